Source: an optimization exercise on an open RTL-to-GDS flow (aim: small area and a short achievable clock period). Production flows keep margins and buffers that such runs may drop.
RTL that was checked went through simulation tests only; none was proved equivalent to the original.
The runs stand in the order in which they began. Some may have run side by side, so a run need not build on the results above it, and the first need not be the original design.
Not every run is shown, and edits may drop behaviour that the tests do not exercise.
Function not checked in runs 2 to 4 and 8: the RTL went through the layout flow alone.
No activity file was given, so power comes from the tool's default toggle rates.

--- flow/config.mk ---
export PLATFORM = sky130hd
export DESIGN_NAME = multi_push_multi_pop_fifo
export DESIGN_NICKNAME = multi_push_multi_pop_fifo
export VERILOG_FILES = /design/flow/design.v
export SDC_FILE = /design/flow/constraint.sdc
export NUM_CORES = 4
export LEC_CHECK = 0
export CAP_MARGIN = 20
export CORE_MARGIN = 2
export CORE_UTILIZATION = 40
export PLACE_DENSITY = 0.6
export SETUP_SLACK_MARGIN = 0.3
export SLEW_MARGIN = 20
--- flow/constraint.sdc ---
create_clock -name core_clock -period 6.0 [get_ports {clk_i}]
set_input_delay 1.2000 -clock core_clock [delete_from_list [all_inputs] [get_ports {clk_i}]]
set_output_delay 1.2000 -clock core_clock [all_outputs]
set_load 0.01 [all_outputs]
--- flow/design.v ---
module multi_push_multi_pop_fifo
    #(
        parameter DATA_WIDTH = 13,                 
        parameter FIFO_DEPTH = 19,                 
        parameter N          = 3,                  
        parameter NW         = $clog2 (N + 1),
        parameter DW         = DATA_WIDTH
    )
    (
        input  wire                  clk_i,        
        input  wire                  rst_i,        
        input  wire [NW-1:0]         push_i,       
        input  wire [N*DW-1:0]       push_data_i,  
        input  wire [NW-1:0]         pop_i,        
        output wire [N*DW-1:0]       pop_data_o,   
        output wire [NW-1:0]         can_push_o,   
        output wire [NW-1:0]         can_pop_o     
    );
    localparam PW    = $clog2(FIFO_DEPTH);  
    localparam PTHRS = FIFO_DEPTH - 1'b1;   
    wire           dont_push_w;
    wire           dont_pop_w;
    wire           do_push_w;
    wire           do_pop_w;
    logic [PW-1:0] counter_l;
    wire  [PW-1:0] counter_next_w;
    wire  [PW-1:0] counter_remainder_w;
    wire  [NW-1:0] wr_update_w;
    wire  [NW-1:0] rd_update_w;
    logic [PW-1:0] wr_ptr_l;
    wire  [PW-1:0] wr_ptr_remainder_w;
    wire  [PW-1:0] wr_ptr_next_w;
    wire           wr_ptr_edge_cross_w;
    logic [PW-1:0] rd_ptr_l;
    wire  [PW-1:0] rd_ptr_remainder_w;
    wire  [PW-1:0] rd_ptr_next_w;
    wire           rd_ptr_edge_cross_w;
    logic [NW-1:0] can_push_l;
    wire  [NW-1:0] can_push_next_w;
    wire           can_push_use_rem_w;
    logic [NW-1:0] can_pop_l;
    wire  [NW-1:0] can_pop_next_w;
    wire           can_pop_use_def_w;
    wire           push_en_w        [N];
    wire  [PW-1:0] push_base_w      [N];
    wire           push_cross_edge_w[N];
    wire  [PW-1:0] push_index_w     [N];
    wire  [PW-1:0] pop_base_w       [N];
    wire           pop_cross_edge_w [N];
    wire  [PW-1:0] pop_index_w      [N];
    logic [DW-1:0] fifo_l               [FIFO_DEPTH];
    wire  [DW-1:0] fifo_next_w          [FIFO_DEPTH];
    wire           fifo_en_w            [FIFO_DEPTH][N];
    wire  [DW-1:0] fifo_data_mask_w     [FIFO_DEPTH][N];
    wire  [DW-1:0] fifo_push_data_w     [FIFO_DEPTH][N];
    logic [DW-1:0] fifo_assembled_data_w[FIFO_DEPTH];
    logic          fifo_assembled_en_w  [FIFO_DEPTH];
    assign dont_push_w         = (can_push_l < push_i);
    assign dont_pop_w          = (can_pop_l  < pop_i );
    assign do_push_w           = ~dont_push_w;
    assign do_pop_w            = ~dont_pop_w;
    assign wr_update_w         = push_i & {NW{do_push_w}};
    assign rd_update_w         = pop_i  & {NW{do_pop_w}};
    assign counter_next_w      = counter_l + wr_update_w - rd_update_w;
    assign counter_remainder_w = FIFO_DEPTH - counter_next_w;
    assign wr_ptr_remainder_w  = PTHRS - wr_ptr_l;
    assign wr_ptr_edge_cross_w = wr_update_w > wr_ptr_remainder_w;
    assign wr_ptr_next_w       = (wr_ptr_edge_cross_w) ? (wr_update_w - wr_ptr_remainder_w - 1'b1) :
                                                         (wr_update_w + wr_ptr_l);
    assign rd_ptr_remainder_w  = PTHRS - rd_ptr_l;
    assign rd_ptr_edge_cross_w = rd_update_w > rd_ptr_remainder_w;
    assign rd_ptr_next_w       = (rd_ptr_edge_cross_w) ? (rd_update_w - rd_ptr_remainder_w - 1'b1) :
                                                         (rd_update_w + rd_ptr_l);
    assign can_push_use_rem_w  = (counter_remainder_w < N);
    assign can_push_next_w     = (can_push_use_rem_w) ? counter_remainder_w[NW-1:0] : N;
    assign can_pop_use_def_w   = (counter_next_w > N);
    assign can_pop_next_w      = (can_pop_use_def_w) ? N : counter_next_w[NW-1:0];
    always_ff @(posedge clk_i)
        if (rst_i) begin
            counter_l  <= {PW{1'b0}};
            wr_ptr_l   <= {PW{1'b0}};
            rd_ptr_l   <= {PW{1'b0}};
            can_push_l <= N;
            can_pop_l  <= {NW{1'b0}};
        end else begin
            counter_l  <= counter_next_w;
            wr_ptr_l   <= wr_ptr_next_w;
            rd_ptr_l   <= rd_ptr_next_w;
            can_push_l <= can_push_next_w;
            can_pop_l  <= can_pop_next_w;
        end
    generate
        for (genvar p = 0; p < N; p = p + 1) begin: port
            assign push_en_w        [p] = wr_update_w > p;
            assign push_base_w      [p] = wr_ptr_l + p;
            assign push_cross_edge_w[p] = (push_base_w[p] > PTHRS);
            assign push_index_w     [p] = (push_cross_edge_w[p]) ? (push_base_w[p] - FIFO_DEPTH) : push_base_w[p];
            assign pop_base_w       [p] = rd_ptr_l + p;
            assign pop_cross_edge_w [p] = (pop_base_w[p] > PTHRS);
            assign pop_index_w      [p] = (pop_cross_edge_w[p] ) ? (pop_base_w[p] - FIFO_DEPTH ) : pop_base_w[p];
            assign pop_data_o[p*DW +: DW] = fifo_l[pop_index_w[p]];
        end
        for (genvar f = 0; f < FIFO_DEPTH; f = f + 1) begin: fifo
            for (genvar p = 0; p < N; p = p + 1) begin
                assign fifo_en_w       [f][p] = (f == push_index_w[p]) && push_en_w[p];
                assign fifo_data_mask_w[f][p] = {DW{fifo_en_w[f][p]}};
                assign fifo_push_data_w[f][p] = push_data_i[p*DW +: DW] & fifo_data_mask_w[f][p];
            end
            always_comb begin
                fifo_assembled_data_w[f] = {DW{1'b0}};
                fifo_assembled_en_w  [f] = 1'b0;
                for (int n = 0; n < N; n = n + 1) begin
                    fifo_assembled_data_w[f] = fifo_assembled_data_w[f] | fifo_push_data_w[f][n];
                    fifo_assembled_en_w  [f] = fifo_assembled_en_w  [f] | fifo_en_w       [f][n];
                end
            end
            assign fifo_next_w[f] = (fifo_assembled_en_w[f]) ? fifo_assembled_data_w[f] : fifo_l[f];
            always_ff @(posedge clk_i)
                fifo_l[f] <= fifo_next_w[f];
        end
    endgenerate
    assign can_push_o = can_push_l;
    assign can_pop_o  = can_pop_l;
endmodule
--- flow/run.sh ---
#!/bin/bash
# synth_recipe.tcl (not shown) runs the flow's synth.tcl, then flattens the netlist and writes it again
# the make line also repeats each setting of config.mk as NAME=value (left out here)
make -C /OpenROAD-flow-scripts/flow DESIGN_CONFIG=/design/flow/config.mk WORK_HOME=/design/flow/orfs CLKGATE_MAP_FILE= SYNTH_SCRIPT=/design/flow/synth_recipe.tcl finish
==> results of run 1 <==
## worst max-delay path by stage
| stage | from | endpoint | slack (ns) |
|---|---|---|---|
| 2_1_floorplan | rd_ptr_l[2]$_SDFF_PP0_ | pop_data_o[27] | 1.45 |
| 4_1_cts | rd_ptr_l[1]$_SDFF_PP0_ | pop_data_o[14] | 0.30 |
| 5_1_grt | rd_ptr_l[2]$_SDFF_PP0_ | pop_data_o[31] | 0.23 |
| 6_report | rd_ptr_l[2]$_SDFF_PP0_ | pop_data_o[31] | 0.26 |
| 3_5_place_dp | pop_i[1] | can_push_l[1]$_SDFF_PP1_ | 0.45 |
| 3_3_place_gp | rd_ptr_l[1]$_SDFF_PP0_ | pop_data_o[30] | 0.47 |
## critical path, delay by kind of cell, from the launching register on
family	cells	cell delay (ns)
simple gates	2	0.62
compound gates	6	1.83
flops	1	0.36
buf+inv	4	1.16
## cell families after synthesis
| logic type | synth area share |
|---|---|
| fa+ha+maj | 0.0252 |
| flops | 0.360 |
| mux | 0.0373 |
| simple gates | 0.182 |
| xor+xnor | 0.0144 |
| buf+inv | 0.0660 |
| compound gates | 0.316 |
## flip-flops by register name, summed over array words and instances, names as in the netlist
register / count
rd_ptr_l: 5
can_pop_l: 2
fifo_l: 247
wr_ptr_l: 5
counter_l: 5
can_push_l: 2
## power by group through the flow
stage	registers (mW)	clock network (mW)	logic [mW]
floorplan	2.59	0	3.87
global placement	2.86	0	7.12
detailed placement	2.84	0	7.14
CTS	2.81	2.15	7.27
global route	2.84	2.22	7.93
finish	2.84	2.14	7.73
## metal layers
layer | vias to the layer above | GRT usage
met5 | - | 0
met4 | 4 | 0.334
met3 | 559 | 0.113
met2 | 2053 | 0.706
met1 | 11600 | 0.544
li1 | 9525 | -
## cells in the final DEF (no fill, tap or decap), types with 18 or more instances in the layout
cell             instances
nand2_1                242
o22ai_1                 25
a32oi_1                 19
ha_1                    29
nand4_1                 18
o21ai_0                 49
clkbuf_16               36
and2_1                 164
inv_1                   93
or3_1                   22
a221o_1                170
a21oi_1                 82
nand3_1                 55
nor3_1                  31
a22o_1                  44
clkdlybuf4s50_1         81
a22oi_1                 75
a222oi_1                94
edfxtp_1               247
mux2i_1                 50
o211ai_1                50
mux2_2                  26
buf_4                  184
a221oi_1                20
nor2_1                 114
## per-stage QoR
| step | util | setup WS, ns | std cells |
|---|---|---|---|
| after global placement | 0.444 | 0.468 | 3073 |
| after global routing | 0.477 | 0.225 | 3156 |
| after CTS | 0.470 | 0.302 | 3142 |
| after floorplan | - | 1.45 | 2357 |
| final | 0.477 | 0.261 | 3161 |
| after detailed placement | 0.444 | 0.449 | 3073 |
## area by class of cell
type	count	area, sq um	area share
inverter	98	372	0.0145
tap	696	871	0.0340
sequential	266	7810	0.305
antenna	5	12.5	0.000489
clock inverter	22	263	0.0103
timing repair buffer	290	2550	0.0995
multi-input combinational	1746	12800	0.502
clock buffer	38	887	0.0346
## timing repair
action	4_1_cts	5_1_grt
endpoints found under the setup margin	39	35
gates resized for setup	40	59
pin swaps	8	10
cloned	0	1
buffers inserted	9	12
==> metrics.md, run 1 <==
| Metric | Value |
|---|---|
| Worst setup SP type | register |
| Fin. max-slew vios | 0 |
| CTS max path bufs | 3 |
| Ys flop type | edfxtp_1 |
| PD cells | 496 mW/mm^2 |
| CTS root buf | clkbuf_16 |
| Register share of total power | 0.224 |
| CTS Buf Count | 34 |
| Flop2flop setup slack | 1.15 ns |
| Synth unique cells | 103 |
| Netlist Area Pre-Place | 0.0217 sq mm |
| Highest routed layer | met5 |
| Slew margin rel. | 0.151 |
| DP Area | around 0.024 sq mm |
| Pin count of the biggest net entering global routing | 36 |
| Via density | 7.51 |
| Met3 wire length | 15000 um |
| Design area | roughly 0.026 sq mm |
| Mapped Nets | between 2000 and 2500 |
| Antenna-violating nets left | 0 |
| Setup violators final | 0 |
| Vias in the first global route | 22200 |
| CTS tree | done |
| Clk slew on worst S/H paths | 0.06 ns |
| Drt total wl | 130000 um |
| Most common cell in the netlist | edfxtp_1 |
| Internal power | 6.58 mW |
| Clk latency of the worst-skew pair | 0.56 ns |
| Die Wd | 237 um |
| Max IR drop VDD | about 0.34 mV |
| CP endpoint kind | output pin |
| Asr flop ratio synth | 0 |
| Area contributors post-synth | edfxtp_1, a221o_1, and2_1 |
| Critical Path Fanout Max | 15 |
| Synth area leader | edfxtp_1 |
| Critical path type | reg -> out |
| Outcome | finished clean |
| Worst path max stage delay | around 0.58 ns |
| Worst-margin pin slew | 1.27 ns |
| Via count | around 24000 |
| Leakage Power | 9.43 nW |
| Total GRT Usage | 0.453 |
| Reg-to-reg startpoint | wr_ptr_l[2]$_SDFF_PP0_ |
| Routed met1 length | 45500 um |
| Area grow syn2layout | 18.2% |
| Combinational share of power | 0.608 |
| Hold/Removal Path Class | reg -> reg |
| Initial drt markers | 4352 |
| Top cell type's share of synthesized area | 0.342 |
| Dpl hpwl | 97200 um |
| # IOs | 88 |
| Sw Ratio | 0.482 |
| Max_cap viols | 0 |
| Synth warn | 4 |
| Share of cells above drive strength 1 | 0.163 |
| Unrepaired setup endpoints after global routing | yes |
| Hold Path End | counter_l[0]$_SDFF_PP0_ |
| Syn Area/Cell | 9.19 sq um |
| Top cells by count, synth | edfxtp_1, nand2_1, a221o_1, and2_1, clkbuf_1 |
| Hold Path Cell Cnt | 3 |
| Most used cell, CP | buf_4 |
| First-pass GRT wire length | approximately 180000 um |
| Starting Density | 0.403 |
| H-tree Lvls | 2 |
| GPL Wtd Cong | between 1 and 1.5 |
| Fillcell total | 5063 |
| Clock Power Share | 0.168 |
| Critical Path RT | ~4.8 ns |
| Residual DRC | 0 |
| # rows | 85 |
| R2R depth | 11 |
| Crit path cell chain | buf_4, nand3_1, or3_1, a2111oi_4, o21ai_2, a21boi_4, buf_12, buf_4, a22oi_1, o21ai_1, o32a_1, clkdlybuf4s50_1 |
| Metal2 WL | 57000 um |
| FF-to-FF End | fifo_l[4][3]$_DFFE_PP_ |
| Arrival time worst endpoint | 4.54 ns |
| GRT overflow | 0 |
| Part of the cycle the worst path needs | 0.957 |
| Post-synth EDFFs | 247 |
| Critical hold path startpoint | counter_l[0]$_SDFF_PP0_ |
| Hold Violations, Final | 0 |
| Die height | 237 um |
| Final Skew | 0.0207 ns |
| Final #Nets | about 2500 |
| Register bit count reported by yosys | 266 |
| TritonRoute pass-1 iters | 10 |
| Final total power | 12.7 mW |
| Antenna violations before repair | 9 |
| Mapped Cells | 2357 |
| Drt wl/cell | between 40 and 50 um |
| Fin crit period | 5.74 ns |
| Core area | 0.0537 sq mm |
| Die area | roughly 0.056 sq mm |
| Hold-fix buffers at CTS | 0 |
| Clock Sinks | 266 |
| Hold slack | 0.687 ns |
| Sw Pwr | between 6 and 7 mW |
| Number of port buffers | 87 |
| Fmax | 174 MHz |
| Final setup TNS | 0 ns |
| Seq/Total Area, Yosys | 0.360 |
| CP max stage cell | clkdlybuf4s50_1 |
==> run 2: changes to the inputs <==
==> flow/design.v (replaced) <==
module multi_push_multi_pop_fifo
    #(
        parameter DATA_WIDTH = 13,
        parameter FIFO_DEPTH = 19,
        parameter N          = 3,
        parameter NW         = $clog2 (N + 1),
        parameter DW         = DATA_WIDTH
    )
    (
        input  wire                  clk_i,
        input  wire                  rst_i,
        input  wire [NW-1:0]         push_i,
        input  wire [N*DW-1:0]       push_data_i,
        input  wire [NW-1:0]         pop_i,
        output wire [N*DW-1:0]       pop_data_o,
        output wire [NW-1:0]         can_push_o,
        output wire [NW-1:0]         can_pop_o
    );
    localparam R  = (FIFO_DEPTH + N - 1) / N;  
    localparam RW = $clog2(R);
    localparam CW = $clog2(FIFO_DEPTH + 1);
    logic [CW-1:0] count_l;
    logic [NW-1:0] can_push_l;
    logic [NW-1:0] can_pop_l;
    logic [N-1:0]  wr_ph_l;               
    logic [N-1:0]  rd_ph_l;               
    logic [RW-1:0] wr_row_l [N];
    logic [RW-1:0] rd_row_l [N];
    logic [DW-1:0] mem_l    [N][R];
    wire  [NW-1:0] np_w = (push_i <= can_push_l) ? push_i : {NW{1'b0}};
    wire  [NW-1:0] nq_w = (pop_i  <= can_pop_l ) ? pop_i  : {NW{1'b0}};
    wire  [CW-1:0] count_next_w = count_l + np_w - nq_w;
    logic [N-1:0]  bank_we_w;
    logic [N-1:0]  bank_re_w;
    logic [DW-1:0] bank_wd_w [N];
    logic [DW-1:0] bank_rd_w [N];
    logic [N-1:0]  wr_ph_next_w;
    logic [N-1:0]  rd_ph_next_w;
    always_comb begin
        for (int b = 0; b < N; b++) begin
            bank_we_w[b] = 1'b0;
            bank_re_w[b] = 1'b0;
            bank_wd_w[b] = {DW{1'b0}};
            for (int k = 0; k < N; k++) begin
                if (wr_ph_l[(b - k + N) % N]) begin
                    bank_we_w[b] = bank_we_w[b] | (np_w > k);
                    bank_wd_w[b] = bank_wd_w[b] | push_data_i[k*DW +: DW];
                end
                if (rd_ph_l[(b - k + N) % N])
                    bank_re_w[b] = bank_re_w[b] | (nq_w > k);
            end
        end
        for (int b = 0; b < N; b++) begin
            wr_ph_next_w[b] = 1'b0;
            rd_ph_next_w[b] = 1'b0;
            for (int k = 0; k < N; k++) begin
                if (np_w == k) wr_ph_next_w[b] = wr_ph_next_w[b] | wr_ph_l[(b - k + N) % N];
                if (nq_w == k) rd_ph_next_w[b] = rd_ph_next_w[b] | rd_ph_l[(b - k + N) % N];
            end
            if (np_w == N) wr_ph_next_w[b] = wr_ph_l[b];
            if (nq_w == N) rd_ph_next_w[b] = rd_ph_l[b];
        end
    end
    always_ff @(posedge clk_i)
        if (rst_i) begin
            count_l    <= {CW{1'b0}};
            can_push_l <= N;
            can_pop_l  <= {NW{1'b0}};
            wr_ph_l    <= 1;
            rd_ph_l    <= 1;
        end else begin
            count_l    <= count_next_w;
            can_push_l <= (FIFO_DEPTH - count_next_w < N) ? FIFO_DEPTH - count_next_w : N;
            can_pop_l  <= (count_next_w > N) ? N : count_next_w;
            wr_ph_l    <= wr_ph_next_w;
            rd_ph_l    <= rd_ph_next_w;
        end
    generate
        for (genvar b = 0; b < N; b++) begin: bank
            always_ff @(posedge clk_i)
                if (rst_i) begin
                    wr_row_l[b] <= {RW{1'b0}};
                    rd_row_l[b] <= {RW{1'b0}};
                end else begin
                    if (bank_we_w[b]) wr_row_l[b] <= (wr_row_l[b] == R - 1) ? {RW{1'b0}} : wr_row_l[b] + 1'b1;
                    if (bank_re_w[b]) rd_row_l[b] <= (rd_row_l[b] == R - 1) ? {RW{1'b0}} : rd_row_l[b] + 1'b1;
                end
            for (genvar r = 0; r < R; r++) begin: row
                always_ff @(posedge clk_i)
                    if (bank_we_w[b] && wr_row_l[b] == r)
                        mem_l[b][r] <= bank_wd_w[b];
            end
            assign bank_rd_w[b] = mem_l[b][rd_row_l[b]];
        end
        for (genvar p = 0; p < N; p++) begin: port
            logic [DW-1:0] word;
            always_comb begin
                word = {DW{1'b0}};
                for (int b = 0; b < N; b++)
                    if (rd_ph_l[(b - p + N) % N]) word = word | bank_rd_w[b];
            end
            assign pop_data_o[p*DW +: DW] = word;
        end
    endgenerate
    assign can_push_o = can_push_l;
    assign can_pop_o  = can_pop_l;
endmodule
==> run 2 against run 1 <==
Compared with the run above:
- still clean on timing, DRC and antenna
- via count decreased by 48%
- global-route usage is 16 points lower
- register-to-register slack better by 1.4 ns
- non-clock buffer count is 147 lower
- sequential cell count rose by 40
- design area down 29%
- hold slack lost 0.12 ns
- clock skew is 0.0057 ns lower
- combinational power fell by 48%
==> metrics.md, run 2 <==
| Metric | Value |
|---|---|
| Outcome | finished clean (unchanged) |
| Clock Sinks | 306 (was 266) |
| Worst setup SP type | register (unchanged) |
| Leading cell types in the layout, fill and taps excluded | edfxtp_1, clkdlybuf4s50_1, nor2_1, nand2_1, inv_1 (was edfxtp_1, nand2_1, buf_4, a221o_1, and2_1) |
| Initial drt markers | 2201 (was 4352) |
| Synth area leader | edfxtp_1 (unchanged) |
| Post-synth EDFFs | 273 (was 247) |
| Leakage Power | 6.28 nW (was 9.43 nW) |
| Max IR drop VDD | 0.343 mV (was 0.340 mV) |
| Mapped Nets | 1335 (was 2442) |
| Top cell type's share of synthesized area | 0.533 (was 0.342) |
| Fmax | 182 MHz (was 174 MHz) |
| Most common cell in the netlist | edfxtp_1 (unchanged) |
| First-pass GRT wire length | 82900 um (was 179000 um) |
| GRT overflow | 0 (unchanged) |
| Hold-fix buffers at CTS | 0 (unchanged) |
| Die Wd | 200 um (was 237 um) |
| PD cells | 516 mW/mm^2 (was 496 mW/mm^2) |
| Worst-margin pin slew | 1.20 ns (was 1.27 ns) |
| Critical Path RT | 4.80 ns (about the same) |
| Unrepaired setup endpoints after global routing | no (was yes) |
| Arrival time worst endpoint | 4.29 ns (was 4.54 ns) |
| Diode count | 0 (was 5) |
| Residual DRC | 0 (unchanged) |
| H-tree Lvls | 2 (unchanged) |
| CTS root buf | clkbuf_16 (unchanged) |
| Core area | 0.0378 sq mm (was 0.0537 sq mm) |
| Asr flop ratio synth | 0 (unchanged) |
| TritonRoute pass-1 iters | 10 (unchanged) |
| Register share of total power | 0.333 (was 0.224) |
| Netlist Area Pre-Place | 0.0154 sq mm (was 0.0217 sq mm) |
| Internal power | 5.76 mW (was 6.58 mW) |
| Critical path type | reg -> out (unchanged) |
| Sw Pwr | 3.58 mW (was 6.13 mW) |
| Combinational share of power | 0.429 (was 0.608) |
| Hold/Removal Path Class | reg -> reg (unchanged) |
| Number of port buffers | 87 (unchanged) |
| Via count | 12500 (was 23700) |
| Die area | 0.0400 sq mm (was 0.0560 sq mm) |
| Vias in the first global route | 11900 (was 22200) |
| CTS Buf Count | 36 (was 34) |
| Clk slew on worst S/H paths | 0.06 ns (about the same) |
| Top cells by count, synth | edfxtp_1, nor2_1, nand2_1, inv_1 (was edfxtp_1, nand2_1, a221o_1, and2_1, clkbuf_1) |
| Share of cells above drive strength 1 | 0.139 (was 0.163) |
| Synth unique cells | 74 (was 103) |
| Ys flop type | edfxtp_1 (unchanged) |
| Seq/Total Area, Yosys | 0.576 (was 0.360) |
| Most common cell after layout, fill and taps aside | edfxtp_1 (unchanged) |
| Largest Register | mem_l (was fifo_l) |
| Final core utilization | 0.479 (was 0.477) |
| Starting Density | 0.407 (was 0.403) |
| Max_cap viols | 0 (unchanged) |
| Synth warn | 6 (was 4) |
| Post_cts resized | 0 (was 40) |
| Biggest regs | mem_l (273), rd_row_l (9), wr_row_l (9) |
| Drt wl/cell | 31.2 um (was 41.1 um) |
| Setup bufs post-CTS | 0 (was 9) |
| Area contributors post-synth | edfxtp_1, dfxtp_1, a222oi_1 (was edfxtp_1, a221o_1, and2_1) |
| Drt total wl | 58800 um (was 130000 um) |
| Area grow syn2layout | 17.7% (was 18.2%) |
| Dpl hpwl | 41300 um (was 97200 um) |
| Mapped Cells | 1272 (was 2357) |
| Clock Power Share | 0.238 (was 0.168) |
| # IOs | 88 (unchanged) |
| CP endpoint kind | output pin (unchanged) |
| CTS max path bufs | 3 (unchanged) |
| Fin. max-slew vios | 0 (unchanged) |
| Final Skew | 0.0150 ns (was 0.0207 ns) |
| Via density | 6.60 (was 7.51) |
| Setup violators final | 0 (unchanged) |
| Sw Ratio | 0.383 (was 0.482) |
| Critical Path Fanout Max | 29 (was 15) |
| Number of flip-flops in the largest register | 273 (was 247) |
| Clk latency of the worst-skew pair | 0.54 ns (was 0.56 ns) |
| Pin count of the biggest net entering global routing | 50 (was 36) |
| Final setup TNS | 0 ns (unchanged) |
| GPL Wtd Cong | 1.01 (was 1.18) |
| CTS tree | done (unchanged) |
| Hold Violations, Final | 0 (unchanged) |
| Fin crit period | 5.49 ns (was 5.74 ns) |
| Antenna-violating nets left | 0 (unchanged) |
| Total GRT Usage | 0.295 (was 0.453) |
| Part of the cycle the worst path needs | 0.915 (was 0.957) |
| Syn Area/Cell | 12.1 sq um (was 9.19 sq um) |
| Die height | 200 um (was 237 um) |
| # rows | 71 (was 85) |
| Slew margin rel. | 0.199 (was 0.151) |
| Final #Nets | 1412 (was 2521) |
| Antenna violations before repair | 0 (was 9) |
| Register bit count reported by yosys | 306 (was 266) |
-- run 2: cell types whose count changed in the layout (fill, tap and decap cells not counted), sizes merged, moves of 24 or more --
| cell | previous run | this run |
|---|---|---|
| a21oi | 87 | 60 |
| buf | 204 | 56 |
| nand2 | 245 | 63 |
| edfxtp | 247 | 273 |
| inv | 98 | 66 |
| o211ai | 50 | 9 |
| nor2 | 120 | 78 |
| a222oi | 94 | 51 |
| mux2i | 51 | 19 |
| nand3 | 59 | 16 |
| a221o | 170 | 15 |
| a22oi | 75 | 40 |
| nor3 | 39 | 15 |
| and2 | 170 | 12 |
-- run 2: power by group through the flow --
stage | combinational (mW) | sequential [mW] | clock (mW)
2_1_floorplan | 2.32 | 2.97 | 0
3_3_place_gp | 3.89 | 3.13 | 0
3_5_place_dp | 3.92 | 3.13 | 0
6_report | 4.00 | 3.10 | 2.22
4_1_cts | 3.94 | 3.09 | 2.23
5_1_grt | 4.25 | 3.12 | 2.33
-- run 2: path summary, 6_finish.rpt --
path                                    start                     endpoint  slack [ns]  cells past startpoint
setup reg to reg      can_pop_l[1]$_SDFF_PP0_      can_pop_l[1]$_SDFF_PP0_        2.56                     16
hold / removal    wr_row_l[0][1]$_SDFFE_PP0P_  wr_row_l[0][1]$_SDFFE_PP0P_        0.57                      2
setup / recovery  rd_row_l[2][1]$_SDFFE_PP0P_               pop_data_o[23]        0.51                      7
hold reg to reg   wr_row_l[0][1]$_SDFFE_PP0P_  wr_row_l[0][1]$_SDFFE_PP0P_        0.57                      2
-- run 2: worst max-delay path: stages (launching register included) --
cell and delay, ns:
dfxtp_2 0.37, inv_1 0.09, ha_2 0.65, inv_1 0.52
o41ai_1 1.03, o22a_1 0.34, a221o_1 0.17, clkdlybuf4s50_1 0.54
-- run 2: area by class of cell --
class                      instances  area [sq um]
inverter                          65           244
sequential                       306          8860
clock buffer                      41           951
clock inverter                    24           238
tap                              511           639
fill                            3354         19700
timing repair buffer             143          1290
multi-input combinational        797          5870
-- run 2: per-stage QoR --
stage	total power, mW	area [sq um]	std cells	worst slack [ns]	hold WS [ns]
floorplan	5.29	15400	1272	1.76	0.505
global placement	7.02	16900	1821	1.13	0.554
detailed placement	7.05	16900	1821	1.08	0.562
CTS	9.26	18100	1886	0.623	0.572
global route	9.70	18100	1887	0.413	0.607
finish	9.33	18100	1887	0.513	0.569
-- run 2: logic make-up (layout without fill, tap and decap cells) --
family	count (synthesis)	after routing	share of synthesized area
and+or+nand+nor	268	268	0.0865
buffers and inverters	169	273	0.0462
adders and majority gates	18	18	0.0156
muxes	75	75	0.0620
AOI/OAI and AO/OA	431	431	0.210
xor gates and xnor gates	5	5	0.00285
DFF	306	306	0.576
-- run 2: routing by layer --
layer | vias up | GRT usage | wire, um
li1 | 5240 | - | -
met1 | 6147 | 0.372 | 21600
met2 | 862 | 0.464 | 26800
met3 | 201 | 0.0724 | 6730
met4 | 0 | 0.168 | 3710
met5 | - | 0 | 0
==> run 3: changes to the inputs <==
--- a/flow/design.v
+++ b/flow/design.v
@@ -18,3 +18,4 @@
     );
-    localparam R  = (FIFO_DEPTH + N - 1) / N;  
+    localparam RD = FIFO_DEPTH - N;           
+    localparam R  = (RD + N - 1) / N;         
     localparam RW = $clog2(R);
@@ -24,4 +25,5 @@
     logic [NW-1:0] can_pop_l;
-    logic [N-1:0]  wr_ph_l;               
-    logic [N-1:0]  rd_ph_l;               
+    logic [DW-1:0] head_l   [N];
+    logic [N-1:0]  wr_ph_l;                   
+    logic [N-1:0]  rd_ph_l;                   
     logic [RW-1:0] wr_row_l [N];
@@ -32,2 +34,9 @@
     wire  [CW-1:0] count_next_w = count_l + np_w - nq_w;
+    wire  [CW-1:0] rest_w       = count_l - nq_w;            
+    wire  [CW-1:0] ring_cnt_w   = (count_l > N) ? count_l - N : {CW{1'b0}};
+    wire  [NW-1:0] ring_pop_w   = (nq_w > ring_cnt_w) ? ring_cnt_w[NW-1:0] : nq_w;
+    wire  [NW-1:0] first_w      = (rest_w >= N) ? {NW{1'b0}} : N - rest_w[NW-1:0];
+    wire  [NW-1:0] ring_push_w  = (np_w > first_w) ? np_w - first_w : {NW{1'b0}};
+    logic [DW-1:0] ring_rd_w [N];             
+    logic [DW-1:0] bank_rd_w [N];
     logic [N-1:0]  bank_we_w;
@@ -35,5 +44,5 @@
     logic [DW-1:0] bank_wd_w [N];
-    logic [DW-1:0] bank_rd_w [N];
     logic [N-1:0]  wr_ph_next_w;
     logic [N-1:0]  rd_ph_next_w;
+    logic [DW-1:0] head_next_w [N];
     always_comb begin
@@ -43,9 +52,10 @@
             bank_wd_w[b] = {DW{1'b0}};
-            for (int k = 0; k < N; k++) begin
-                if (wr_ph_l[(b - k + N) % N]) begin
-                    bank_we_w[b] = bank_we_w[b] | (np_w > k);
-                    bank_wd_w[b] = bank_wd_w[b] | push_data_i[k*DW +: DW];
+            for (int j = 0; j < N; j++) begin
+                if (wr_ph_l[(b - j + N) % N]) begin
+                    bank_we_w[b] = bank_we_w[b] | (ring_push_w > j);
+                    for (int k = 0; k < N; k++)
+                        if (first_w + j == k) bank_wd_w[b] = bank_wd_w[b] | push_data_i[k*DW +: DW];
                 end
-                if (rd_ph_l[(b - k + N) % N])
-                    bank_re_w[b] = bank_re_w[b] | (nq_w > k);
+                if (rd_ph_l[(b - j + N) % N])
+                    bank_re_w[b] = bank_re_w[b] | (ring_pop_w > j);
             end
@@ -56,7 +66,26 @@
             for (int k = 0; k < N; k++) begin
-                if (np_w == k) wr_ph_next_w[b] = wr_ph_next_w[b] | wr_ph_l[(b - k + N) % N];
-                if (nq_w == k) rd_ph_next_w[b] = rd_ph_next_w[b] | rd_ph_l[(b - k + N) % N];
+                if (ring_push_w == k) wr_ph_next_w[b] = wr_ph_next_w[b] | wr_ph_l[(b - k + N) % N];
+                if (ring_pop_w  == k) rd_ph_next_w[b] = rd_ph_next_w[b] | rd_ph_l[(b - k + N) % N];
             end
-            if (np_w == N) wr_ph_next_w[b] = wr_ph_l[b];
-            if (nq_w == N) rd_ph_next_w[b] = rd_ph_l[b];
+            if (ring_push_w == N) wr_ph_next_w[b] = wr_ph_l[b];
+            if (ring_pop_w  == N) rd_ph_next_w[b] = rd_ph_l[b];
+        end
+        for (int j = 0; j < N; j++) begin
+            ring_rd_w[j] = {DW{1'b0}};
+            for (int b = 0; b < N; b++)
+                if (rd_ph_l[(b - j + N) % N]) ring_rd_w[j] = ring_rd_w[j] | bank_rd_w[b];
+        end
+        for (int p = 0; p < N; p++) begin
+            head_next_w[p] = {DW{1'b0}};
+            for (int i = 0; i <= N; i++) begin
+                int e;
+                e = p + i;
+                if (nq_w == i) begin
+                    if (e < count_l)
+                        head_next_w[p] = (e < N) ? head_l[e % N] : ring_rd_w[(e - N) % N];
+                    else
+                        for (int k = 0; k < N; k++)
+                            if (e - count_l == k) head_next_w[p] = push_data_i[k*DW +: DW];
+                end
+            end
         end
@@ -77,2 +106,5 @@
         end
+    always_ff @(posedge clk_i)
+        for (int p = 0; p < N; p++)
+            head_l[p] <= head_next_w[p];
     generate
@@ -95,9 +127,3 @@
         for (genvar p = 0; p < N; p++) begin: port
-            logic [DW-1:0] word;
-            always_comb begin
-                word = {DW{1'b0}};
-                for (int b = 0; b < N; b++)
-                    if (rd_ph_l[(b - p + N) % N]) word = word | bank_rd_w[b];
-            end
-            assign pop_data_o[p*DW +: DW] = word;
+            assign pop_data_o[p*DW +: DW] = head_l[p];
         end
--- a/flow/config.mk
+++ b/flow/config.mk
@@ -11,3 +11,3 @@
 export PLACE_DENSITY = 0.6
-export SETUP_SLACK_MARGIN = 0.3
+export SETUP_SLACK_MARGIN = 3.6
 export SLEW_MARGIN = 20
==> run 3 against run 2 <==
Compared with the run above:
- still clean
- synthesized cell count increased by 57%
- critical path depth up 15
- combinational power rose to 3.1 times the previous value
- critical path type is now in -> reg
- highest routed layer is now met5
==> metrics.md, run 3 <==
| Metric | Value |
|---|---|
| Leakage Power | 9.90 nW (was 6.28 nW) |
| Die height | 221 um (was 200 um) |
| Dpl hpwl | 62200 um (was 41300 um) |
| R2R depth | 22 (was 16) |
| Total GRT Usage | 0.363 (was 0.295) |
| Top cells by count, synth | edfxtp_1, nand2_1, a21oi_1, o21ai_0, nor2_1 (was edfxtp_1, nor2_1, nand2_1, inv_1) |
| Seq/Total Area, Yosys | 0.448 (was 0.576) |
| Simple-gate portion of the synthesized area | 0.144 (was 0.0865) |
| Worst-margin pin slew | 0.804 ns (was 1.20 ns) |
| Max_cap viols | 0 (unchanged) |
| Critical Path RT | 6.30 ns (was 4.80 ns) |
| Hold/Removal Path Class | reg -> reg (unchanged) |
| Final #Nets | 2395 (was 1412) |
| Clock Sinks | 306 (unchanged) |
| Critical Path Fanout Max | 7 (was 29) |
| Final Skew | 0.0390 ns (was 0.0150 ns) |
| Delay-heaviest family, CP | simple AND/OR/NAND/NOR gates (was compound AO/OA/AOI/OAI gates) |
| Vias in the first global route | 18500 (was 11900) |
| Hold Path End | head_l[0][9]$_DFF_P_ (was wr_row_l[0][1]$_SDFFE_PP0P_) |
| Area contributors post-synth | edfxtp_1, dfxtp_1, a21oi_1 (was edfxtp_1, dfxtp_1, a222oi_1) |
| Die Wd | 221 um (was 200 um) |
| Worst Path Buf+Inv | 7 (was 3) |
| Critical hold path startpoint | head_l[0][9]$_DFF_P_ (was wr_row_l[0][1]$_SDFFE_PP0P_) |
| Hold Path Cell Cnt | 2 (unchanged) |
| Flop2flop setup slack | 1.35 ns (was 2.56 ns) |
| First-pass GRT wire length | 132000 um (was 82900 um) |
| CTS Buf Count | 36 (unchanged) |
| Starting Density | 0.406 (was 0.407) |
| CTS root buf | clkbuf_16 (unchanged) |
| Main combinational cell family by area after synthesis | compound AO/OA/AOI/OAI gates (unchanged) |
| Worst setup SP type | primary input (was register) |
| Post-synth EDFFs | 234 (was 273) |
| DP Area | 0.0207 sq mm (was 0.0169 sq mm) |
| Synth area leader | edfxtp_1 (unchanged) |
| TritonRoute pass-1 iters | 10 (unchanged) |
| Arrival time worst endpoint | 5.15 ns (was 4.29 ns) |
| Via density | 7.22 (was 6.60) |
| Number of port buffers | 87 (unchanged) |
| Biggest regs | mem_l (234), head_l (39) (was mem_l (273), rd_row_l (9), wr_row_l (9)) |
| H-tree Lvls | 2 (unchanged) |
| Clk slew on worst S/H paths | 0.06 ns (about the same) |
| Most common cell after layout, fill and taps aside | edfxtp_1 (unchanged) |
| Top cell type's share of synthesized area | 0.372 (was 0.533) |
| Outcome | finished clean (unchanged) |
| # IOs | 88 (unchanged) |
| Synth unique cells | 94 (was 74) |
| Setup violators final | 0 (unchanged) |
| Adder-Cell Fraction of Synth Area | 0.0301 (was 0.0156) |
| Die area | 0.0490 sq mm (was 0.0400 sq mm) |
| Synth warn | 9 (was 6) |
| Mapped Nets | 2082 (was 1335) |
| Drt total wl | 98200 um (was 58800 um) |
| Critical path type | in -> reg (was reg -> out) |
| Leading cell types in the layout, fill and taps excluded | edfxtp_1, buf_4, nand2_1, a21oi_1, nor2_1 (was edfxtp_1, clkdlybuf4s50_1, nor2_1, nand2_1, inv_1) |
| Hold Violations, Final | 0 (unchanged) |
| Worst path max stage delay | 0.55 ns (was 1.03 ns) |
| Syn Area/Cell | 9.47 sq um (was 12.1 sq um) |
| Antenna-violating nets left | 0 (unchanged) |
| Asr flop ratio synth | 0 (unchanged) |
| CTS max path bufs | 3 (unchanged) |
| # rows | 79 (was 71) |
| Pin count of the biggest net entering global routing | 62 (was 50) |
| Fillcell total | 3662 (was 3354) |
| Fin crit period | 4.85 ns (was 5.49 ns) |
| GPL Wtd Cong | 1.02 (was 1.01) |
| Unrepaired setup endpoints after global routing | yes (was no) |
| Crit path cell chain | buf_8, ha_4, nor2b_4, o21ai_4, nand2_4, inv_4, ha_4, inv_4, fa_2, o31ai_4, buf_4, nand3_4, or2_4, fa_2, nand3_4, buf_4, nor2_4, a21oi_4, or3_4, nor2_4, buf_12, buf_16 (was inv_1, ha_2, inv_1, o41ai_1, o22a_1, a221o_1, clkdlybuf4s50_1) |
| Netlist Area Pre-Place | 0.0189 sq mm (was 0.0154 sq mm) |
| Clk latency of the worst-skew pair | 0.59 ns (was 0.54 ns) |
| Slew margin rel. | 0.462 (was 0.199) |
| Mux cell area share after synthesis | 0.0286 (was 0.0620) |
| Core area | 0.0466 sq mm (was 0.0378 sq mm) |
| PD cells | 669 mW/mm^2 (was 516 mW/mm^2) |
| Largest Register | mem_l (unchanged) |
| Initial drt markers | 4512 (was 2201) |
| Multi-input logic area | 0.0121 sq mm (was 0.00587 sq mm) |
| Part of the cycle the worst path needs | 0.808 (was 0.915) |
| Max IR drop VDD | 0.304 mV (was 0.343 mV) |
| Final setup TNS | 0 ns (unchanged) |
| Register bit count reported by yosys | 306 (unchanged) |
| CP max stage cell | fa_2 (was o41ai_1) |
| CP endpoint kind | register (was output pin) |
| Fmax | 206 MHz (was 182 MHz) |
| Fin. max-slew vios | 0 (unchanged) |
| Via count | 21300 (was 12500) |
| Complex-gate fraction of the synthesized area | 0.289 (was 0.210) |
| Mapped Cells | 1994 (was 1272) |
| Post-synthesis xor/xnor area fraction | 0.00464 (was 0.00285) |
| Share of cells above drive strength 1 | 0.401 (was 0.139) |
| Design area | 0.0278 sq mm (was 0.0181 sq mm) |
| GRT overflow | 0 (unchanged) |
| Number of flip-flops in the largest register | 234 (was 273) |
| FF-to-FF End | mem_l[5][0]$_DFFE_PP_ (was can_pop_l[1]$_SDFF_PP0_) |
| Reg-to-reg startpoint | can_pop_l[1]$_SDFF_PP0_ (unchanged) |
| CTS tree | done (unchanged) |
| Most common cell in the netlist | edfxtp_1 (unchanged) |
| Area grow syn2layout | 47.2% (was 17.7%) |
| Drt wl/cell | 33.4 um (was 31.2 um) |
| Antenna violations before repair | 3 (was 0) |
| Residual DRC | 0 (unchanged) |
| Ys flop type | edfxtp_1 (unchanged) |
| Storage cell area | 0.00852 sq mm (was 0.00886 sq mm) |
==> run 3: kinds of logic after synthesis <==
| logic type | count (synthesis) |
|---|---|
| AOI/OAI and AO/OA | 782 |
| and+or+nand+nor | 551 |
| DFF | 306 |
| buffers and inverters | 253 |
| muxes | 49 |
| adders and majority gates | 43 |
| xor gates and xnor gates | 10 |
==> run 3: worst register-to-register path, delay by kind of cell (launching register included) <==
kind                       cells  cell delay (ns)
DFF                            1             0.38
buffers and inverters          7             0.79
adders and majority gates      4             1.29
AOI/OAI and AO/OA              3             0.53
and+or+nand+nor                8             1.39
==> run 3: metrics by stage <==
stage           util  power [mW]  hold WS (ns)  cells  worst slack (ns)
4_1_cts        0.538        15.6         0.527   2807              1.23
3_3_place_gp   0.445        11.4         0.489   2591             0.186
3_5_place_dp   0.445        11.5         0.491   2591            0.0665
6_report       0.597        18.6         0.505   2943              1.15
5_1_grt        0.597        19.0         0.531   2940              1.07
2_1_floorplan      -        8.22         0.465   1994             0.666
==> run 3: final cells by class <==
| class | count | share of cell area |
|---|---|---|
| diodes | 3 | 0.000270 |
| clock inverters | 17 | 0.00828 |
| multi-input cells | 1437 | 0.437 |
| well taps | 607 | 0.0273 |
| repair buffers | 460 | 0.172 |
| clock buffers | 47 | 0.0365 |
| repair inverters | 2 | 0.000585 |
| flip-flops and latches | 306 | 0.307 |
| inverters | 64 | 0.0116 |
==> run 3: worst max path at each step <==
stage                                   end  startpoint  cells after the start  slack [ns]
floorplan             mem_l[5][0]$_DFFE_PP_    pop_i[1]                     20        0.67
global placement      mem_l[5][7]$_DFFE_PP_    pop_i[1]                     17        0.19
detailed placement  mem_l[11][10]$_DFFE_PP_    pop_i[1]                     17        0.07
CTS                  mem_l[13][5]$_DFFE_PP_    pop_i[1]                     20        1.23
global route          mem_l[5][9]$_DFFE_PP_    pop_i[1]                     22        1.07
finish                mem_l[5][0]$_DFFE_PP_    pop_i[1]                     22        1.15
==> run 3: what timing repair did <==
item	CTS	global route
endpoints found under the setup margin	583	574
setup buffers	134	120
cloned	18	13
hold buffers	0	0
resized for setup	521	421
pin swaps	93	180
==> run 3: power by group <==
| part | leakage, nW | internal, mW | switching, mW |
|---|---|---|---|
| Combinational | 6.56 | 5.08 | 7.41 |
| Sequential | 2.74 | 3.23 | 0.557 |
| Clock | 0.607 | 1.37 | 0.947 |
==> run 3: routing by layer <==
layer | track usage | part of all wire | up-vias
met5 | 0 | 0.00013 | -
met4 | 0.210 | 0.084 | 2
li1 | - | - | 8429
met2 | 0.517 | 0.40 | 2215
met3 | 0.0983 | 0.16 | 562
met1 | 0.493 | 0.35 | 10100
==> run 4: changes to the inputs <==
--- a/flow/design.v
+++ b/flow/design.v
@@ -31,4 +31,18 @@
     logic [DW-1:0] mem_l    [N][R];
-    wire  [NW-1:0] np_w = (push_i <= can_push_l) ? push_i : {NW{1'b0}};
-    wire  [NW-1:0] nq_w = (pop_i  <= can_pop_l ) ? pop_i  : {NW{1'b0}};
+    wire  [DW-1:0] pd_w [N];
+    for (genvar k = 0; k < N; k++) begin: pd
+        assign pd_w[k] = push_data_i[k*DW +: DW];
+    end
+    wire           do_push_w = (push_i <= can_push_l);
+    wire           do_pop_w  = (pop_i  <= can_pop_l );
+    wire  [NW-1:0] np_w = do_push_w ? push_i : {NW{1'b0}};
+    wire  [NW-1:0] nq_w = do_pop_w  ? pop_i  : {NW{1'b0}};
+    logic [N:0]    nq_oh_w;
+    logic [2*N-1:0] cnt_oh_w;                 
+    logic [2*N:0]  cgt_w;                     
+    always_comb begin
+        for (int i = 0; i <= N; i++) nq_oh_w[i] = (nq_w == i);
+        for (int v = 0; v < 2*N; v++) cnt_oh_w[v] = (count_l == v);
+        for (int e = 0; e <= 2*N; e++) cgt_w[e] = (count_l > e);
+    end
     wire  [CW-1:0] count_next_w = count_l + np_w - nq_w;
@@ -56,3 +70,3 @@
                     for (int k = 0; k < N; k++)
-                        if (first_w + j == k) bank_wd_w[b] = bank_wd_w[b] | push_data_i[k*DW +: DW];
+                        if (first_w + j == k) bank_wd_w[b] = bank_wd_w[b] | pd_w[k];
                 end
@@ -77,15 +91,19 @@
         end
-        for (int p = 0; p < N; p++) begin
+    end
+    for (genvar p = 0; p < N; p++) begin: hd
+        logic [N:0]   sel_old;                
+        logic [N-1:0] sel_new;                
+        always_comb begin
+            sel_new = {N{1'b0}};
+            for (int i = 0; i <= N; i++) begin
+                sel_old[i] = nq_oh_w[i] & cgt_w[p + i];
+                for (int k = 0; k < N; k++)
+                    if (p + i - k >= 0)
+                        sel_new[k] = sel_new[k] | (nq_oh_w[i] & cnt_oh_w[p + i - k]);
+            end
             head_next_w[p] = {DW{1'b0}};
-            for (int i = 0; i <= N; i++) begin
-                int e;
-                e = p + i;
-                if (nq_w == i) begin
-                    if (e < count_l)
-                        head_next_w[p] = (e < N) ? head_l[e % N] : ring_rd_w[(e - N) % N];
-                    else
-                        for (int k = 0; k < N; k++)
-                            if (e - count_l == k) head_next_w[p] = push_data_i[k*DW +: DW];
-                end
-            end
+            for (int i = 0; i <= N; i++)
+                head_next_w[p] = head_next_w[p] | ({DW{sel_old[i]}} & ((p + i < N) ? head_l[(p + i) % N] : ring_rd_w[(p + i + N) % N]));
+            for (int k = 0; k < N; k++)
+                head_next_w[p] = head_next_w[p] | ({DW{sel_new[k]}} & pd_w[k]);
         end
==> run 4 against run 3 <==
Compared with the run above:
- still clean on timing, DRC and antenna
- hold slack gained 0.031 ns
- core utilization shrank 5.6 points
- synthesized area shrank 9.6%
- design area shrank 18%
- cell count shrank 21%
- combinational power shrank 25%
- critical endpoint is now mem_l[5][5]$_DFFE_PP_
- largest power group unchanged
==> metrics.md, run 4 <==
| Metric | Value |
|---|---|
| Final total power | 15.3 mW (was 18.6 mW) |
| Fmax | 200 MHz (was 206 MHz) |
| Max IR drop VDD | 0.414 mV (was 0.304 mV) |
| Number of flip-flops in the largest register | 234 (unchanged) |
| TritonRoute pass-1 iters | 12 (was 10) |
| Hold Path Cell Cnt | 2 (unchanged) |
| Reg-to-reg startpoint | can_pop_l[1]$_SDFF_PP0_ (unchanged) |
| Hold Path End | head_l[0][7]$_DFF_P_ (was head_l[0][9]$_DFF_P_) |
| Drt wl/cell | 27.7 um (was 33.4 um) |
| Combinational share of power | 0.611 (was 0.671) |
| Flop2flop setup slack | 1.30 ns (was 1.35 ns) |
| Via count | 15700 (was 21300) |
| Total GRT Usage | 0.283 (was 0.363) |
| CTS root buf | clkbuf_16 (unchanged) |
| Fillcell total | 3517 (was 3662) |
| Residual DRC | 0 (unchanged) |
| Post-synth EDFFs | 234 (unchanged) |
| Die height | 211 um (was 221 um) |
| Setup violators final | 0 (unchanged) |
| Critical hold path startpoint | head_l[2][7]$_DFF_P_ (was head_l[0][9]$_DFF_P_) |
| Antenna violations before repair | 1 (was 3) |
| Final #Nets | 1849 (was 2395) |
| Die Wd | 211 um (was 221 um) |
| Area grow syn2layout | 33.3% (was 47.2%) |
| GPL Wtd Cong | 0.931 (was 1.02) |
| Hold/Removal Path Class | reg -> reg (unchanged) |
| Fin crit period | 4.99 ns (was 4.85 ns) |
| Critical path type | in -> reg (unchanged) |
| Outcome | finished clean (unchanged) |
| Sw Ratio | 0.439 (was 0.479) |
| Asr flop ratio synth | 0 (unchanged) |
| Arrival time worst endpoint | 5.28 ns (was 5.15 ns) |
| R2R depth | 24 (was 22) |
| Mapped Nets | 1679 (was 2082) |
| Share of cells above drive strength 1 | 0.310 (was 0.401) |
| Core area | 0.0420 sq mm (was 0.0466 sq mm) |
| CTS Buf Count | 37 (was 36) |
| Register bit count reported by yosys | 306 (unchanged) |
| Register share of total power | 0.241 (was 0.204) |
| Top cell type's share of synthesized area | 0.412 (was 0.372) |
| Most common cell in the netlist | edfxtp_1 (unchanged) |
| Unrepaired setup endpoints after global routing | yes (unchanged) |
| Clk slew on worst S/H paths | 0.06 ns (about the same) |
| Number of port buffers | 87 (unchanged) |
| Most common cell after layout, fill and taps aside | edfxtp_1 (unchanged) |
| Seq/Total Area, Yosys | 0.496 (was 0.448) |
| Placed cell count | 2169 (was 2591) |
| Clk latency of the worst-skew pair | 0.57 ns (was 0.59 ns) |
| Ys flop type | edfxtp_1 (unchanged) |
| Leakage Power | 7.83 nW (was 9.90 nW) |
| Synth area leader | edfxtp_1 (unchanged) |
| # rows | 75 (was 79) |
| CP endpoint kind | register (unchanged) |
| CTS max path bufs | 3 (unchanged) |
| Antenna-violating nets left | 0 (unchanged) |
| Top cells by count, synth | edfxtp_1, nand2_1, clkbuf_1, a222oi_1 (was edfxtp_1, nand2_1, a21oi_1, o21ai_0, nor2_1) |
| Post-route insts no fill | 2339 (was 2943) |
| Critical Path RT | 6.29 ns (was 6.30 ns) |
| Final Skew | 0.0258 ns (was 0.0390 ns) |
| Largest Register | mem_l (unchanged) |
| Fin. max-slew vios | 0 (unchanged) |
| Biggest regs | mem_l (234), head_l (39) (unchanged) |
| Sw Pwr | 6.74 mW (was 8.91 mW) |
| Mapped Cells | 1600 (was 1994) |
| Syn Area/Cell | 10.7 sq um (was 9.47 sq um) |
| Slew margin rel. | 0.262 (was 0.462) |
| Clock Sinks | 306 (unchanged) |
| Worst-margin pin slew | 1.10 ns (was 0.804 ns) |
| Internal power | 8.61 mW (was 9.69 mW) |
| Critical Path Fanout Max | 7 (unchanged) |
| Pin count of the biggest net entering global routing | 54 (was 62) |
| CTS tree | done (unchanged) |
| Area contributors post-synth | edfxtp_1, dfxtp_1, a222oi_1 (was edfxtp_1, dfxtp_1, a21oi_1) |
| Initial drt markers | 2269 (was 4512) |
| Netlist Area Pre-Place | 0.0171 sq mm (was 0.0189 sq mm) |
| FF-to-FF End | mem_l[5][5]$_DFFE_PP_ (was mem_l[5][0]$_DFFE_PP_) |
| Via density | 6.72 (was 7.22) |
| Clock Power Share | 0.148 (was 0.125) |
| Worst setup SP type | primary input (unchanged) |
| Synth unique cells | 78 (was 94) |
| Part of the cycle the worst path needs | 0.832 (was 0.808) |
| Max_cap viols | 0 (unchanged) |
| Final core utilization | 0.542 (was 0.597) |
| PD cells | 674 mW/mm^2 (was 669 mW/mm^2) |
| First-pass GRT wire length | 95400 um (was 132000 um) |
| Hold Violations, Final | 0 (unchanged) |
| GRT overflow | 0 (unchanged) |
| Starting Density | 0.406 (about the same) |
| Dpl hpwl | 44700 um (was 62200 um) |
| H-tree Lvls | 2 (unchanged) |
| Leading cell types in the layout, fill and taps excluded | edfxtp_1, nand2_1, buf_4, a222oi_1, a22oi_1 (was edfxtp_1, buf_4, nand2_1, a21oi_1, nor2_1) |
| Die area | 0.0444 sq mm (was 0.0490 sq mm) |
| Synth warn | 9 (unchanged) |
| Final setup TNS | 0 ns (unchanged) |
| # IOs | 88 (unchanged) |
| Drt total wl | 64700 um (was 98200 um) |
| Vias in the first global route | 15100 (was 18500) |
run 4: changes by cell type after synthesis, moves of 21 or more:
cell,previous run,this run
nand3_1,41,62
a222oi_1,21,94
a22oi_1,60,92
a21oi_1,174,51
a221oi_1,68,14
inv_1,60,39
o21ai_0,156,92
a32oi_1,47,19
mux2i_1,39,18
nor2_1,128,44
a211oi_1,36,8
buf_2,48,26
run 4: final cells by class:
class	instances	area (sq um)	share of cell area
timing repair buffer	272	2910	0.128
sequential	306	8510	0.374
antenna	1	2.50	0.000110
clock inverter	24	250	0.0110
multi-input combinational	1112	9270	0.407
tap	539	674	0.0296
inverter	41	180	0.00791
clock buffer	44	972	0.0427
run 4: critical path, stage by stage:
cell and delay (ns):
buf_8 0.10, ha_4 0.20, nor2b_4 0.12, o21a_1 0.21, nor2_4 0.13, ha_2 0.19, inv_2 0.04, fa_2 0.33
nor2b_1 0.12, a32oi_1 0.11, a2111o_2 0.46, nor2_2 0.11, ha_2 0.17, inv_2 0.04, fa_2 0.55, nand3_4 0.10
buf_6 0.14, nor2_4 0.09, a21oi_4 0.05, buf_6 0.14, nor4b_4 0.28, buf_6 0.15, buf_12 0.10, buf_16 0.13
run 4: timing repair:
| item | in CTS | in global routing |
|---|---|---|
| hold buffers | 0 | 0 |
| setup buffers | 64 | 25 |
| setup endpoints to repair | 583 | 561 |
| gates cloned | 8 | 4 |
| gates resized for setup | 390 | 110 |
| pin swaps | 97 | 73 |
run 4: kinds of logic (layout without fill, tap and decap cells):
group	count (synthesis)	count (layout)	share of synthesized area
compound gates	564	564	0.253
xor+xnor	6	6	0.00308
fa+ha+maj	34	34	0.0267
buf+inv	183	381	0.0454
flops	306	306	0.496
mux	47	47	0.0383
other cells	0	1	0
simple gates	460	461	0.137
run 4: how the worst max path moves through the flow:
stage	from	to	slack [ns]	cells past startpoint
2_1_floorplan	pop_i[0]	mem_l[5][0]$_DFFE_PP_	0.16	22
3_3_place_gp	pop_i[0]	mem_l[9][9]$_DFFE_PP_	-0.12	18
3_5_place_dp	pop_i[0]	mem_l[7][12]$_DFFE_PP_	-0.24	19
4_1_cts	pop_i[1]	mem_l[11][3]$_DFFE_PP_	0.98	22
5_1_grt	pop_i[1]	mem_l[5][3]$_DFFE_PP_	0.87	24
6_report	pop_i[1]	mem_l[5][5]$_DFFE_PP_	1.01	24
run 4: layer usage:
layer | GRT usage | routed length, um | vias up
met4 | 0.117 | 2800 | 0
met2 | 0.482 | 31800 | 915
met1 | 0.361 | 24700 | 7828
li1 | - | - | 6843
met5 | 0 | 0 | -
met3 | 0.0401 | 5440 | 137
run 4: per-stage QoR:
step | instance area [sq um] | worst slack (ns) | hold slack [ns]
2_1_floorplan | 17500 | 0.157 | 0.468
3_3_place_gp | 19200 | -0.122 | 0.480
3_5_place_dp | 19200 | -0.243 | 0.506
4_1_cts | 22100 | 0.979 | 0.532
5_1_grt | 22800 | 0.872 | 0.545
6_report | 22800 | 1.01 | 0.536
run 4: power by group through the flow:
stage               registers [mW]  clock network, mW  logic [mW]
floorplan                     3.56                  0        4.40
global placement              3.70                  0        6.69
detailed placement            3.70                  0        6.84
CTS                           3.68               2.29        8.47
global route                  3.73               2.38        9.94
finish                        3.70               2.26        9.38
==> run 5: changes to the inputs <==
==> flow/design.v (replaced) <==
module multi_push_multi_pop_fifo
    #(
        parameter DATA_WIDTH = 13,
        parameter FIFO_DEPTH = 19,
        parameter N          = 3,
        parameter NW         = $clog2 (N + 1),
        parameter DW         = DATA_WIDTH
    )
    (
        input  wire                  clk_i,
        input  wire                  rst_i,
        input  wire [NW-1:0]         push_i,
        input  wire [N*DW-1:0]       push_data_i,
        input  wire [NW-1:0]         pop_i,
        output wire [N*DW-1:0]       pop_data_o,
        output wire [NW-1:0]         can_push_o,
        output wire [NW-1:0]         can_pop_o
    );
    localparam R  = (FIFO_DEPTH - 1 + N - 1) / N;   
    localparam RW = $clog2(R);
    localparam CW = $clog2(FIFO_DEPTH + 1);
    logic [CW-1:0] count_l;
    logic [NW-1:0] can_push_l;
    logic [NW-1:0] can_pop_l;
    logic [DW-1:0] head_l   [N];
    logic [N-1:0]  wr_ph_l;                   
    logic [N-1:0]  rd_ph_l;                   
    logic [RW-1:0] wr_row_l [N];
    logic [RW-1:0] rd_row_l [N];
    logic [DW-1:0] mem_l    [N][R];
    wire  [DW-1:0] pd_w [N];
    for (genvar k = 0; k < N; k++) begin: pd
        assign pd_w[k] = push_data_i[k*DW +: DW];
    end
    logic [2*N:0]  ceq_w;                     
    logic [2*N:0]  cgt_w;                     
    logic [N:0]    cpush_ge_w;                
    logic [N:0]    cpop_ge_w;                 
    logic [CW-1:0] cnt_d_w   [2*N+1];         
    logic [NW-1:0] cpush_d_w [2*N+1];
    logic [NW-1:0] cpop_d_w  [2*N+1];
    always_comb begin
        for (int v = 0; v <= 2*N; v++) begin
            ceq_w[v] = (count_l == v);
            cgt_w[v] = (count_l >  v);
        end
        for (int n = 0; n <= N; n++) begin
            cpush_ge_w[n] = (can_push_l >= n);
            cpop_ge_w[n]  = (can_pop_l  >= n);
        end
        for (int d = 0; d <= 2*N; d++) begin
            logic [CW:0] c;
            c = {1'b0, count_l} + d - N;
            cnt_d_w[d]   = c[CW-1:0];
            cpush_d_w[d] = (FIFO_DEPTH - c < N) ? FIFO_DEPTH - c : N;
            cpop_d_w[d]  = (c > N) ? N : c;
        end
    end
    logic [N:0]    np_oh_w, nq_oh_w;          
    logic [N+1:0]  np_ge_w, nq_ge_w;          
    always_comb begin
        for (int n = 1; n <= N; n++) begin
            np_oh_w[n] = (push_i == n) & cpush_ge_w[n];
            nq_oh_w[n] = (pop_i  == n) & cpop_ge_w[n];
        end
        np_oh_w[0] = ~|np_oh_w[N:1];
        nq_oh_w[0] = ~|nq_oh_w[N:1];
        np_ge_w[N+1] = 1'b0;
        nq_ge_w[N+1] = 1'b0;
        for (int n = N; n >= 0; n--) begin
            np_ge_w[n] = np_ge_w[n+1] | np_oh_w[n];
            nq_ge_w[n] = nq_ge_w[n+1] | nq_oh_w[n];
        end
    end
    logic [2*N:0]  d_oh_w;
    always_comb begin
        d_oh_w = {(2*N+1){1'b0}};
        for (int n = 0; n <= N; n++)
            for (int i = 0; i <= N; i++)
                d_oh_w[n - i + N] = d_oh_w[n - i + N] | (np_oh_w[n] & nq_oh_w[i]);
    end
    logic [CW-1:0] count_next_w;
    logic [NW-1:0] can_push_next_w, can_pop_next_w;
    always_comb begin
        count_next_w    = {CW{1'b0}};
        can_push_next_w = {NW{1'b0}};
        can_pop_next_w  = {NW{1'b0}};
        for (int d = 0; d <= 2*N; d++) begin
            count_next_w    = count_next_w    | ({CW{d_oh_w[d]}} & cnt_d_w[d]);
            can_push_next_w = can_push_next_w | ({NW{d_oh_w[d]}} & cpush_d_w[d]);
            can_pop_next_w  = can_pop_next_w  | ({NW{d_oh_w[d]}} & cpop_d_w[d]);
        end
    end
    logic [DW-1:0] bank_rd_w [N];
    logic [N-1:0]  bank_we_w;
    logic [N-1:0]  bank_re_w;
    logic [DW-1:0] bank_wd_w [N];
    logic [N-1:0]  wr_ph_next_w;
    logic [N-1:0]  rd_ph_next_w;
    always_comb begin
        for (int b = 0; b < N; b++) begin
            bank_we_w[b] = 1'b0;
            bank_re_w[b] = 1'b0;
            bank_wd_w[b] = {DW{1'b0}};
            wr_ph_next_w[b] = 1'b0;
            rd_ph_next_w[b] = 1'b0;
            for (int j = 0; j < N; j++) begin
                if (wr_ph_l[(b - j + N) % N]) begin
                    bank_we_w[b] = bank_we_w[b] | np_ge_w[j + 1];
                    bank_wd_w[b] = bank_wd_w[b] | pd_w[j];
                end
                if (rd_ph_l[(b - j + N) % N])
                    bank_re_w[b] = bank_re_w[b] | nq_ge_w[j + 1];
            end
            for (int m = 0; m <= N; m++) begin
                wr_ph_next_w[b] = wr_ph_next_w[b] | (np_oh_w[m] & wr_ph_l[(b - m % N + N) % N]);
                rd_ph_next_w[b] = rd_ph_next_w[b] | (nq_oh_w[m] & rd_ph_l[(b - m % N + N) % N]);
            end
        end
    end
    logic [DW-1:0] head_next_w [N];
    for (genvar p = 0; p < N; p++) begin: hd
        logic [N-1:0] sel_head;               
        logic [N-1:0] sel_bank;               
        logic [N-1:0] sel_new;                
        always_comb begin
            sel_head = {N{1'b0}};
            sel_bank = {N{1'b0}};
            sel_new  = {N{1'b0}};
            for (int i = 0; i <= N; i++) begin
                if (p + i < N)
                    sel_head[p + i] = nq_oh_w[i] & cgt_w[p + i];
                else
                    for (int b = 0; b < N; b++)
                        sel_bank[b] = sel_bank[b] | (nq_oh_w[i] & cgt_w[p + i] & rd_ph_l[(b - (p + i - N) + N) % N]);
                for (int k = 0; k < N; k++)
                    if (p + i - k >= 0)
                        sel_new[k] = sel_new[k] | (nq_oh_w[i] & ceq_w[p + i - k]);
            end
            head_next_w[p] = {DW{1'b0}};
            for (int e = 0; e < N; e++)
                head_next_w[p] = head_next_w[p] | ({DW{sel_head[e]}} & head_l[e]);
            for (int b = 0; b < N; b++)
                head_next_w[p] = head_next_w[p] | ({DW{sel_bank[b]}} & bank_rd_w[b]);
            for (int k = 0; k < N; k++)
                head_next_w[p] = head_next_w[p] | ({DW{sel_new[k]}} & pd_w[k]);
        end
    end
    always_ff @(posedge clk_i)
        if (rst_i) begin
            count_l    <= {CW{1'b0}};
            can_push_l <= N;
            can_pop_l  <= {NW{1'b0}};
            wr_ph_l    <= 1;
            rd_ph_l    <= 1;                  
        end else begin
            count_l    <= count_next_w;
            can_push_l <= can_push_next_w;
            can_pop_l  <= can_pop_next_w;
            wr_ph_l    <= wr_ph_next_w;
            rd_ph_l    <= rd_ph_next_w;
        end
    always_ff @(posedge clk_i)
        for (int p = 0; p < N; p++)
            head_l[p] <= head_next_w[p];
    generate
        for (genvar b = 0; b < N; b++) begin: bank
            always_ff @(posedge clk_i)
                if (rst_i) begin
                    wr_row_l[b] <= {RW{1'b0}};
                    rd_row_l[b] <= 1;         
                end else begin
                    if (bank_we_w[b]) wr_row_l[b] <= (wr_row_l[b] == R - 1) ? {RW{1'b0}} : wr_row_l[b] + 1'b1;
                    if (bank_re_w[b]) rd_row_l[b] <= (rd_row_l[b] == R - 1) ? {RW{1'b0}} : rd_row_l[b] + 1'b1;
                end
            for (genvar r = 0; r < R; r++) begin: row
                always_ff @(posedge clk_i)
                    if (bank_we_w[b] && wr_row_l[b] == r)
                        mem_l[b][r] <= bank_wd_w[b];
            end
            assign bank_rd_w[b] = mem_l[b][rd_row_l[b]];
        end
        for (genvar p = 0; p < N; p++) begin: port
            assign pop_data_o[p*DW +: DW] = head_l[p];
        end
    endgenerate
    assign can_push_o = can_push_l;
    assign can_pop_o  = can_pop_l;
endmodule
==> flow/flow/run.sh (new file) <==
#!/bin/bash
# Standard ORFS layout, except that ABC maps the logic with flow/abc_speed.script
# (area-leaner than ORFS's speed script; the registers are mapped as in the
# standard synthesis, before ABC runs). Each step's output goes to its own log.
set -euo pipefail
W=$PWD
rm -rf "$W/scripts_mod"
cp -r "$FLOW_HOME/scripts" "$W/scripts_mod"
cp "$W/flow/abc_speed.script" "$W/scripts_mod/abc_speed.script"
bash standard.sh SCRIPTS_DIR="$W/scripts_mod" synth > "$W/synth.log" 2>&1
bash standard.sh SCRIPTS_DIR="$W/scripts_mod" finish > "$W/layout.log" 2>&1
==> flow/flow/abc_speed.script (new file) <==
strash
&get -n
&st
&dch
&nf -R 1000
&put
buffer -c
upsize -c
dnsize -c
==> flow/standard.sh (new file) <==
#!/bin/bash
# synth_recipe.tcl (not shown) runs the flow's synth.tcl, then flattens the netlist and writes it again
# the make line also repeats each setting of config.mk as NAME=value (left out here)
make -C /OpenROAD-flow-scripts/flow DESIGN_CONFIG=/design/flow/config.mk WORK_HOME=/design/flow/orfs CLKGATE_MAP_FILE= SYNTH_SCRIPT=/design/flow/synth_recipe.tcl "${@:-finish}"
--- a/flow/config.mk
+++ b/flow/config.mk
@@ -11,3 +11,3 @@
 export PLACE_DENSITY = 0.6
-export SETUP_SLACK_MARGIN = 3.6
+export SETUP_SLACK_MARGIN = 3.5
 export SLEW_MARGIN = 20
removed: flow/run.sh
==> run 5 against run 4 <==
Compared with the run above:
- combinational power decreased by 54%
- core utilization about the same
- global-route usage decreased by 2.2 points
- largest power group unchanged
- critical path depth decreased by 12
- count of clock-buffer cells in the layout decreased by 1
- register-to-register slack improved by 2.1 ns
- maximum frequency increased by 94%
- still clean
- via count decreased by 13%
- die area decreased by 11%
- total power decreased by 38%
- sequential cell count unchanged
- synthesized area decreased by 11%
==> metrics.md, run 5 <==
| Metric | Value |
|---|---|
| Outcome | finished clean (unchanged) |
| Number of port buffers | 87 (unchanged) |
| CP endpoint kind | register (unchanged) |
| Top cell type's share of synthesized area | 0.465 (was 0.412) |
| # IOs | 88 (unchanged) |
| Unrepaired setup endpoints after global routing | yes (unchanged) |
| Max IR drop VDD | 0.340 mV (was 0.414 mV) |
| Asr flop ratio synth | 0 (unchanged) |
| Core area | 0.0374 sq mm (was 0.0420 sq mm) |
| Area grow syn2layout | 34.0% (was 33.3%) |
| CTS Buf Count | 34 (was 37) |
| Hold/Removal Path Class | reg -> reg (unchanged) |
| Area contributors post-synth | edfxtp_1, dfxtp_1, a222oi_1 (unchanged) |
| Netlist Area Pre-Place | 0.0151 sq mm (was 0.0171 sq mm) |
| Starting Density | 0.404 (was 0.406) |
| Final total power | 9.54 mW (was 15.3 mW) |
| Post-synth EDFFs | 234 (unchanged) |
| First-pass GRT wire length | 78100 um (was 95400 um) |
| Initial drt markers | 2218 (was 2269) |
| Total GRT Usage | 0.261 (was 0.283) |
| Worst-margin pin slew | 0.870 ns (was 1.10 ns) |
| Final Skew | 0.0292 ns (was 0.0258 ns) |
| Number of flip-flops in the largest register | 234 (unchanged) |
| Complex-gate fraction of the synthesized area | 0.242 (was 0.253) |
| Seq/Total Area, Yosys | 0.560 (was 0.496) |
| Dpl hpwl | 34900 um (was 44700 um) |
| Die Wd | 198 um (was 211 um) |
| Share of cells above drive strength 1 | 0.278 (was 0.310) |
| Top cells by count, synth | edfxtp_1, nand2_1, a22oi_1, a222oi_1, nor2_1 (was edfxtp_1, nand2_1, clkbuf_1, a222oi_1) |
| Critical Path RT | 6.40 ns (was 6.29 ns) |
| Synth unique cells | 65 (was 78) |
| Mapped Cells | 1384 (was 1600) |
| GRT overflow | 0 (unchanged) |
| Setup violators final | 0 (unchanged) |
| Antenna-violating nets left | 0 (unchanged) |
| Clock Sinks | 306 (unchanged) |
| Critical Path Fanout Max | 7 (unchanged) |
| Antenna violations before repair | 0 (was 1) |
| Simple-gate portion of the synthesized area | 0.135 (was 0.137) |
| Most common cell after layout, fill and taps aside | edfxtp_1 (unchanged) |
| Via count | 13700 (was 15700) |
| PD cells | 471 mW/mm^2 (was 674 mW/mm^2) |
| Ys flop type | edfxtp_1 (unchanged) |
| GPL Wtd Cong | 0.907 (was 0.931) |
| Largest Register | mem_l (unchanged) |
| Leakage Power | 7.16 nW (was 7.83 nW) |
| Main combinational cell family by area after synthesis | compound AO/OA/AOI/OAI gates (unchanged) |
| Part of the cycle the worst path needs | 0.429 (was 0.832) |
| Register bit count reported by yosys | 306 (unchanged) |
| Hold slack | 0.494 ns (was 0.536 ns) |
| Most common cell in the netlist | edfxtp_1 (unchanged) |
| Die height | 198 um (was 211 um) |
| Syn Area/Cell | 10.9 sq um (was 10.7 sq um) |
| Post-synthesis xor/xnor area fraction | 0.00927 (was 0.00308) |
| Die area | 0.0393 sq mm (was 0.0444 sq mm) |
| # rows | 71 (was 75) |
| Via density | 6.50 (was 6.72) |
| Fmax | 388 MHz (was 200 MHz) |
| CTS max path bufs | 3 (unchanged) |
| Vias in the first global route | 12700 (was 15100) |
| Fillcell total | 3182 (was 3517) |
| Adder-Cell Fraction of Synth Area | 0.0174 (was 0.0267) |
| Pin count of the biggest net entering global routing | 46 (was 54) |
| Leading cell types in the layout, fill and taps excluded | edfxtp_1, nand2_1, a22oi_1, buf_4, a222oi_1 (was edfxtp_1, nand2_1, buf_4, a222oi_1, a22oi_1) |
| Synth warn | 11 (was 9) |
| Mapped Nets | 1450 (was 1679) |
| Final #Nets | 1634 (was 1849) |
| Synth area leader | edfxtp_1 (unchanged) |
| Drt wl/cell | 25.3 um (was 27.7 um) |
| Slew margin rel. | 0.418 (was 0.262) |
| Fin. max-slew vios | 0 (unchanged) |
| Diode count | 0 (was 1) |
| Arrival time worst endpoint | 2.98 ns (was 5.28 ns) |
| Fin crit period | 2.58 ns (was 4.99 ns) |
| Storage cell area | 0.00852 sq mm (was 0.00851 sq mm) |
| Drt total wl | 53200 um (was 64700 um) |
| Max_cap viols | 0 (unchanged) |
| Critical path type | in -> reg (unchanged) |
| Clk slew on worst S/H paths | 0.06 ns (about the same) |
| Hold-fix buffers at CTS | 0 (unchanged) |
| Multi-input logic area | 0.00741 sq mm (was 0.00927 sq mm) |
| Clk latency of the worst-skew pair | 0.54 ns (was 0.57 ns) |
| Mux cell area share after synthesis | 0.00207 (was 0.0383) |
| H-tree Lvls | 2 (unchanged) |
| CTS tree | done (unchanged) |
| CTS root buf | clkbuf_16 (unchanged) |
| Biggest regs | mem_l (234), head_l (39) (unchanged) |
| Worst setup SP type | primary input (unchanged) |
| Residual DRC | 0 (unchanged) |
| Final setup TNS | 0 ns (unchanged) |
| TritonRoute pass-1 iters | 9 (was 12) |
| Hold Violations, Final | 0 (unchanged) |
==> run 5: changes by cell type in the layout (fill, tap and decap cells not counted), sizes merged, moves of 21 or more <==
cell,before,now
clkdlybuf4s15,30,0
nand3b,23,0
o21ai,94,51
dlygate4sd2,4,43
buf,182,160
nor2,44,99
a22oi,92,130
o22ai,10,31
==> run 5: repair_timing <==
item	in CTS	in global routing
setup endpoints to repair	345	99
pin swaps	46	74
cloned	5	2
resized for setup	209	131
setup buffers	67	57
==> run 5: logic make-up after synthesis <==
kind of cell,Yosys count
buffers and inverters,119
adder cells (fa/ha/maj),21
flip-flops,306
AO/OA/AOI/OAI,478
multiplexers,3
XOR/XNOR,16
AND/OR/NAND/NOR,441
==> run 5: where the power goes <==
part | switching (mW) | internal, mW
Combinational | 2.48 | 1.82
Sequential | 0.351 | 2.75
Clock | 0.866 | 1.26
Total | 3.70 | 5.84
==> run 5: metal layers <==
metal	vias up	GRT usage	part of all wire
met5	-	0	0
met4	0	0.0760	0.029
met3	116	0.0482	0.10
met2	876	0.398	0.45
met1	6697	0.378	0.42
li1	5983	-	-
==> run 5: critical path, stage by stage <==
cell	delay (ns)
buf_8	0.09
nand4_1	0.11
buf_6	0.15
buf_6	0.12
nand2_4	0.06
nor2_4	0.06
a21oi_2	0.20
o21ai_4	0.11
buf_12	0.14
a222oi_1	0.28
o21ai_1	0.12
or3_1	0.33
==> run 5: stage by stage <==
stage	utilization	setup slack, ns	cell area (sq um)	cells
final	0.541	3.42	20200	2105
after CTS	0.514	3.45	19200	2046
after detailed placement	0.451	1.76	16900	1912
after floorplan	-	3.11	15600	1384
after global routing	0.541	3.32	20200	2105
after global placement	0.451	1.79	16900	1912
==> run 5: final cells by class <==
type,count,area share
flip-flops and latches,306,0.421
multi-input cells,960,0.366
repair buffers,246,0.121
clock buffers,43,0.0452
well taps,511,0.0316
clock inverters,19,0.0105
inverters,20,0.00414
==> run 5: worst paths after layout <==
check                              start                           to  slack [ns]  cells past startpoint
max reg2reg        count_l[1]$_SDFF_PP0_        head_l[0][11]$_DFF_P_        3.43                     14
max                             pop_i[1]         head_l[2][0]$_DFF_P_        3.42                     12
min reg2reg  rd_row_l[1][2]$_SDFFE_PP0P_  rd_row_l[1][2]$_SDFFE_PP0P_        0.49                      1
min          rd_row_l[1][2]$_SDFFE_PP0P_  rd_row_l[1][2]$_SDFFE_PP0P_        0.49                      1
==> run 6: changes to the inputs <==
==> flow/run.sh (new file) <==
#!/bin/bash
# synth_recipe.tcl (not shown) runs the flow's synth.tcl, then flattens the netlist and writes it again
# the make line also repeats each setting of config.mk as NAME=value (left out here)
make -C /OpenROAD-flow-scripts/flow DESIGN_CONFIG=/design/flow/config.mk WORK_HOME=/design/flow/orfs CLKGATE_MAP_FILE= SYNTH_SCRIPT=/design/flow/synth_recipe.tcl finish
removed: flow/flow/run.sh
removed: flow/flow/abc_speed.script
removed: flow/standard.sh
==> run 6 against run 5 <==
Compared with the run above:
- largest cell class is now multi-input combinational cells
- synthesized cell count grew 14%
- clock power grew 13%
- global-route usage rose by 3.7 points
- critical path type unchanged
- total power increased by 4.8%
- sequential share of layout area is 3.8 points lower
- design area is 9.7% higher
- register-to-register slack better by 0.08 ns
==> metrics.md, run 6 <==
| Metric | Value |
|---|---|
| Combinational share of power | 0.452 (about the same) |
| Post-synth EDFFs | 234 (unchanged) |
| Area contributors post-synth | edfxtp_1, dfxtp_1, a222oi_1 (unchanged) |
| Synth area leader | edfxtp_1 (unchanged) |
| Ys flop type | edfxtp_1 (unchanged) |
| Die Wd | 209 um (was 198 um) |
| H-tree Lvls | 2 (unchanged) |
| Reg-to-reg startpoint | rd_row_l[1][1]$_SDFFE_PP0P_ (was count_l[1]$_SDFF_PP0_) |
| Drt total wl | 68100 um (was 53200 um) |
| Worst Path Buf+Inv | 2 (was 4) |
| Biggest regs | mem_l (234), head_l (39) (unchanged) |
| Drt wl/cell | 29.4 um (was 25.3 um) |
| First-pass GRT wire length | 97400 um (was 78100 um) |
| GRT overflow | 0 (unchanged) |
| Die height | 209 um (was 198 um) |
| DP Area | 0.0184 sq mm (was 0.0169 sq mm) |
| Clk latency of the worst-skew pair | 0.56 ns (was 0.54 ns) |
| Final Skew | 0.0296 ns (was 0.0292 ns) |
| Flop2flop setup slack | 3.51 ns (was 3.43 ns) |
| Syn Area/Cell | 10.7 sq um (was 10.9 sq um) |
| Synth warn | 11 (unchanged) |
| Antenna-violating nets left | 0 (unchanged) |
| Final worst slack | 3.44 ns (was 3.42 ns) |
| Register bit count reported by yosys | 306 (unchanged) |
| Part of the cycle the worst path needs | 0.427 (was 0.429) |
| CTS root buf | clkbuf_16 (unchanged) |
| Origin of the worst setup path | push_data_i[4] (was pop_i[1]) |
| Worst-margin pin slew | 1.02 ns (was 0.870 ns) |
| Worst path depth | 3 (was 12) |
| Share of cells above drive strength 1 | 0.259 (was 0.278) |
| CP max stage cell | a222oi_1 (was or3_1) |
| Asr flop ratio synth | 0 (unchanged) |
| Mapped Nets | 1642 (was 1450) |
| Leakage Power | 7.70 nW (was 7.16 nW) |
| Clk slew on worst S/H paths | 0.06 ns (about the same) |
| Hold/Removal Path Class | reg -> reg (unchanged) |
| R2R depth | 9 (was 14) |
| Delay-heaviest family, CP | buffers and inverters (was compound AO/OA/AOI/OAI gates) |
| Setup violators final | 0 (unchanged) |
| Placed cell count | 2097 (was 1912) |
| CP endpoint kind | register (unchanged) |
| Fmax | 391 MHz (was 388 MHz) |
| Design area | 0.0222 sq mm (was 0.0202 sq mm) |
| Slew margin rel. | 0.320 (was 0.418) |
| Via count | 15800 (was 13700) |
| Worst path max stage delay | 0.76 ns (was 0.33 ns) |
| Seq/Total Area, Yosys | 0.502 (was 0.560) |
| PD cells | 450 mW/mm^2 (was 471 mW/mm^2) |
| Antenna violations before repair | 1 (was 0) |
| Residual DRC | 0 (unchanged) |
| # IOs | 88 (unchanged) |
| # rows | 75 (was 71) |
| Largest Register | mem_l (unchanged) |
| Most common cell after layout, fill and taps aside | edfxtp_1 (unchanged) |
| Max_cap viols | 0 (unchanged) |
| Sw Pwr | 3.90 mW (was 3.70 mW) |
| Final core utilization | 0.532 (was 0.541) |
| Vias in the first global route | 14700 (was 12700) |
| Clock Power Share | 0.241 (was 0.223) |
| Total GRT Usage | 0.298 (was 0.261) |
| Most common cell in the netlist | edfxtp_1 (unchanged) |
| FF-to-FF End | head_l[0][7]$_DFF_P_ (was head_l[0][11]$_DFF_P_) |
| Register share of total power | 0.307 (was 0.325) |
| Internal power | 6.09 mW (was 5.84 mW) |
| Max IR drop VDD | 0.273 mV (was 0.340 mV) |
| Core area | 0.0418 sq mm (was 0.0374 sq mm) |
| Fin crit period | 2.56 ns (was 2.58 ns) |
| Netlist Area Pre-Place | 0.0169 sq mm (was 0.0151 sq mm) |
| Sw Ratio | 0.390 (was 0.388) |
| Post-route insts no fill | 2319 (was 2105) |
| GPL Wtd Cong | 0.957 (was 0.907) |
| Fin. max-slew vios | 0 (unchanged) |
| Dpl hpwl | 44200 um (was 34900 um) |
| Critical Path Fanout Max | 6 (was 7) |
| Hold Violations, Final | 0 (unchanged) |
| Crit path cell chain | clkdlybuf4s50_1, a222oi_1, inv_1 (was buf_8, nand4_1, buf_6, buf_6, nand2_4, nor2_4, a21oi_2, o21ai_4, buf_12, a222oi_1, o21ai_1, or3_1) |
| Number of flip-flops in the largest register | 234 (unchanged) |
| Via density | 6.80 (was 6.50) |
| Outcome | finished clean (unchanged) |
| Number of port buffers | 87 (unchanged) |
| Top cell type's share of synthesized area | 0.416 (was 0.465) |
| Top cells by count, synth | edfxtp_1, nand2_1, a222oi_1, nor2_1, a21oi_1 (was edfxtp_1, nand2_1, a22oi_1, a222oi_1, nor2_1) |
| TritonRoute pass-1 iters | 12 (was 9) |
| Die area | 0.0439 sq mm (was 0.0393 sq mm) |
| Critical path type | in -> reg (unchanged) |
| Area grow syn2layout | 31.6% (was 34.0%) |
| Hold-fix buffers at CTS | 0 (unchanged) |
| Worst setup SP type | primary input (unchanged) |
| CTS tree | done (unchanged) |
| Arrival time worst endpoint | 2.78 ns (was 2.98 ns) |
| Fillcell total | 3561 (was 3182) |
| Initial drt markers | 2510 (was 2218) |
| Synth unique cells | 96 (was 65) |
| Unrepaired setup endpoints after global routing | yes (unchanged) |
| Starting Density | 0.404 (about the same) |
| Leading cell types in the layout, fill and taps excluded | edfxtp_1, buf_4, nand2_1, a222oi_1, nor2_1 (was edfxtp_1, nand2_1, a22oi_1, buf_4, a222oi_1) |
| Final setup TNS | 0 ns (unchanged) |
| Critical Path RT | 6.22 ns (was 6.40 ns) |
| Pre-CTS setup slack | 2.03 ns (was 1.76 ns) |
| CP endpoint | mem_l[14][4]$_DFFE_PP_ (was head_l[2][0]$_DFF_P_) |
| Final #Nets | 1816 (was 1634) |
| CTS Buf Count | 36 (was 34) |
| Pin count of the biggest net entering global routing | 63 (was 46) |
| Clock Sinks | 306 (unchanged) |
| Mapped Cells | 1576 (was 1384) |
| CTS max path bufs | 3 (unchanged) |
==> run 6: cell types whose count changed after synthesis, moves of 18 or more <==
cell | previous run | this run
mux2i_1 | 2 | 29
a22oi_1 | 128 | 74
buf_2 | 22 | 48
nand3b_1 | 0 | 22
a21oi_1 | 58 | 76
mux2_2 | 1 | 23
inv_1 | 14 | 72
nand2_1 | 177 | 108
==> run 6: worst min-delay path by stage <==
stage                           startpoint                           to  slack (ns)  cells after the start
6_report              head_l[0][4]$_DFF_P_         head_l[0][4]$_DFF_P_        0.51                      2
5_1_grt               head_l[0][4]$_DFF_P_         head_l[0][4]$_DFF_P_        0.55                      2
4_1_cts               head_l[0][4]$_DFF_P_         head_l[0][4]$_DFF_P_        0.51                      2
3_5_place_dp   rd_row_l[1][1]$_SDFFE_PP0P_  rd_row_l[1][1]$_SDFFE_PP0P_        0.48                      2
3_3_place_gp   rd_row_l[1][1]$_SDFFE_PP0P_  rd_row_l[1][1]$_SDFFE_PP0P_        0.47                      2
2_1_floorplan  rd_row_l[1][2]$_SDFFE_PP0P_  rd_row_l[1][2]$_SDFFE_PP0P_        0.53                      2
==> run 6: final cells by class <==
| class | instances | area (sq um) | area share |
|---|---|---|---|
| multi-input combinational | 1073 | 8700 | 0.392 |
| sequential | 306 | 8520 | 0.383 |
| timing repair buffer | 258 | 2730 | 0.123 |
| clock buffer | 48 | 967 | 0.0435 |
| tap | 539 | 674 | 0.0304 |
| inverter | 73 | 305 | 0.0137 |
| clock inverter | 18 | 300 | 0.0135 |
| timing repair inverter | 2 | 15.0 | 0.000676 |
| antenna | 2 | 5.00 | 0.000225 |
==> run 6: layer usage <==
metal	vias to the layer above	GRT usage	wire [um]
met5	-	0	0
met4	0	0.174	4550
met3	213	0.0410	6020
met2	1015	0.497	32400
met1	7767	0.370	25100
li1	6764	-	-
==> run 6: kinds of logic (layout without fill, tap and decap cells) <==
family	count (synthesis)	in the layout	share of synthesized area
xor gates and xnor gates	8	8	0.00415
DFF	306	306	0.502
AOI/OAI and AO/OA	555	559	0.255
and+or+nand+nor	427	428	0.131
adders and majority gates	21	21	0.0156
muxes	57	57	0.0385
other	0	2	0
buffers and inverters	202	399	0.0536
==> run 6: what timing repair did <==
item / in CTS / in global routing
pin swaps: 44 / 44
endpoints found under the setup margin: 390 / 179
endpoints found under the hold margin: 0 / 0
gates cloned: 8 / 4
buffers inserted: 70 / 72
resized for setup: 216 / 91
==> run 6: per-stage QoR <==
step,total power [mW],hold WS [ns]
finish,9.99,0.510
global route,10.3,0.552
CTS,9.34,0.515
detailed placement,6.51,0.482
global placement,6.47,0.475
floorplan,5.34,0.531
==> run 6: tightest hold or removal path, stage by stage (launching register included) <==
cell and delay, ns:
dfxtp_1 0.33, a221oi_1 0.08, nand3_1 0.07
==> run 6: power by group through the flow <==
stage               registers [mW]  logic (mW)  clock network [mW]
global placement              3.09        3.38                   0
finish                        3.07        4.52                2.41
CTS                           3.06        3.87                2.41
detailed placement            3.09        3.42                   0
global route                  3.09        4.76                2.50
floorplan                     2.97        2.37                   0
==> run 7: changes to the inputs <==
==> flow/flow/run.sh (new file) <==
#!/bin/bash
# Standard ORFS layout, except that ABC maps the logic with flow/abc_speed.script
# (area-leaner than ORFS's speed script; the registers are mapped as in the
# standard synthesis, before ABC runs). Each step's output goes to its own log.
# Ports are buffered with buf_4 instead of the default pick (clkdlybuf4s50_1).
set -euo pipefail
W=$PWD
rm -rf "$W/scripts_mod"
cp -r "$FLOW_HOME/scripts" "$W/scripts_mod"
cp "$W/flow/abc_speed.script" "$W/scripts_mod/abc_speed.script"
bash standard.sh SCRIPTS_DIR="$W/scripts_mod" synth > "$W/synth.log" 2>&1
bash standard.sh SCRIPTS_DIR="$W/scripts_mod" "BUFFER_PORTS_ARGS=-buffer_cell sky130_fd_sc_hd__buf_4" finish > "$W/layout.log" 2>&1
==> flow/flow/abc_speed.script (new file) <==
strash
&get -n
&st
&dch
&nf -R 1000
&put
buffer -c
upsize -c
dnsize -c
==> flow/standard.sh (new file) <==
#!/bin/bash
# synth_recipe.tcl (not shown) runs the flow's synth.tcl, then flattens the netlist and writes it again
# the make line also repeats each setting of config.mk as NAME=value (left out here)
make -C /OpenROAD-flow-scripts/flow DESIGN_CONFIG=/design/flow/config.mk WORK_HOME=/design/flow/orfs CLKGATE_MAP_FILE= SYNTH_SCRIPT=/design/flow/synth_recipe.tcl "${@:-finish}"
removed: flow/run.sh
==> run 7 against run 6 <==
Compared with the run above:
- first-iteration DRC count fell by 13%
- sequential share of layout area rose by 3.7 points
- core utilization rose by 0.91 points
- cell count fell by 8.8%
- sequential cell count did not move
- hold slack improved by 0.0025 ns
- register-to-register slack got worse by 0.03 ns
- critical path depth rose by 9
- maximum frequency fell by 0.71%
- design area fell by 8.9%
==> metrics.md, run 7 <==
| Metric | Value |
|---|---|
| Fmax | 388 MHz (was 391 MHz) |
| Synth area leader | edfxtp_1 (unchanged) |
| Die area | 0.0393 sq mm (was 0.0439 sq mm) |
| Critical path type | in -> reg (unchanged) |
| Critical Path RT | 6.42 ns (was 6.22 ns) |
| # IOs | 88 (unchanged) |
| Residual DRC | 0 (unchanged) |
| Placed cell count | 1906 (was 2097) |
| PD cells | 475 mW/mm^2 (was 450 mW/mm^2) |
| Worst path max stage delay | 0.34 ns (was 0.76 ns) |
| Max IR drop VDD | 0.363 mV (was 0.273 mV) |
| Asr flop ratio synth | 0 (unchanged) |
| Register bit count reported by yosys | 306 (unchanged) |
| CP max stage cell | a222oi_1 (unchanged) |
| Via count | 13800 (was 15800) |
| Hold-fix buffers at CTS | 0 (unchanged) |
| Area grow syn2layout | 33.9% (was 31.6%) |
| Mapped Nets | 1450 (was 1642) |
| CTS max path bufs | 3 (unchanged) |
| Hold Violations, Final | 0 (unchanged) |
| Ys flop type | edfxtp_1 (unchanged) |
| Synth unique cells | 65 (was 96) |
| Initial drt markers | 2187 (was 2510) |
| Vias in the first global route | 12600 (was 14700) |
| Met3 wire length | 5850 um (was 6020 um) |
| Clock Sinks | 306 (unchanged) |
| First-pass GRT wire length | 78100 um (was 97400 um) |
| Starting Density | 0.404 (about the same) |
| Area contributors post-synth | edfxtp_1, dfxtp_1, a222oi_1 (unchanged) |
| Critical Path Fanout Max | 4 (was 6) |
| Delay-heaviest family, CP | compound AO/OA/AOI/OAI gates (was buffers and inverters) |
| Slew margin rel. | 0.402 (was 0.320) |
| Fin. max-slew vios | 0 (unchanged) |
| CP endpoint kind | register (unchanged) |
| Post-route insts no fill | 2116 (was 2319) |
| Antenna violations before repair | 0 (was 1) |
| Seq/Total Area, Yosys | 0.560 (was 0.502) |
| CTS root buf | clkbuf_16 (unchanged) |
| H-tree Lvls | 2 (unchanged) |
| TritonRoute pass-1 iters | 7 (was 12) |
| Mapped Cells | 1384 (was 1576) |
| Metal2 WL | 24800 um (was 32400 um) |
| Diode count | 0 (was 2) |
| Setup violators final | 0 (unchanged) |
| Reg-to-reg startpoint | count_l[1]$_SDFF_PP0_ (was rd_row_l[1][1]$_SDFFE_PP0P_) |
| Unrepaired setup endpoints after global routing | yes (unchanged) |
| Antenna-violating nets left | 0 (unchanged) |
| Drt wl/cell | 25.5 um (was 29.4 um) |
| Total GRT Usage | 0.260 (was 0.298) |
| Crit path cell chain | buf_8, nand4_1, buf_6, buf_6, buf_6, o22ai_4, a21oi_2, o21ai_4, buf_12, a222oi_1, o21ai_1, a211o_1 (was clkdlybuf4s50_1, a222oi_1, inv_1) |
| Final Skew | 0.0214 ns (was 0.0296 ns) |
| Largest Register | mem_l (unchanged) |
| Post-synth EDFFs | 234 (unchanged) |
| Via density | 6.51 (was 6.80) |
| CTS tree | done (unchanged) |
| Top cells by count, synth | edfxtp_1, nand2_1, a22oi_1, a222oi_1, nor2_1 (was edfxtp_1, nand2_1, a222oi_1, nor2_1, a21oi_1) |
| Leakage Power | 7.21 nW (was 7.70 nW) |
| Die height | 198 um (was 209 um) |
| Hold/Removal Path Class | reg -> reg (unchanged) |
| Routed met1 length | 21900 um (was 25100 um) |
| Most common cell after layout, fill and taps aside | edfxtp_1 (unchanged) |
| Outcome | finished clean (unchanged) |
| CTS Buf Count | 34 (was 36) |
| Final setup TNS | 0 ns (unchanged) |
| Final #Nets | 1646 (was 1816) |
| Fin crit period | 2.58 ns (was 2.56 ns) |
| Clk slew on worst S/H paths | 0.06 ns (about the same) |
| Most used cell, CP | buf_6 |
| Biggest regs | mem_l (234), head_l (39) (unchanged) |
| Core area | 0.0374 sq mm (was 0.0418 sq mm) |
| Top cell type's share of synthesized area | 0.465 (was 0.416) |
| Drt total wl | 53900 um (was 68100 um) |
| Max_cap viols | 0 (unchanged) |
| Arrival time worst endpoint | 3.00 ns (was 2.78 ns) |
| Worst Path Buf+Inv | 5 (was 2) |
| Worst-margin pin slew | 0.894 ns (was 1.02 ns) |
| Die Wd | 198 um (was 209 um) |
| Netlist Area Pre-Place | 0.0151 sq mm (was 0.0169 sq mm) |
| Leading cell types in the layout, fill and taps excluded | edfxtp_1, buf_4, nand2_1, a22oi_1, a222oi_1 (was edfxtp_1, buf_4, nand2_1, a222oi_1, nor2_1) |
| GPL Wtd Cong | 0.882 (was 0.957) |
| Origin of the worst setup path | pop_i[1] (was push_data_i[4]) |
| Critical hold path startpoint | rd_row_l[0][0]$_SDFFE_PP1P_ (was head_l[0][4]$_DFF_P_) |
| Synth warn | 11 (unchanged) |
| Syn Area/Cell | 10.9 sq um (was 10.7 sq um) |
| Highest routed layer | met4 (unchanged) |
| Worst setup SP type | primary input (unchanged) |
| Most common cell in the netlist | edfxtp_1 (unchanged) |
| Pin count of the biggest net entering global routing | 46 (was 63) |
| GRT overflow | 0 (unchanged) |
| # rows | 71 (was 75) |
| Part of the cycle the worst path needs | 0.430 (was 0.427) |
| Number of port buffers | 87 (unchanged) |
| Clk latency of the worst-skew pair | 0.54 ns (was 0.56 ns) |
| Share of cells above drive strength 1 | 0.341 (was 0.259) |
| Number of flip-flops in the largest register | 234 (unchanged) |
| Dpl hpwl | 34800 um (was 44200 um) |
## run 7: cell types whose count changed after synthesis, moves of 13 or more
| cell | delta |
|---|---|
| o21ai_0 | -13 |
| a22o_1 | -13 |
| a22oi_1 | +54 |
| mux2_2 | -22 |
| o22a_1 | -13 |
| clkbuf_1 | +14 |
| mux2i_1 | -27 |
| nand2_1 | +69 |
| inv_1 | -58 |
| buf_2 | -26 |
| a21oi_1 | -18 |
| nand3b_1 | -22 |
## run 7: what timing repair did
item,4_1_cts,5_1_grt
cloned,4,6
pin swaps,47,96
hold endpoints to repair,0,0
setup buffers,74,65
gates resized for setup,124,171
setup endpoints to repair,222,128
## run 7: routing by layer
metal,vias to the layer above,track usage
li1,6007,-
met1,6796,0.374
met2,890,0.405
met3,87,0.0492
met4,0,0.0635
met5,-,0
## run 7: worst paths after layout
kind | end | cells after the start | slack [ns]
max | head_l[2][12]$_DFF_P_ | 12 | 3.42
min | rd_row_l[0][0]$_SDFFE_PP1P_ | 1 | 0.51
max reg2reg | head_l[2][12]$_DFF_P_ | 11 | 3.48
min reg2reg | rd_row_l[0][0]$_SDFFE_PP1P_ | 1 | 0.51
## run 7: final cells by class
cell class / instances / area [sq um]
Fill cell: 3168 / 17200
Multi-Input combinational cell: 962 / 7530
Clock inverter: 19 / 205
Inverter: 20 / 83.8
Sequential cell: 306 / 8510
Timing Repair Buffer: 256 / 2380
Clock buffer: 42 / 891
Tap cell: 511 / 639
## run 7: cell families (layout without fill, tap and decap cells)
family	Yosys count	after routing	share of synthesized area
buffers and inverters	119	337	0.0336
adder cells (fa/ha/maj)	21	21	0.0174
AND/OR/NAND/NOR	441	444	0.135
multiplexers	3	3	0.00207
XOR/XNOR	16	16	0.00927
AO/OA/AOI/OAI	478	478	0.242
flip-flops	306	306	0.560
## run 7: report_power, final
group          total [mW]  internal [mW]  switching, mW  leakage (nW)
Combinational        4.40           1.91           2.49          3.93
Sequential           3.11           2.75          0.366          2.74
Clock                2.10           1.20          0.897         0.536
## run 7: stage by stage
| step | setup slack (ns) | hold WS (ns) | area [sq um] | total power, mW | util |
|---|---|---|---|---|---|
| finish | 3.42 | 0.513 | 20200 | 9.61 | 0.541 |
| global route | 3.39 | 0.554 | 20200 | 10.0 | 0.541 |
| CTS | 3.43 | 0.481 | 18900 | 8.95 | 0.506 |
| detailed placement | 2.19 | 0.520 | 16600 | 6.26 | 0.444 |
| global placement | 2.23 | 0.503 | 16600 | 6.22 | 0.443 |
| floorplan | 3.11 | 0.480 | 15600 | 5.26 | - |
==> run 8: changes to the inputs <==
--- a/flow/design.v
+++ b/flow/design.v
@@ -22,2 +22,3 @@
     logic [CW-1:0] count_l;
+    logic [2*N-1:0] cgt_l;                    
     logic [NW-1:0] can_push_l;
@@ -36,2 +37,3 @@
     logic [2*N:0]  cgt_w;                     
+    logic [4*N-1:0] cgt_u_w;                  
     logic [N:0]    cpush_ge_w;                
@@ -42,6 +44,12 @@
     always_comb begin
-        for (int v = 0; v <= 2*N; v++) begin
-            ceq_w[v] = (count_l == v);
-            cgt_w[v] = (count_l >  v);
-        end
+        for (int v = 0; v < 2*N; v++)
+            cgt_w[v] = cgt_l[v];
+        cgt_w[2*N] = (count_l > 2*N);
+        ceq_w[0] = ~cgt_w[0];
+        for (int v = 1; v <= 2*N; v++)
+            ceq_w[v] = cgt_w[v-1] & ~cgt_w[v];
+        for (int u = 0; u < 4*N; u++)
+            if (u < N)            cgt_u_w[u] = 1'b1;
+            else if (u - N < 2*N) cgt_u_w[u] = cgt_l[u - N];
+            else                  cgt_u_w[u] = (count_l > u - N);
         for (int n = 0; n <= N; n++) begin
@@ -82,4 +90,10 @@
     logic [CW-1:0] count_next_w;
+    logic [2*N-1:0] cgt_next_w;
     logic [NW-1:0] can_push_next_w, can_pop_next_w;
     always_comb begin
+        for (int v = 0; v < 2*N; v++) begin
+            cgt_next_w[v] = 1'b0;
+            for (int d = 0; d <= 2*N; d++)
+                cgt_next_w[v] = cgt_next_w[v] | (d_oh_w[d] & cgt_u_w[v + 2*N - d]);
+        end
         count_next_w    = {CW{1'b0}};
@@ -151,2 +165,3 @@
             count_l    <= {CW{1'b0}};
+            cgt_l      <= {(2*N){1'b0}};
             can_push_l <= N;
@@ -157,2 +172,3 @@
             count_l    <= count_next_w;
+            cgt_l      <= cgt_next_w;
             can_push_l <= can_push_next_w;
==> run 8 against run 7 <==
Compared with the run above:
- clock power about the same
- synthesized area rose by 1.9%
- wire length is 8.9% higher
- non-clock buffer count shrank 1
- sequential share of layout area increased by 0.11 points
- sequential cell count rose by 6
- clock skew barely moved
- critical path type is now reg -> reg
- largest cell class unchanged
- largest power group unchanged
- highest routed layer unchanged
==> metrics.md, run 8 <==
| Metric | Value |
|---|---|
| Clock Sinks | 312 (was 306) |
| Clk latency of the worst-skew pair | 0.54 ns (about the same) |
| Pre-CTS setup slack | 2.28 ns (was 2.19 ns) |
| Syn Area/Cell | 10.9 sq um (about the same) |
| GPL Wtd Cong | 0.918 (was 0.882) |
| Initial drt markers | 2628 (was 2187) |
| Asr flop ratio synth | 0 (unchanged) |
| Fmax | 376 MHz (was 388 MHz) |
| CTS Buf Count | 35 (was 34) |
| Area contributors post-synth | edfxtp_1, dfxtp_1, a222oi_1 (unchanged) |
| Hold-fix buffers at CTS | 0 (unchanged) |
| Critical path type | reg -> reg (was in -> reg) |
| Final Skew | 0.0209 ns (was 0.0214 ns) |
| Synth unique cells | 61 (was 65) |
| Drt wl/cell | 27.4 um (was 25.5 um) |
| Largest Register | mem_l (unchanged) |
| Pin count of the biggest net entering global routing | 46 (unchanged) |
| Netlist Area Pre-Place | 0.0154 sq mm (was 0.0151 sq mm) |
| Max IR drop VDD | 0.295 mV (was 0.363 mV) |
| Number of flip-flops in the largest register | 234 (unchanged) |
| Leading cell types in the layout, fill and taps excluded | edfxtp_1, buf_4, nand2_1, a22oi_1, a222oi_1 (unchanged) |
| Placed cell count | 1932 (was 1906) |
| Die Wd | 200 um (was 198 um) |
| # rows | 71 (unchanged) |
| Number of port buffers | 87 (unchanged) |
| Flop2flop setup slack | 3.34 ns (was 3.48 ns) |
| Arrival time worst endpoint | 3.08 ns (was 3.00 ns) |
| Die height | 200 um (was 198 um) |
| FF-to-FF End | head_l[2][4]$_DFF_P_ (was head_l[2][12]$_DFF_P_) |
| Fin. max-slew vios | 0 (unchanged) |
| Leakage Power | 7.23 nW (was 7.21 nW) |
| Synth warn | 11 (unchanged) |
| Final setup TNS | 0 ns (unchanged) |
| Diode count | 0 (unchanged) |
| Slew margin rel. | 0.506 (was 0.402) |
| Seq/Total Area, Yosys | 0.558 (was 0.560) |
| Biggest regs | mem_l (234), head_l (39) (unchanged) |
| Worst setup SP type | register (was primary input) |
| Reg-to-reg startpoint | rd_row_l[1][1]$_SDFFE_PP0P_ (was count_l[1]$_SDFF_PP0_) |
| Residual DRC | 0 (unchanged) |
| Share of cells above drive strength 1 | 0.306 (was 0.341) |
| Register bit count reported by yosys | 312 (was 306) |
| Max_cap viols | 0 (unchanged) |
| Critical Path RT | 6.42 ns (about the same) |
| Via density | 6.85 (was 6.51) |
| Antenna violations before repair | 1 (was 0) |
| CTS max path bufs | 3 (unchanged) |
| Antenna-violating nets left | 0 (unchanged) |
| Top cell type's share of synthesized area | 0.457 (was 0.465) |
| Critical hold path startpoint | head_l[0][9]$_DFF_P_ (was rd_row_l[0][0]$_SDFFE_PP1P_) |
| Via count | 14600 (was 13800) |
| CP endpoint kind | register (unchanged) |
| Final core utilization | 0.541 (about the same) |
| CTS root buf | clkbuf_16 (unchanged) |
| TritonRoute pass-1 iters | 11 (was 7) |
| Final #Nets | 1670 (was 1646) |
| Unrepaired setup endpoints after global routing | yes (unchanged) |
| Final total power | 8.89 mW (was 9.61 mW) |
| Mapped Cells | 1411 (was 1384) |
| Vias in the first global route | 13400 (was 12600) |
| GRT overflow | 0 (unchanged) |
| Hold Violations, Final | 0 (unchanged) |
| R2R depth | 11 (unchanged) |
| Drt total wl | 58600 um (was 53900 um) |
| Post-route insts no fill | 2137 (was 2116) |
| Ys flop type | edfxtp_1 (unchanged) |
| Die area | 0.0401 sq mm (was 0.0393 sq mm) |
| Starting Density | 0.408 (was 0.404) |
| CTS tree | done (unchanged) |
| Hold/Removal Path Class | reg -> reg (unchanged) |
| Fin crit period | 2.66 ns (was 2.58 ns) |
| Hold Path Cell Cnt | 2 (was 1) |
| DP Area | 0.0168 sq mm (was 0.0166 sq mm) |
| Worst-margin pin slew | 0.741 ns (was 0.894 ns) |
| Outcome | finished clean (unchanged) |
| Top cells by count, synth | edfxtp_1, nand2_1, a22oi_1, a222oi_1, clkbuf_1 (was edfxtp_1, nand2_1, a22oi_1, a222oi_1, nor2_1) |
| Total GRT Usage | 0.277 (was 0.260) |
| Synth area leader | edfxtp_1 (unchanged) |
| Core area | 0.0378 sq mm (was 0.0374 sq mm) |
| Design area | 0.0204 sq mm (was 0.0202 sq mm) |
| Area grow syn2layout | 32.7% (was 33.9%) |
| Critical Path Fanout Max | 6 (was 4) |
| H-tree Lvls | 2 (unchanged) |
| Part of the cycle the worst path needs | 0.443 (was 0.430) |
| First-pass GRT wire length | 85800 um (was 78100 um) |
| # IOs | 88 (unchanged) |
| Mapped Nets | 1477 (was 1450) |
| Post-synth EDFFs | 234 (unchanged) |
| PD cells | 435 mW/mm^2 (was 475 mW/mm^2) |
| Hold slack | 0.507 ns (was 0.513 ns) |
| Dpl hpwl | 37200 um (was 34800 um) |
| Final worst slack | 3.34 ns (was 3.42 ns) |
| Hold Path End | head_l[0][9]$_DFF_P_ (was rd_row_l[0][0]$_SDFFE_PP1P_) |
| Most common cell after layout, fill and taps aside | edfxtp_1 (unchanged) |
| Most common cell in the netlist | edfxtp_1 (unchanged) |
| Setup violators final | 0 (unchanged) |
| Clk slew on worst S/H paths | 0.06 ns (about the same) |
run 8: cell count changes after synthesis, moves of 11 or more:
cell | previous run | this run
nand3_1 | 55 | 86
buf_2 | 22 | 2
o22ai_1 | 31 | 12
nand2_1 | 177 | 197
a222oi_1 | 98 | 109
nor2_1 | 97 | 63
a221oi_1 | 24 | 46
clkbuf_1 | 71 | 95
run 8: power by group:
| group | switching (mW) | internal (mW) |
|---|---|---|
| registers | 0.422 | 2.77 |
| logic | 2.11 | 1.49 |
| clock network | 0.894 | 1.21 |
run 8: cell families (layout without fill, tap and decap cells):
kind of cell	count (synthesis)	after routing	share of synthesized area
AOI/OAI and AO/OA	484	484	0.245
muxes	3	3	0.00195
DFF	312	312	0.558
xor gates and xnor gates	16	16	0.00911
and+or+nand+nor	457	459	0.138
adders and majority gates	21	21	0.0171
buffers and inverters	118	331	0.0300
run 8: cell type report:
cell class                 count  area [sq um]
multi-input combinational    983          7570
clock buffer                  46           947
inverter                      17          70.1
fill                        3166         17300
tap                          511           639
timing repair buffer         255          2440
sequential                   312          8610
clock inverter                13           149
run 8: routing by layer:
metal / global-route usage / routed length [um] / vias to the layer above
met1: 0.408 / 24000 / 7196
met2: 0.405 / 25600 / 1117
met5: 0 / 0 / -
met4: 0.0776 / 1560 / 0
met3: 0.0648 / 7490 / 141
li1: - / - / 6178
run 8: worst max path at each step:
stage | from | endpoint | slack (ns) | depth (start not counted)
after detailed placement | pop_i[0] | head_l[1][5]$_DFF_P_ | 2.28 | 9
final | rd_row_l[1][1]$_SDFFE_PP0P_ | head_l[2][4]$_DFF_P_ | 3.34 | 11
after global placement | pop_i[0] | head_l[1][12]$_DFF_P_ | 2.39 | 9
after floorplan | pop_i[1] | cgt_l[4]$_SDFF_PP0_ | 2.93 | 10
after global routing | rd_row_l[1][1]$_SDFFE_PP0P_ | head_l[0][11]$_DFF_P_ | 3.26 | 10
after CTS | push_i[1] | mem_l[5][12]$_DFFE_PP_ | 3.33 | 11
run 8: worst max-delay path, cell delays in order (launching register included):
cell and delay (ns):
dfxtp_4 0.38, inv_4 0.05, ha_4 0.26, buf_6 0.13
and2_4 0.18, a222oi_1 0.29, nand3_1 0.19, a211oi_4 0.23
buf_4 0.18, o221ai_2 0.10, a221o_1 0.29, a221o_1 0.27
run 8: repair_timing:
action                                  4_1_cts  5_1_grt
pin swaps                                    64       91
endpoints found under the setup margin      238      123
gates resized for setup                     137      130
setup buffers                                88       50
cloned                                        5        3
==> run 9: changes to the inputs <==
--- a/flow/design.v
+++ b/flow/design.v
@@ -19,6 +19,3 @@
     localparam R  = (FIFO_DEPTH - 1 + N - 1) / N;   
-    localparam RW = $clog2(R);
-    localparam CW = $clog2(FIFO_DEPTH + 1);
-    logic [CW-1:0] count_l;
-    logic [2*N-1:0] cgt_l;                    
+    logic [FIFO_DEPTH-1:0] cgt_l;             
     logic [NW-1:0] can_push_l;
@@ -28,4 +25,4 @@
     logic [N-1:0]  rd_ph_l;                   
-    logic [RW-1:0] wr_row_l [N];
-    logic [RW-1:0] rd_row_l [N];
+    logic [R-1:0]  wr_row_l [N];              
+    logic [R-1:0]  rd_row_l [N];              
     logic [DW-1:0] mem_l    [N][R];
@@ -37,12 +34,8 @@
     logic [2*N:0]  cgt_w;                     
-    logic [4*N-1:0] cgt_u_w;                  
     logic [N:0]    cpush_ge_w;                
     logic [N:0]    cpop_ge_w;                 
-    logic [CW-1:0] cnt_d_w   [2*N+1];         
-    logic [NW-1:0] cpush_d_w [2*N+1];
-    logic [NW-1:0] cpop_d_w  [2*N+1];
+    wire  [FIFO_DEPTH+3*N-1:0] cgt_u_w = {{(2*N){1'b0}}, cgt_l, {N{1'b1}}};
     always_comb begin
-        for (int v = 0; v < 2*N; v++)
+        for (int v = 0; v <= 2*N; v++)
             cgt_w[v] = cgt_l[v];
-        cgt_w[2*N] = (count_l > 2*N);
         ceq_w[0] = ~cgt_w[0];
@@ -50,6 +43,2 @@
             ceq_w[v] = cgt_w[v-1] & ~cgt_w[v];
-        for (int u = 0; u < 4*N; u++)
-            if (u < N)            cgt_u_w[u] = 1'b1;
-            else if (u - N < 2*N) cgt_u_w[u] = cgt_l[u - N];
-            else                  cgt_u_w[u] = (count_l > u - N);
         for (int n = 0; n <= N; n++) begin
@@ -57,9 +46,2 @@
             cpop_ge_w[n]  = (can_pop_l  >= n);
-        end
-        for (int d = 0; d <= 2*N; d++) begin
-            logic [CW:0] c;
-            c = {1'b0, count_l} + d - N;
-            cnt_d_w[d]   = c[CW-1:0];
-            cpush_d_w[d] = (FIFO_DEPTH - c < N) ? FIFO_DEPTH - c : N;
-            cpop_d_w[d]  = (c > N) ? N : c;
         end
@@ -89,7 +71,7 @@
     end
-    logic [CW-1:0] count_next_w;
-    logic [2*N-1:0] cgt_next_w;
+    logic [FIFO_DEPTH-1:0] cgt_next_w;
+    logic [N:0]    cpush_ge_next_w, cpop_ge_next_w;
     logic [NW-1:0] can_push_next_w, can_pop_next_w;
     always_comb begin
-        for (int v = 0; v < 2*N; v++) begin
+        for (int v = 0; v < FIFO_DEPTH; v++) begin
             cgt_next_w[v] = 1'b0;
@@ -98,10 +80,12 @@
         end
-        count_next_w    = {CW{1'b0}};
-        can_push_next_w = {NW{1'b0}};
-        can_pop_next_w  = {NW{1'b0}};
-        for (int d = 0; d <= 2*N; d++) begin
-            count_next_w    = count_next_w    | ({CW{d_oh_w[d]}} & cnt_d_w[d]);
-            can_push_next_w = can_push_next_w | ({NW{d_oh_w[d]}} & cpush_d_w[d]);
-            can_pop_next_w  = can_pop_next_w  | ({NW{d_oh_w[d]}} & cpop_d_w[d]);
+        for (int n = 1; n <= N; n++) begin
+            cpush_ge_next_w[n] = 1'b0;
+            cpop_ge_next_w[n]  = 1'b0;
+            for (int d = 0; d <= 2*N; d++) begin
+                cpush_ge_next_w[n] = cpush_ge_next_w[n] | (d_oh_w[d] & ~cgt_u_w[FIFO_DEPTH - n + 2*N - d]);
+                cpop_ge_next_w[n]  = cpop_ge_next_w[n]  | (d_oh_w[d] &  cgt_u_w[n - 1 + 2*N - d]);
+            end
         end
+        can_push_next_w = cpush_ge_next_w[3] ? 2'd3 : cpush_ge_next_w[2] ? 2'd2 : cpush_ge_next_w[1] ? 2'd1 : 2'd0;
+        can_pop_next_w  = cpop_ge_next_w[3]  ? 2'd3 : cpop_ge_next_w[2]  ? 2'd2 : cpop_ge_next_w[1]  ? 2'd1 : 2'd0;
     end
@@ -164,4 +148,3 @@
         if (rst_i) begin
-            count_l    <= {CW{1'b0}};
-            cgt_l      <= {(2*N){1'b0}};
+            cgt_l      <= {FIFO_DEPTH{1'b0}};
             can_push_l <= N;
@@ -171,3 +154,2 @@
         end else begin
-            count_l    <= count_next_w;
             cgt_l      <= cgt_next_w;
@@ -185,7 +167,7 @@
                 if (rst_i) begin
-                    wr_row_l[b] <= {RW{1'b0}};
-                    rd_row_l[b] <= 1;         
+                    wr_row_l[b] <= 1;
+                    rd_row_l[b] <= 2;         
                 end else begin
-                    if (bank_we_w[b]) wr_row_l[b] <= (wr_row_l[b] == R - 1) ? {RW{1'b0}} : wr_row_l[b] + 1'b1;
-                    if (bank_re_w[b]) rd_row_l[b] <= (rd_row_l[b] == R - 1) ? {RW{1'b0}} : rd_row_l[b] + 1'b1;
+                    if (bank_we_w[b]) wr_row_l[b] <= {wr_row_l[b][R-2:0], wr_row_l[b][R-1]};
+                    if (bank_re_w[b]) rd_row_l[b] <= {rd_row_l[b][R-2:0], rd_row_l[b][R-1]};
                 end
@@ -193,6 +175,10 @@
                 always_ff @(posedge clk_i)
-                    if (bank_we_w[b] && wr_row_l[b] == r)
+                    if (bank_we_w[b] && wr_row_l[b][r])
                         mem_l[b][r] <= bank_wd_w[b];
             end
-            assign bank_rd_w[b] = mem_l[b][rd_row_l[b]];
+            always_comb begin
+                bank_rd_w[b] = {DW{1'b0}};
+                for (int r = 0; r < R; r++)
+                    bank_rd_w[b] = bank_rd_w[b] | ({DW{rd_row_l[b][r]}} & mem_l[b][r]);
+            end
         end
==> run 9 against run 8 <==
Compared with the run above:
- synthesized area shrank 6.8%
- synthesized cell count shrank 17%
- sequential share of layout area rose by 9.4 points
- combinational power decreased by 66%
- clock power hardly changed
- total power down 29%
- largest cell class unchanged
==> metrics.md, run 9 <==
| Metric | Value |
|---|---|
| # rows | 69 (was 71) |
| Clock Power Share | 0.329 (was 0.236) |
| PD cells | 358 mW/mm^2 (was 435 mW/mm^2) |
| Pre-CTS setup slack | 2.33 ns (was 2.28 ns) |
| Area contributors post-synth | edfxtp_1, dfxtp_1, a222oi_1 (unchanged) |
| First-pass GRT wire length | 69200 um (was 85800 um) |
| Final #Nets | 1358 (was 1670) |
| Mapped Cells | 1176 (was 1411) |
| Clock Sinks | 338 (was 312) |
| Storage cell area | 0.00912 sq mm (was 0.00861 sq mm) |
| Part of the cycle the worst path needs | 0.428 (was 0.443) |
| Core area | 0.0355 sq mm (was 0.0378 sq mm) |
| Final setup TNS | 0 ns (unchanged) |
| Residual DRC | 0 (unchanged) |
| Synth area leader | edfxtp_1 (unchanged) |
| Largest Register | mem_l (unchanged) |
| Delay-heaviest family, CP | simple AND/OR/NAND/NOR gates (was compound AO/OA/AOI/OAI gates) |
| Die Wd | 193 um (was 200 um) |
| Drt wl/cell | 26.9 um (was 27.4 um) |
| Top cells by count, synth | edfxtp_1, nand2_1, a222oi_1, dfxtp_1, clkbuf_1 (was edfxtp_1, nand2_1, a22oi_1, a222oi_1, clkbuf_1) |
| Asr flop ratio synth | 0 (unchanged) |
| Crit path cell chain | buf_12, nand2_8, or2_4, nand2_4, nor2_4, and2_4, buf_6, a222oi_1, o221ai_1, a211oi_1, nand3_1 (was inv_4, ha_4, buf_6, and2_4, a222oi_1, nand3_1, a211oi_4, buf_4, o221ai_2, a221o_1, a221o_1) |
| Hold Violations, Final | 0 (unchanged) |
| Netlist Area Pre-Place | 0.0143 sq mm (was 0.0154 sq mm) |
| Clk slew on worst S/H paths | 0.06 ns (about the same) |
| CP max stage cell | a222oi_1 (was dfxtp_4) |
| Placed cell count | 1653 (was 1932) |
| Starting Density | 0.404 (was 0.408) |
| Pin count of the biggest net entering global routing | 62 (was 46) |
| Synth unique cells | 58 (was 61) |
| H-tree Lvls | 2 (unchanged) |
| Number of port buffers | 87 (unchanged) |
| CTS max path bufs | 3 (unchanged) |
| Origin of the worst setup path | pop_i[1] (was rd_row_l[1][1]$_SDFFE_PP0P_) |
| Synth warn | 8 (was 11) |
| Worst setup SP type | primary input (was register) |
| Clk latency of the worst-skew pair | 0.52 ns (was 0.54 ns) |
| Initial drt markers | 2099 (was 2628) |
| Sw Pwr | 1.91 mW (was 3.43 mW) |
| Fin crit period | 2.57 ns (was 2.66 ns) |
| Diode count | 0 (unchanged) |
| Mapped Nets | 1221 (was 1477) |
| Die height | 193 um (was 200 um) |
| Worst Path Buf+Inv | 2 (was 3) |
| Combinational share of power | 0.195 (was 0.405) |
| Max IR drop VDD | 0.197 mV (was 0.295 mV) |
| Critical path type | in -> reg (was reg -> reg) |
| Final Skew | 0.0237 ns (was 0.0209 ns) |
| # IOs | 88 (unchanged) |
| CTS root buf | clkbuf_16 (unchanged) |
| Register share of total power | 0.476 (was 0.359) |
| Vias in the first global route | 10900 (was 13400) |
| Final worst slack | 3.43 ns (was 3.34 ns) |
| Final total power | 6.33 mW (was 8.89 mW) |
| Share of cells above drive strength 1 | 0.247 (was 0.306) |
| Leakage Power | 6.19 nW (was 7.23 nW) |
| Fmax | 390 MHz (was 376 MHz) |
| CTS Buf Count | 37 (was 35) |
| Critical Path Fanout Max | 7 (was 6) |
| CTS tree | done (unchanged) |
| Sw Ratio | 0.302 (was 0.385) |
| Post-synth EDFFs | 234 (unchanged) |
| GRT overflow | 0 (unchanged) |
| Number of flip-flops in the largest register | 234 (unchanged) |
| Most common cell in the netlist | edfxtp_1 (unchanged) |
| Outcome | finished clean (unchanged) |
| Critical hold path startpoint | wr_row_l[0][0]$_SDFFE_PP1N_ (was head_l[0][9]$_DFF_P_) |
| Worst-margin pin slew | 0.761 ns (was 0.741 ns) |
| Via count | 11800 (was 14600) |
| Most common cell after layout, fill and taps aside | edfxtp_1 (unchanged) |
| Worst path max stage delay | 0.29 ns (was 0.38 ns) |
| Fillcell total | 3095 (was 3166) |
| Area grow syn2layout | 23.4% (was 32.7%) |
| Seq/Total Area, Yosys | 0.635 (was 0.558) |
| Via density | 6.57 (was 6.85) |
| Setup violators final | 0 (unchanged) |
| Multi-input logic area | 0.00531 sq mm (was 0.00757 sq mm) |
| Fin. max-slew vios | 0 (unchanged) |
| Hold/Removal Path Class | reg -> reg (unchanged) |
| Internal power | 4.42 mW (was 5.46 mW) |
| Top cell type's share of synthesized area | 0.490 (was 0.457) |
| Total GRT Usage | 0.240 (was 0.277) |
| Critical Path RT | 6.39 ns (was 6.42 ns) |
| CP endpoint kind | register (unchanged) |
| Dpl hpwl | 29400 um (was 37200 um) |
| Drt total wl | 48500 um (was 58600 um) |
| Final core utilization | 0.499 (was 0.541) |
| Post-route insts no fill | 1802 (was 2137) |
| Antenna-violating nets left | 0 (unchanged) |
| Biggest regs | mem_l (234), head_l (39), cgt_l (19) (was mem_l (234), head_l (39)) |
| Slew margin rel. | 0.492 (was 0.506) |
| Antenna violations before repair | 0 (was 1) |
| Reg-to-reg startpoint | can_pop_l[1]$_SDFF_PP0_ (was rd_row_l[1][1]$_SDFFE_PP0P_) |
| Arrival time worst endpoint | 2.95 ns (was 3.08 ns) |
| TritonRoute pass-1 iters | 10 (was 11) |
| Leading cell types in the layout, fill and taps excluded | edfxtp_1, nand2_1, buf_4, a222oi_1, dfxtp_1 (was edfxtp_1, buf_4, nand2_1, a22oi_1, a222oi_1) |
| Syn Area/Cell | 12.2 sq um (was 10.9 sq um) |
| Ys flop type | edfxtp_1 (unchanged) |
| GPL Wtd Cong | 0.899 (was 0.918) |
| Register bit count reported by yosys | 338 (was 312) |
| Hold-fix buffers at CTS | 0 (unchanged) |
| Unrepaired setup endpoints after global routing | yes (unchanged) |
| Max_cap viols | 0 (unchanged) |
| Die area | 0.0374 sq mm (was 0.0401 sq mm) |
[run 9: changes by cell type in the layout (fill, tap and decap cells not counted), sizes merged, moves of 26 or more]
cell | previous run | this run
dfxtp | 78 | 104
a22oi | 125 | 72
nand3 | 87 | 25
buf | 252 | 178
a222oi | 109 | 137
and2 | 22 | 50
a21oi | 60 | 25
[run 9: path summary, 6_finish.rpt]
path                                 endpoint  slack [ns]  cells past startpoint
hold / removal    wr_row_l[0][0]$_SDFFE_PP1N_        0.50                      1
setup reg to reg         head_l[0][2]$_DFF_P_        3.70                     10
hold reg to reg   wr_row_l[0][0]$_SDFFE_PP1N_        0.50                      1
setup / recovery         head_l[0][2]$_DFF_P_        3.43                     11
[run 9: logic make-up after synthesis]
| group | after synthesis | share of synthesized area |
|---|---|---|
| multiplexers | 8 | 0.00558 |
| AND/OR/NAND/NOR | 346 | 0.107 |
| AO/OA/AOI/OAI | 388 | 0.225 |
| buffers and inverters | 96 | 0.0272 |
| flip-flops | 338 | 0.635 |
[run 9: what timing repair did]
action / in CTS / in global routing
gates cloned: 0 / 7
pin swaps: 9 / 55
resized for setup: 40 / 63
buffers inserted: 21 / 54
endpoints found under the setup margin: 316 / 246
[run 9: layout make-up]
cell class              count  share of cell area
flip-flops and latches    338               0.515
multi-input cells         745               0.300
inverters                  10             0.00311
repair buffers            181              0.0871
clock buffers              51              0.0565
well taps                 461              0.0326
clock inverters            16             0.00551
[run 9: worst reg2reg max path, cell delays in order, from the launching register on]
cell      delay (ns)
dfxtp_2         0.50
nand2_8         0.08
or2_4           0.26
nand2_4         0.09
nor2_4          0.06
and2_4          0.20
buf_6           0.14
a222oi_1        0.29
o221ai_1        0.18
a211oi_1        0.27
nand3_1         0.10
[run 9: layer usage]
metal	up-vias	global-route usage	wire, um
li1	5116	-	-
met1	5776	0.331	19000
met2	796	0.388	22400
met3	143	0.0438	5530
met4	0	0.0696	1640
met5	-	0	0
[run 9: power groups by stage]
stage	Sequential (mW)	Combinational (mW)	Clock, mW
6_report	3.01	1.24	2.08
5_1_grt	3.02	1.31	2.19
4_1_cts	3.00	1.07	2.10
3_5_place_dp	3.04	1.02	0
3_3_place_gp	3.04	1.01	0
2_1_floorplan	2.91	0.612	0
[run 9: stage by stage]
step	hold slack (ns)	instance area, sq um
global route	0.532	17700
floorplan	0.459	14500
CTS	0.490	16900
global placement	0.469	15500
detailed placement	0.477	15500
finish	0.496	17700
==> run 10: changes to the inputs <==
==> flow/run.sh (new file) <==
#!/bin/bash
# synth_recipe.tcl (not shown) runs the flow's synth.tcl, then flattens the netlist and writes it again
# the make line also repeats each setting of config.mk as NAME=value (left out here)
make -C /OpenROAD-flow-scripts/flow DESIGN_CONFIG=/design/flow/config.mk WORK_HOME=/design/flow/orfs CLKGATE_MAP_FILE= SYNTH_SCRIPT=/design/flow/synth_recipe.tcl finish
removed: flow/flow/run.sh
removed: flow/flow/abc_speed.script
removed: flow/standard.sh
==> run 10 against run 9 <==
Compared with the run above:
- still clean on timing, DRC and antenna
- critical path depth is 2 lower
- sequential share of layout area is 0.75 points higher
- die area is 0.49% higher
- first-iteration DRC count is 5.0% lower
- worst setup slack worse by 0.0034 ns
- clock skew is 0.0020 ns lower
- synthesized area is 0.51% higher
- critical endpoint is now can_pop_l[1]$_SDFF_PP0_
- highest routed layer unchanged
==> metrics.md, run 10 <==
| Metric | Value |
|---|---|
| Initial drt markers | 1995 (was 2099) |
| Pre-CTS setup slack | 1.76 ns (was 2.33 ns) |
| Worst Path Buf+Inv | 2 (unchanged) |
| # IOs | 88 (unchanged) |
| Critical path type | in -> reg (unchanged) |
| Drt total wl | 47000 um (was 48500 um) |
| Leakage Power | 6.13 nW (was 6.19 nW) |
| Worst path depth | 9 (was 11) |
| Unrepaired setup endpoints after global routing | yes (unchanged) |
| Core area | 0.0356 sq mm (was 0.0355 sq mm) |
| PD cells | 368 mW/mm^2 (was 358 mW/mm^2) |
| Final #Nets | 1337 (was 1358) |
| Hold-fix buffers at CTS | 0 (unchanged) |
| Fin crit period | 2.57 ns (about the same) |
| Crit path cell chain | buf_12, nand2_4, nor2_4, buf_8, a222oi_1, o21ai_4, a221o_1, a221oi_2, a31oi_1 (was buf_12, nand2_8, or2_4, nand2_4, nor2_4, and2_4, buf_6, a222oi_1, o221ai_1, a211oi_1, nand3_1) |
| Pin count of the biggest net entering global routing | 63 (was 62) |
| Total GRT Usage | 0.240 (about the same) |
| Most common cell after layout, fill and taps aside | edfxtp_1 (unchanged) |
| Share of cells above drive strength 1 | 0.169 (was 0.247) |
| CTS root buf | clkbuf_16 (unchanged) |
| Grt met2 use | 0.373 (was 0.388) |
| CTS max path bufs | 3 (unchanged) |
| Worst path max stage delay | 0.47 ns (was 0.29 ns) |
| CTS Buf Count | 36 (was 37) |
| Post-synth EDFFs | 234 (unchanged) |
| GPL Wtd Cong | 0.838 (was 0.899) |
| Worst setup SP type | primary input (unchanged) |
| Die height | 194 um (was 193 um) |
| Ys flop type | edfxtp_1 (unchanged) |
| CTS tree | done (unchanged) |
| Hold Violations, Final | 0 (unchanged) |
| Antenna-violating nets left | 0 (unchanged) |
| Synth unique cells | 45 (was 58) |
| Arrival time worst endpoint | 2.93 ns (was 2.95 ns) |
| Clk latency of the worst-skew pair | 0.53 ns (was 0.52 ns) |
| Vias in the first global route | 11000 (was 10900) |
| DP Area | 0.0158 sq mm (was 0.0155 sq mm) |
| GRT overflow | 0 (unchanged) |
| Register bit count reported by yosys | 338 (unchanged) |
| Leading cell types in the layout, fill and taps excluded | edfxtp_1, a22oi_1, nor2_1, a222oi_1, dfxtp_1 (was edfxtp_1, nand2_1, buf_4, a222oi_1, dfxtp_1) |
| Delay-heaviest family, CP | compound AO/OA/AOI/OAI gates (was simple AND/OR/NAND/NOR gates) |
| Area grow syn2layout | 21.4% (was 23.4%) |
| Top cell type's share of synthesized area | 0.487 (was 0.490) |
| Biggest regs | mem_l (234), head_l (39), cgt_l (19) (unchanged) |
| Storage cell area | 0.00915 sq mm (was 0.00912 sq mm) |
| Asr flop ratio synth | 0 (unchanged) |
| H-tree Lvls | 2 (unchanged) |
| Drt wl/cell | 26.4 um (was 26.9 um) |
| # rows | 69 (unchanged) |
| Die area | 0.0376 sq mm (was 0.0374 sq mm) |
| Clk slew on worst S/H paths | 0.06 ns (about the same) |
| Mapped Cells | 1200 (was 1176) |
| Critical Path Fanout Max | 7 (unchanged) |
| Seq/Total Area, Yosys | 0.632 (was 0.635) |
| Max_cap viols | 0 (unchanged) |
| Number of flip-flops in the largest register | 234 (unchanged) |
| Routing usage on met1 | 0.346 (was 0.331) |
| Final Skew | 0.0217 ns (was 0.0237 ns) |
| Final worst slack | 3.43 ns (about the same) |
| Die Wd | 194 um (was 193 um) |
| First-pass GRT wire length | 69600 um (was 69200 um) |
| Syn Area/Cell | 12.0 sq um (was 12.2 sq um) |
| Part of the cycle the worst path needs | 0.428 (about the same) |
| Flop2flop setup slack | 3.70 ns (about the same) |
| Max IR drop VDD | 0.191 mV (was 0.197 mV) |
| Synth warn | 8 (unchanged) |
| Fin. max-slew vios | 0 (unchanged) |
| Top cells by count, synth | edfxtp_1, a22oi_1, dfxtp_1, nor2_1, a222oi_1 (was edfxtp_1, nand2_1, a222oi_1, dfxtp_1, clkbuf_1) |
| Slew margin rel. | 0.384 (was 0.492) |
| R2R depth | 6 (was 10) |
| Netlist Area Pre-Place | 0.0144 sq mm (was 0.0143 sq mm) |
| Mapped Nets | 1245 (was 1221) |
| Dpl hpwl | 29000 um (was 29400 um) |
| Outcome | finished clean (unchanged) |
| Multi-input logic area | 0.00511 sq mm (was 0.00531 sq mm) |
| Diode count | 0 (unchanged) |
| Busiest grt layer | met2 (unchanged) |
| Fmax | 389 MHz (was 390 MHz) |
| Starting Density | 0.405 (was 0.404) |
| Number of port buffers | 87 (unchanged) |
| Residual DRC | 0 (unchanged) |
| CP max stage cell | a222oi_1 (unchanged) |
| Synth area leader | edfxtp_1 (unchanged) |
| Clock Sinks | 338 (unchanged) |
| Via count | 11700 (was 11800) |
| TritonRoute pass-1 iters | 10 (unchanged) |
| Antenna violations before repair | 2 (was 0) |
| Area contributors post-synth | edfxtp_1, dfxtp_1, a22oi_1 (was edfxtp_1, dfxtp_1, a222oi_1) |
| Design area | 0.0175 sq mm (was 0.0177 sq mm) |
| Largest Register | mem_l (unchanged) |
| CP endpoint kind | register (unchanged) |
| Most common cell in the netlist | edfxtp_1 (unchanged) |
| Final setup TNS | 0 ns (unchanged) |
| Hold/Removal Path Class | reg -> reg (unchanged) |
| Setup violators final | 0 (unchanged) |
| Via density | 6.57 (about the same) |
| Worst-margin pin slew | 0.925 ns (was 0.761 ns) |
| Met3 usage | 0.0365 (was 0.0438) |
| Hold Path Cell Cnt | 1 (unchanged) |
| Critical Path RT | 6.36 ns (was 6.39 ns) |
| Fillcell total | 3180 (was 3095) |
## run 10: kinds of logic (layout without fill, tap and decap cells)
kind of cell,after synthesis,in the layout,synth area share
compound gates,449,449,0.240
buf+inv,144,258,0.0394
flops,338,338,0.632
mux,15,15,0.0104
simple gates,254,259,0.0782
## run 10: power breakdown
group,internal [mW],switching [mW],total [mW],leakage [nW]
Sequential,2.78,0.274,3.05,2.99
Clock,1.26,0.912,2.17,0.546
Combinational,0.484,0.723,1.21,2.59
Total,4.53,1.91,6.43,6.13
## run 10: final cells by class
class,instances,share of cell area
clock inverter,20,0.0107
inverter,51,0.0109
clock buffer,45,0.0546
sequential,338,0.523
tap,461,0.0330
multi-input combinational,723,0.292
timing repair buffer,142,0.0759
## run 10: what timing repair did
action | CTS | global route
setup endpoints to repair | 381 | 197
gates cloned | 1 | 4
resized for setup | 129 | 23
pin swaps | 17 | 20
buffers inserted | 32 | 10
## run 10: routing by layer
metal / wire length, um / vias to the layer above
met5: 0 / -
met4: 1420 / 0
met3: 4380 / 96
met2: 21100 / 714
met1: 20000 / 5832
li1: - / 5058
## run 10: worst paths after layout
| check | from | end |
|---|---|---|
| worst min register to register | wr_row_l[0][0]$_SDFFE_PP1N_ | wr_row_l[0][0]$_SDFFE_PP1N_ |
| worst max-delay path | pop_i[1] | can_pop_l[1]$_SDFF_PP0_ |
| worst min-delay path | wr_row_l[0][0]$_SDFFE_PP1N_ | wr_row_l[0][0]$_SDFFE_PP1N_ |
| worst max register to register | rd_row_l[1][4]$_SDFFE_PP0P_ | head_l[2][3]$_DFF_P_ |
## run 10: stage by stage
| stage | instances | hold slack [ns] | power, mW | util |
|---|---|---|---|---|
| 2_1_floorplan | 1200 | 0.436 | 3.62 | - |
| 3_3_place_gp | 1668 | 0.443 | 4.21 | 0.443 |
| 3_5_place_dp | 1668 | 0.450 | 4.23 | 0.443 |
| 4_1_cts | 1766 | 0.465 | 6.39 | 0.486 |
| 5_1_grt | 1780 | 0.477 | 6.65 | 0.492 |
| 6_report | 1780 | 0.464 | 6.43 | 0.492 |
==> run 11: changes to the inputs <==
==> flow/flow/run.sh (new file) <==
#!/bin/bash
# Standard ORFS layout (standard.sh), except that the ports are
# buffered with buf_2 instead of the default pick (clkdlybuf4s50_1).
# Each step's output goes to its own log in the work folder.
set -euo pipefail
W=$PWD
bash standard.sh synth > "$W/synth.log" 2>&1
bash standard.sh "BUFFER_PORTS_ARGS=-buffer_cell sky130_fd_sc_hd__buf_2" finish > "$W/layout.log" 2>&1
==> flow/standard.sh (new file) <==
#!/bin/bash
# synth_recipe.tcl (not shown) runs the flow's synth.tcl, then flattens the netlist and writes it again
# the make line also repeats each setting of config.mk as NAME=value (left out here)
make -C /OpenROAD-flow-scripts/flow DESIGN_CONFIG=/design/flow/config.mk WORK_HOME=/design/flow/orfs CLKGATE_MAP_FILE= SYNTH_SCRIPT=/design/flow/synth_recipe.tcl "${@:-finish}"
--- a/flow/config.mk
+++ b/flow/config.mk
@@ -10,2 +10,3 @@
 export CORE_UTILIZATION = 40
+export CTS_BUF_LIST = sky130_fd_sc_hd__clkbuf_4 sky130_fd_sc_hd__clkbuf_8
 export PLACE_DENSITY = 0.6
removed: flow/run.sh
==> run 11 against run 10 <==
Compared with the run above:
- maximum frequency increased by 2.9%
- via count hardly changed
- still clean on timing, DRC and antenna
- total power fell by 1.1%
- largest cell class unchanged
- register-to-register slack lost 0.04 ns
- critical path depth decreased by 2
- sequential share of layout area up 1.4 points
- count of clock-buffer cells in the layout up 44
- cell count grew 1.3%
- wire length up 0.11%
- sequential cell count unchanged
==> metrics.md, run 11 <==
| Metric | Value |
|---|---|
| Worst setup SP type | primary input (unchanged) |
| Adder-Cell Fraction of Synth Area | 0 (unchanged) |
| Netlist Area Pre-Place | 0.0144 sq mm (unchanged) |
| Leading cell types in the layout, fill and taps excluded | edfxtp_1, a22oi_1, dfxtp_1, nor2_1, buf_2 (was edfxtp_1, a22oi_1, nor2_1, a222oi_1, dfxtp_1) |
| Leakage Power | 6.04 nW (was 6.13 nW) |
| Die Wd | 194 um (unchanged) |
| Top cells by count, synth | edfxtp_1, a22oi_1, dfxtp_1, nor2_1, a222oi_1 (unchanged) |
| Origin of the worst setup path | pop_i[1] (unchanged) |
| Hold-fix buffers at CTS | 0 (unchanged) |
| Asr flop ratio synth | 0 (unchanged) |
| Complex-gate fraction of the synthesized area | 0.240 (unchanged) |
| Unrepaired setup endpoints after global routing | yes (unchanged) |
| Ys flop type | edfxtp_1 (unchanged) |
| Synth warn | 8 (unchanged) |
| Largest Register | mem_l (unchanged) |
| Drt total wl | 47000 um (about the same) |
| CTS tree | done (unchanged) |
| Multi-input logic area | 0.00505 sq mm (was 0.00511 sq mm) |
| Antenna violations before repair | 2 (unchanged) |
| Die height | 194 um (unchanged) |
| Residual DRC | 0 (unchanged) |
| CTS max path bufs | 3 (unchanged) |
| Antenna-violating nets left | 0 (unchanged) |
| Mapped Cells | 1200 (unchanged) |
| PD cells | 375 mW/mm^2 (was 368 mW/mm^2) |
| Area grow syn2layout | 17.8% (was 21.4%) |
| Synth area leader | edfxtp_1 (unchanged) |
| Max_cap viols | 0 (unchanged) |
| Dpl hpwl | 29200 um (was 29000 um) |
| Final #Nets | 1339 (was 1337) |
| Fillcell total | 3268 (was 3180) |
| Final total power | 6.37 mW (was 6.43 mW) |
| Critical Path Fanout Max | 8 (was 7) |
| Core area | 0.0356 sq mm (unchanged) |
| Most common cell after layout, fill and taps aside | edfxtp_1 (unchanged) |
| Top cell type's share of synthesized area | 0.487 (unchanged) |
| Fin. max-slew vios | 0 (unchanged) |
| Post-synthesis xor/xnor area fraction | 0 (unchanged) |
| DP Area | 0.0153 sq mm (was 0.0158 sq mm) |
| Design area | 0.0170 sq mm (was 0.0175 sq mm) |
| Hold/Removal Path Class | reg -> reg (unchanged) |
| Synth unique cells | 45 (unchanged) |
| Clk slew on worst S/H paths | 0.06 ns (about the same) |
| Number of port buffers | 87 (unchanged) |
| CTS root buf | clkbuf_8 (was clkbuf_16) |
| Initial drt markers | 1925 (was 1995) |
| CTS Buf Count | 56 (was 36) |
| Critical hold path startpoint | wr_row_l[0][0]$_SDFFE_PP1N_ (unchanged) |
| Worst-margin pin slew | 1.08 ns (was 0.925 ns) |
| Pin count of the biggest net entering global routing | 63 (unchanged) |
| Final setup TNS | 0 ns (unchanged) |
| Fmax | 401 MHz (was 389 MHz) |
| GRT overflow | 0 (unchanged) |
| Mapped Nets | 1245 (unchanged) |
| Number of flip-flops in the largest register | 234 (unchanged) |
| Hold Violations, Final | 0 (unchanged) |
| Part of the cycle the worst path needs | 0.416 (was 0.428) |
| Share of cells above drive strength 1 | 0.231 (was 0.169) |
| Final Skew | 0.0141 ns (was 0.0217 ns) |
| Reg-to-reg startpoint | can_pop_l[1]$_SDFF_PP0_ (was rd_row_l[1][4]$_SDFFE_PP0P_) |
| Critical Path RT | 6.44 ns (was 6.36 ns) |
| # rows | 69 (unchanged) |
| Mux cell area share after synthesis | 0.0104 (unchanged) |
| H-tree Lvls | 2 (unchanged) |
| Arrival time worst endpoint | 2.94 ns (was 2.93 ns) |
| Fin crit period | 2.50 ns (was 2.57 ns) |
| Biggest regs | mem_l (234), head_l (39), cgt_l (19) (unchanged) |
| TritonRoute pass-1 iters | 11 (was 10) |
| Post-synth EDFFs | 234 (unchanged) |
| Clk latency of the worst-skew pair | 0.60 ns (was 0.53 ns) |
| Outcome | finished clean (unchanged) |
| Critical path type | in -> reg (unchanged) |
| Slew margin rel. | 0.274 (was 0.384) |
| # IOs | 88 (unchanged) |
| GPL Wtd Cong | 0.870 (was 0.838) |
| Via count | 11700 (about the same) |
| Seq/Total Area, Yosys | 0.632 (unchanged) |
| Diode count | 0 (unchanged) |
| Die area | 0.0376 sq mm (unchanged) |
| Area contributors post-synth | edfxtp_1, dfxtp_1, a22oi_1 (unchanged) |
| Drt wl/cell | 26.1 um (was 26.4 um) |
| Max IR drop VDD | 0.213 mV (was 0.191 mV) |
| Most common cell in the netlist | edfxtp_1 (unchanged) |
| Storage cell area | 0.00912 sq mm (was 0.00915 sq mm) |
| Simple-gate portion of the synthesized area | 0.0782 (unchanged) |
| Setup violators final | 0 (unchanged) |
| CP endpoint kind | register (unchanged) |
| Syn Area/Cell | 12.0 sq um (unchanged) |
| Main combinational cell family by area after synthesis | compound AO/OA/AOI/OAI gates (unchanged) |
| Starting Density | 0.405 (unchanged) |
| Total GRT Usage | 0.239 (was 0.240) |
| Vias in the first global route | 10800 (was 11000) |
| Clock Sinks | 338 (unchanged) |
| First-pass GRT wire length | 69600 um (about the same) |
| Register bit count reported by yosys | 338 (unchanged) |
| Via density | 6.49 (was 6.57) |
## run 11: cell counts after synthesis
No cell type changed its count.
## run 11: final timing paths
kind	slack [ns]	endpoint	cells after the start
min reg2reg	0.47	wr_row_l[0][0]$_SDFFE_PP1N_	1
max reg2reg	3.66	can_pop_l[1]$_SDFF_PP0_	7
min	0.47	wr_row_l[0][0]$_SDFFE_PP1N_	1
max	3.50	can_pop_l[1]$_SDFF_PP0_	7
## run 11: what timing repair did
item,4_1_cts,5_1_grt
endpoints found under the setup margin,314,208
pin swaps,9,16
gates cloned,0,1
buffers inserted,12,15
gates resized for setup,24,27
## run 11: cell type report
class,instances,share of cell area
repair buffers,128,0.0478
inverters,51,0.0113
well taps,461,0.0340
clock inverters,17,0.00987
multi-input cells,719,0.297
flip-flops and latches,338,0.537
clock buffers,89,0.0629
## run 11: worst max-delay path: stages
cell and delay, ns:
buf_4 0.16, and4_4 0.22, a222oi_1 0.49, o21ai_4 0.17, a221o_1 0.36, a221oi_4 0.22, a31oi_1 0.12
## run 11: cell families (layout without fill, tap and decap cells)
family,count (synthesis),after routing
AO/OA/AOI/OAI,449,449
flip-flops,338,338
AND/OR/NAND/NOR,254,255
buffers and inverters,144,285
multiplexers,15,15
## run 11: routing by layer
layer / track usage / vias up / wire, um
li1: - / 5074 / -
met4: 0.0671 / 4 / 1170
met1: 0.331 / 5850 / 19400
met2: 0.384 / 662 / 22000
met3: 0.0464 / 104 / 4350
met5: 0 / - / 24
## run 11: where the power goes
group | internal [mW] | switching, mW | leakage, nW
Sequential | 2.76 | 0.264 | 2.99
Combinational | 0.414 | 0.725 | 2.40
Clock | 1.26 | 0.936 | 0.654
## run 11: metrics by stage
step | setup slack, ns | std cells | utilization | hold slack (ns)
final | 3.50 | 1803 | 0.477 | 0.467
after CTS | 3.48 | 1787 | 0.471 | 0.464
after floorplan | 3.18 | 1200 | - | 0.436
after global placement | 2.28 | 1668 | 0.431 | 0.443
after detailed placement | 2.24 | 1669 | 0.431 | 0.450
after global routing | 3.42 | 1803 | 0.477 | 0.506
==> run 12: changes to the inputs <==
--- a/flow/design.v
+++ b/flow/design.v
@@ -25,4 +25,13 @@
     logic [N-1:0]  rd_ph_l;                   
-    logic [R-1:0]  wr_row_l [N];              
-    logic [R-1:0]  rd_row_l [N];              
+    localparam JW = R / 2;                    
+    logic [JW-1:0] wr_row_l [N];
+    logic [JW-1:0] rd_row_l [N];
+    function automatic logic [R-1:0] row_oh(input logic [JW-1:0] q);
+        row_oh[0] = ~q[JW-1] & ~q[0];
+        for (int k = 1; k < JW; k++)
+            row_oh[k] = q[k-1] & ~q[k];
+        row_oh[JW] = q[JW-1] & q[0];
+        for (int k = JW + 1; k < R; k++)
+            row_oh[k] = ~q[k-JW-1] & q[k-JW];
+    endfunction
     logic [DW-1:0] mem_l    [N][R];
@@ -134,3 +143,3 @@
                 for (int k = 0; k < N; k++)
-                    if (p + i - k >= 0)
+                    if (k <= p)               
                         sel_new[k] = sel_new[k] | (nq_oh_w[i] & ceq_w[p + i - k]);
@@ -167,11 +176,13 @@
                 if (rst_i) begin
-                    wr_row_l[b] <= 1;
-                    rd_row_l[b] <= 2;         
+                    wr_row_l[b] <= {JW{1'b0}};
+                    rd_row_l[b] <= 1;         
                 end else begin
-                    if (bank_we_w[b]) wr_row_l[b] <= {wr_row_l[b][R-2:0], wr_row_l[b][R-1]};
-                    if (bank_re_w[b]) rd_row_l[b] <= {rd_row_l[b][R-2:0], rd_row_l[b][R-1]};
+                    if (bank_we_w[b]) wr_row_l[b] <= {wr_row_l[b][JW-2:0], ~wr_row_l[b][JW-1]};
+                    if (bank_re_w[b]) rd_row_l[b] <= {rd_row_l[b][JW-2:0], ~rd_row_l[b][JW-1]};
                 end
+            wire [R-1:0] wr_oh = row_oh(wr_row_l[b]);
+            wire [R-1:0] rd_oh = row_oh(rd_row_l[b]);
             for (genvar r = 0; r < R; r++) begin: row
                 always_ff @(posedge clk_i)
-                    if (bank_we_w[b] && wr_row_l[b][r])
+                    if (bank_we_w[b] && wr_oh[r])
                         mem_l[b][r] <= bank_wd_w[b];
@@ -181,3 +192,3 @@
                 for (int r = 0; r < R; r++)
-                    bank_rd_w[b] = bank_rd_w[b] | ({DW{rd_row_l[b][r]}} & mem_l[b][r]);
+                    bank_rd_w[b] = bank_rd_w[b] | ({DW{rd_oh[r]}} & mem_l[b][r]);
             end
--- a/flow/config.mk
+++ b/flow/config.mk
@@ -10,3 +10,5 @@
 export CORE_UTILIZATION = 40
-export CTS_BUF_LIST = sky130_fd_sc_hd__clkbuf_4 sky130_fd_sc_hd__clkbuf_8
+export CTS_BUF_LIST = sky130_fd_sc_hd__clkbuf_8 sky130_fd_sc_hd__clkbuf_16
+export CTS_CLUSTER_DIAMETER = 120
+export CTS_CLUSTER_SIZE = 30
 export PLACE_DENSITY = 0.6
==> run 12 against run 11 <==
Compared with the run above:
- core utilization rose by 1.5 points
- design area barely moved
- count of clock-buffer cells in the layout fell by 73
- first-iteration DRC count rose by 12%
- cell count fell by 3.5%
- largest cell class unchanged
==> metrics.md, run 12 <==
| Metric | Value |
|---|---|
| Outcome | finished clean (unchanged) |
| Post-synth EDFFs | 234 (unchanged) |
| Mapped Cells | 1153 (was 1200) |
| Dpl hpwl | 29100 um (was 29200 um) |
| Die area | 0.0364 sq mm (was 0.0376 sq mm) |
| Top cells by count, synth | edfxtp_1, a22oi_1, nor2_1, a222oi_1, dfxtp_1 (was edfxtp_1, a22oi_1, dfxtp_1, nor2_1, a222oi_1) |
| Routing usage on met1 | 0.346 (was 0.331) |
| Synth warn | 8 (unchanged) |
| Unrepaired setup endpoints after global routing | no (was yes) |
| GRT overflow | 0 (unchanged) |
| Adder-Cell Fraction of Synth Area | 0 (unchanged) |
| Initial drt markers | 2164 (was 1925) |
| # IOs | 88 (unchanged) |
| Core area | 0.0345 sq mm (was 0.0356 sq mm) |
| Largest Register | mem_l (unchanged) |
| Critical Path RT | 6.46 ns (was 6.44 ns) |
| Via density | 6.60 (was 6.49) |
| Antenna violations before repair | 1 (was 2) |
| Critical Path Fanout Max | 8 (unchanged) |
| Pin count of the biggest net entering global routing | 46 (was 63) |
| DP Area | 0.0152 sq mm (was 0.0153 sq mm) |
| Slew margin rel. | 0.274 (about the same) |
| CTS root buf | clkbuf_16 (was clkbuf_8) |
| Vias in the first global route | 10100 (was 10800) |
| Final total power | 5.85 mW (was 6.37 mW) |
| CTS tree | done (unchanged) |
| Drt wl/cell | 26.8 um (was 26.1 um) |
| Worst setup SP type | primary input (unchanged) |
| Starting Density | 0.405 (about the same) |
| CP endpoint kind | register (unchanged) |
| Mux cell area share after synthesis | 0.00143 (was 0.0104) |
| Complex-gate fraction of the synthesized area | 0.248 (was 0.240) |
| Setup violators final | 0 (unchanged) |
| Hold Violations, Final | 0 (unchanged) |
| Final #Nets | 1320 (was 1339) |
| Busiest grt layer | met2 (unchanged) |
| Max_cap viols | 0 (unchanged) |
| Synth unique cells | 58 (was 45) |
| GPL Wtd Cong | 0.883 (was 0.870) |
| Hold slack | 0.521 ns (was 0.467 ns) |
| Area contributors post-synth | edfxtp_1, dfxtp_1, a222oi_1 (was edfxtp_1, dfxtp_1, a22oi_1) |
| Number of port buffers | 87 (unchanged) |
| Total GRT Usage | 0.240 (was 0.239) |
| Synth area leader | edfxtp_1 (unchanged) |
| Biggest regs | mem_l (234), head_l (39), cgt_l (19) (unchanged) |
| Netlist Area Pre-Place | 0.0140 sq mm (was 0.0144 sq mm) |
| Asr flop ratio synth | 0 (unchanged) |
| Hold/Removal Path Class | reg -> reg (unchanged) |
| # rows | 68 (was 69) |
| Register bit count reported by yosys | 320 (was 338) |
| Most common cell in the netlist | edfxtp_1 (unchanged) |
| Antenna-violating nets left | 0 (unchanged) |
| Residual DRC | 0 (unchanged) |
| Hold-fix buffers at CTS | 0 (unchanged) |
| Part of the cycle the worst path needs | 0.413 (was 0.416) |
| Design area | 0.0170 sq mm (about the same) |
| Via count | 11500 (was 11700) |
| Grt met2 use | 0.376 (was 0.384) |
| Post-synthesis xor/xnor area fraction | 0 (unchanged) |
| Clk latency of the worst-skew pair | 0.52 ns (was 0.60 ns) |
| R2R depth | 5 (was 7) |
| First-pass GRT wire length | 66000 um (was 69600 um) |
| Final Skew | 0.0175 ns (was 0.0141 ns) |
| Die Wd | 191 um (was 194 um) |
| Most common cell after layout, fill and taps aside | edfxtp_1 (unchanged) |
| Fin. max-slew vios | 0 (unchanged) |
| Syn Area/Cell | 12.1 sq um (was 12.0 sq um) |
| Final setup TNS | 0 ns (unchanged) |
| CTS max path bufs | 3 (unchanged) |
| Max IR drop VDD | 0.165 mV (was 0.213 mV) |
| Drt total wl | 46600 um (was 47000 um) |
| Main combinational cell family by area after synthesis | compound AO/OA/AOI/OAI gates (unchanged) |
| Worst-margin pin slew | 1.09 ns (was 1.08 ns) |
| Mapped Nets | 1198 (was 1245) |
| Die height | 191 um (was 194 um) |
| Seq/Total Area, Yosys | 0.627 (was 0.632) |
| Number of flip-flops in the largest register | 234 (unchanged) |
| Arrival time worst endpoint | 2.94 ns (about the same) |
| Top cell type's share of synthesized area | 0.503 (was 0.487) |
| PD cells | 345 mW/mm^2 (was 375 mW/mm^2) |
| Ys flop type | edfxtp_1 (unchanged) |
| Area grow syn2layout | 21.5% (was 17.8%) |
| Leading cell types in the layout, fill and taps excluded | edfxtp_1, a222oi_1, a22oi_1, buf_2, nor2_1 (was edfxtp_1, a22oi_1, dfxtp_1, nor2_1, buf_2) |
| Clk slew on worst S/H paths | 0.11 ns (was 0.06 ns) |
| Simple-gate portion of the synthesized area | 0.0824 (was 0.0782) |
| Hold Path Cell Cnt | 2 (was 1) |
| Fmax | 404 MHz (was 401 MHz) |
| TritonRoute pass-1 iters | 10 (was 11) |
| Leakage Power | 5.78 nW (was 6.04 nW) |
| CTS Buf Count | 14 (was 56) |
| Met3 usage | 0.0355 (was 0.0464) |
| H-tree Lvls | 1 (was 2) |
| Share of cells above drive strength 1 | 0.273 (was 0.231) |
| Clock Sinks | 320 (was 338) |
| Critical path type | in -> reg (unchanged) |
| Fin crit period | 2.48 ns (was 2.50 ns) |
-- run 12: cell count changes in the layout (fill, tap and decap cells not counted), moves of 19 or more --
cell       delta
o22ai_1      -30
a22oi_1      -59
clkbuf_4     -25
a221oi_1     +19
clkbuf_8     -64
clkbuf_16    +20
buf_4        +38
dfxtp_1      -23
-- run 12: what timing repair did --
item,CTS,global route
cloned,2,7
hold endpoints to repair,0,0
gates resized for setup,36,36
endpoints found under the setup margin,289,184
buffers inserted,29,60
pin swaps,21,16
-- run 12: logic make-up after synthesis --
group / count (synthesis)
compound gates: 433
mux: 2
flops: 320
simple gates: 253
buf+inv: 145
-- run 12: area by class of cell --
class | count | area (sq um)
Sequential cell | 320 | 8760
Antenna cell | 1 | 2.50
Tap cell | 455 | 569
Timing Repair Buffer | 188 | 1530
Clock buffer | 16 | 400
Inverter | 58 | 238
Clock inverter | 8 | 56.3
Multi-Input combinational cell | 693 | 5420
Fill cell | 3026 | 17500
-- run 12: final timing paths --
check | endpoint | slack (ns) | startpoint
setup reg to reg | head_l[2][10]$_DFF_P_ | 3.58 | cgt_l[2]$_SDFF_PP0_
hold / removal | head_l[0][1]$_DFF_P_ | 0.52 | head_l[0][1]$_DFF_P_
setup / recovery | head_l[2][10]$_DFF_P_ | 3.52 | pop_i[1]
hold reg to reg | head_l[0][1]$_DFF_P_ | 0.52 | head_l[0][1]$_DFF_P_
-- run 12: report_power, final --
part	leakage, nW	internal, mW	switching [mW]
logic	2.69	0.675	0.999
clock network	0.245	0.531	0.677
registers	2.84	2.65	0.317
-- run 12: worst max-delay path: stages --
cell and delay (ns):
buf_4 0.16, nor2b_4 0.14, o21ai_2 0.14, o32ai_1 0.69, a211o_2 0.34, a222oi_1 0.14, nand3_1 0.12
-- run 12: metrics by stage --
step / util / std cells / setup WS [ns]
6_report: 0.492 / 1739 / 3.52
5_1_grt: 0.492 / 1739 / 3.49
4_1_cts: 0.471 / 1671 / 3.39
3_5_place_dp: 0.442 / 1616 / 2.24
3_3_place_gp: 0.442 / 1616 / 2.27
2_1_floorplan: - / 1153 / 3.27
-- run 12: metal layers --
metal / vias to the layer above / wire length, um
met5: - / 0
met4: 0 / 1930
met3: 133 / 4550
met2: 717 / 21400
met1: 5621 / 18700
li1: 5004 / -
==> run 13: changes to the inputs <==
==> flow/flow/run.sh (replaced) <==
#!/bin/bash
# Standard ORFS layout (standard.sh), except that the ports are
# buffered with buf_1 instead of the default pick (clkdlybuf4s50_1).
# Each step's output goes to its own log in the work folder.
set -euo pipefail
W=$PWD
bash standard.sh synth > "$W/synth.log" 2>&1
bash standard.sh "BUFFER_PORTS_ARGS=-buffer_cell sky130_fd_sc_hd__buf_1" finish > "$W/layout.log" 2>&1
==> run 13 against run 12 <==
Compared with the run above:
- total power shrank 3.6%
- largest power group unchanged
- critical endpoint is now head_l[1][2]$_DFF_P_
- non-clock buffer count shrank 34
- cell count shrank 1.8%
==> metrics.md, run 13 <==
| Metric | Value |
|---|---|
| GRT overflow | 0 (unchanged) |
| Worst path max stage delay | 0.47 ns (was 0.69 ns) |
| DP Area | 0.0151 sq mm (was 0.0152 sq mm) |
| Dpl hpwl | 29000 um (was 29100 um) |
| Sw Ratio | 0.349 (was 0.341) |
| Main combinational cell family by area after synthesis | compound AO/OA/AOI/OAI gates (unchanged) |
| Mux cell area share after synthesis | 0.00143 (unchanged) |
| Core area | 0.0345 sq mm (unchanged) |
| Leakage Power | 5.31 nW (was 5.78 nW) |
| Pin count of the biggest net entering global routing | 46 (unchanged) |
| Worst setup SP type | primary input (unchanged) |
| CTS max path bufs | 3 (unchanged) |
| Clk latency of the worst-skew pair | 0.52 ns (about the same) |
| Most common cell in the netlist | edfxtp_1 (unchanged) |
| Crit path cell chain | buf_6, nand4_1, or3_1, o2111ai_4, buf_6, a22oi_1, o2111ai_1 (was buf_4, nor2b_4, o21ai_2, o32ai_1, a211o_2, a222oi_1, nand3_1) |
| Hold Violations, Final | 0 (unchanged) |
| Pre-CTS setup slack | 2.06 ns (was 2.24 ns) |
| Register bit count reported by yosys | 320 (unchanged) |
| Final core utilization | 0.477 (was 0.492) |
| Die height | 191 um (unchanged) |
| Delay-heaviest family, CP | simple AND/OR/NAND/NOR gates (was compound AO/OA/AOI/OAI gates) |
| Combinational share of power | 0.271 (was 0.286) |
| Hold/Removal Path Class | reg -> reg (unchanged) |
| Adder-Cell Fraction of Synth Area | 0 (unchanged) |
| Top cell type's share of synthesized area | 0.503 (unchanged) |
| PD cells | 343 mW/mm^2 (was 345 mW/mm^2) |
| Fin. max-slew vios | 0 (unchanged) |
| Internal power | 3.68 mW (was 3.86 mW) |
| CTS Buf Count | 14 (unchanged) |
| Synth unique cells | 58 (unchanged) |
| Initial drt markers | 1777 (was 2164) |
| Final #Nets | 1288 (was 1320) |
| Die Wd | 191 um (unchanged) |
| Post-synthesis xor/xnor area fraction | 0 (unchanged) |
| CTS tree | done (unchanged) |
| Setup violators final | 0 (unchanged) |
| Share of cells above drive strength 1 | 0.186 (was 0.273) |
| Clock Power Share | 0.205 (was 0.206) |
| Area contributors post-synth | edfxtp_1, dfxtp_1, a222oi_1 (unchanged) |
| Critical path type | in -> reg (unchanged) |
| Drt total wl | 45900 um (was 46600 um) |
| Final Skew | 0.0155 ns (was 0.0175 ns) |
| Asr flop ratio synth | 0 (unchanged) |
| Final worst slack | 3.51 ns (was 3.52 ns) |
| Reg-to-reg startpoint | wr_ph_l[0]$_SDFF_PP1_ (was cgt_l[2]$_SDFF_PP0_) |
| Via density | 6.63 (was 6.60) |
| # IOs | 88 (unchanged) |
| Syn Area/Cell | 12.1 sq um (unchanged) |
| Fmax | 402 MHz (was 404 MHz) |
| Clock Sinks | 320 (unchanged) |
| CTS root buf | clkbuf_16 (unchanged) |
| Unrepaired setup endpoints after global routing | yes (was no) |
| CP endpoint kind | register (unchanged) |
| Worst Path Buf+Inv | 2 (was 1) |
| Hold-fix buffers at CTS | 0 (unchanged) |
| CP max stage cell | or3_1 (was o32ai_1) |
| Max_cap viols | 0 (unchanged) |
| Antenna-violating nets left | 0 (unchanged) |
| Flop2flop setup slack | 3.59 ns (was 3.58 ns) |
| GPL Wtd Cong | 0.864 (was 0.883) |
| Drt wl/cell | 26.9 um (was 26.8 um) |
| Most used cell, CP | buf_6 |
| Critical Path RT | 6.44 ns (was 6.46 ns) |
| Mapped Cells | 1153 (unchanged) |
| Die area | 0.0364 sq mm (unchanged) |
| # rows | 68 (unchanged) |
| Synth warn | 8 (unchanged) |
| Most common cell after layout, fill and taps aside | edfxtp_1 (unchanged) |
| Simple-gate portion of the synthesized area | 0.0824 (unchanged) |
| Netlist Area Pre-Place | 0.0140 sq mm (unchanged) |
| Outcome | finished clean (unchanged) |
| Biggest regs | mem_l (234), head_l (39), cgt_l (19) (unchanged) |
| R2R depth | 5 (unchanged) |
| Vias in the first global route | 10200 (was 10100) |
| Worst-margin pin slew | 1.09 ns (about the same) |
| Final setup TNS | 0 ns (unchanged) |
| Hold Path End | head_l[0][2]$_DFF_P_ (was head_l[0][1]$_DFF_P_) |
| Synth area leader | edfxtp_1 (unchanged) |
| First-pass GRT wire length | 65600 um (was 66000 um) |
| Max IR drop VDD | 0.190 mV (was 0.165 mV) |
| Complex-gate fraction of the synthesized area | 0.248 (unchanged) |
| H-tree Lvls | 1 (unchanged) |
| Post-synth EDFFs | 234 (unchanged) |
| Area grow syn2layout | 17.8% (was 21.5%) |
| Design area | 0.0164 sq mm (was 0.0170 sq mm) |
| Via count | 11300 (was 11500) |
| Critical hold path startpoint | head_l[0][2]$_DFF_P_ (was head_l[0][1]$_DFF_P_) |
| FF-to-FF End | mem_l[14][8]$_DFFE_PP_ (was head_l[2][10]$_DFF_P_) |
| Leading cell types in the layout, fill and taps excluded | edfxtp_1, a222oi_1, a22oi_1, nor2_1, buf_1 (was edfxtp_1, a222oi_1, a22oi_1, buf_2, nor2_1) |
| Part of the cycle the worst path needs | 0.415 (was 0.413) |
| Total GRT Usage | 0.238 (was 0.240) |
| Post-route insts no fill | 1707 (was 1739) |
| Largest Register | mem_l (unchanged) |
| Arrival time worst endpoint | 2.93 ns (was 2.94 ns) |
| Slew margin rel. | 0.273 (was 0.274) |
| Fin crit period | 2.49 ns (was 2.48 ns) |
| Critical Path Fanout Max | 39 (was 8) |
| Mapped Nets | 1198 (unchanged) |
| Antenna violations before repair | 0 (was 1) |
| Number of port buffers | 87 (unchanged) |
| Top cells by count, synth | edfxtp_1, a22oi_1, nor2_1, a222oi_1, dfxtp_1 (unchanged) |
| Seq/Total Area, Yosys | 0.627 (unchanged) |
| Number of flip-flops in the largest register | 234 (unchanged) |
| Placed cell count | 1618 (was 1616) |
| Hold Path Cell Cnt | 2 (unchanged) |
| Starting Density | 0.405 (unchanged) |
| Register share of total power | 0.524 (was 0.508) |
| Sw Pwr | 1.97 mW (was 1.99 mW) |
| TritonRoute pass-1 iters | 19 (was 10) |
| Residual DRC | 0 (unchanged) |
| Clk slew on worst S/H paths | 0.12 ns (was 0.11 ns) |
| Ys flop type | edfxtp_1 (unchanged) |
## run 13: final cells by class
type / count / area (sq um)
clock buffers: 16 / 389
repair buffers: 154 / 1020
fillers: 3100 / 18000
multi-input cells: 695 / 5420
flip-flops and latches: 320 / 8760
clock inverters: 8 / 35.0
diodes: 1 / 2.50
inverters: 58 / 241
well taps: 455 / 569
## run 13: logic make-up (layout without fill, tap and decap cells)
logic type             after synthesis  in the layout
AO/OA/AOI/OAI                      433            437
buffers and inverters              145            236
flip-flops                         320            320
multiplexers                         2              2
other                                0              1
AND/OR/NAND/NOR                    253            256
## run 13: metal layers
| metal | global-route usage | routed length (um) |
|---|---|---|
| met1 | 0.337 | 18700 |
| met2 | 0.379 | 21300 |
| met4 | 0.0695 | 1480 |
| met3 | 0.0353 | 4460 |
| met5 | 0 | 0 |
## run 13: power by group through the flow
stage	Sequential, mW	Combinational, mW	Clock, mW
finish	2.96	1.53	1.16
global route	2.97	1.62	1.23
CTS	2.94	1.43	1.17
detailed placement	2.98	1.31	0
global placement	2.98	1.30	0
floorplan	2.90	0.880	0
## run 13: metrics by stage
step,hold slack [ns],power [mW]
floorplan,0.506,3.78
global placement,0.483,4.27
detailed placement,0.501,4.29
CTS,0.536,5.53
global route,0.545,5.83
finish,0.536,5.65
## run 13: worst max path at each step
stage / cells after the start / startpoint / to / slack, ns
final: 7 / pop_i[1] / head_l[1][2]$_DFF_P_ / 3.51
after global routing: 5 / rd_row_l[2][1]$_SDFFE_PP0P_ / head_l[0][8]$_DFF_P_ / 3.45
after CTS: 7 / pop_i[1] / can_pop_l[0]$_SDFF_PP0_ / 3.33
after detailed placement: 7 / pop_i[1] / can_pop_l[1]$_SDFF_PP0_ / 2.06
after global placement: 7 / pop_i[1] / can_pop_l[1]$_SDFF_PP0_ / 2.09
after floorplan: 4 / push_i[1] / mem_l[17][0]$_DFFE_PP_ / 3.27
## run 13: timing repair
action / 4_1_cts / 5_1_grt
buffers inserted: 31 / 26
gates cloned: 2 / 5
pin swaps: 18 / 16
resized for setup: 34 / 33
endpoints found under the setup margin: 306 / 162
## run 13: tightest hold or removal path, stage by stage (launching register included)
cell and delay (ns):
dfxtp_1 0.38, a221oi_2 0.07, nand2_1 0.07
==> run 14: changes to the inputs <==
==> flow/flow/run.sh (replaced) <==
#!/bin/bash
# Standard ORFS layout (standard.sh), except that the ports are
# buffered with buf_2 instead of the default pick (clkdlybuf4s50_1).
# Each step's output goes to its own log in the work folder.
set -euo pipefail
W=$PWD
bash standard.sh synth > "$W/synth.log" 2>&1
bash standard.sh "BUFFER_PORTS_ARGS=-buffer_cell sky130_fd_sc_hd__buf_2" finish > "$W/layout.log" 2>&1
--- a/flow/config.mk
+++ b/flow/config.mk
@@ -10,5 +10,5 @@
 export CORE_UTILIZATION = 40
-export CTS_BUF_LIST = sky130_fd_sc_hd__clkbuf_8 sky130_fd_sc_hd__clkbuf_16
-export CTS_CLUSTER_DIAMETER = 120
-export CTS_CLUSTER_SIZE = 30
+export CTS_BUF_LIST = sky130_fd_sc_hd__clkbuf_4 sky130_fd_sc_hd__clkbuf_8
+export CTS_CLUSTER_DIAMETER = 80
+export CTS_CLUSTER_SIZE = 15
 export PLACE_DENSITY = 0.6
==> run 14 against run 13 <==
Compared with the run above:
- sequential cell count unchanged
- critical path depth increased by 2
- clock skew increased by 0.011 ns
- synthesized cell count unchanged
- still clean
- sequential power about the same
- critical endpoint is now cgt_l[18]$_SDFF_PP0_
- die area unchanged
==> metrics.md, run 14 <==
| Metric | Value |
|---|---|
| Top cells by count, synth | edfxtp_1, a22oi_1, nor2_1, a222oi_1, dfxtp_1 (unchanged) |
| Residual DRC | 0 (unchanged) |
| Fin. max-slew vios | 0 (unchanged) |
| FF-to-FF End | head_l[0][4]$_DFF_P_ (was mem_l[14][8]$_DFFE_PP_) |
| Main combinational cell family by area after synthesis | compound AO/OA/AOI/OAI gates (unchanged) |
| Internal power | 3.76 mW (was 3.68 mW) |
| Hold slack | 0.525 ns (was 0.536 ns) |
| CTS root buf | clkbuf_8 (was clkbuf_16) |
| Most common cell in the netlist | edfxtp_1 (unchanged) |
| Final total power | 5.75 mW (was 5.65 mW) |
| Slew margin rel. | 0.273 (about the same) |
| Clock Power Share | 0.216 (was 0.205) |
| Ys flop type | edfxtp_1 (unchanged) |
| CTS max path bufs | 3 (unchanged) |
| PD cells | 345 mW/mm^2 (was 343 mW/mm^2) |
| Clock Sinks | 320 (unchanged) |
| Die Wd | 191 um (unchanged) |
| Synth warn | 8 (unchanged) |
| Mux cell area share after synthesis | 0.00143 (unchanged) |
| Netlist Area Pre-Place | 0.0140 sq mm (unchanged) |
| Reg-to-reg startpoint | rd_row_l[0][2]$_SDFFE_PP0P_ (was wr_ph_l[0]$_SDFF_PP1_) |
| # IOs | 88 (unchanged) |
| Setup violators final | 0 (unchanged) |
| Combinational share of power | 0.268 (was 0.271) |
| Part of the cycle the worst path needs | 0.411 (was 0.415) |
| Area grow syn2layout | 19.3% (was 17.8%) |
| Flop2flop setup slack | 3.59 ns (about the same) |
| Post-route insts no fill | 1729 (was 1707) |
| Origin of the worst setup path | pop_i[0] (was pop_i[1]) |
| Starting Density | 0.405 (unchanged) |
| Complex-gate fraction of the synthesized area | 0.248 (unchanged) |
| Hold/Removal Path Class | reg -> reg (unchanged) |
| Post-synth EDFFs | 234 (unchanged) |
| Asr flop ratio synth | 0 (unchanged) |
| Antenna violations before repair | 1 (was 0) |
| Die height | 191 um (unchanged) |
| Sw Ratio | 0.345 (was 0.349) |
| Fmax | 405 MHz (was 402 MHz) |
| Hold Violations, Final | 0 (unchanged) |
| Adder-Cell Fraction of Synth Area | 0 (unchanged) |
| Seq/Total Area, Yosys | 0.627 (unchanged) |
| First-pass GRT wire length | 66400 um (was 65600 um) |
| Fin crit period | 2.47 ns (was 2.49 ns) |
| Most common cell after layout, fill and taps aside | edfxtp_1 (unchanged) |
| GRT overflow | 0 (unchanged) |
| Leading cell types in the layout, fill and taps excluded | edfxtp_1, a222oi_1, a22oi_1, buf_2, nor2_1 (was edfxtp_1, a222oi_1, a22oi_1, nor2_1, buf_1) |
| H-tree Lvls | 1 (unchanged) |
| GPL Wtd Cong | 0.883 (was 0.864) |
| Sw Pwr | 1.98 mW (was 1.97 mW) |
| Vias in the first global route | 10200 (unchanged) |
| Via density | 6.52 (was 6.63) |
| Most used cell, CP | a211o_1 (was buf_6) |
| Critical Path RT | 6.52 ns (was 6.44 ns) |
| Via count | 11300 (about the same) |
| CP max stage cell | and3b_4 (was or3_1) |
| Critical Path Fanout Max | 14 (was 39) |
| Post-synthesis xor/xnor area fraction | 0 (unchanged) |
| Syn Area/Cell | 12.1 sq um (unchanged) |
| Placed cell count | 1616 (was 1618) |
| Mapped Cells | 1153 (unchanged) |
| Worst-margin pin slew | 1.09 ns (about the same) |
| R2R depth | 8 (was 5) |
| Total GRT Usage | 0.242 (was 0.238) |
| Area contributors post-synth | edfxtp_1, dfxtp_1, a222oi_1 (unchanged) |
| Crit path cell chain | buf_2, and3b_4, o21ai_1, o2bb2ai_4, buf_12, a211o_1, a211o_1, a221oi_2, nor2b_1 (was buf_6, nand4_1, or3_1, o2111ai_4, buf_6, a22oi_1, o2111ai_1) |
| Drt wl/cell | 26.3 um (was 26.9 um) |
| Die area | 0.0364 sq mm (unchanged) |
| Hold-fix buffers at CTS | 0 (unchanged) |
| Dpl hpwl | 29100 um (was 29000 um) |
| Register bit count reported by yosys | 320 (unchanged) |
| Final #Nets | 1299 (was 1288) |
| Initial drt markers | 1756 (was 1777) |
| TritonRoute pass-1 iters | 14 (was 19) |
| Top cell type's share of synthesized area | 0.503 (unchanged) |
| Final Skew | 0.0263 ns (was 0.0155 ns) |
| Critical hold path startpoint | head_l[0][1]$_DFF_P_ (was head_l[0][2]$_DFF_P_) |
| Worst path max stage delay | 0.30 ns (was 0.47 ns) |
| CP endpoint | cgt_l[18]$_SDFF_PP0_ (was head_l[1][2]$_DFF_P_) |
| CTS tree | done (unchanged) |
| Worst setup SP type | primary input (unchanged) |
| Unrepaired setup endpoints after global routing | yes (unchanged) |
| Simple-gate portion of the synthesized area | 0.0824 (unchanged) |
| Drt total wl | 45500 um (was 45900 um) |
| Biggest regs | mem_l (234), head_l (39), cgt_l (19) (unchanged) |
| Core area | 0.0345 sq mm (unchanged) |
| Max IR drop VDD | 0.154 mV (was 0.190 mV) |
| Clk slew on worst S/H paths | 0.11 ns (was 0.12 ns) |
| Final core utilization | 0.484 (was 0.477) |
| Final setup TNS | 0 ns (unchanged) |
| Synth unique cells | 58 (unchanged) |
| CTS Buf Count | 25 (was 14) |
| Largest Register | mem_l (unchanged) |
| Leakage Power | 5.61 nW (was 5.31 nW) |
| Share of cells above drive strength 1 | 0.269 (was 0.186) |
| Fillcell total | 3058 (was 3100) |
| Clk latency of the worst-skew pair | 0.60 ns (was 0.52 ns) |
| Number of port buffers | 87 (unchanged) |
| Register share of total power | 0.517 (was 0.524) |
| Outcome | finished clean (unchanged) |
| Number of flip-flops in the largest register | 234 (unchanged) |
| Pin count of the biggest net entering global routing | 46 (unchanged) |
| CP endpoint kind | register (unchanged) |
| Max_cap viols | 0 (unchanged) |
| Arrival time worst endpoint | 2.99 ns (was 2.93 ns) |
| # rows | 68 (unchanged) |
| Critical path type | in -> reg (unchanged) |
| Antenna-violating nets left | 0 (unchanged) |
| Mapped Nets | 1198 (unchanged) |
| Synth area leader | edfxtp_1 (unchanged) |
[run 14: cell counts after synthesis]
No cell type changed its count.
[run 14: logic make-up (layout without fill, tap and decap cells)]
logic type,Yosys count,count (layout)
AOI/OAI and AO/OA,433,436
other,0,1
buffers and inverters,145,262
and+or+nand+nor,253,253
muxes,2,2
DFF,320,320
[run 14: routing by layer]
metal  wire length, um  global-route usage  up-vias
met5                 0                   0        -
met4              1280              0.0665        0
met3              3790              0.0363       93
met2             21300               0.379      579
met1             19100               0.348     5639
li1                  -                   -     4968
[run 14: worst max-delay path, delay by kind of cell]
kind                   cells  cell delay, ns
and+or+nand+nor            2            0.45
AOI/OAI and AO/OA          5            0.97
buffers and inverters      2            0.34
[run 14: worst min-delay path by stage]
stage	end	slack [ns]	cells past startpoint
after CTS	head_l[0][1]$_DFF_P_	0.51	2
final	head_l[0][1]$_DFF_P_	0.52	2
after floorplan	cgt_l[15]$_SDFF_PP0_	0.51	2
after global routing	head_l[0][1]$_DFF_P_	0.52	2
after global placement	head_l[0][1]$_DFF_P_	0.49	2
after detailed placement	head_l[0][1]$_DFF_P_	0.48	2
[run 14: cell type report]
type | count | area (sq um) | area share
Antenna cell | 1 | 2.50 | 0.000150
Clock buffer | 44 | 493 | 0.0296
Clock inverter | 2 | 20.0 | 0.00120
Inverter | 58 | 238 | 0.0143
Multi-Input combinational cell | 691 | 5370 | 0.322
Sequential cell | 320 | 8760 | 0.526
Tap cell | 455 | 569 | 0.0342
Timing Repair Buffer | 158 | 1200 | 0.0721
[run 14: repair_timing]
item	4_1_cts	5_1_grt
pin swaps	16	8
cloned	2	1
endpoints found under the setup margin	246	168
resized for setup	25	30
buffers inserted	27	36
[run 14: per-stage QoR]
stage	instance area, sq um	worst slack (ns)
floorplan	14600	3.27
global placement	15200	2.27
detailed placement	15200	2.24
CTS	16200	3.28
global route	16700	3.47
finish	16700	3.53
[run 14: power groups by stage]
stage | registers [mW] | logic, mW | clock network [mW]
2_1_floorplan | 2.90 | 0.880 | 0
4_1_cts | 2.95 | 1.44 | 1.27
5_1_grt | 2.99 | 1.64 | 1.34
3_5_place_dp | 2.99 | 1.33 | 0
6_report | 2.97 | 1.54 | 1.24
3_3_place_gp | 2.99 | 1.32 | 0
==> run 15: changes to the inputs <==
==> flow/flow/run.sh (replaced) <==
#!/bin/bash
# Standard ORFS layout (standard.sh), except that the ports are
# buffered with buf_1 instead of the default pick (clkdlybuf4s50_1).
# Each step's output goes to its own log in the work folder.
set -euo pipefail
W=$PWD
bash standard.sh synth > "$W/synth.log" 2>&1
bash standard.sh "BUFFER_PORTS_ARGS=-buffer_cell sky130_fd_sc_hd__buf_1" finish > "$W/layout.log" 2>&1
==> run 15 against run 14 <==
Compared with the run above:
- still clean on timing, DRC and antenna
- core utilization is 0.57 points lower
- cell count decreased by 0.40%
- synthesized area stayed put
- worst setup slack got worse by 0.017 ns
- sequential power hardly changed
- wire length is 0.85% lower
- count of clock-buffer cells in the layout shrank 1
- critical path depth shrank 8
- critical endpoint is now pop_data_o[29]
- highest routed layer unchanged
==> metrics.md, run 15 <==
| Metric | Value |
|---|---|
| Critical hold path startpoint | head_l[0][2]$_DFF_P_ (was head_l[0][1]$_DFF_P_) |
| CP endpoint kind | output pin (was register) |
| First-pass GRT wire length | 66200 um (was 66400 um) |
| Critical Path RT | 4.80 ns (was 6.52 ns) |
| Fin crit period | 2.48 ns (was 2.47 ns) |
| Max IR drop VDD | 0.176 mV (was 0.154 mV) |
| Worst path max stage delay | 0.39 ns (was 0.30 ns) |
| Most common cell after layout, fill and taps aside | edfxtp_1 (unchanged) |
| Drt total wl | 45100 um (was 45500 um) |
| Clk latency of the worst-skew pair | 0.62 ns (was 0.60 ns) |
| H-tree Lvls | 1 (unchanged) |
| PD cells | 351 mW/mm^2 (was 345 mW/mm^2) |
| TritonRoute pass-1 iters | 9 (was 14) |
| Fmax | 402 MHz (was 405 MHz) |
| Number of flip-flops in the largest register | 234 (unchanged) |
| Max_cap viols | 0 (unchanged) |
| Drt wl/cell | 26.2 um (was 26.3 um) |
| Largest Register | mem_l (unchanged) |
| Clock Power Share | 0.229 (was 0.216) |
| Hold Violations, Final | 0 (unchanged) |
| Share of cells above drive strength 1 | 0.201 (was 0.269) |
| Final core utilization | 0.478 (was 0.484) |
| Synth warn | 8 (unchanged) |
| Antenna violations before repair | 0 (was 1) |
| Hold/Removal Path Class | reg -> reg (unchanged) |
| Area grow syn2layout | 17.9% (was 19.3%) |
| Asr flop ratio synth | 0 (unchanged) |
| Clock Sinks | 320 (unchanged) |
| Post-synth EDFFs | 234 (unchanged) |
| Top cell type's share of synthesized area | 0.503 (unchanged) |
| Final setup TNS | 0 ns (unchanged) |
| Synth area leader | edfxtp_1 (unchanged) |
| Dpl hpwl | 29000 um (was 29100 um) |
| Die height | 191 um (unchanged) |
| Fin. max-slew vios | 0 (unchanged) |
| Arrival time worst endpoint | 1.28 ns (was 2.99 ns) |
| Biggest regs | mem_l (234), head_l (39), cgt_l (19) (unchanged) |
| Reg-to-reg startpoint | rd_row_l[0][2]$_SDFFE_PP0P_ (unchanged) |
| Vias in the first global route | 10400 (was 10200) |
| CP max stage cell | dfxtp_1 (was and3b_4) |
| CTS root buf | clkbuf_8 (unchanged) |
| CTS tree | done (unchanged) |
| Die area | 0.0364 sq mm (unchanged) |
| Sw Ratio | 0.343 (was 0.345) |
| Leading cell types in the layout, fill and taps excluded | edfxtp_1, a222oi_1, a22oi_1, nor2_1, buf_1 (was edfxtp_1, a222oi_1, a22oi_1, buf_2, nor2_1) |
| Worst setup SP type | register (was primary input) |
| Leakage Power | 5.34 nW (was 5.61 nW) |
| CTS max path bufs | 3 (unchanged) |
| Hold-fix buffers at CTS | 0 (unchanged) |
| Origin of the worst setup path | head_l[2][3]$_DFF_P_ (was pop_i[0]) |
| Seq/Total Area, Yosys | 0.627 (unchanged) |
| Delay-heaviest family, CP | flip-flops (was compound AO/OA/AOI/OAI gates) |
| Post-route insts no fill | 1722 (was 1729) |
| GRT overflow | 0 (unchanged) |
| Clk slew on worst S/H paths | 0.11 ns (about the same) |
| # rows | 68 (unchanged) |
| Diode count | 0 (was 1) |
| Via count | 11100 (was 11300) |
| Antenna-violating nets left | 0 (unchanged) |
| GPL Wtd Cong | 0.864 (was 0.883) |
| Netlist Area Pre-Place | 0.0140 sq mm (unchanged) |
| Initial drt markers | 1831 (was 1756) |
| Core area | 0.0345 sq mm (unchanged) |
| Hold slack | 0.536 ns (was 0.525 ns) |
| Total GRT Usage | 0.240 (was 0.242) |
| Most common cell in the netlist | edfxtp_1 (unchanged) |
| Top cells by count, synth | edfxtp_1, a22oi_1, nor2_1, a222oi_1, dfxtp_1 (unchanged) |
| Crit path cell chain | buf_1 (was buf_2, and3b_4, o21ai_1, o2bb2ai_4, buf_12, a211o_1, a211o_1, a221oi_2, nor2b_1) |
| Via density | 6.47 (was 6.52) |
| Setup violators final | 0 (unchanged) |
| Worst Path Buf+Inv | 1 (was 2) |
| Die Wd | 191 um (unchanged) |
| Number of port buffers | 87 (unchanged) |
| Mapped Nets | 1198 (unchanged) |
| Placed cell count | 1618 (was 1616) |
| Unrepaired setup endpoints after global routing | no (was yes) |
| Internal power | 3.80 mW (was 3.76 mW) |
| Ys flop type | edfxtp_1 (unchanged) |
| Final Skew | 0.0463 ns (was 0.0263 ns) |
| Outcome | finished clean (unchanged) |
| Final #Nets | 1293 (was 1299) |
| Part of the cycle the worst path needs | 0.414 (was 0.411) |
| # IOs | 88 (unchanged) |
| Critical Path Fanout Max | 4 (was 14) |
| Register bit count reported by yosys | 320 (unchanged) |
| Syn Area/Cell | 12.1 sq um (unchanged) |
| Fillcell total | 3094 (was 3058) |
| CTS Buf Count | 25 (unchanged) |
| Pin count of the biggest net entering global routing | 46 (unchanged) |
| Synth unique cells | 58 (unchanged) |
| Register share of total power | 0.511 (was 0.517) |
| Combinational share of power | 0.261 (was 0.268) |
| Sw Pwr | 1.98 mW (about the same) |
| Worst-margin pin slew | 1.17 ns (was 1.09 ns) |
| Critical path type | reg -> out (was in -> reg) |
| Slew margin rel. | 0.214 (was 0.273) |
| Starting Density | 0.405 (unchanged) |
| Mapped Cells | 1153 (unchanged) |
| Area contributors post-synth | edfxtp_1, dfxtp_1, a222oi_1 (unchanged) |
| Residual DRC | 0 (unchanged) |
## run 15: layout make-up
type	instances	area, sq um	share of cell area
Timing Repair Buffer	153	982	0.0597
Multi-Input combinational cell	690	5350	0.325
Inverter	58	241	0.0147
Clock inverter	3	71.3	0.00433
Tap cell	455	569	0.0346
Clock buffer	43	485	0.0295
Sequential cell	320	8770	0.532
## run 15: cells by family after synthesis
group | count (synthesis) | synth area share
DFF | 320 | 0.627
and+or+nand+nor | 253 | 0.0824
muxes | 2 | 0.00143
AOI/OAI and AO/OA | 433 | 0.248
buffers and inverters | 145 | 0.0413
## run 15: metal layers
metal	track usage	part of all wire	vias up	wire, um
li1	-	-	4954	-
met1	0.338	0.41	5517	18400
met2	0.380	0.46	573	20900
met3	0.0386	0.096	92	4340
met4	0.0722	0.031	0	1380
met5	0	0	-	0
## run 15: through the flow
stage                     total power [mW]  cell area (sq um)  setup slack [ns]
after floorplan                       3.78              14600              3.27
after global placement                4.27              15100              2.09
after detailed placement              4.29              15100              2.06
after CTS                             5.71              16200              3.50
after global routing                  5.99              16500              3.48
final                                 5.78              16500              3.52
## run 15: path summary, 6_finish.rpt
path,endpoint,slack [ns],cells after the start
max,pop_data_o[29],3.52,1
min reg2reg,head_l[0][2]$_DFF_P_,0.54,2
max reg2reg,head_l[1][11]$_DFF_P_,3.58,6
min,head_l[0][2]$_DFF_P_,0.54,2
## run 15: repair_timing
item / 4_1_cts / 5_1_grt
resized for setup: 32 / 23
setup endpoints to repair: 300 / 82
buffers inserted: 31 / 24
pin swaps: 18 / 7
endpoints found under the hold margin: 0 / 0
cloned: 2 / 0
## run 15: power by group through the flow
stage,clock [mW],sequential [mW],combinational (mW)
after floorplan,0,2.90,0.880
after global placement,0,2.98,1.30
after detailed placement,0,2.98,1.31
after CTS,1.35,2.94,1.42
after global routing,1.42,2.97,1.60
final,1.32,2.95,1.51
==> run 16: changes to the inputs <==
--- a/flow/config.mk
+++ b/flow/config.mk
@@ -13,3 +13,3 @@
 export CTS_CLUSTER_SIZE = 15
-export PLACE_DENSITY = 0.6
+export PLACE_DENSITY = 0.7
 export SETUP_SLACK_MARGIN = 3.5
==> run 16 against run 15 <==
Compared with the run above:
- non-clock buffer count is 13 lower
- synthesized cell count stayed put
- sequential power hardly changed
- critical path type unchanged
==> metrics.md, run 16 <==
| Metric | Value |
|---|---|
| Outcome | finished clean (unchanged) |
| Fin. max-slew vios | 0 (unchanged) |
| Vias in the first global route | 10300 (was 10400) |
| Die area | 0.0364 sq mm (unchanged) |
| Design area | 0.0164 sq mm (was 0.0165 sq mm) |
| Most common cell after layout, fill and taps aside | edfxtp_1 (unchanged) |
| Final #Nets | 1281 (was 1293) |
| Critical Path Fanout Max | 4 (unchanged) |
| Drt total wl | 44000 um (was 45100 um) |
| Starting Density | 0.405 (unchanged) |
| Top cells by count, synth | edfxtp_1, a22oi_1, nor2_1, a222oi_1, dfxtp_1 (unchanged) |
| Seq/Total Area, Yosys | 0.627 (unchanged) |
| CP max stage cell | dfxtp_1 (unchanged) |
| Worst Path Buf+Inv | 1 (unchanged) |
| GPL Wtd Cong | 0.885 (was 0.864) |
| Worst path depth | 1 (unchanged) |
| Post-synth EDFFs | 234 (unchanged) |
| Largest Register | mem_l (unchanged) |
| Final Skew | 0.0290 ns (was 0.0463 ns) |
| Mapped Cells | 1153 (unchanged) |
| CTS root buf | clkbuf_8 (unchanged) |
| Via count | 11200 (was 11100) |
| Synth unique cells | 58 (unchanged) |
| Hold Violations, Final | 0 (unchanged) |
| Top cell type's share of synthesized area | 0.503 (unchanged) |
| Leading cell types in the layout, fill and taps excluded | edfxtp_1, a222oi_1, a22oi_1, nor2_1, buf_1 (unchanged) |
| Total GRT Usage | 0.231 (was 0.240) |
| GRT overflow | 0 (unchanged) |
| Die height | 191 um (unchanged) |
| PD cells | 346 mW/mm^2 (was 351 mW/mm^2) |
| Final setup TNS | 0 ns (unchanged) |
| Die Wd | 191 um (unchanged) |
| Core area | 0.0345 sq mm (unchanged) |
| Asr flop ratio synth | 0 (unchanged) |
| Register bit count reported by yosys | 320 (unchanged) |
| Clock Sinks | 320 (unchanged) |
| Pre-CTS setup slack | 2.02 ns (was 2.06 ns) |
| Setup violators final | 0 (unchanged) |
| Slew margin rel. | 0.390 (was 0.214) |
| Drt wl/cell | 25.7 um (was 26.2 um) |
| Dpl hpwl | 28200 um (was 29000 um) |
| Biggest regs | mem_l (234), head_l (39), cgt_l (19) (unchanged) |
| Arrival time worst endpoint | 1.29 ns (was 1.28 ns) |
| CTS max path bufs | 3 (unchanged) |
| Final worst slack | 3.51 ns (was 3.52 ns) |
| Hold-fix buffers at CTS | 0 (unchanged) |
| DP Area | 0.0151 sq mm (about the same) |
| Number of port buffers | 87 (unchanged) |
| Area contributors post-synth | edfxtp_1, dfxtp_1, a222oi_1 (unchanged) |
| # IOs | 88 (unchanged) |
| Final total power | 5.66 mW (was 5.78 mW) |
| # rows | 68 (unchanged) |
| Critical path type | reg -> out (unchanged) |
| Leakage Power | 5.28 nW (was 5.34 nW) |
| Storage cell area | 0.00876 sq mm (was 0.00877 sq mm) |
| Delay-heaviest family, CP | flip-flops (unchanged) |
| First-pass GRT wire length | 64300 um (was 66200 um) |
| Worst path max stage delay | 0.46 ns (was 0.39 ns) |
| Clk latency of the worst-skew pair | 0.61 ns (was 0.62 ns) |
| Crit path cell chain | buf_1 (unchanged) |
| Critical Path RT | 4.80 ns (about the same) |
| Synth warn | 8 (unchanged) |
| Max IR drop VDD | 0.166 mV (was 0.176 mV) |
| Fin crit period | 2.49 ns (was 2.48 ns) |
| Most common cell in the netlist | edfxtp_1 (unchanged) |
| Hold Path Cell Cnt | 2 (unchanged) |
| R2R depth | 7 (was 6) |
| Unrepaired setup endpoints after global routing | yes (was no) |
| Part of the cycle the worst path needs | 0.414 (about the same) |
| H-tree Lvls | 1 (unchanged) |
| Mapped Nets | 1198 (unchanged) |
| CP endpoint kind | output pin (unchanged) |
| Netlist Area Pre-Place | 0.0140 sq mm (unchanged) |
| Antenna-violating nets left | 0 (unchanged) |
| Pin count of the biggest net entering global routing | 46 (unchanged) |
| Syn Area/Cell | 12.1 sq um (unchanged) |
| Antenna violations before repair | 1 (was 0) |
| Placed cell count | 1618 (unchanged) |
| Fmax | 402 MHz (about the same) |
| Hold/Removal Path Class | reg -> reg (unchanged) |
| Number of flip-flops in the largest register | 234 (unchanged) |
| Initial drt markers | 1860 (was 1831) |
| Post-route insts no fill | 1711 (was 1722) |
| Residual DRC | 0 (unchanged) |
| Share of cells above drive strength 1 | 0.193 (was 0.201) |
| Max_cap viols | 0 (unchanged) |
| Worst setup SP type | register (unchanged) |
| Worst-margin pin slew | 0.913 ns (was 1.17 ns) |
| Synth area leader | edfxtp_1 (unchanged) |
| Clk slew on worst S/H paths | 0.11 ns (about the same) |
| Via density | 6.57 (was 6.47) |
| Multi-input logic area | 0.00536 sq mm (was 0.00535 sq mm) |
| Area grow syn2layout | 17.2% (was 17.9%) |
| TritonRoute pass-1 iters | 13 (was 9) |
| Fillcell total | 3014 (was 3094) |
| CTS Buf Count | 25 (unchanged) |
| CTS tree | done (unchanged) |
| Ys flop type | edfxtp_1 (unchanged) |
==> run 16: cell count changes in the layout (fill, tap and decap cells not counted), sizes merged <==
| cell | before | now |
|---|---|---|
| clkinv | 0 | 2 |
| a211o | 7 | 8 |
| bufinv | 2 | 0 |
| clkinvlp | 5 | 4 |
| diode | 0 | 1 |
| buf | 150 | 135 |
| clkbuf | 46 | 49 |
==> run 16: final timing paths <==
check / startpoint / to / slack, ns
worst max register to register: cgt_l[3]$_SDFF_PP0_ / head_l[2][10]$_DFF_P_ / 3.63
worst min register to register: head_l[0][1]$_DFF_P_ / head_l[0][1]$_DFF_P_ / 0.51
worst max-delay path: head_l[2][5]$_DFF_P_ / pop_data_o[31] / 3.51
worst min-delay path: head_l[0][1]$_DFF_P_ / head_l[0][1]$_DFF_P_ / 0.51
==> run 16: final cells by class <==
class / count / area share
Clock inverter: 2 / 0.00122
Multi-Input combinational cell: 691 / 0.328
Clock buffer: 44 / 0.0301
Antenna cell: 1 / 0.000153
Tap cell: 455 / 0.0348
Inverter: 58 / 0.0144
Timing Repair Buffer: 140 / 0.0558
Sequential cell: 320 / 0.536
==> run 16: worst reg2reg max path, delay by kind of cell (launching register included) <==
kind,cells,cell delay [ns]
buffers and inverters,2,0.30
AO/OA/AOI/OAI,4,0.92
flip-flops,1,0.93
AND/OR/NAND/NOR,1,0.11
==> run 16: timing repair <==
| item | CTS | global route |
|---|---|---|
| setup buffers | 22 | 21 |
| gates cloned | 2 | 1 |
| gates resized for setup | 31 | 26 |
| setup endpoints to repair | 303 | 68 |
| pin swaps | 18 | 5 |
==> run 16: kinds of logic after synthesis <==
kind of cell,share of synthesized area
AO/OA/AOI/OAI,0.248
buffers and inverters,0.0413
flip-flops,0.627
multiplexers,0.00143
AND/OR/NAND/NOR,0.0824
==> run 16: per-layer routing <==
layer / GRT usage / share of wire / up-vias
li1: - / - / 4927
met1: 0.325 / 0.39 / 5464
met2: 0.361 / 0.46 / 747
met3: 0.0432 / 0.11 / 102
met4: 0.0766 / 0.035 / 0
met5: 0 / 0 / -
==> run 16: metrics by stage <==
stage                     utilization  hold slack, ns
after global placement          0.439           0.478
after global routing            0.475           0.543
after floorplan                     -           0.506
after CTS                       0.467           0.513
after detailed placement        0.439           0.482
final                           0.475           0.512
==> run 16: report_power, final <==
part	switching (mW)	total, mW	leakage, nW	internal (mW)
clock network	0.709	1.23	0.280	0.522
logic	0.942	1.47	2.15	0.530
registers	0.299	2.95	2.84	2.65
total	1.95	5.66	5.28	3.71
==> run 17: changes to the inputs <==
--- a/flow/config.mk
+++ b/flow/config.mk
@@ -13,4 +13,4 @@
 export CTS_CLUSTER_SIZE = 15
-export PLACE_DENSITY = 0.7
-export SETUP_SLACK_MARGIN = 3.5
+export PLACE_DENSITY = 0.6
+export SETUP_SLACK_MARGIN = 3.4
 export SLEW_MARGIN = 20
==> run 17 against run 16 <==
Compared with the run above:
- via count shrank 0.20%
- sequential share of layout area increased by 1.0 points
- combinational power fell by 8%
- largest cell class unchanged
- highest routed layer unchanged
==> metrics.md, run 17 <==
| Metric | Value |
|---|---|
| Outcome | finished clean (unchanged) |
| Critical path type | in -> reg (was reg -> out) |
| Dpl hpwl | 29400 um (was 28200 um) |
| TritonRoute pass-1 iters | 14 (was 13) |
| Clk latency of the worst-skew pair | 0.64 ns (was 0.61 ns) |
| Hold Violations, Final | 0 (unchanged) |
| Synth area leader | edfxtp_1 (unchanged) |
| Critical hold path startpoint | head_l[1][3]$_DFF_P_ (was head_l[0][1]$_DFF_P_) |
| GRT overflow | 0 (unchanged) |
| CTS tree | done (unchanged) |
| Top cell type's share of synthesized area | 0.503 (unchanged) |
| Delay-heaviest family, CP | compound AO/OA/AOI/OAI gates (was flip-flops) |
| Fmax | 392 MHz (was 402 MHz) |
| Synth warn | 8 (unchanged) |
| Sw Ratio | 0.349 (was 0.345) |
| Starting Density | 0.405 (unchanged) |
| First-pass GRT wire length | 65900 um (was 64300 um) |
| Hold Path Cell Cnt | 2 (unchanged) |
| Post-route insts no fill | 1697 (was 1711) |
| CTS Buf Count | 26 (was 25) |
| Post-synth EDFFs | 234 (unchanged) |
| CP endpoint kind | register (was output pin) |
| Critical Path Fanout Max | 19 (was 4) |
| Part of the cycle the worst path needs | 0.425 (was 0.414) |
| Biggest regs | mem_l (234), head_l (39), cgt_l (19) (unchanged) |
| Vias in the first global route | 10200 (was 10300) |
| Clock Power Share | 0.226 (was 0.218) |
| Reg-to-reg startpoint | rd_row_l[2][2]$_SDFFE_PP0P_ (was cgt_l[3]$_SDFF_PP0_) |
| CTS max path bufs | 3 (unchanged) |
| Number of flip-flops in the largest register | 234 (unchanged) |
| Hold slack | 0.557 ns (was 0.512 ns) |
| Max IR drop VDD | 0.196 mV (was 0.166 mV) |
| Die height | 191 um (unchanged) |
| Synth unique cells | 58 (unchanged) |
| Via density | 6.61 (was 6.57) |
| H-tree Lvls | 1 (unchanged) |
| Multi-input logic area | 0.00512 sq mm (was 0.00536 sq mm) |
| Final setup TNS | 0 ns (unchanged) |
| Die area | 0.0364 sq mm (unchanged) |
| Critical Path RT | 6.55 ns (was 4.80 ns) |
| Final #Nets | 1266 (was 1281) |
| Max_cap viols | 0 (unchanged) |
| Fin crit period | 2.55 ns (was 2.49 ns) |
| Pin count of the biggest net entering global routing | 46 (unchanged) |
| Worst path max stage delay | 0.50 ns (was 0.46 ns) |
| Worst setup SP type | primary input (was register) |
| Hold/Removal Path Class | reg -> reg (unchanged) |
| Storage cell area | 0.00876 sq mm (about the same) |
| Hold-fix buffers at CTS | 0 (unchanged) |
| Slew margin rel. | 0.272 (was 0.390) |
| Register share of total power | 0.532 (was 0.522) |
| Arrival time worst endpoint | 3.10 ns (was 1.29 ns) |
| CTS root buf | clkbuf_8 (unchanged) |
| Number of port buffers | 87 (unchanged) |
| Leading cell types in the layout, fill and taps excluded | edfxtp_1, a22oi_1, a222oi_1, nor2_1, buf_1 (was edfxtp_1, a222oi_1, a22oi_1, nor2_1, buf_1) |
| Via count | 11200 (about the same) |
| Netlist Area Pre-Place | 0.0140 sq mm (unchanged) |
| Worst-margin pin slew | 1.09 ns (was 0.913 ns) |
| Most common cell after layout, fill and taps aside | edfxtp_1 (unchanged) |
| Combinational share of power | 0.241 (was 0.260) |
| Register bit count reported by yosys | 320 (unchanged) |
| Unrepaired setup endpoints after global routing | yes (unchanged) |
| Most common cell in the netlist | edfxtp_1 (unchanged) |
| Die Wd | 191 um (unchanged) |
| R2R depth | 6 (was 7) |
| Residual DRC | 0 (unchanged) |
| Flop2flop setup slack | 3.55 ns (was 3.63 ns) |
| Syn Area/Cell | 12.1 sq um (unchanged) |
| Crit path cell chain | buf_2, and3b_4, o21ai_1, o2bb2ai_4, a222oi_1, a31oi_1, or2_1 (was buf_1) |
| Initial drt markers | 1812 (was 1860) |
| FF-to-FF End | head_l[0][9]$_DFF_P_ (was head_l[2][10]$_DFF_P_) |
| Mapped Nets | 1198 (unchanged) |
| Top cells by count, synth | edfxtp_1, a22oi_1, nor2_1, a222oi_1, dfxtp_1 (unchanged) |
| Asr flop ratio synth | 0 (unchanged) |
| Drt total wl | 45100 um (was 44000 um) |
| Antenna violations before repair | 0 (was 1) |
| Placed cell count | 1619 (was 1618) |
| Fillcell total | 3132 (was 3014) |
| Internal power | 3.66 mW (was 3.71 mW) |
| Core area | 0.0345 sq mm (unchanged) |
| Sw Pwr | 1.96 mW (was 1.95 mW) |
| CP max stage cell | and3b_4 (was dfxtp_1) |
| Final Skew | 0.0373 ns (was 0.0290 ns) |
| Worst Path Buf+Inv | 1 (unchanged) |
| Clock Sinks | 320 (unchanged) |
| Leakage Power | 5.18 nW (was 5.28 nW) |
| Antenna-violating nets left | 0 (unchanged) |
| Seq/Total Area, Yosys | 0.627 (unchanged) |
| Drt wl/cell | 26.6 um (was 25.7 um) |
| # rows | 68 (unchanged) |
| Share of cells above drive strength 1 | 0.159 (was 0.193) |
| Mapped Cells | 1153 (unchanged) |
| Fin. max-slew vios | 0 (unchanged) |
| Hold Path End | head_l[1][3]$_DFF_P_ (was head_l[0][1]$_DFF_P_) |
| Setup violators final | 0 (unchanged) |
| Area contributors post-synth | edfxtp_1, dfxtp_1, a222oi_1 (unchanged) |
| Area grow syn2layout | 14.9% (was 17.2%) |
| # IOs | 88 (unchanged) |
| Clk slew on worst S/H paths | 0.11 ns (about the same) |
| PD cells | 350 mW/mm^2 (was 346 mW/mm^2) |
| Largest Register | mem_l (unchanged) |
| GPL Wtd Cong | 0.913 (was 0.885) |
| Ys flop type | edfxtp_1 (unchanged) |
| Total GRT Usage | 0.242 (was 0.231) |
-- run 17: cell families (layout without fill, tap and decap cells) --
family / Yosys count / after routing / synth area share
muxes: 2 / 2 / 0.00143
other: 0 / 1 / 0
and+or+nand+nor: 253 / 253 / 0.0824
buffers and inverters: 145 / 233 / 0.0413
DFF: 320 / 320 / 0.627
AOI/OAI and AO/OA: 433 / 433 / 0.248
-- run 17: layout make-up --
| class | instances | area share |
|---|---|---|
| well taps | 455 | 0.0355 |
| clock buffers | 43 | 0.0303 |
| repair buffers | 127 | 0.0523 |
| flip-flops and latches | 320 | 0.546 |
| inverters | 58 | 0.0144 |
| clock inverters | 5 | 0.00257 |
| multi-input cells | 688 | 0.319 |
| diodes | 1 | 0.000156 |
-- run 17: how the worst max path moves through the flow --
stage	startpoint	to	cells after the start
4_1_cts	push_i[0]	mem_l[14][10]$_DFFE_PP_	7
3_3_place_gp	pop_i[1]	can_pop_l[1]$_SDFF_PP0_	7
3_5_place_dp	pop_i[1]	can_pop_l[1]$_SDFF_PP0_	7
6_report	pop_i[0]	can_pop_l[1]$_SDFF_PP0_	7
2_1_floorplan	push_i[1]	mem_l[17][0]$_DFFE_PP_	4
5_1_grt	rd_row_l[1][2]$_SDFFE_PP0P_	head_l[0][11]$_DFF_P_	8
-- run 17: layer usage --
layer / GRT usage / wire (um) / vias to the layer above
met2: 0.375 / 20400 / 709
met1: 0.343 / 18200 / 5538
met4: 0.0698 / 1390 / 0
li1: - / - / 4881
met3: 0.0508 / 5080 / 89
met5: 0 / 0 / -
-- run 17: what timing repair did --
| item | 4_1_cts | 5_1_grt |
|---|---|---|
| gates cloned | 0 | 0 |
| pin swaps | 15 | 2 |
| setup endpoints to repair | 271 | 120 |
| setup buffers | 21 | 7 |
| gates resized for setup | 19 | 12 |
-- run 17: power groups by stage --
stage	Clock, mW	Sequential [mW]	Combinational (mW)
3_3_place_gp	0	3.02	1.23
4_1_cts	1.30	2.98	1.30
6_report	1.27	2.99	1.35
2_1_floorplan	0	2.90	0.834
3_5_place_dp	0	3.03	1.25
5_1_grt	1.38	3.00	1.46
-- run 17: metrics by stage --
stage           util  cell area (sq um)  total power [mW]  setup WS, ns
2_1_floorplan      -              14400              3.73          3.27
3_3_place_gp   0.435              15000              4.25          2.10
3_5_place_dp   0.436              15000              4.28          2.03
4_1_cts        0.461              15900              5.57          3.40
5_1_grt        0.466              16000              5.84          3.37
6_report       0.466              16000              5.62          3.45
-- run 17: worst register-to-register path: stages (launching register included) --
cell and delay, ns:
dfxtp_1 0.33, buf_4 0.26, clkinvlp_4 0.38, a221oi_1 0.37
o21ai_0 0.42, a222oi_1 0.43, nand3_1 0.11
==> run 18: changes to the inputs <==
--- a/flow/config.mk
+++ b/flow/config.mk
@@ -14,3 +14,3 @@
 export PLACE_DENSITY = 0.6
-export SETUP_SLACK_MARGIN = 3.4
+export SETUP_SLACK_MARGIN = 3.6
 export SLEW_MARGIN = 20
==> run 18 against run 17 <==
Compared with the run above:
- still clean on timing, DRC and antenna
- hold slack worse by 0.029 ns
- synthesized area unchanged
- design area up 5.4%
- via count up 2.4%
- register-to-register slack better by 0.13 ns
- count of clock-buffer cells in the layout down 1
- sequential power down 1%
- global-route usage up 0.17 points
- largest power group unchanged
==> metrics.md, run 18 <==
| Metric | Value |
|---|---|
| Most common cell in the netlist | edfxtp_1 (unchanged) |
| Die height | 191 um (unchanged) |
| Number of flip-flops in the largest register | 234 (unchanged) |
| # rows | 68 (unchanged) |
| Post-synth EDFFs | 234 (unchanged) |
| Seq/Total Area, Yosys | 0.627 (unchanged) |
| Pin count of the biggest net entering global routing | 46 (unchanged) |
| Final core utilization | 0.491 (was 0.466) |
| Top cell type's share of synthesized area | 0.503 (unchanged) |
| Biggest regs | mem_l (234), head_l (39), cgt_l (19) (unchanged) |
| Largest Register | mem_l (unchanged) |
| Top cells by count, synth | edfxtp_1, a22oi_1, nor2_1, a222oi_1, dfxtp_1 (unchanged) |
| Residual DRC | 0 (unchanged) |
| Final setup TNS | 0 ns (unchanged) |
| Adder-Cell Fraction of Synth Area | 0 (unchanged) |
| Final #Nets | 1325 (was 1266) |
| Hold Violations, Final | 0 (unchanged) |
| Synth unique cells | 58 (unchanged) |
| Pre-CTS setup slack | 1.95 ns (was 2.03 ns) |
| Setup violators final | 0 (unchanged) |
| Via density | 6.56 (was 6.61) |
| Number of port buffers | 87 (unchanged) |
| Clk slew on worst S/H paths | 0.10 ns (was 0.11 ns) |
| Share of cells above drive strength 1 | 0.247 (was 0.159) |
| TritonRoute pass-1 iters | 12 (was 14) |
| Fin. max-slew vios | 0 (unchanged) |
| Drt total wl | 46300 um (was 45100 um) |
| Main combinational cell family by area after synthesis | compound AO/OA/AOI/OAI gates (unchanged) |
| Register bit count reported by yosys | 320 (unchanged) |
| Crit path cell chain | clkbuf_4, and4_2, a21oi_2, nor2_4, o21ai_4, inv_2, nand2_2, nor2_4, buf_12 (was buf_2, and3b_4, o21ai_1, o2bb2ai_4, a222oi_1, a31oi_1, or2_1) |
| Grt met2 use | 0.389 (was 0.375) |
| Critical Path Fanout Max | 13 (was 19) |
| Arrival time worst endpoint | 2.76 ns (was 3.10 ns) |
| Outcome | finished clean (unchanged) |
| Part of the cycle the worst path needs | 0.405 (was 0.425) |
| Via count | 11500 (was 11200) |
| Most used cell, CP | nor2_4 |
| Max IR drop VDD | 0.211 mV (was 0.196 mV) |
| Critical Path RT | 6.33 ns (was 6.55 ns) |
| Antenna violations before repair | 0 (unchanged) |
| CTS root buf | clkbuf_8 (unchanged) |
| Leakage Power | 5.58 nW (was 5.18 nW) |
| Core area | 0.0345 sq mm (unchanged) |
| Antenna-violating nets left | 0 (unchanged) |
| Most common cell after layout, fill and taps aside | edfxtp_1 (unchanged) |
| Area grow syn2layout | 21.1% (was 14.9%) |
| Vias in the first global route | 10500 (was 10200) |
| Mapped Cells | 1153 (unchanged) |
| Drt wl/cell | 26.4 um (was 26.6 um) |
| PD cells | 343 mW/mm^2 (was 350 mW/mm^2) |
| Synth area leader | edfxtp_1 (unchanged) |
| CTS max path bufs | 3 (unchanged) |
| Met3 usage | 0.0344 (was 0.0508) |
| Hold/Removal Path Class | reg -> reg (unchanged) |
| Diode count | 0 (was 1) |
| CP endpoint kind | register (unchanged) |
| Asr flop ratio synth | 0 (unchanged) |
| Syn Area/Cell | 12.1 sq um (unchanged) |
| Post-synthesis xor/xnor area fraction | 0 (unchanged) |
| CTS tree | done (unchanged) |
| Total GRT Usage | 0.244 (was 0.242) |
| Worst-margin pin slew | 0.960 ns (was 1.09 ns) |
| Max_cap viols | 0 (unchanged) |
| Busiest grt layer | met2 (unchanged) |
| Final worst slack | 3.57 ns (was 3.45 ns) |
| Leading cell types in the layout, fill and taps excluded | edfxtp_1, a222oi_1, a22oi_1, nor2_1 (was edfxtp_1, a22oi_1, a222oi_1, nor2_1, buf_1) |
| Die area | 0.0364 sq mm (unchanged) |
| Clk latency of the worst-skew pair | 0.58 ns (was 0.64 ns) |
| Worst path max stage delay | 0.41 ns (was 0.50 ns) |
| Simple-gate portion of the synthesized area | 0.0824 (unchanged) |
| Mux cell area share after synthesis | 0.00143 (unchanged) |
| Routing usage on met1 | 0.348 (was 0.343) |
| Starting Density | 0.405 (unchanged) |
| Critical path type | in -> reg (unchanged) |
| Netlist Area Pre-Place | 0.0140 sq mm (unchanged) |
| Synth warn | 8 (unchanged) |
| GRT overflow | 0 (unchanged) |
| H-tree Lvls | 1 (unchanged) |
| Fin crit period | 2.43 ns (was 2.55 ns) |
| Dpl hpwl | 28800 um (was 29400 um) |
| Hold-fix buffers at CTS | 0 (unchanged) |
| Fmax | 412 MHz (was 392 MHz) |
| Final Skew | 0.0200 ns (was 0.0373 ns) |
| # IOs | 88 (unchanged) |
| Complex-gate fraction of the synthesized area | 0.248 (unchanged) |
| Slew margin rel. | 0.353 (was 0.272) |
| Initial drt markers | 1835 (was 1812) |
| Unrepaired setup endpoints after global routing | yes (unchanged) |
| Area contributors post-synth | edfxtp_1, dfxtp_1, a222oi_1 (unchanged) |
| CTS Buf Count | 25 (was 26) |
| CP max stage cell | o21ai_4 (was and3b_4) |
| Die Wd | 191 um (unchanged) |
| First-pass GRT wire length | 67300 um (was 65900 um) |
| Mapped Nets | 1198 (unchanged) |
| Worst setup SP type | primary input (unchanged) |
| GPL Wtd Cong | 0.864 (was 0.913) |
| Clock Sinks | 320 (unchanged) |
| Ys flop type | edfxtp_1 (unchanged) |
run 18: what timing repair did:
item,4_1_cts,5_1_grt
gates resized for setup,69,44
gates cloned,4,4
endpoints found under the setup margin,323,182
setup buffers,48,31
pin swaps,26,19
run 18: path summary, 6_finish.rpt:
kind	to	slack (ns)	from	depth (start not counted)
worst max-delay path	mem_l[7][2]$_DFFE_PP_	3.57	push_i[0]	9
worst min register to register	head_l[0][1]$_DFF_P_	0.53	head_l[0][1]$_DFF_P_	2
worst min-delay path	head_l[0][1]$_DFF_P_	0.53	head_l[0][1]$_DFF_P_	2
worst max register to register	head_l[0][6]$_DFF_P_	3.68	rd_row_l[0][1]$_SDFFE_PP0P_	6
run 18: per-layer routing:
| layer | share of wire | vias up |
|---|---|---|
| met4 | 0.028 | 0 |
| met5 | 0 | - |
| met3 | 0.10 | 85 |
| met1 | 0.40 | 5675 |
| met2 | 0.47 | 707 |
| li1 | - | 5020 |
run 18: cells by family after synthesis:
kind of cell | count (synthesis)
buffers and inverters | 145
flip-flops | 320
AND/OR/NAND/NOR | 253
multiplexers | 2
AO/OA/AOI/OAI | 433
run 18: area by class of cell:
cell class	count	area, sq um
clock buffers	42	478
clock inverters	2	16.3
fillers	3084	17500
inverters	58	240
multi-input cells	694	5480
flip-flops and latches	320	8790
well taps	455	569
repair buffers	180	1330
repair inverters	1	5.00
run 18: worst max-delay path: cells and delay by family:
family / cells / cell delay (ns)
AND/OR/NAND/NOR: 4 / 0.51
AO/OA/AOI/OAI: 2 / 0.59
buffers and inverters: 3 / 0.44
run 18: stage by stage:
stage          power [mW]  hold slack, ns  cell area [sq um]  instances
5_1_grt              6.01           0.548              16900       1752
3_3_place_gp         4.27           0.490              15100       1620
2_1_floorplan        3.79           0.506              14600       1153
3_5_place_dp         4.29           0.490              15200       1621
4_1_cts              5.68           0.514              16500       1717
6_report             5.80           0.528              16900       1752
run 18: power breakdown:
group | leakage (nW) | switching (mW) | total (mW) | internal [mW]
sequential | 2.84 | 0.283 | 2.95 | 2.67
combinational | 2.47 | 1.02 | 1.65 | 0.628
clock | 0.265 | 0.700 | 1.21 | 0.505
total | 5.58 | 2.00 | 5.80 | 3.80

afterwards: timing with drivers on the ports:
The flow's constraints put no driver on any port. The routed layouts listed below were extracted and timed again, unchanged, in two steps.
Step 1 assumes that a clkbuf_16 drives the clock port and a buf_2 every other input.
Step 2 adds t to the input delays and takes it off the output delays; t is the mean of the earliest and latest rising clock arrival at the registers after step 1. Input paths then give back, and output paths get back, about the clock's delay inside the block.
Three values: no drivers, after step 1, after step 2; two values: the first two.
| run | t, ns | slack for setup (ns) | hold WS [ns] | clock arrival spread, ns | worst slew at a driven data input, ns |
|---|---|---|---|---|---|
| run 1 | 0.609 | 0.261 / 0.199 / 0.367 | 0.687 / 0.687 / 0.687 | 0.029 / 0.029 | 0.04 |
| run 2 | 0.587 | 0.513 / 0.460 / 1.006 | 0.569 / 0.569 / 0.569 | 0.022 / 0.021 | 0.05 |
| run 3 | 0.633 | 1.151 / 1.169 / 0.536 | 0.505 / 0.505 / 0.505 | 0.039 / 0.039 | 0.05 |
| run 4 | 0.609 | 1.006 / 1.017 / 0.408 | 0.536 / 0.536 / 0.536 | 0.028 / 0.028 | 0.05 |
| run 5 | 0.574 | 3.423 / 3.427 / 2.853 | 0.494 / 0.494 / 0.494 | 0.033 / 0.033 | 0.05 |
| run 6 | 0.605 | 3.440 / 3.460 / 2.855 | 0.510 / 0.510 / 0.510 | 0.030 / 0.029 | 0.08 |
| run 7 | 0.589 | 3.422 / 3.435 / 2.846 | 0.513 / 0.513 / 0.513 | 0.023 / 0.023 | 0.06 |
| run 8 | 0.585 | 3.343 / 3.336 / 2.751 | 0.507 / 0.507 / 0.507 | 0.023 / 0.024 | 0.08 |
| run 9 | 0.562 | 3.434 / 3.423 / 2.861 | 0.496 / 0.496 / 0.496 | 0.025 / 0.025 | 0.06 |
| run 10 | 0.567 | 3.431 / 3.436 / 2.869 | 0.464 / 0.464 / 0.464 | 0.021 / 0.022 | 0.06 |
| run 11 | 0.643 | 3.504 / 3.487 / 2.873 | 0.467 / 0.467 / 0.467 | 0.015 / 0.015 | 0.07 |
| run 12 | 0.561 | 3.522 / 3.528 / 2.976 | 0.521 / 0.521 / 0.521 | 0.022 / 0.021 | 0.07 |
| run 13 | 0.565 | 3.512 / 3.491 / 2.926 | 0.536 / 0.536 / 0.536 | 0.020 / 0.020 | 0.08 |
| run 14 | 0.633 | 3.532 / 3.504 / 2.901 | 0.525 / 0.525 / 0.525 | 0.028 / 0.029 | 0.08 |
| run 15 | 0.649 | 3.515 / 3.466 / 2.899 | 0.536 / 0.536 / 0.536 | 0.050 / 0.050 | 0.07 |
| run 16 | 0.637 | 3.513 / 3.469 / 2.922 | 0.512 / 0.512 / 0.512 | 0.031 / 0.030 | 0.11 |
| run 17 | 0.663 | 3.449 / 3.429 / 2.812 | 0.557 / 0.557 / 0.557 | 0.039 / 0.038 | 0.09 |
| run 18 | 0.621 | 3.572 / 3.564 / 2.968 | 0.528 / 0.528 / 0.528 | 0.020 / 0.020 | 0.07 |
After both steps setup and hold are still met in every run listed. For run 17, which loses most, drivers alone change the setup slack by -0.020 ns; drivers and shift together by -0.637 ns.
